Background: an optimization exercise with open tools, aiming at small area. Do not read the settings as production practice. The RTL was checked by simulation tests, not by an equivalence proof against the original design. Order is by start time. A run may have started before the one above it ended, and the first run may already hold edits. Not every run is shown, and edits may drop behaviour that the tests do not exercise. No activity file was given, so power comes from the tool's default toggle rates.

==> flow/design.v <==
`timescale 1ns / 1ps
module M65C02_MPCv4 #(
    parameter pAddrWidth = 9
)(
    input   Rst,
    input   Clk,
    input   Wait,
    output  reg [2:0] MC,
    input   [2:0] I,
    input   [2:0] MW,
    input   [(pAddrWidth-1):0] BA,
    output  [1:0] Via,
    output  reg [(pAddrWidth-1):0] PC
);
reg     [(pAddrWidth-1):0] Next;
reg     c;
integer i;
always @(posedge Clk)
begin
    if(Rst)
        MC <= 6;
    else
        case(MC)
            4 : MC <= 6;
            6 : MC <= 7;
            7 : MC <= 5;
            5 : MC <= ((Wait) ? 0 : 4);
            0 : MC <= 2;
            2 : MC <= 3;
            3 : MC <= 1;
            1 : MC <= ((Wait) ? 0 : 4);
        endcase
end
assign Via = {I[2] & I[1], I[2] & I[0]};
always @(*)
begin
    c = 1'b1;
    for(i = 0; i < pAddrWidth; i = i + 1) begin
        Next[i] = PC[i] ^ c;
        c       = PC[i] & c;
    end
end
always @(posedge Clk)
begin
    if(Rst)
        PC <= 0;
    else if(MC == 4)
        PC <= ((I[2]) ? BA : ((I[0]) ? {BA[(pAddrWidth - 1):3], MW} : Next));
end
endmodule
`timescale 1ns / 1ps
module M65C02_AddrGen(
    input   Rst,
    input   Clk,
    input   [15:0] Vector,
    input   [3:0] NA_Op,
    input   [1:0] PC_Op,
    input   [1:0] Stk_Op,
    input   ZP,
    input   CC,
    input   BRV3,
    input   Int,
    input   Rdy,
    input   [7:0] DI,
    input   [7:0] OP1,
    input   [7:0] OP2,
    input   [7:0] StkPtr,
    input   [7:0] X,
    input   [7:0] Y,
    output  [15:0] AO,
    output  reg [15:0] PC,
    output  reg [15:0] dPC
);
reg     [ 6:0] Op_Sel;
reg     [15:0] AL, MAR;
reg     [ 7:0] AR;
reg     [15:0] NA;
reg     [ 4:0] PC_Sel;
reg     [15:0] PCL, PCR, PC_Nxt;
reg     c1, c2;
integer i, j;
always @(*)
begin
    case(NA_Op)
        4'b0000 : Op_Sel = 7'b1000_00_0;
        4'b0001 : Op_Sel = 7'b1000_00_1;
        4'b0010 : Op_Sel = 7'b0100_00_0;
        4'b0011 : Op_Sel = 7'b0100_00_1;
        4'b0100 : Op_Sel = 7'b0010_00_0;
        4'b0101 : Op_Sel = 7'b0001_00_0;
        4'b0110 : Op_Sel = 7'b0001_10_0;
        4'b0111 : Op_Sel = 7'b0001_01_0;
        4'b1110 : Op_Sel = 7'b0001_10_0;
        4'b1111 : Op_Sel = 7'b0001_01_0;
        default : Op_Sel = 7'b0001_00_0;
    endcase
end
always @(*) AL = (  ((Op_Sel[ 6]) ? PC              : 0)
                  | ((Op_Sel[ 5]) ? MAR             : 0)
                  | ((Op_Sel[ 4]) ? {8'h01, StkPtr} : 0)
                  | ((Op_Sel[ 3]) ? {OP2  , OP1   } : 0));
always @(*) AR = (  ((Op_Sel[ 2]) ? X               : 0)
                  | ((Op_Sel[ 1]) ? Y               : 0));
always @(*)
begin
    c1 = Op_Sel[0];
    for(i = 0; i < 8; i = i + 1) begin
        NA[i] = AL[i] ^ AR[i] ^ c1;
        c1    = (AL[i] & AR[i]) | (c1 & (AL[i] ^ AR[i]));
    end
    for(i = 8; i < 16; i = i + 1) begin
        NA[i] = AL[i] ^ c1;
        c1    = AL[i] & c1;
    end
end
assign AO = NA & ((ZP) ? 16'h00FF : 16'hFFFF);
always @(posedge Clk)
begin
    if(Rst)
        MAR <= Vector;
    else if((|NA_Op) & Rdy)
        MAR <= AO;
end
wire CE_PC = ((BRV3) ? ((|PC_Op) & ~Int) : (|PC_Op)) & Rdy;
always @(*)
begin
    case({PC_Op, Stk_Op})
        4'b0100, 4'b0101, 4'b0110, 4'b0111 : PC_Sel = 5'b100_0_1;
        4'b1000, 4'b1001                   : PC_Sel = 5'b010_0_0;
        4'b1010                            : PC_Sel = 5'b001_0_0;
        4'b1011                            : PC_Sel = 5'b010_0_1;
        4'b1100, 4'b1101, 4'b1110, 4'b1111 : PC_Sel = 5'b100_1_1;
        default                            : PC_Sel = 5'b100_0_0;
    endcase
end
always @(*) PCL = (  ((PC_Sel[4]) ? PC         : 0)
                   | ((PC_Sel[3]) ? { DI, OP1} : 0)
                   | ((PC_Sel[2]) ? {OP2, OP1} : 0));
always @(*) PCR =    ((PC_Sel[1] & CC) ? {{8{DI[7]}}, DI} : 0);
always @(*)
begin
    c2 = PC_Sel[0];
    for(j = 0; j < 16; j = j + 1) begin
        PC_Nxt[j] = PCL[j] ^ PCR[j] ^ c2;
        c2        = (PCL[j] & PCR[j]) | (c2 & (PCL[j] ^ PCR[j]));
    end
end
always @(posedge Clk)
begin
    if(Rst)
        PC <= Vector;
    else if(CE_PC)
        PC <= PC_Nxt;
end
always @(posedge Clk)
begin
    if(Rst)
        dPC <= Vector;
    else if(CE_PC)
        dPC <= PC;
end
endmodule
`timescale 1ns / 1ps
module M65C02_BIN(
    input   [7:0] A,
    input   [7:0] B,
    input   Ci,
    output  reg [7:0] S,
    output  reg C3,
    output  reg C6,
    output  reg C7
);
reg     c;
integer i;
always @(*)
begin
    c  = Ci;
    C3 = 1'b0;
    C6 = 1'b0;
    for(i = 0; i < 8; i = i + 1) begin
        S[i] = A[i] ^ B[i] ^ c;
        c    = (A[i] & B[i]) | (c & (A[i] ^ B[i]));
        if(i == 3) C3 = c;
        if(i == 6) C6 = c;
    end
    C7 = c;
end
endmodule
`timescale 1ns / 1ps
module M65C02_BCD(
    input   Rst,
    input   Clk,
    input   En,
    input   Op,
    input   [7:0] S,
    input   C3,
    input   C7,
    output  [8:0] Out,
    output  OV,
    output  Valid
);
reg     rEn_q, rOp_q;
wire    rEn, rOp;
reg     [7:0] rS;
reg     rC3, rC7;
wire    MSN_GT9, MSN_GT8, LSN_GT9;
wire    [1:0] DA;
wire    [7:0] K;
reg     [7:0] Adj;
reg     c;
integer i;
always @(posedge Clk)
begin
    if(Rst | ~En)
        {rEn_q, rOp_q} <= 0;
    else
        {rEn_q, rOp_q} <= {En, Op};
end
assign rEn = rEn_q & En & ~Rst;
assign rOp = rOp_q & En & ~Rst;
always @(posedge Clk)
begin
    if(Rst)
        {rC7, rC3, rS} <= 0;
    else if(En)
        {rC7, rC3, rS} <= {C7, C3, S};
end
assign MSN_GT9 = rS[7] & (rS[6] | rS[5]);
assign MSN_GT8 = rS[7] & (rS[6] | rS[5] | rS[4]);
assign LSN_GT9 = rS[3] & (rS[2] | rS[1]);
assign DA[0] = ((rOp) ? ~rC3 : rC3 | LSN_GT9);
assign DA[1] = ((rOp) ? ~rC7 | (DA[0] & MSN_GT9)
                      :  rC7 | MSN_GT9 | (DA[0] & ~rC3 & MSN_GT8));
assign K[3:0] = ((DA[0]) ? ((rOp) ? 4'hA : 4'h6) : 4'h0);
assign K[7:4] = ((DA[1]) ? ((rOp) ? ((DA[0]) ? 4'h9 : 4'hA) : 4'h6)
                         : ((DA[0] & rOp) ? 4'hF : 4'h0));
always @(*)
begin
    c = 1'b0;
    for(i = 0; i < 8; i = i + 1) begin
        Adj[i] = rS[i] ^ K[i] ^ c;
        c      = (rS[i] & K[i]) | (c & (rS[i] ^ K[i]));
    end
end
assign Out   = ((rEn) ? {(rOp ^ DA[1]), Adj} : 0);
assign OV    = ((rEn) ? DA[1]                : 0);
assign Valid = rEn;
endmodule
`timescale 1ns / 1ps
module M65C02_ALU #(
    parameter pStkPtr_Rst = 0
)(
    input   Rst,
    input   Clk,
    input   Rdy,
    input   [2:0] Reg_WE,
    input   ISR,
    input   [3:0] Op,
    input   [1:0] QSel,
    input   RSel,
    input   Sub,
    input   CSel,
    input   [2:0] WSel,
    input   [2:0] OSel,
    input   [4:0] CCSel,
    input   [2:0] Bit,
    input   [7:0] M,
    output  [7:0] Out,
    output  reg CC_Out,
    input   [1:0] StkOp,
    output  [7:0] StkPtr,
    output  reg [7:0] A,
    output  reg [7:0] X,
    output  reg [7:0] Y,
    output  reg [7:0] S,
    output  [7:0] P
);
localparam pALU_NOP = 0;
localparam pALU_ADC = 4;
localparam pALU_SBC = 5;
localparam pALU_INC = 6;
localparam pALU_DEC = 7;
localparam pALU_CMP = 15;
localparam pSel_P   = 6;
localparam pBBR  = 7;
localparam pBBS  = 6;
localparam pCC   = 8;
localparam pCS   = 9;
localparam pNE   = 10;
localparam pEQ   = 11;
localparam pVC   = 12;
localparam pVS   = 13;
localparam pPL   = 14;
localparam pMI   = 15;
localparam pCLC  = 16;
localparam pSEC  = 17;
localparam pCLI  = 18;
localparam pSEI  = 19;
localparam pCLD  = 20;
localparam pSED  = 21;
localparam pCLV  = 22;
localparam pBRK  = 23;
localparam pZ    = 24;
localparam pNZ   = 25;
localparam pNZC  = 26;
localparam pNVZ  = 27;
localparam pNVZC = 28;
localparam pPSW  = 31;
wire    En = |Reg_WE;
reg     [5:0] PSW;
wire    N, V, D, I, Z, C;
wire    [7:0] W, U, Q, T, R;
wire    Ci;
reg     [8:0] LU, SU, BU, RU, LST;
wire    [8:0] AU, DU;
wire    [7:0] Sum;
wire    C3, C6, C7;
wire    COut;
wire    En_LU, En_AU, En_DU, En_SU, En_BU, En_RU, LST_En;
wire    AU_Valid, DU_Valid, Valid;
wire    OV_DU, OV;
wire    [7:0] BitMsk;
reg     SelA, SelX, SelY, SelS, SelP;
assign W = ((QSel[0]) ? M : A);
assign U = ((QSel[0]) ? Y : X);
assign Q = ((QSel[1]) ? U : W);
assign T = ((RSel) ? 8'h01 : M);
assign R = ((Sub)  ? ~T    : T);
assign Ci = ((CSel) ? Sub : C);
M65C02_BIN BIN (.A(Q), .B(R), .Ci(Ci), .S(Sum), .C3(C3), .C6(C6), .C7(C7));
assign En_LU = (En & (Op[3:2] == 2'b00) & |Op[1:0]);
always @(*)
begin
    if(En_LU)
        case(Op[1:0])
            2'b01   : LU = {1'b0, A & M};
            2'b10   : LU = {1'b0, A | M};
            default : LU = {1'b0, A ^ M};
        endcase
    else
        LU = 0;
end
assign En_AU = (  (En & ((Op == pALU_ADC) | (Op == pALU_SBC)) & ~D)
                | (En & ((Op == pALU_INC) | (Op == pALU_DEC) | (Op == pALU_CMP))));
assign AU       = ((En_AU) ? {C7, Sum} : 0);
assign AU_Valid = En_AU;
assign En_DU = (En & ((Op == pALU_ADC) | (Op == pALU_SBC)) & D);
M65C02_BCD BCD (
    .Rst(Rst), .Clk(Clk), .En(En_DU), .Op(Sub), .S(Sum), .C3(C3), .C7(C7),
    .Out(DU), .OV(OV_DU), .Valid(DU_Valid)
);
assign OV = ((AU_Valid) ? (C7 ^ C6) : OV_DU);
assign En_SU = (En & (Op[3:2] == 2'b10));
always @(*)
begin
    if(En_SU)
        case(Op[1:0])
            2'b00 : SU = {W[7], {W[6:0], 1'b0}};
            2'b01 : SU = {W[0], {1'b0, W[7:1]}};
            2'b10 : SU = {W[7], {W[6:0], C}};
            2'b11 : SU = {W[0], {C, W[7:1]}};
        endcase
    else
        SU = 0;
end
assign En_BU = (En & ((Op[3:2] == 2'b11) & ~(Op == pALU_CMP)));
always @(*)
begin
    if(En_BU)
        case(Op[1:0])
            2'b01   : BU = {1'b0,  ~A & M};
            2'b10   : BU = {1'b0,   A | M};
            default : BU = {1'b0,   A & M};
        endcase
    else
        BU = 0;
end
assign BitMsk = (8'h01 << Bit);
assign En_RU  = (CCSel[4:2] == 3'b001);
always @(*)
begin
    if(En_RU)
        case(CCSel[1:0])
            2'b00 : RU = {1'b0,  BitMsk |  M};
            2'b01 : RU = {1'b0, ~BitMsk &  M};
            2'b10 : RU = {1'b0,  BitMsk &  M};
            2'b11 : RU = {1'b0,  BitMsk & ~M};
        endcase
    else
        RU = 0;
end
assign LST_En = ((Op == pALU_NOP) & ~En_RU);
always @(*)
begin
    if(LST_En)
        case(OSel)
            3'b001  : LST = {1'b0, A};
            3'b010  : LST = {1'b0, X};
            3'b011  : LST = {1'b0, Y};
            3'b100  : LST = 0;
            3'b101  : LST = {1'b0, S};
            3'b110  : LST = {1'b0, P};
            default : LST = {1'b0, M};
        endcase
    else
        LST = 0;
end
assign {COut, Out} = LU | AU | DU | SU | BU | RU | LST;
assign Valid = En_LU | AU_Valid | DU_Valid | En_SU | En_BU | En_RU | LST_En;
always @(*)
begin
    case(CCSel)
        pBBR    : CC_Out = |RU;
        pBBS    : CC_Out = |RU;
        pCC     : CC_Out = ~C;
        pCS     : CC_Out =  C;
        pNE     : CC_Out = ~Z;
        pEQ     : CC_Out =  Z;
        pVC     : CC_Out = ~V;
        pVS     : CC_Out =  V;
        pPL     : CC_Out = ~N;
        pMI     : CC_Out =  N;
        default : CC_Out =  1;
    endcase
end
always @(*)
begin
    casez({Reg_WE, WSel})
        6'b001???   : {SelA, SelX, SelY, SelS, SelP} = 5'b1000_1;
        6'b100001   : {SelA, SelX, SelY, SelS, SelP} = 5'b1000_1;
        6'b010???   : {SelA, SelX, SelY, SelS, SelP} = 5'b0100_1;
        6'b100010   : {SelA, SelX, SelY, SelS, SelP} = 5'b0100_1;
        6'b011???   : {SelA, SelX, SelY, SelS, SelP} = 5'b0010_1;
        6'b100011   : {SelA, SelX, SelY, SelS, SelP} = 5'b0010_1;
        6'b101???   : {SelA, SelX, SelY, SelS, SelP} = 5'b0001_0;
        6'b100101   : {SelA, SelX, SelY, SelS, SelP} = 5'b0001_0;
        6'b110???   : {SelA, SelX, SelY, SelS, SelP} = 5'b0000_1;
        6'b100110   : {SelA, SelX, SelY, SelS, SelP} = 5'b0000_1;
        6'b111???   : {SelA, SelX, SelY, SelS, SelP} = 5'b0000_1;
        6'b100111   : {SelA, SelX, SelY, SelS, SelP} = 5'b0000_1;
        default     : {SelA, SelX, SelY, SelS, SelP} = 5'b0000_0;
    endcase
end
wire WE_A = SelA & Valid & Rdy;
wire WE_X = SelX & Valid & Rdy;
wire WE_Y = SelY & Valid & Rdy;
wire WE_P = SelP & Valid & Rdy;
always @(posedge Clk)
begin
    if(Rst)
        A <= 0;
    else if(WE_A)
        A <= Out;
end
always @(posedge Clk)
begin
    if(Rst)
        X <= 0;
    else if(WE_X)
        X <= Out;
end
always @(posedge Clk)
begin
    if(Rst)
        Y <= 0;
    else if(WE_Y)
        Y <= Out;
end
always @(posedge Clk)
begin
    if(Rst)
        PSW <= 6'b00_0100;
    else if(ISR & Rdy)
        PSW <= {N, V, 1'b0, 1'b1, Z, C};
    else if(WE_P)
        case(CCSel)
            pCLC    : PSW <= {     N,   V,   D,   I,        Z,1'b0};
            pSEC    : PSW <= {     N,   V,   D,   I,        Z,1'b1};
            pCLI    : PSW <= {     N,   V,   D,1'b0,        Z,   C};
            pSEI    : PSW <= {     N,   V,   D,1'b1,        Z,   C};
            pCLD    : PSW <= {     N,   V,1'b0,   I,        Z,   C};
            pSED    : PSW <= {     N,   V,1'b1,   I,        Z,   C};
            pCLV    : PSW <= {     N,1'b0,   D,   I,        Z,   C};
            pZ      : PSW <= {     N,   V,   D,   I,~|(A & M),   C};
            pNZ     : PSW <= {Out[7],   V,   D,   I,    ~|Out,   C};
            pNZC    : PSW <= {Out[7],   V,   D,   I,    ~|Out,COut};
            pNVZ    : PSW <= {  M[7],M[6],   D,   I,~|(A & M),   C};
            pNVZC   : PSW <= {Out[7],  OV,   D,   I,    ~|Out,COut};
            pPSW    : PSW <= {Out[7:6], Out[3:0]};
            default : PSW <= PSW;
        endcase
end
assign N = PSW[5];
assign V = PSW[4];
assign D = PSW[3];
assign I = PSW[2];
assign Z = PSW[1];
assign C = PSW[0];
assign P = {N, V, 1'b1, ((CCSel == pBRK) | (OSel == pSel_P)), D, I, Z, C};
reg     [7:0] S_Sum;
reg     c;
integer i;
always @(*)
begin
    c = 1'b0;
    for(i = 0; i < 8; i = i + 1) begin
        S_Sum[i] = S[i] ^ ((i == 0) | ~StkOp[0]) ^ c;
        c        = (S[i] & ((i == 0) | ~StkOp[0])) | (c & (S[i] ^ ((i == 0) | ~StkOp[0])));
    end
end
assign StkPtr = ((&StkOp) ? S_Sum : S);
wire Ld_S = Rdy & (SelS & Valid);
wire CE_S = Rdy & StkOp[1];
always @(posedge Clk)
begin
    if(Rst)
        S <= pStkPtr_Rst;
    else if(Ld_S)
        S <= X;
    else if(CE_S)
        S <= S_Sum;
end
endmodule
`timescale 1ns / 1ps
module M65C02_Core #(
    parameter pStkPtr_Rst  = 8'hFF,
    parameter pInt_Hndlr   = 9'h021
)(
    input   Rst,
    input   Clk,
    output  IRQ_Msk,
    input   xIRQ,
    input   Int,
    input   [15:0] Vector,
    output  Done,
    output  SC,
    output  [2:0] Mode,
    output  RMW,
    output  reg IntSvc,
    output  ISR,
    output  [2:0] MC,
    output  [1:0] MemTyp,
    input   Wait,
    output  Rdy,
    output  [ 1:0] IO_Op,
    output  [15:0] AO,
    input   [ 7:0] DI,
    output  reg [7:0] DO,
    output  [ 7:0] A,
    output  [ 7:0] X,
    output  [ 7:0] Y,
    output  [ 7:0] S,
    output  [ 7:0] P,
    output  [15:0] PC,
    output  reg [7:0] IR,
    output  reg [7:0] OP1,
    output  reg [7:0] OP2
);
localparam  pNOP     = 8'hEA;
localparam  pDI_OP2  = 2'b01;
localparam  pDI_OP1  = 2'b10;
localparam  pIO_WR   = 2'b01;
localparam  pDO_PSW  = 2'b11;
wire    [2:0] I;
wire    [2:0] MW;
reg     [8:0] BA;
wire    [1:0] Via;
wire    [8:0] uPC;
reg     [30:0] uPL;
wire    [8:0] uP_BA;
wire    ZP;
wire    [3:0] NA_Op;
wire    [1:0] PC_Op;
wire    [1:0] DI_Op;
wire    [1:0] DO_Op;
wire    [1:0] Stk_Op;
wire    [2:0] Reg_WE;
reg     [23:0] IDEC;
wire    [3:0] Op;
wire    [1:0] QSel;
wire    RSel, Sub, CSel;
wire    [2:0] WSel, OSel;
wire    [4:0] CCSel;
wire    [7:0] Out;
wire    [7:0] StkPtr;
wire    CC;
wire    [15:0] dPC;
wire    WAI, BRV1, BRV2, BRV3, BMW;
assign Done = (|Via);
assign SC   = (&Via);
assign Rdy  = (MC == 4);
assign BRV1 = (Via == 2'b01);
assign BRV2 = (Via == 2'b10);
assign BRV3 = (Via == 2'b11);
assign BMW  = (I == 3'b011);
assign MW = ((WAI) ? {uP_BA[2], xIRQ, Int} : {uP_BA[2:1], Int});
always @(*)
begin
    case(Via)
        2'b01   : BA = {1'b1, DI[3:0], DI[7:4]};
        2'b11   : BA = ((Int) ? pInt_Hndlr : {1'b1, DI[3:0], DI[7:4]});
        default : BA = uP_BA;
    endcase
end
M65C02_MPCv4 #(.pAddrWidth(9)) MPCv4 (
    .Rst(Rst), .Clk(Clk), .Wait(Wait), .MC(MC),
    .I(I), .MW(MW), .BA(BA), .Via(Via), .PC(uPC)
);
always @(*)
begin
    case(uPC)
        9'h000 : uPL = 31'b1100000000010010000000000000000;
        9'h001 : uPL = 31'b0100000000000011000001010000000;
        9'h002 : uPL = 31'b0100000000000010011101001000000;
        9'h003 : uPL = 31'b1010000000000010000011111000000;
        9'h004 : uPL = 31'b0000000000000000000000000000000;
        9'h005 : uPL = 31'b0000000000000000000000000000000;
        9'h006 : uPL = 31'b0000000000000000000000000000000;
        9'h007 : uPL = 31'b0000000000000000000000000000000;
        9'h008 : uPL = 31'b0000000000000000000000000000000;
        9'h009 : uPL = 31'b0000000000000000000000000000000;
        9'h00a : uPL = 31'b0000000000000000000000000000000;
        9'h00b : uPL = 31'b0000000000000000000000000000000;
        9'h00c : uPL = 31'b0000000000000000000000000000000;
        9'h00d : uPL = 31'b0000000000000000000000000000000;
        9'h00e : uPL = 31'b0000000000000000000000000000000;
        9'h00f : uPL = 31'b0000000000000000000000000000000;
        9'h010 : uPL = 31'b0000000000000000000000000000000;
        9'h011 : uPL = 31'b0000000000000000000000000000000;
        9'h012 : uPL = 31'b0000000000000000000000000000000;
        9'h013 : uPL = 31'b0000000000000000000000000000000;
        9'h014 : uPL = 31'b0000000000000000000000000000000;
        9'h015 : uPL = 31'b0000000000000000000000000000000;
        9'h016 : uPL = 31'b0000000000000000000000000000000;
        9'h017 : uPL = 31'b0000000000000000000000000000000;
        9'h018 : uPL = 31'b0000000000000000000000000000000;
        9'h019 : uPL = 31'b0000000000000000000000000000000;
        9'h01a : uPL = 31'b0000000000000000000000000000000;
        9'h01b : uPL = 31'b0000000000000000000000000000000;
        9'h01c : uPL = 31'b0000000000000000000000000000000;
        9'h01d : uPL = 31'b0000000000000000000000000000000;
        9'h01e : uPL = 31'b0000000000000000000000000000000;
        9'h01f : uPL = 31'b0000000000000000000000000000000;
        9'h020 : uPL = 31'b1010000000000010000011111001000;
        9'h021 : uPL = 31'b1100001000100010100000101101000;
        9'h022 : uPL = 31'b0100000000000010100000110100000;
        9'h023 : uPL = 31'b0100000000000010100100111100001;
        9'h024 : uPL = 31'b0100000000000011000001010000000;
        9'h025 : uPL = 31'b0100000000000010011101001000000;
        9'h026 : uPL = 31'b1010000000000010000011111000000;
        9'h027 : uPL = 31'b0100000000000010000001101000000;
        9'h028 : uPL = 31'b0100000000000010100000101100000;
        9'h029 : uPL = 31'b1000001000000010100100110100000;
        9'h02a : uPL = 31'b0100000000000010100001010111100;
        9'h02b : uPL = 31'b0100000000000010100101001110000;
        9'h02c : uPL = 31'b1010000000000010000011111000000;
        9'h02d : uPL = 31'b1000001000000010100101001110000;
        9'h02e : uPL = 31'b1000001000000010000101101000000;
        9'h02f : uPL = 31'b0100000000000010000011101000000;
        9'h030 : uPL = 31'b0100000000000011000001010000000;
        9'h031 : uPL = 31'b1000001000000010011101001000000;
        9'h032 : uPL = 31'b0100000000000010000011101000000;
        9'h033 : uPL = 31'b0100000000000011110001010000000;
        9'h034 : uPL = 31'b1000001000000010011101001000000;
        9'h035 : uPL = 31'b0110001000001010101001010000000;
        9'h036 : uPL = 31'b0110001000001010110001010000000;
        9'h037 : uPL = 31'b0110001000001010111001010000000;
        9'h038 : uPL = 31'b0100000000001010101001010000000;
        9'h039 : uPL = 31'b0100000000001010011001001000000;
        9'h03a : uPL = 31'b0110001000000011000001010000000;
        9'h03b : uPL = 31'b0100000000001010110001010000000;
        9'h03c : uPL = 31'b0100000000001010011001001000000;
        9'h03d : uPL = 31'b0110001000000011000001010000000;
        9'h03e : uPL = 31'b0100000000001010101001010000000;
        9'h03f : uPL = 31'b0100000000001010011001001000000;
        9'h040 : uPL = 31'b0110001000000011111001010000000;
        9'h041 : uPL = 31'b0100000000000010000011101000000;
        9'h042 : uPL = 31'b0110001000000011000001010000000;
        9'h043 : uPL = 31'b0100000000000010000011101000000;
        9'h044 : uPL = 31'b0110001000000011110001010000000;
        9'h045 : uPL = 31'b0100000000000010000011101000000;
        9'h046 : uPL = 31'b0110001000000011111001010000000;
        9'h047 : uPL = 31'b0110001000001010101000100000000;
        9'h048 : uPL = 31'b0110001000001010110000100000000;
        9'h049 : uPL = 31'b0110001000001010111000100000000;
        9'h04a : uPL = 31'b0100000000001010101001010000000;
        9'h04b : uPL = 31'b0100000000001010011001001000000;
        9'h04c : uPL = 31'b0110001000000011000000100000000;
        9'h04d : uPL = 31'b0100000000001010110001010000000;
        9'h04e : uPL = 31'b0100000000001010011001001000000;
        9'h04f : uPL = 31'b0110001000000011000000100000000;
        9'h050 : uPL = 31'b0100000000001010101001010000000;
        9'h051 : uPL = 31'b0100000000001010011001001000000;
        9'h052 : uPL = 31'b0110001000000011111000100000000;
        9'h053 : uPL = 31'b0100000000000010000011101000000;
        9'h054 : uPL = 31'b0110001000000011000000100000000;
        9'h055 : uPL = 31'b0100000000000010000011101000000;
        9'h056 : uPL = 31'b0110001000000011110000100000000;
        9'h057 : uPL = 31'b0100000000000010000011101000000;
        9'h058 : uPL = 31'b0110001000000011111000100000000;
        9'h059 : uPL = 31'b0000000000000000000000000000000;
        9'h05a : uPL = 31'b0000000000000000000000000000000;
        9'h05b : uPL = 31'b0000000000000000000000000000000;
        9'h05c : uPL = 31'b0000000000000000000000000000000;
        9'h05d : uPL = 31'b0000000000000000000000000000000;
        9'h05e : uPL = 31'b0000000000000000000000000000000;
        9'h05f : uPL = 31'b0000000000000000000000000000000;
        9'h060 : uPL = 31'b1010000000000010000011111000000;
        9'h061 : uPL = 31'b1100001000100010100000101100000;
        9'h062 : uPL = 31'b0100000000001010101001010000000;
        9'h063 : uPL = 31'b0110011000001010010000100001000;
        9'h064 : uPL = 31'b0100000000001010110001010000000;
        9'h065 : uPL = 31'b0110011000001010010000100001000;
        9'h066 : uPL = 31'b0000000000000000000000000000000;
        9'h067 : uPL = 31'b0000000000000000000000000000000;
        9'h068 : uPL = 31'b0100000000000010000011101000000;
        9'h069 : uPL = 31'b0100000000000011000001010000000;
        9'h06a : uPL = 31'b0110011000000010010000100001000;
        9'h06b : uPL = 31'b0100000000000010000011101000000;
        9'h06c : uPL = 31'b0100000000000011110001010000000;
        9'h06d : uPL = 31'b0110011000000010010000100001000;
        9'h06e : uPL = 31'b0000000000000000000000000000000;
        9'h06f : uPL = 31'b0000000000000000000000000000000;
        9'h070 : uPL = 31'b0000000000000000000000000000000;
        9'h071 : uPL = 31'b0100000000001010101001010000000;
        9'h072 : uPL = 31'b1000001000000010000111110000000;
        9'h073 : uPL = 31'b0000000000000000000000000000000;
        9'h074 : uPL = 31'b0000000000000000000000000000000;
        9'h075 : uPL = 31'b0000000000000000000000000000000;
        9'h076 : uPL = 31'b0000000000000000000000000000000;
        9'h077 : uPL = 31'b0000000000000000000000000000000;
        9'h078 : uPL = 31'b0000000000000000000000000000000;
        9'h079 : uPL = 31'b0000000000000000000000000000000;
        9'h07a : uPL = 31'b0000000000000000000000000000000;
        9'h07b : uPL = 31'b0000000000000000000000000000000;
        9'h07c : uPL = 31'b0000000000000000000000000000000;
        9'h07d : uPL = 31'b0000000000000000000000000000000;
        9'h07e : uPL = 31'b0000000000000000000000000000000;
        9'h07f : uPL = 31'b0000000000000000000000000000000;
        9'h080 : uPL = 31'b0000000000000000000000000000000;
        9'h081 : uPL = 31'b0000000000000000000000000000000;
        9'h082 : uPL = 31'b0000000000000000000000000000000;
        9'h083 : uPL = 31'b0000000000000000000000000000000;
        9'h084 : uPL = 31'b0000000000000000000000000000000;
        9'h085 : uPL = 31'b0000000000000000000000000000000;
        9'h086 : uPL = 31'b0000000000000000000000000000000;
        9'h087 : uPL = 31'b0000000000000000000000000000000;
        9'h088 : uPL = 31'b0000000000000000000000000000000;
        9'h089 : uPL = 31'b0000000000000000000000000000000;
        9'h08a : uPL = 31'b0000000000000000000000000000000;
        9'h08b : uPL = 31'b0000000000000000000000000000000;
        9'h08c : uPL = 31'b0000000000000000000000000000000;
        9'h08d : uPL = 31'b0000000000000000000000000000000;
        9'h08e : uPL = 31'b0000000000000000000000000000000;
        9'h08f : uPL = 31'b0000000000000000000000000000000;
        9'h090 : uPL = 31'b0000000000000000000000000000000;
        9'h091 : uPL = 31'b0000000000000000000000000000000;
        9'h092 : uPL = 31'b0000000000000000000000000000000;
        9'h093 : uPL = 31'b0000000000000000000000000000000;
        9'h094 : uPL = 31'b0000000000000000000000000000000;
        9'h095 : uPL = 31'b0000000000000000000000000000000;
        9'h096 : uPL = 31'b0000000000000000000000000000000;
        9'h097 : uPL = 31'b0000000000000000000000000000000;
        9'h098 : uPL = 31'b0000000000000000000000000000000;
        9'h099 : uPL = 31'b0000000000000000000000000000000;
        9'h09a : uPL = 31'b0000000000000000000000000000000;
        9'h09b : uPL = 31'b0000000000000000000000000000000;
        9'h09c : uPL = 31'b0000000000000000000000000000000;
        9'h09d : uPL = 31'b0000000000000000000000000000000;
        9'h09e : uPL = 31'b0000000000000000000000000000000;
        9'h09f : uPL = 31'b0000000000000000000000000000000;
        9'h0a0 : uPL = 31'b0000000000000000000000000000000;
        9'h0a1 : uPL = 31'b0000000000000000000000000000000;
        9'h0a2 : uPL = 31'b0000000000000000000000000000000;
        9'h0a3 : uPL = 31'b0000000000000000000000000000000;
        9'h0a4 : uPL = 31'b0000000000000000000000000000000;
        9'h0a5 : uPL = 31'b0000000000000000000000000000000;
        9'h0a6 : uPL = 31'b0000000000000000000000000000000;
        9'h0a7 : uPL = 31'b0000000000000000000000000000000;
        9'h0a8 : uPL = 31'b0000000000000000000000000000000;
        9'h0a9 : uPL = 31'b0000000000000000000000000000000;
        9'h0aa : uPL = 31'b0000000000000000000000000000000;
        9'h0ab : uPL = 31'b0000000000000000000000000000000;
        9'h0ac : uPL = 31'b0000000000000000000000000000000;
        9'h0ad : uPL = 31'b0000000000000000000000000000000;
        9'h0ae : uPL = 31'b0000000000000000000000000000000;
        9'h0af : uPL = 31'b0000000000000000000000000000000;
        9'h0b0 : uPL = 31'b0000000000000000000000000000000;
        9'h0b1 : uPL = 31'b0000000000000000000000000000000;
        9'h0b2 : uPL = 31'b0000000000000000000000000000000;
        9'h0b3 : uPL = 31'b0000000000000000000000000000000;
        9'h0b4 : uPL = 31'b0000000000000000000000000000000;
        9'h0b5 : uPL = 31'b0000000000000000000000000000000;
        9'h0b6 : uPL = 31'b0000000000000000000000000000000;
        9'h0b7 : uPL = 31'b0000000000000000000000000000000;
        9'h0b8 : uPL = 31'b0000000000000000000000000000000;
        9'h0b9 : uPL = 31'b0000000000000000000000000000000;
        9'h0ba : uPL = 31'b0000000000000000000000000000000;
        9'h0bb : uPL = 31'b0000000000000000000000000000000;
        9'h0bc : uPL = 31'b0000000000000000000000000000000;
        9'h0bd : uPL = 31'b0000000000000000000000000000000;
        9'h0be : uPL = 31'b0000000000000000000000000000000;
        9'h0bf : uPL = 31'b0000000000000000000000000000000;
        9'h0c0 : uPL = 31'b0000000000000000000000000000000;
        9'h0c1 : uPL = 31'b0000000000000000000000000000000;
        9'h0c2 : uPL = 31'b0000000000000000000000000000000;
        9'h0c3 : uPL = 31'b0000000000000000000000000000000;
        9'h0c4 : uPL = 31'b0000000000000000000000000000000;
        9'h0c5 : uPL = 31'b0000000000000000000000000000000;
        9'h0c6 : uPL = 31'b0000000000000000000000000000000;
        9'h0c7 : uPL = 31'b0000000000000000000000000000000;
        9'h0c8 : uPL = 31'b0000000000000000000000000000000;
        9'h0c9 : uPL = 31'b0000000000000000000000000000000;
        9'h0ca : uPL = 31'b0000000000000000000000000000000;
        9'h0cb : uPL = 31'b0000000000000000000000000000000;
        9'h0cc : uPL = 31'b0000000000000000000000000000000;
        9'h0cd : uPL = 31'b0000000000000000000000000000000;
        9'h0ce : uPL = 31'b0000000000000000000000000000000;
        9'h0cf : uPL = 31'b0000000000000000000000000000000;
        9'h0d0 : uPL = 31'b0000000000000000000000000000000;
        9'h0d1 : uPL = 31'b0000000000000000000000000000000;
        9'h0d2 : uPL = 31'b0000000000000000000000000000000;
        9'h0d3 : uPL = 31'b0000000000000000000000000000000;
        9'h0d4 : uPL = 31'b0000000000000000000000000000000;
        9'h0d5 : uPL = 31'b0000000000000000000000000000000;
        9'h0d6 : uPL = 31'b0000000000000000000000000000000;
        9'h0d7 : uPL = 31'b0000000000000000000000000000000;
        9'h0d8 : uPL = 31'b0000000000000000000000000000000;
        9'h0d9 : uPL = 31'b0000000000000000000000000000000;
        9'h0da : uPL = 31'b0000000000000000000000000000000;
        9'h0db : uPL = 31'b0000000000000000000000000000000;
        9'h0dc : uPL = 31'b0000000000000000000000000000000;
        9'h0dd : uPL = 31'b0000000000000000000000000000000;
        9'h0de : uPL = 31'b0000000000000000000000000000000;
        9'h0df : uPL = 31'b0000000000000000000000000000000;
        9'h0e0 : uPL = 31'b0000000000000000000000000000000;
        9'h0e1 : uPL = 31'b0000000000000000000000000000000;
        9'h0e2 : uPL = 31'b0000000000000000000000000000000;
        9'h0e3 : uPL = 31'b0000000000000000000000000000000;
        9'h0e4 : uPL = 31'b0000000000000000000000000000000;
        9'h0e5 : uPL = 31'b0000000000000000000000000000000;
        9'h0e6 : uPL = 31'b0000000000000000000000000000000;
        9'h0e7 : uPL = 31'b0000000000000000000000000000000;
        9'h0e8 : uPL = 31'b0000000000000000000000000000000;
        9'h0e9 : uPL = 31'b0000000000000000000000000000000;
        9'h0ea : uPL = 31'b0000000000000000000000000000000;
        9'h0eb : uPL = 31'b0000000000000000000000000000000;
        9'h0ec : uPL = 31'b0000000000000000000000000000000;
        9'h0ed : uPL = 31'b0000000000000000000000000000000;
        9'h0ee : uPL = 31'b0000000000000000000000000000000;
        9'h0ef : uPL = 31'b0000000000000000000000000000000;
        9'h0f0 : uPL = 31'b0000000000000000000000000000000;
        9'h0f1 : uPL = 31'b0000000000000000000000000000000;
        9'h0f2 : uPL = 31'b0000000000000000000000000000000;
        9'h0f3 : uPL = 31'b0000000000000000000000000000000;
        9'h0f4 : uPL = 31'b0000000000000000000000000000000;
        9'h0f5 : uPL = 31'b0000000000000000000000000000000;
        9'h0f6 : uPL = 31'b0000000000000000000000000000000;
        9'h0f7 : uPL = 31'b0000000000000000000000000000000;
        9'h0f8 : uPL = 31'b0000000000000000000000000000000;
        9'h0f9 : uPL = 31'b0000000000000000000000000000000;
        9'h0fa : uPL = 31'b0000000000000000000000000000000;
        9'h0fb : uPL = 31'b0000000000000000000000000000000;
        9'h0fc : uPL = 31'b0110111111000010000000000000000;
        9'h0fd : uPL = 31'b1000001000010010000000000000000;
        9'h0fe : uPL = 31'b1000001000000010000000000000000;
        9'h0ff : uPL = 31'b1000001000010010000000000000000;
        9'h100 : uPL = 31'b1100001000100010100000101101100;
        9'h101 : uPL = 31'b1000001000000010000111110000000;
        9'h102 : uPL = 31'b1000001001110010000011110000000;
        9'h103 : uPL = 31'b1000001000000010000111110000000;
        9'h104 : uPL = 31'b1000001010100010100001010110000;
        9'h105 : uPL = 31'b1000001000000010000111110000000;
        9'h106 : uPL = 31'b1000001011010010100001010110000;
        9'h107 : uPL = 31'b1000001000000010000111110000000;
        9'h108 : uPL = 31'b1000001000000010000111110000000;
        9'h109 : uPL = 31'b1000001000000010000111110000000;
        9'h10a : uPL = 31'b0110001000000010000011110000000;
        9'h10b : uPL = 31'b1000001000000010000111110000000;
        9'h10c : uPL = 31'b0110001000000010000011110000000;
        9'h10d : uPL = 31'b1000001000000010000111110000000;
        9'h10e : uPL = 31'b0110001000000010000011110000000;
        9'h10f : uPL = 31'b1000001000000010000111110000000;
        9'h110 : uPL = 31'b1000001110110010000011110000000;
        9'h111 : uPL = 31'b1000001111100010000011110000000;
        9'h112 : uPL = 31'b1000001110110010000011110000000;
        9'h113 : uPL = 31'b1000001111100010000011110000000;
        9'h114 : uPL = 31'b1000001110110010000011110000000;
        9'h115 : uPL = 31'b1000001111100010000011110000000;
        9'h116 : uPL = 31'b1000001110110010000011110000000;
        9'h117 : uPL = 31'b1000001111100010000011110000000;
        9'h118 : uPL = 31'b1000010011010010000011110000000;
        9'h119 : uPL = 31'b1000010100000010000011110000000;
        9'h11a : uPL = 31'b1000001110110010000011110000000;
        9'h11b : uPL = 31'b1000001111100010000011110000000;
        9'h11c : uPL = 31'b1000001110110010000011110000000;
        9'h11d : uPL = 31'b1000001111100010000011110000000;
        9'h11e : uPL = 31'b1000001110110010000011110000000;
        9'h11f : uPL = 31'b1000001111100010000011110000000;
        9'h120 : uPL = 31'b1110000000000010000011111000000;
        9'h121 : uPL = 31'b1000001110000010000011110000000;
        9'h122 : uPL = 31'b1110000000000010000011111000000;
        9'h123 : uPL = 31'b1000001110000010000011110000000;
        9'h124 : uPL = 31'b1110000000000010000011111000000;
        9'h125 : uPL = 31'b1000001110000010000011110000000;
        9'h126 : uPL = 31'b1110000000000010000011111000000;
        9'h127 : uPL = 31'b1000001110000010000011110000000;
        9'h128 : uPL = 31'b1110000000000010000011111000000;
        9'h129 : uPL = 31'b1000010010100010000011110000000;
        9'h12a : uPL = 31'b0110001000000010000011110000000;
        9'h12b : uPL = 31'b1000001110000010000011110000000;
        9'h12c : uPL = 31'b1110000000000010000011111000000;
        9'h12d : uPL = 31'b1000001110000010000011110000000;
        9'h12e : uPL = 31'b1110000000000010000011111000000;
        9'h12f : uPL = 31'b1000001110000010000011110000000;
        9'h130 : uPL = 31'b1110000000000010000011111000000;
        9'h131 : uPL = 31'b1110000000000010000011111000000;
        9'h132 : uPL = 31'b1110000000000010000011111000000;
        9'h133 : uPL = 31'b1110000000000010000011111000000;
        9'h134 : uPL = 31'b1110000000000010000011111000000;
        9'h135 : uPL = 31'b1110000000000010000011111000000;
        9'h136 : uPL = 31'b1110000000000010000011111000000;
        9'h137 : uPL = 31'b1110000000000010000011111000000;
        9'h138 : uPL = 31'b1110000000000010000011111000000;
        9'h139 : uPL = 31'b1110000000000010000011111000000;
        9'h13a : uPL = 31'b1110000000000010000011111000000;
        9'h13b : uPL = 31'b1110000000000010000011111000000;
        9'h13c : uPL = 31'b1110000000000010000011111000000;
        9'h13d : uPL = 31'b1110000000000010000011111000000;
        9'h13e : uPL = 31'b1110000000000010000011111000000;
        9'h13f : uPL = 31'b1110000000000010000011111000000;
        9'h140 : uPL = 31'b1000011000100010000011110000000;
        9'h141 : uPL = 31'b1000011000100010000011110000000;
        9'h142 : uPL = 31'b1000001101010010000011110000000;
        9'h143 : uPL = 31'b1000001101100010000011110000000;
        9'h144 : uPL = 31'b1110000000000010000011111000000;
        9'h145 : uPL = 31'b1110000000000010000011111000000;
        9'h146 : uPL = 31'b1000010001110010000011110000000;
        9'h147 : uPL = 31'b1000010010000010000011110000000;
        9'h148 : uPL = 31'b1000010001110010000011110000000;
        9'h149 : uPL = 31'b1000010010000010000011110000000;
        9'h14a : uPL = 31'b1000001101010010000011110000000;
        9'h14b : uPL = 31'b1000001101100010000011110000000;
        9'h14c : uPL = 31'b1000001101010010000011110000000;
        9'h14d : uPL = 31'b1110000000000010000011111000000;
        9'h14e : uPL = 31'b1000001101010010000011110000000;
        9'h14f : uPL = 31'b1110000000000010000011111000000;
        9'h150 : uPL = 31'b1000001101010010000011110000000;
        9'h151 : uPL = 31'b1000001101100010000011110000000;
        9'h152 : uPL = 31'b1000001101010010000011110000000;
        9'h153 : uPL = 31'b1000001101100010000011110000000;
        9'h154 : uPL = 31'b1000001101010010000011110000000;
        9'h155 : uPL = 31'b1000001101100010000011110000000;
        9'h156 : uPL = 31'b1000001101010010000011110000000;
        9'h157 : uPL = 31'b1000001101100010000011110000000;
        9'h158 : uPL = 31'b1000010001110010000011110000000;
        9'h159 : uPL = 31'b1000010010000010000011110000000;
        9'h15a : uPL = 31'b1000001101010010000011110000000;
        9'h15b : uPL = 31'b1000001101100010000011110000000;
        9'h15c : uPL = 31'b1000001101010010000011110000000;
        9'h15d : uPL = 31'b1000001101100010000011110000000;
        9'h15e : uPL = 31'b1000001101010010000011110000000;
        9'h15f : uPL = 31'b1000001101100010000011110000000;
        9'h160 : uPL = 31'b1000011000100010000011110000000;
        9'h161 : uPL = 31'b1000011001000010000011110000000;
        9'h162 : uPL = 31'b1000011000100010000011110000000;
        9'h163 : uPL = 31'b1000011001000010000011110000000;
        9'h164 : uPL = 31'b1000011000100010000011110000000;
        9'h165 : uPL = 31'b1000011001000010000011110000000;
        9'h166 : uPL = 31'b1000011000100010000011110000000;
        9'h167 : uPL = 31'b1000011001000010000011110000000;
        9'h168 : uPL = 31'b1000010001110010000011110000000;
        9'h169 : uPL = 31'b1000010010010010000011110000000;
        9'h16a : uPL = 31'b1000001101010010000011110000000;
        9'h16b : uPL = 31'b1000001101110010000011110000000;
        9'h16c : uPL = 31'b1000011000100010000011110000000;
        9'h16d : uPL = 31'b1000011001000010000011110000000;
        9'h16e : uPL = 31'b1000011000100010000011110000000;
        9'h16f : uPL = 31'b1000011001000010000011110000000;
        9'h170 : uPL = 31'b1000011000100010000011110000000;
        9'h171 : uPL = 31'b1000011000100010000011110000000;
        9'h172 : uPL = 31'b1000011000100010000011110000000;
        9'h173 : uPL = 31'b1000011000100010000011110000000;
        9'h174 : uPL = 31'b1000011000100010000011110000000;
        9'h175 : uPL = 31'b1000011000100010000011110000000;
        9'h176 : uPL = 31'b1000011000100010000011110000000;
        9'h177 : uPL = 31'b1000011000100010000011110000000;
        9'h178 : uPL = 31'b1000011000100010000011110000000;
        9'h179 : uPL = 31'b1000011000100010000011110000000;
        9'h17a : uPL = 31'b1000011000100010000011110000000;
        9'h17b : uPL = 31'b1000011000100010000011110000000;
        9'h17c : uPL = 31'b1000011000100010000011110000000;
        9'h17d : uPL = 31'b1000011000100010000011110000000;
        9'h17e : uPL = 31'b1000011000100010000011110000000;
        9'h17f : uPL = 31'b1000011000100010000011110000000;
        9'h180 : uPL = 31'b1000001000000010100000100100000;
        9'h181 : uPL = 31'b1110000000000010000011111001100;
        9'h182 : uPL = 31'b1000001000000010100001010110000;
        9'h183 : uPL = 31'b1110000000000010000011111001100;
        9'h184 : uPL = 31'b1000001000000010100000100100000;
        9'h185 : uPL = 31'b1010000000000010000011111001100;
        9'h186 : uPL = 31'b1000001000000010100001010110000;
        9'h187 : uPL = 31'b1010000000000010000011111001100;
        9'h188 : uPL = 31'b1110000000000010000011111000110;
        9'h189 : uPL = 31'b1110000000000010000011111000010;
        9'h18a : uPL = 31'b1110000000000010000011111000110;
        9'h18b : uPL = 31'b1110000000000010000011111001100;
        9'h18c : uPL = 31'b1110000000000010000011111000110;
        9'h18d : uPL = 31'b1110000000000010000011111001100;
        9'h18e : uPL = 31'b1110000000000010000011111000100;
        9'h18f : uPL = 31'b1110000000000010000011111001100;
        9'h190 : uPL = 31'b0110001000000010000011110000000;
        9'h191 : uPL = 31'b1000010001010010000011110000000;
        9'h192 : uPL = 31'b0110001000000010000011110000000;
        9'h193 : uPL = 31'b1000010001010010000011110000000;
        9'h194 : uPL = 31'b0110001000000010000011110000000;
        9'h195 : uPL = 31'b1000010001010010000011110000000;
        9'h196 : uPL = 31'b0110001000000010000011110000000;
        9'h197 : uPL = 31'b1000010001010010000011110000000;
        9'h198 : uPL = 31'b0110001000000010000011110000000;
        9'h199 : uPL = 31'b1000010101110010000011110000000;
        9'h19a : uPL = 31'b0110001000000010000011110000000;
        9'h19b : uPL = 31'b1000010001010010000011110000000;
        9'h19c : uPL = 31'b0110001000000010000011110000000;
        9'h19d : uPL = 31'b1000010001010010000011110000000;
        9'h19e : uPL = 31'b0110001000000010000011110000000;
        9'h19f : uPL = 31'b1000010001010010000011110000000;
        9'h1a0 : uPL = 31'b1110000000000010000011111000010;
        9'h1a1 : uPL = 31'b1110000000000010000011111000010;
        9'h1a2 : uPL = 31'b1110000000000010000011111000010;
        9'h1a3 : uPL = 31'b1110000000000010000011111000010;
        9'h1a4 : uPL = 31'b1110000000000010000011111000010;
        9'h1a5 : uPL = 31'b1000001000000010100000100100000;
        9'h1a6 : uPL = 31'b1110000000000010000011111000010;
        9'h1a7 : uPL = 31'b1000001000000010100001010110000;
        9'h1a8 : uPL = 31'b1110000000000010000011111000010;
        9'h1a9 : uPL = 31'b1110000000000010000011111001010;
        9'h1aa : uPL = 31'b1110000000000010000011111000100;
        9'h1ab : uPL = 31'b1110000000000010000011111000100;
        9'h1ac : uPL = 31'b1110000000000010000011111000100;
        9'h1ad : uPL = 31'b1000001000000010100000100100000;
        9'h1ae : uPL = 31'b1110000000000010000011111000000;
        9'h1af : uPL = 31'b1000001000000010100001010110000;
        9'h1b0 : uPL = 31'b1110000000000010000011111000000;
        9'h1b1 : uPL = 31'b1110000000000010000011111000000;
        9'h1b2 : uPL = 31'b1110000000000010000011111000000;
        9'h1b3 : uPL = 31'b1110000000000010000011111000000;
        9'h1b4 : uPL = 31'b1110000000000010000011111000000;
        9'h1b5 : uPL = 31'b1110000000000010000011111000000;
        9'h1b6 : uPL = 31'b1110000000000010000011111000000;
        9'h1b7 : uPL = 31'b1110000000000010000011111000000;
        9'h1b8 : uPL = 31'b1110000000000010000011111000000;
        9'h1b9 : uPL = 31'b1110000000000010000011111000000;
        9'h1ba : uPL = 31'b1110000000000010000011111000000;
        9'h1bb : uPL = 31'b1110000000000010000011111000000;
        9'h1bc : uPL = 31'b1000111111000010000000000000000;
        9'h1bd : uPL = 31'b1001101111010010000000000000000;
        9'h1be : uPL = 31'b1110000000000010000011111000000;
        9'h1bf : uPL = 31'b1110000000000010000011111000000;
        9'h1c0 : uPL = 31'b1000011010000010000011110000000;
        9'h1c1 : uPL = 31'b1000011010000010000011110000000;
        9'h1c2 : uPL = 31'b1000010000010010000011110000000;
        9'h1c3 : uPL = 31'b1000010000110010000011110000000;
        9'h1c4 : uPL = 31'b1000001011100010000011110000000;
        9'h1c5 : uPL = 31'b1110000000000010000011111000000;
        9'h1c6 : uPL = 31'b1000001011110010000011110000000;
        9'h1c7 : uPL = 31'b1000001100100010000011110000000;
        9'h1c8 : uPL = 31'b1000010100110010000011110000000;
        9'h1c9 : uPL = 31'b1000010100110010000011110000000;
        9'h1ca : uPL = 31'b1000010000010010000011110000000;
        9'h1cb : uPL = 31'b1000010000110010000011110000000;
        9'h1cc : uPL = 31'b1000010000010010000011110000000;
        9'h1cd : uPL = 31'b1110000000000010000011111000000;
        9'h1ce : uPL = 31'b1000010000010010000011110000000;
        9'h1cf : uPL = 31'b1110000000000010000011111000000;
        9'h1d0 : uPL = 31'b1000010000010010000011110000000;
        9'h1d1 : uPL = 31'b1000010000110010000011110000000;
        9'h1d2 : uPL = 31'b1000010000010010000011110000000;
        9'h1d3 : uPL = 31'b1000010000110010000011110000000;
        9'h1d4 : uPL = 31'b1000010000010010000011110000000;
        9'h1d5 : uPL = 31'b1000010000110010000011110000000;
        9'h1d6 : uPL = 31'b1000010000010010000011110000000;
        9'h1d7 : uPL = 31'b1000010000110010000011110000000;
        9'h1d8 : uPL = 31'b1000010100110010000011110000000;
        9'h1d9 : uPL = 31'b1000010101010010000011110000000;
        9'h1da : uPL = 31'b1000010000010010000011110000000;
        9'h1db : uPL = 31'b1000010000110010000011110000000;
        9'h1dc : uPL = 31'b1000010000010010000011110000000;
        9'h1dd : uPL = 31'b1000010000110010000011110000000;
        9'h1de : uPL = 31'b1000010000010010000011110000000;
        9'h1df : uPL = 31'b1000010000110010000011110000000;
        9'h1e0 : uPL = 31'b1000011010000010000011110000000;
        9'h1e1 : uPL = 31'b1000011010110010000011110000000;
        9'h1e2 : uPL = 31'b1000011010000010000011110000000;
        9'h1e3 : uPL = 31'b1000011010110010000011110000000;
        9'h1e4 : uPL = 31'b1000011010000010000011110000000;
        9'h1e5 : uPL = 31'b1000011010110010000011110000000;
        9'h1e6 : uPL = 31'b1000011010000010000011110000000;
        9'h1e7 : uPL = 31'b1000011010110010000011110000000;
        9'h1e8 : uPL = 31'b1000010100110010000011110000000;
        9'h1e9 : uPL = 31'b1000010101010010000011110000000;
        9'h1ea : uPL = 31'b1000010000010010000011110000000;
        9'h1eb : uPL = 31'b1000010001010010000011110000000;
        9'h1ec : uPL = 31'b1000011010000010000011110000000;
        9'h1ed : uPL = 31'b1000011010110010000011110000000;
        9'h1ee : uPL = 31'b1000011010000010000011110000000;
        9'h1ef : uPL = 31'b1000011010110010000011110000000;
        9'h1f0 : uPL = 31'b1000011100010010000011110000000;
        9'h1f1 : uPL = 31'b1000011100010010000011110000000;
        9'h1f2 : uPL = 31'b1000011100010010000011110000000;
        9'h1f3 : uPL = 31'b1000011100010010000011110000000;
        9'h1f4 : uPL = 31'b1000011100010010000011110000000;
        9'h1f5 : uPL = 31'b1000011100010010000011110000000;
        9'h1f6 : uPL = 31'b1000011100010010000011110000000;
        9'h1f7 : uPL = 31'b1000011100010010000011110000000;
        9'h1f8 : uPL = 31'b1000011100010010000011110000000;
        9'h1f9 : uPL = 31'b1000011100010010000011110000000;
        9'h1fa : uPL = 31'b1000011100010010000011110000000;
        9'h1fb : uPL = 31'b1000011100010010000011110000000;
        9'h1fc : uPL = 31'b1000011100010010000011110000000;
        9'h1fd : uPL = 31'b1000011100010010000011110000000;
        9'h1fe : uPL = 31'b1000011100010010000011110000000;
        9'h1ff : uPL = 31'b1000011100010010000011110000000;
    endcase
end
assign I      = uPL[30:28];
assign uP_BA  = uPL[27:19];
assign ZP     = uPL[18];
assign MemTyp = uPL[17:16];
assign NA_Op  = uPL[15:12];
assign PC_Op  = uPL[11:10];
assign IO_Op  = uPL[9:8];
assign DI_Op  = uPL[7:6];
assign DO_Op  = uPL[7:6];
assign Stk_Op = uPL[5:4];
assign Reg_WE = uPL[3:1];
assign ISR    = uPL[0];
wire CE_IR  = (BRV1 | (BRV3 & ~Int)) & Rdy;
wire CE_OP2 = IO_Op[1] & (DI_Op == pDI_OP2) & Rdy & ~CE_IR;
wire CE_OP1 = IO_Op[1] & (DI_Op == pDI_OP1) & Rdy & ~CE_IR;
always @(posedge Clk)
begin
    if(Rst)
        OP2 <= 0;
    else if(BRV2)
        OP2 <= Vector[15:8];
    else if(CE_OP2)
        OP2 <= DI;
end
always @(posedge Clk)
begin
    if(Rst)
        OP1 <= 0;
    else if(BRV2)
        OP1 <= Vector[7:0];
    else if(CE_OP1)
        OP1 <= DI;
end
always @(posedge Clk)
begin
    if(Rst)
        IR <= pNOP;
    else if(CE_IR)
        IR <= DI;
end
always @(*)
begin
    case(IR)
        8'h00 : IDEC = 24'b010000000000011000010111;
        8'h01 : IDEC = 24'b110000100000000100011001;
        8'h02 : IDEC = 24'b001000000000000000000000;
        8'h03 : IDEC = 24'b001000000000000000000000;
        8'h04 : IDEC = 24'b110111100000011000011000;
        8'h05 : IDEC = 24'b110000100000000100011001;
        8'h06 : IDEC = 24'b110110000100011000011010;
        8'h07 : IDEC = 24'b110100000100000000000101;
        8'h08 : IDEC = 24'b100000000000000011000000;
        8'h09 : IDEC = 24'b110000100000000100011001;
        8'h0a : IDEC = 24'b101010000000000100011010;
        8'h0b : IDEC = 24'b001000000000000000000000;
        8'h0c : IDEC = 24'b110111100000011000011000;
        8'h0d : IDEC = 24'b110000100000000100011001;
        8'h0e : IDEC = 24'b110110000100011000011010;
        8'h0f : IDEC = 24'b011000000100000000000111;
        8'h10 : IDEC = 24'b011000000000000000001110;
        8'h11 : IDEC = 24'b110000100000000100011001;
        8'h12 : IDEC = 24'b110000100000000100011001;
        8'h13 : IDEC = 24'b001000000000000000000000;
        8'h14 : IDEC = 24'b110111010100011000011000;
        8'h15 : IDEC = 24'b110000100000000100011001;
        8'h16 : IDEC = 24'b110110000100011000011010;
        8'h17 : IDEC = 24'b110100000100000000000101;
        8'h18 : IDEC = 24'b101000000000011000010000;
        8'h19 : IDEC = 24'b110000100000000100011001;
        8'h1a : IDEC = 24'b101001100010100100011001;
        8'h1b : IDEC = 24'b001000000000000000000000;
        8'h1c : IDEC = 24'b110111010000011000011000;
        8'h1d : IDEC = 24'b110000100000000100011001;
        8'h1e : IDEC = 24'b110110000100011000011010;
        8'h1f : IDEC = 24'b011000000100000000000111;
        8'h20 : IDEC = 24'b011000000000000000000000;
        8'h21 : IDEC = 24'b110000010000000100011001;
        8'h22 : IDEC = 24'b001000000000000000000000;
        8'h23 : IDEC = 24'b001000000000000000000000;
        8'h24 : IDEC = 24'b110011000000011000011011;
        8'h25 : IDEC = 24'b110000010000000100011001;
        8'h26 : IDEC = 24'b110110100100011000011010;
        8'h27 : IDEC = 24'b110100000100000000000101;
        8'h28 : IDEC = 24'b100000000000011000011111;
        8'h29 : IDEC = 24'b110000010000000100011001;
        8'h2a : IDEC = 24'b101010100000000100011010;
        8'h2b : IDEC = 24'b001000000000000000000000;
        8'h2c : IDEC = 24'b110011000000011000011011;
        8'h2d : IDEC = 24'b110000010000000100011001;
        8'h2e : IDEC = 24'b110110100100011000011010;
        8'h2f : IDEC = 24'b011000000100000000000111;
        8'h30 : IDEC = 24'b011000000000000000001111;
        8'h31 : IDEC = 24'b110000010000000100011001;
        8'h32 : IDEC = 24'b110000010000000100011001;
        8'h33 : IDEC = 24'b001000000000000000000000;
        8'h34 : IDEC = 24'b110011000000011000011011;
        8'h35 : IDEC = 24'b110000010000000100011001;
        8'h36 : IDEC = 24'b110110100100011000011010;
        8'h37 : IDEC = 24'b110100000100000000000101;
        8'h38 : IDEC = 24'b101000010000011000010001;
        8'h39 : IDEC = 24'b110000010000000100011001;
        8'h3a : IDEC = 24'b101001110011100100011001;
        8'h3b : IDEC = 24'b001000000000000000000000;
        8'h3c : IDEC = 24'b110011000000011000011011;
        8'h3d : IDEC = 24'b110000010000000100011001;
        8'h3e : IDEC = 24'b110110100100011000011010;
        8'h3f : IDEC = 24'b011000000100000000000111;
        8'h40 : IDEC = 24'b011000000000011000011111;
        8'h41 : IDEC = 24'b110000110000000100011001;
        8'h42 : IDEC = 24'b001000000000000000000000;
        8'h43 : IDEC = 24'b001000000000000000000000;
        8'h44 : IDEC = 24'b001000000000000000000000;
        8'h45 : IDEC = 24'b110000110000000100011001;
        8'h46 : IDEC = 24'b110110010100011000011010;
        8'h47 : IDEC = 24'b110100000100000000000101;
        8'h48 : IDEC = 24'b100000000000000000100000;
        8'h49 : IDEC = 24'b110000110000000100011001;
        8'h4a : IDEC = 24'b101010010000000100011010;
        8'h4b : IDEC = 24'b001000000000000000000000;
        8'h4c : IDEC = 24'b011000000000000000000000;
        8'h4d : IDEC = 24'b110000110000000100011001;
        8'h4e : IDEC = 24'b110110010100011000011010;
        8'h4f : IDEC = 24'b011000000100000000000111;
        8'h50 : IDEC = 24'b011000000000000000001100;
        8'h51 : IDEC = 24'b110000110000000100011001;
        8'h52 : IDEC = 24'b110000110000000100011001;
        8'h53 : IDEC = 24'b001000000000000000000000;
        8'h54 : IDEC = 24'b001000000000000000000000;
        8'h55 : IDEC = 24'b110000110000000100011001;
        8'h56 : IDEC = 24'b110110010100011000011010;
        8'h57 : IDEC = 24'b110100000100000000000101;
        8'h58 : IDEC = 24'b101000000000011000010010;
        8'h59 : IDEC = 24'b110000110000000100011001;
        8'h5a : IDEC = 24'b100000000000000001100000;
        8'h5b : IDEC = 24'b001000000000000000000000;
        8'h5c : IDEC = 24'b001000000000000000000000;
        8'h5d : IDEC = 24'b110000110000000100011001;
        8'h5e : IDEC = 24'b110110010100011000011010;
        8'h5f : IDEC = 24'b011000000100000000000111;
        8'h60 : IDEC = 24'b011000000000000000000000;
        8'h61 : IDEC = 24'b110001000000000100011100;
        8'h62 : IDEC = 24'b001000000000000000000000;
        8'h63 : IDEC = 24'b001000000000000000000000;
        8'h64 : IDEC = 24'b110000000000000010000000;
        8'h65 : IDEC = 24'b110001000000000100011100;
        8'h66 : IDEC = 24'b110110110100011000011010;
        8'h67 : IDEC = 24'b001100000100000000000101;
        8'h68 : IDEC = 24'b100000000000000100011001;
        8'h69 : IDEC = 24'b110001000000000100011100;
        8'h6a : IDEC = 24'b110010110000000100011010;
        8'h6b : IDEC = 24'b001000000000000000000000;
        8'h6c : IDEC = 24'b011000000000000000000000;
        8'h6d : IDEC = 24'b110001000000000100011100;
        8'h6e : IDEC = 24'b110110110100011000011010;
        8'h6f : IDEC = 24'b011000000100000000000111;
        8'h70 : IDEC = 24'b011000000000000000001101;
        8'h71 : IDEC = 24'b110001000000000100011100;
        8'h72 : IDEC = 24'b110001000000000100011100;
        8'h73 : IDEC = 24'b001000000000000000000000;
        8'h74 : IDEC = 24'b110000000000000010000000;
        8'h75 : IDEC = 24'b110001000000000100011100;
        8'h76 : IDEC = 24'b110110110100011000011010;
        8'h77 : IDEC = 24'b110100000100000000000101;
        8'h78 : IDEC = 24'b101000000000011000010011;
        8'h79 : IDEC = 24'b110001000000000100011100;
        8'h7a : IDEC = 24'b100000000100001100011001;
        8'h7b : IDEC = 24'b001000000000000000000000;
        8'h7c : IDEC = 24'b011000000000000000000000;
        8'h7d : IDEC = 24'b110001000000000100011100;
        8'h7e : IDEC = 24'b110110110100011000011010;
        8'h7f : IDEC = 24'b011000000100000000000111;
        8'h80 : IDEC = 24'b011000000000000000000000;
        8'h81 : IDEC = 24'b110000000000000000100000;
        8'h82 : IDEC = 24'b001000000000000000000000;
        8'h83 : IDEC = 24'b001000000000000000000000;
        8'h84 : IDEC = 24'b110000000000000001100000;
        8'h85 : IDEC = 24'b110000000000000000100000;
        8'h86 : IDEC = 24'b110000000000000001000000;
        8'h87 : IDEC = 24'b110100000100000000000100;
        8'h88 : IDEC = 24'b101001111111101101111001;
        8'h89 : IDEC = 24'b110011000000011000011000;
        8'h8a : IDEC = 24'b101000000000000101011001;
        8'h8b : IDEC = 24'b001000000000000000000000;
        8'h8c : IDEC = 24'b110000000000000001100000;
        8'h8d : IDEC = 24'b110000000000000000100000;
        8'h8e : IDEC = 24'b110000000000000001000000;
        8'h8f : IDEC = 24'b011000000100000000000110;
        8'h90 : IDEC = 24'b011000000000000000001000;
        8'h91 : IDEC = 24'b110000000000000000100000;
        8'h92 : IDEC = 24'b110000000000000000100000;
        8'h93 : IDEC = 24'b001000000000000000000000;
        8'h94 : IDEC = 24'b110000000000000001100000;
        8'h95 : IDEC = 24'b110000000000000000100000;
        8'h96 : IDEC = 24'b110000000000000001000000;
        8'h97 : IDEC = 24'b110100000100000000000100;
        8'h98 : IDEC = 24'b101000000000000101111001;
        8'h99 : IDEC = 24'b110000000000000000100000;
        8'h9a : IDEC = 24'b101000000000010101000000;
        8'h9b : IDEC = 24'b001000000000000000000000;
        8'h9c : IDEC = 24'b110000000000000010000000;
        8'h9d : IDEC = 24'b110000000000000000100000;
        8'h9e : IDEC = 24'b110000000000000010000000;
        8'h9f : IDEC = 24'b011000000100000000000110;
        8'ha0 : IDEC = 24'b110000000000001100011001;
        8'ha1 : IDEC = 24'b110000000000000100011001;
        8'ha2 : IDEC = 24'b110000000000001000011001;
        8'ha3 : IDEC = 24'b001000000000000000000000;
        8'ha4 : IDEC = 24'b110000000000001100011001;
        8'ha5 : IDEC = 24'b110000000000000100011001;
        8'ha6 : IDEC = 24'b110000000000001000011001;
        8'ha7 : IDEC = 24'b110100000100000000000100;
        8'ha8 : IDEC = 24'b101000000000001100111001;
        8'ha9 : IDEC = 24'b110000000000000100011001;
        8'haa : IDEC = 24'b101000000000001000111001;
        8'hab : IDEC = 24'b001000000000000000000000;
        8'hac : IDEC = 24'b110000000000001100011001;
        8'had : IDEC = 24'b110000000000000100011001;
        8'hae : IDEC = 24'b110000000000001000011001;
        8'haf : IDEC = 24'b011000000100000000000110;
        8'hb0 : IDEC = 24'b011000000000000000001001;
        8'hb1 : IDEC = 24'b110000000000000100011001;
        8'hb2 : IDEC = 24'b110000000000000100011001;
        8'hb3 : IDEC = 24'b001000000000000000000000;
        8'hb4 : IDEC = 24'b110000000000001100011001;
        8'hb5 : IDEC = 24'b110000000000000100011001;
        8'hb6 : IDEC = 24'b110000000000001000011001;
        8'hb7 : IDEC = 24'b110100000100000000000100;
        8'hb8 : IDEC = 24'b101000000000011000010110;
        8'hb9 : IDEC = 24'b110000000000000100011001;
        8'hba : IDEC = 24'b101000000000001010111001;
        8'hbb : IDEC = 24'b001000000000000000000000;
        8'hbc : IDEC = 24'b110000000000001100011001;
        8'hbd : IDEC = 24'b110000000000000100011001;
        8'hbe : IDEC = 24'b110000000000001000011001;
        8'hbf : IDEC = 24'b011000000100000000000110;
        8'hc0 : IDEC = 24'b110011111101111000011010;
        8'hc1 : IDEC = 24'b110011110001111000011010;
        8'hc2 : IDEC = 24'b001000000000000000000000;
        8'hc3 : IDEC = 24'b001000000000000000000000;
        8'hc4 : IDEC = 24'b110011111101111000011010;
        8'hc5 : IDEC = 24'b110011110001111000011010;
        8'hc6 : IDEC = 24'b110101110111111000011001;
        8'hc7 : IDEC = 24'b110100000100000000000100;
        8'hc8 : IDEC = 24'b101001101110101100011001;
        8'hc9 : IDEC = 24'b110011110001111000011010;
        8'hca : IDEC = 24'b101001111011101000011001;
        8'hcb : IDEC = 24'b111000000000000000000000;
        8'hcc : IDEC = 24'b110011111101111000011010;
        8'hcd : IDEC = 24'b110011110001111000011010;
        8'hce : IDEC = 24'b110101110111111000011001;
        8'hcf : IDEC = 24'b011000000100000000000110;
        8'hd0 : IDEC = 24'b011000000000000000001010;
        8'hd1 : IDEC = 24'b110011110001111000011010;
        8'hd2 : IDEC = 24'b110011110001111000011010;
        8'hd3 : IDEC = 24'b001000000000000000000000;
        8'hd4 : IDEC = 24'b001000000000000000000000;
        8'hd5 : IDEC = 24'b110011110001111000011010;
        8'hd6 : IDEC = 24'b110101110111111000011001;
        8'hd7 : IDEC = 24'b110100000100000000000100;
        8'hd8 : IDEC = 24'b101000000000011000010100;
        8'hd9 : IDEC = 24'b110011110001111000011010;
        8'hda : IDEC = 24'b100000000000000001000000;
        8'hdb : IDEC = 24'b000000000000000000000000;
        8'hdc : IDEC = 24'b001000000000000000000000;
        8'hdd : IDEC = 24'b110011110001111000011010;
        8'hde : IDEC = 24'b110101110111111000011001;
        8'hdf : IDEC = 24'b011000000100000000000110;
        8'he0 : IDEC = 24'b110011111001111000011010;
        8'he1 : IDEC = 24'b110001010001000100011100;
        8'he2 : IDEC = 24'b001000000000000000000000;
        8'he3 : IDEC = 24'b001000000000000000000000;
        8'he4 : IDEC = 24'b110011111001111000011010;
        8'he5 : IDEC = 24'b110001010001000100011100;
        8'he6 : IDEC = 24'b110101100110111000011001;
        8'he7 : IDEC = 24'b110100000100000000000100;
        8'he8 : IDEC = 24'b101001101010101000011001;
        8'he9 : IDEC = 24'b110001010001000100011100;
        8'hea : IDEC = 24'b101000000000000000000000;
        8'heb : IDEC = 24'b001000000000000000000000;
        8'hec : IDEC = 24'b110011111001111000011010;
        8'hed : IDEC = 24'b110001010001000100011100;
        8'hee : IDEC = 24'b110101100110111000011001;
        8'hef : IDEC = 24'b011000000100000000000110;
        8'hf0 : IDEC = 24'b011000000000000000001011;
        8'hf1 : IDEC = 24'b110001010001000100011100;
        8'hf2 : IDEC = 24'b110001010001000100011100;
        8'hf3 : IDEC = 24'b001000000000000000000000;
        8'hf4 : IDEC = 24'b001000000000000000000000;
        8'hf5 : IDEC = 24'b110001010001000100011100;
        8'hf6 : IDEC = 24'b110101100110111000011001;
        8'hf7 : IDEC = 24'b110100000100000000000100;
        8'hf8 : IDEC = 24'b101000000000011000010101;
        8'hf9 : IDEC = 24'b110001010001000100011100;
        8'hfa : IDEC = 24'b100000000100001000011001;
        8'hfb : IDEC = 24'b001000000000000000000000;
        8'hfc : IDEC = 24'b001000000000000000000000;
        8'hfd : IDEC = 24'b110001010001000100011100;
        8'hfe : IDEC = 24'b110101100110111000011001;
        8'hff : IDEC = 24'b011000000100000000000110;
    endcase
end
assign Mode  = IDEC[23:21];
assign RMW   = IDEC[20];
assign Op    = IDEC[19:16];
assign QSel  = IDEC[15:14];
assign RSel  = IDEC[13];
assign Sub   = IDEC[12];
assign CSel  = IDEC[11];
assign WSel  = IDEC[10: 8];
assign OSel  = IDEC[ 7: 5];
assign CCSel = IDEC[ 4: 0];
assign WAI = &Mode;
M65C02_AddrGen AddrGen (
    .Rst(Rst), .Clk(Clk), .Vector(Vector), .NA_Op(NA_Op), .PC_Op(PC_Op),
    .Stk_Op(Stk_Op), .ZP(ZP), .CC(CC), .BRV3(BRV3), .Int(Int), .Rdy(Rdy),
    .DI(DI), .OP1(OP1), .OP2(OP2), .StkPtr(StkPtr), .X(X), .Y(Y),
    .AO(AO), .PC(PC), .dPC(dPC)
);
wire CE_IntSvc = (Int & (BRV3 | BMW)) | ((IO_Op == pIO_WR) & (DO_Op == pDO_PSW));
always @(posedge Clk)
begin
    if(Rst)
        IntSvc <= 0;
    else if(CE_IntSvc)
        IntSvc <= (Int & (BRV3 | BMW));
end
M65C02_ALU #(.pStkPtr_Rst(pStkPtr_Rst)) ALU (
    .Rst(Rst), .Clk(Clk), .Rdy(Rdy), .Reg_WE(Reg_WE), .ISR(ISR),
    .Op(Op), .QSel(QSel), .RSel(RSel), .Sub(Sub), .CSel(CSel), .WSel(WSel),
    .OSel(OSel), .CCSel(CCSel), .Bit(IR[6:4]), .M(OP1), .Out(Out),
    .CC_Out(CC), .StkOp(Stk_Op), .StkPtr(StkPtr),
    .A(A), .X(X), .Y(Y), .S(S), .P(P)
);
assign IRQ_Msk = P[2];
always @(*)
begin
    case(DO_Op)
        2'b00 : DO = Out;
        2'b01 : DO = ((IntSvc) ? dPC[15:8] : PC[15:8]);
        2'b10 : DO = ((IntSvc) ? dPC[ 7:0] : PC[ 7:0]);
        2'b11 : DO = P;
    endcase
end
endmodule
==> flow/run.sh <==
#!/bin/bash
# synth_recipe.tcl (not shown) runs the flow's synth.tcl, then flattens the netlist and writes it again
# the make line also repeats each setting of config.mk as NAME=value (left out here)
make -C /OpenROAD-flow-scripts/flow DESIGN_CONFIG=/design/flow/config.mk WORK_HOME=/design/flow/orfs CLKGATE_MAP_FILE= SYNTH_SCRIPT=/design/flow/synth_recipe.tcl finish
==> flow/config.mk <==
export PLATFORM = sky130hd
export DESIGN_NAME = M65C02_Core
export DESIGN_NICKNAME = M65C02_Core
export VERILOG_FILES = /design/flow/design.v
export SDC_FILE = /design/flow/constraint.sdc
export NUM_CORES = 4
export LEC_CHECK = 0
export ABC_AREA = 1
export CAP_MARGIN = 20
export CORE_MARGIN = 2
export CORE_UTILIZATION = 40
export SLEW_MARGIN = 20
export SYNTH_MEMORY_MAX_BITS = 32768
==> flow/constraint.sdc <==
create_clock -name core_clock -period 10.0 [get_ports {Clk}]
set_input_delay 2.0000 -clock core_clock [delete_from_list [all_inputs] [get_ports {Clk}]]
set_output_delay 2.0000 -clock core_clock [all_outputs]
set_load 0.01 [all_outputs]
==> run_results.csv, run 1 <==
group,metric,value,unit
run_status,status,"timing/DRC/antenna clean",
critical_path,regToRegSetupSlack,1750,ps
routing,first_pass_iters,6,
cells_and_area,nFillCells,4615,
cells_and_area,multiInputGateArea,0.0113,sq mm
power_and_ir_drop,p_int,1460,uW
routing,drc,0,
critical_path,criticalPathCategory,"reg -> out",
cts,hold_buffers,0,
critical_path,cp_data_required_time,8000,ps
synthesis,yosysTopAreaCellShare,16.2,%
cells_and_area,drive_gt1_share,5.88,%
floorplan,fp.dieH,213,um
power_and_ir_drop,swShare,40.8,%
sta,slew_violations,0,
critical_path,critPathCaptureType,"output port",
power_and_ir_drop,p_seq_share,36.6,%
floorplan,fp.dieW,213,um
critical_path,critPathMaxFanout,16,
placed_design,place_hpwl,65.1,mm
sta,final.min_clock_period,9310,ps
sta,fmax,107,MHz
power_and_ir_drop,irDropWorstVdd,0.000111,V
power_and_ir_drop,power_density,125,mW/mm^2
synthesis,syn_nets,2832,
critical_path,r2r_start,"IDEC[1]",
cells_and_area,final_cell_mix,"645 x nand2_1, 292 x inv_1, 257 x o21ai_0, 237 x nor2_1, 191 x a21oi_1",
cts,cts_buffer_depth,2,
synthesis,yosys_warnings,6,
routing,vias,20599,
synthesis,synth_cells,2693,
cts,cts_resized,0,
min_path,hold_end,"MPCv4.MC[1]",
critical_path,startpoint_type,"register",
sta,worst_pin_slew,1010,ps
placed_design,portBuffers,147,
cts,cts_setup_buffers,0,
synthesis,synth_area,0.0174,sq mm
sta,final-hold-violation-count,0,
synthesis,syn_area_per_cell,6.46,sq um
cts,cts.sinks,189,
routing,vias_per_cell,6.13,
critical_path,reg2reg_depth,32,
synthesis,synthDistinctLibCells,60,
global_route,grt_remaining_overflow,0,
floorplan,ios,150,
synthesis,synth_ff_type,"dfxtp_1",
critical_path,cp_data_arrival_time,7310,ps
synthesis,synth_largest_area_cell,"dfxtp_1",
cells_and_area,final_net_count,2897,
cells_and_area,area_growth_syn_to_layout,13.4,%
global_route,grt_pass1_wl,125,mm
synthesis,ys_seq_area_share,24.5,%
power_and_ir_drop,leakagePower,0.00839,uW
sta,setup_violations,0,
synthesis,synth_area_leaders,"dfxtp_1 16%, nand2_1 14%, edfxtp_1 8.3%, o21ai_0 7.4%, inv_1 6.3%",
min_path,worstHoldPathCells,1,
cells_and_area,layout_commonest_cell,"nand2_1",
synthesis,async_flop_share,0,%
sta,finalCritPeriodShare,93.1,%
job,cap_violations,0,
cts,numCtsBuffers,17,
power_and_ir_drop,clock_power_share,28.8,%
floorplan,start_util,40.5,%
power_and_ir_drop,power.net_switching,1010,uW
floorplan,rows,76,
min_path,min_from,"MPCv4.MC[0]",
sta,slew_headroom,33.0,%
cts,cts_tree,"built",
sta,fin_skew,21.9,ps
placed_design,place.gp.congestion,1.03,
power_and_ir_drop,power.share.combinational,34.7,%
global_route,grt_usage,37.4,%
synthesis,ys_ff_latch,189,
cells_and_area,regArea,0.00426,sq mm
sta,fin_tns_setup,0,ps
cts,cts-htree-levels,4,
sta,rsz0062_at_grt,"false",
synthesis,synth_edf_count,48,
routing,drt-total-wl,85.1,mm
cts,clk_pin_slew_worst_paths,80,ps
floorplan,fp.coreArea,0.0430,sq mm
routing,ant_nets,0,
global_route,grt_max_degree,80,
cts,root_buffer,"clkbuf_16",
global_route,grt_pass1_vias,19210,
global_route,antenna_found_initial,1,
cts,insertion_delay,490,ps
placed_design,dp_slack,1130,ps
routing,drtIter0Drc,2368,
sta,timing.final.ws_setup,689,ps
routing,routedWlPerCell,25.3,um
floorplan,die_area,0.0452,sq mm
critical_path,worstReg2RegEnd,"AddrGen.PC[15]",
min_path,min_path_type,"reg -> reg",
==> state kept, by name, indices dropped and copies added (netlist names) <==
| name | count |
|---|---|
| IR | 8 |
| AddrGen.PC | 16 |
| MPCv4.MC | 3 |
| ALU.BCD.rOp_q | 1 |
| ALU.X | 8 |
| IDEC | 24 |
| ALU.BCD.rS | 8 |
| AddrGen.dPC | 16 |
| IntSvc | 1 |
| ALU.BCD.rC7 | 1 |
| MPCv4.PC | 9 |
| OP1 | 8 |
| ALU.BCD.rC3 | 1 |
| AddrGen.MAR | 16 |
| ALU.Y | 8 |
| ALU.BCD.rEn_q | 1 |
| ALU.PSW | 6 |
| OP2 | 8 |
| ALU.A | 8 |
| ALU.S | 8 |
| uPL | 30 |
==> metal layers <==
layer	vias to the layer above	track usage (%)	wire length (um)
li1	9237	-	-
met1	9768	50.9	35200
met2	1347	57.0	37100
met3	247	7.06	8580
met4	0	17.9	4280
met5	-	0	0
==> cells by family (layout without fill, tap and decap cells) <==
family	after synthesis	in the layout	synth area share (%)
XOR/XNOR	14	14	0.704
AO/OA/AOI/OAI	698	698	23.5
flip-flops	189	189	24.5
AND/OR/NAND/NOR	1241	1241	30.9
buffers and inverters	439	517	10.6
other	2	6	0.0431
adder cells (fa/ha/maj)	110	110	9.72
==> through the flow <==
step / cells / area (sq um) / hold slack, ps / util [%] / power, uW
after floorplan: 2693 / 17400 / 434 / - / 1370
after global placement: 3323 / 19100 / 419 / 44.5 / 1750
after detailed placement: 3323 / 19100 / 419 / 44.5 / 1750
after CTS: 3355 / 19700 / 445 / 45.8 / 2450
after global routing: 3356 / 19700 / 470 / 45.9 / 2570
final: 3360 / 19700 / 452 / 45.9 / 2460
==> layout make-up <==
| type | count | share of cell area [%] |
|---|---|---|
| diodes | 4 | 0.0507 |
| clock buffers | 18 | 2.17 |
| clock inverters | 14 | 0.761 |
| inverters | 319 | 6.08 |
| multi-input cells | 2065 | 57.4 |
| flip-flops and latches | 189 | 21.6 |
| well taps | 585 | 3.71 |
| repair buffers | 166 | 8.26 |
==> Yosys cell counts, types with 37 or more instances <==
library cell  instances
fa_1                 42
nor3_1               44
dfxtp_1             141
o21ai_0             259
a21oi_1             191
inv_1               293
nand3_1             189
nor2_1              239
edfxtp_1             48
o211ai_1             56
ha_1                 68
nand4_1              37
nand2_1             645
clkbuf_1             53
==> worst max path at each step <==
stage               startpoint        endpoint  cells past startpoint
finish                 uPL[14]          AO[15]                     26
global route           uPL[14]          AO[15]                     26
CTS                    uPL[14]          AO[15]                     26
detailed placement       DI[0]  AddrGen.PC[15]                     26
global placement         DI[0]  AddrGen.PC[15]                     26
floorplan                DI[0]  AddrGen.PC[15]                     25
==> power groups by stage <==
stage	clock [uW]	sequential [uW]	combinational, uW
finish	709	901	854
global route	748	907	914
CTS	720	900	832
detailed placement	0	917	829
global placement	0	915	832
floorplan	0	903	466
==> critical path, cell delays in order, from the launching register on <==
cell	delay, ps
dfxtp_1	320
nor2_1	90
inv_1	80
nor2_1	750
a221oi_1	180
o21ai_0	160
fa_1	220
inv_1	60
fa_1	450
fa_1	460
fa_1	470
fa_1	460
fa_1	470
fa_1	420
inv_1	90
fa_1	170
ha_1	150
ha_1	150
ha_1	150
ha_1	140
ha_1	150
ha_1	160
ha_1	140
inv_1	40
nand2_1	50
nor3b_1	240
clkdlybuf4s50_1	590
==> run 2: too many edits to list; what changed since run 1 <==
flow/design.v: 1469 -> 8305 lines; modules unchanged: 0
  M65C02_Core: edited, 945 -> 8304 lines, shown in part
  removed: M65C02_MPCv4, M65C02_AddrGen, M65C02_BIN, M65C02_BCD, M65C02_ALU
  code outside the modules changed too, not shown
==> module M65C02_Core as of run 2, first 105 of 8304 lines <==
module M65C02_Core(Rst, Clk, IRQ_Msk, xIRQ, Int, Vector, Done, SC, Mode, RMW, IntSvc, ISR, MC, MemTyp, Wait, Rdy, IO_Op, AO, DI, DO, A
, X, Y, S, P, PC, IR, OP1, OP2);
  input Rst;
  wire Rst;
  input Clk;
  wire Clk;
  output IRQ_Msk;
  reg IRQ_Msk;
  input xIRQ;
  wire xIRQ;
  input Int;
  wire Int;
  input [15:0] Vector;
  wire [15:0] Vector;
  output Done;
  wire Done;
  output SC;
  wire SC;
  output [2:0] Mode;
  wire [2:0] Mode;
  output RMW;
  wire RMW;
  output IntSvc;
  reg IntSvc;
  output ISR;
  wire ISR;
  output [2:0] MC;
  reg [2:0] MC;
  output [1:0] MemTyp;
  wire [1:0] MemTyp;
  input Wait;
  wire Wait;
  output Rdy;
  wire Rdy;
  output [1:0] IO_Op;
  wire [1:0] IO_Op;
  output [15:0] AO;
  wire [15:0] AO;
  input [7:0] DI;
  wire [7:0] DI;
  output [7:0] DO;
  wire [7:0] DO;
  output [7:0] A;
  reg [7:0] A;
  output [7:0] X;
  reg [7:0] X;
  output [7:0] Y;
  reg [7:0] Y;
  output [7:0] S;
  reg [7:0] S;
  output [7:0] P;
  wire [7:0] P;
  output [15:0] PC;
  reg [15:0] PC;
  output [7:0] IR;
  reg [7:0] IR;
  output [7:0] OP1;
  reg [7:0] OP1;
  output [7:0] OP2;
  reg [7:0] OP2;
  wire _0000_;
  wire _0001_;
  wire _0002_;
  wire _0003_;
  wire _0004_;
  wire _0005_;
  wire _0006_;
  wire _0007_;
  wire _0008_;
  wire _0009_;
  wire _0010_;
  wire _0011_;
  wire _0012_;
  wire _0013_;
  wire _0014_;
  wire _0015_;
  wire _0016_;
  wire _0017_;
  wire _0018_;
  wire _0019_;
  wire _0020_;
  wire _0021_;
  wire _0022_;
  wire _0023_;
  wire _0024_;
  wire _0025_;
  wire _0026_;
  wire _0027_;
  wire _0028_;
  wire _0029_;
  wire _0030_;
  wire _0031_;
  wire _0032_;
  wire _0033_;
  wire _0034_;
  wire _0035_;
  wire _0036_;
  wire _0037_;
  wire _0038_;
  wire _0039_;
  wire _0040_;
  wire _0041_;
  wire _0042_;
  wire _0043_;
  wire _0044_;
==> run_results.csv, run 2 <==
group,metric,value,unit
routing,routedWlPerCell,25.1,um
cts,cts.sinks,135,
cts,insertion_delay,460,ps
sta,fin_skew,20.0,ps
critical_path,startpoint,"IR[0]",
routing,vias_per_cell,6.05,
routing,drt-total-wl,69.1,mm
critical_path,path_buf_inv,11,
routing,ant_nets,0,
synthesis,ys_seq_area_share,23.9,%
run_status,status,"timing/DRC/antenna clean",
floorplan,die_area,0.0348,sq mm
job,cap_violations,0,
global_route,grt_pass1_vias,16029,
synthesis,synthDistinctLibCells,67,
synthesis,synth_edf_count,48,
critical_path,critPathCaptureType,"output port",
synthesis,synth_largest_area_cell,"nand2_1",
sta,fmax,105,MHz
critical_path,reg2reg_depth,56,
cells_and_area,final_net_count,2389,
placed_design,place.gp.congestion,1.04,
floorplan,start_util,40.8,%
critical_path,r2r_start,"IR[0]",
sta,worst_pin_slew,879,ps
global_route,grt_remaining_overflow,0,
synthesis,synth_common_cells,"474 x nand2_1, 313 x inv_1, 261 x nor2_1",
floorplan,ios,150,
power_and_ir_drop,total_power,2090,uW
synthesis,yosysTopAreaCellShare,13.3,%
critical_path,critPathTopFamily,"adder cells",
critical_path,cp_common_cell,"inv_1",
min_path,min_from,"MC[0]",
cells_and_area,nFillCells,3479,
critical_path,critPathMaxFanout,9,
synthesis,synth_ff_type,"dfxtp_1",
cts,cts_buffer_depth,2,
placed_design,place_hpwl,55.0,mm
synthesis,syn_nets,2230,
sta,setup_violations,0,
cells_and_area,drive_gt1_share,9.64,%
global_route,antenna_found_initial,0,
cells_and_area,area_growth_syn_to_layout,20.9,%
critical_path,slowest_delay,530,ps
critical_path,cp_slowest_cell,"clkdlybuf4s50_1",
routing,vias,16675,
critical_path,cp_data_required_time,8000,ps
global_route,grt_usage,38.9,%
synthesis,ys_ff_latch,135,
power_and_ir_drop,leakagePower,0.00749,uW
floorplan,rows,66,
synthesis,yosys.cell_count.top_type,"nand2_1",
power_and_ir_drop,power_density,129,mW/mm^2
global_route,grt_pass1_wl,103,mm
global_route,grt_max_degree,47,
routing,first_pass_iters,7,
routing,drtIter0Drc,2738,
sta,rsz0062_at_grt,"false",
floorplan,fp.dieW,187,um
synthesis,synth_cells,2141,
critical_path,criticalPathCategory,"reg -> out",
sta,fin_tns_setup,0,ps
routing,drc,0,
sta,finalCritPeriodShare,95.1,%
cells_and_area,final_cell_mix,"474 x nand2_1, 313 x inv_1, 252 x nor2_1, 184 x o21ai_0, 145 x clkdlybuf4s50_1",
synthesis,async_flop_share,0,%
synthesis,syn_area_per_cell,6.23,sq um
critical_path,crit_cells,35,
cells_and_area,layout_commonest_cell,"nand2_1",
min_path,min_path_type,"reg -> reg",
floorplan,fp.dieH,187,um
placed_design,portBuffers,147,
power_and_ir_drop,irDropWorstVdd,0.000142,V
cts,root_buffer,"clkbuf_16",
synthesis,yosys_warnings,1,
sta,final.min_clock_period,9510,ps
cts,cts_setup_buffers,0,
critical_path,cp_data_arrival_time,7510,ps
cts,clk_pin_slew_worst_paths,60,ps
critical_path,startpoint_type,"register",
sta,slew_headroom,40.6,%
min_path,worstHoldPathCells,1,
synthesis,synth_area,0.0133,sq mm
cts,cts-htree-levels,4,
cts,numCtsBuffers,17,
cts,cts_tree,"built",
floorplan,fp.coreArea,0.0327,sq mm
sta,slew_violations,0,
sta,final-hold-violation-count,0,
synthesis,synth_area_leaders,"nand2_1 13%, dfxtp_1 13%, edfxtp_1 11%, inv_1 8.8%, nor2_1 7.3%",
[run 2: cell types whose count changed after synthesis, moves of 17 or more]
| cell | change |
|---|---|
| a21oi_1 | -77 |
| buf_2 | -17 |
| clkbuf_1 | -26 |
| dfxtp_1 | -54 |
| fa_1 | -23 |
| ha_1 | -27 |
| inv_1 | +20 |
| nand2_1 | -171 |
| nand3_1 | -60 |
| nand4_1 | -17 |
| nor2_1 | +22 |
| o211ai_1 | -23 |
| o21ai_0 | -73 |
[run 2: layer usage]
layer  vias to the layer above  share of wire (%)  track usage (%)
met5                         -                  0                0
met1                      7721                 38             49.2
met3                       245                 12             7.90
met2                      1248                 45             63.4
li1                       7461                  -                -
met4                         0                5.4             18.7
[run 2: power breakdown]
part	leakage, uW	switching [uW]	total [uW]	internal [uW]
Sequential	0.00119	57.4	671	614
Clock	0.000280	289	659	370
Combinational	0.00602	489	757	268
Total	0.00749	835	2090	1250
[run 2: path summary, 6_finish.rpt]
path	end	slack (ps)
min	MC[1]	420
max	DO[7]	490
min reg2reg	MC[1]	420
max reg2reg	PC[15]	820
[run 2: cell type report]
| class | count | area (sq um) | share of cell area, % |
|---|---|---|---|
| tap | 442 | 553 | 3.43 |
| antenna | 1 | 2.50 | 0.0155 |
| inverter | 351 | 1320 | 8.21 |
| clock buffer | 18 | 429 | 2.66 |
| sequential | 135 | 3200 | 19.8 |
| multi-input combinational | 1589 | 8530 | 52.9 |
| timing repair buffer | 206 | 1930 | 12.0 |
| clock inverter | 14 | 153 | 0.947 |
[run 2: worst reg2reg max path: cells and delay by family, from the launching register on]
family / cells / cell delay (ps)
adder cells (fa/ha/maj): 11 / 2660
AO/OA/AOI/OAI: 10 / 1550
flip-flops: 1 / 450
XOR/XNOR: 1 / 160
buffers and inverters: 11 / 830
AND/OR/NAND/NOR: 23 / 3300
[run 2: cell families after synthesis]
| group | share of synthesized area (%) |
|---|---|
| other | 0.0563 |
| DFF | 23.9 |
| and+or+nand+nor | 33.3 |
| adders and majority gates | 6.70 |
| xor gates and xnor gates | 0.854 |
| buffers and inverters | 12.6 |
| AOI/OAI and AO/OA | 22.7 |
[run 2: stage by stage]
step | setup WS (ps) | hold slack [ps] | util (%) | instances | area [sq um]
CTS | 111 | 427 | 49.0 | 2754 | 16000
global placement | 651 | 396 | 47.2 | 2722 | 15400
finish | 487 | 420 | 49.3 | 2756 | 16100
global route | 55.2 | 443 | 49.3 | 2755 | 16100
floorplan | 1740 | 423 | - | 2141 | 13300
detailed placement | 553 | 411 | 47.2 | 2722 | 15400
[run 2: what timing repair did]
action                                  4_1_cts  5_1_grt
resized for setup                             0       26
hold buffers                                  0        0
endpoints found under the setup margin        0        7
==> run 3, diff against run 2 <==
==> flow/flow/run.sh (new file) <==
#!/bin/bash
# Layout flow: the standard flow (standard.sh, unchanged synthesis and
# steps), with the port buffers that global placement inserts on every input
# and output made from the smallest buffer, sky130_fd_sc_hd__buf_1, instead of
# the default choice.
set -o pipefail
export BUFFER_PORTS_ARGS="-buffer_cell sky130_fd_sc_hd__buf_1"
bash standard.sh > standard.log 2>&1
==> flow/standard.sh (new file) <==
#!/bin/bash
# synth_recipe.tcl (not shown) runs the flow's synth.tcl, then flattens the netlist and writes it again
# the make line also repeats each setting of config.mk as NAME=value (left out here)
make -C /OpenROAD-flow-scripts/flow DESIGN_CONFIG=/design/flow/config.mk WORK_HOME=/design/flow/orfs CLKGATE_MAP_FILE= SYNTH_SCRIPT=/design/flow/synth_recipe.tcl "${@:-finish}"
--- a/flow/config.mk
+++ b/flow/config.mk
@@ -11,2 +11,3 @@
 export CORE_UTILIZATION = 40
+export CTS_BUF_LIST = sky130_fd_sc_hd__clkbuf_8
 export SLEW_MARGIN = 20
removed: flow/run.sh
==> run_results.csv, run 3 <==
group,metric,value,unit
run_status,status,"timing/DRC/antenna clean",
sta,fin_tns_setup,0,ps
power_and_ir_drop,power.net_switching,813,uW
sta,slew_violations,0,
routing,vias,16786,
sta,final.min_clock_period,9550,ps
job,cap_violations,0,
synthesis,synth_edf_count,48,
synthesis,synthAdderAreaFrac,6.70,%
placed_design,place_hpwl,56.1,mm
sta,fmax,105,MHz
placed_design,place.gp.congestion,1.05,
synthesis,synth_area,0.0133,sq mm
cts,insertion_delay,510,ps
cts,cts_buffer_depth,2,
cells_and_area,nFillCells,3687,
synthesis,yosys_warnings,1,
sta,fin_skew,20.3,ps
power_and_ir_drop,p_seq_share,37.6,%
synthesis,synth_ff_type,"dfxtp_1",
power_and_ir_drop,power_density,120,mW/mm^2
critical_path,cp_slowest_cell,"dfxtp_1",
synthesis,synth_largest_area_cell,"nand2_1",
sta,setup_violations,0,
global_route,grtUsageMet1,49.4,%
floorplan,die_area,0.0348,sq mm
cts,root_buffer,"clkbuf_8",
critical_path,cp_data_arrival_time,7550,ps
synthesis,ys_ff_latch,135,
critical_path,criticalPathCategory,"reg -> out",
routing,drtIter0Drc,2271,
power_and_ir_drop,leakagePower,0.00692,uW
synthesis,synthDistinctLibCells,67,
sta,worst_pin_slew,1030,ps
cells_and_area,final_net_count,2376,
floorplan,ios,150,
critical_path,cp_data_required_time,8000,ps
cts,cts-htree-levels,4,
global_route,grt_remaining_overflow,0,
cells_and_area,layout_commonest_cell,"nand2_1",
synthesis,synth_common_cells,"474 x nand2_1, 313 x inv_1, 261 x nor2_1",
cells_and_area,utilization,45.4,%
cells_and_area,final_cell_mix,"474 x nand2_1, 312 x inv_1, 259 x nor2_1, 183 x o21ai_0, 146 x buf_1",
cts,numCtsBuffers,17,
global_route,grt_use_met3,8.93,%
floorplan,rows,66,
power_and_ir_drop,power.share.combinational,37.5,%
sta,final-hold-violation-count,0,
synthesis,synth_simple_gate_area_share,33.3,%
power_and_ir_drop,clock_power_share,24.8,%
min_path,min_path_type,"reg -> reg",
placed_design,portBuffers,147,
global_route,grt_usage,39.3,%
power_and_ir_drop,swShare,45.6,%
routing,drt-total-wl,70.3,mm
global_route,grtUsageMet2,62.6,%
global_route,grt_pass1_wl,103,mm
global_route,grt_max_degree,56,
cts,cts_tree,"built",
cells_and_area,drive_gt1_share,8.83,%
cts,cts.sinks,135,
synthesis,synth_area_leaders,"nand2_1 13%, dfxtp_1 13%, edfxtp_1 11%, inv_1 8.8%, nor2_1 7.3%",
synthesis,syn_nets,2230,
synthesis,synth-xor-area-share,0.854,%
synthesis,synth_cells,2141,
routing,first_pass_iters,6,
global_route,top_usage_layer,"met2",
routing,routedWlPerCell,25.6,um
synthesis,synthMuxAreaShare,0,%
critical_path,slowest_delay,570,ps
floorplan,fp.coreArea,0.0327,sq mm
power_and_ir_drop,p_int,969,uW
synthesis,synth_top_family_by_area,"simple AND/OR/NAND/NOR gates",
sta,slew_headroom,31.3,%
routing,ant_nets,0,
critical_path,critPathMaxFanout,14,
power_and_ir_drop,total_power,1780,uW
synthesis,synth_compound_area_share,22.7,%
cts,clk_pin_slew_worst_paths,90,ps
sta,finalCritPeriodShare,95.5,%
synthesis,syn_area_per_cell,6.23,sq um
sta,rsz0062_at_grt,"false",
global_route,grt_pass1_vias,16073,
routing,drc,0,
synthesis,ys_seq_area_share,23.9,%
critical_path,startpoint_type,"register",
floorplan,start_util,40.8,%
critical_path,critPathCaptureType,"output port",
floorplan,fp.dieW,187,um
routing,vias_per_cell,6.12,
synthesis,yosysTopAreaCellShare,13.3,%
global_route,antenna_found_initial,2,
synthesis,async_flop_share,0,%
synthesis,yosys.cell_count.top_type,"nand2_1",
power_and_ir_drop,irDropWorstVdd,0.0000888,V
floorplan,fp.dieH,187,um
cells_and_area,area_growth_syn_to_layout,11.3,%
[run 3: final cells by class]
type	count	area, sq um	area share [%]
diodes	1	2.50	0.0169
clock buffers	17	234	1.58
clock inverters	15	105	0.708
inverters	351	1320	8.92
multi-input cells	1589	8510	57.3
flip-flops and latches	135	3200	21.5
well taps	442	553	3.73
repair buffers	193	918	6.19
[run 3: timing repair]
action	CTS	global route
hold buffers	0	0
buffers inserted	0	3
setup endpoints to repair	0	10
resized for setup	0	19
[run 3: cell families (layout without fill, tap and decap cells)]
group / count (synthesis) / after routing
buf+inv: 417 / 576
other cells: 2 / 3
xor+xnor: 13 / 13
flops: 135 / 135
simple gates: 1003 / 1003
fa+ha+maj: 60 / 60
compound gates: 511 / 511
[run 3: power groups by stage]
stage / clock network [uW] / logic, uW / registers, uW
after floorplan: 0 / 388 / 658
after global placement: 0 / 644 / 681
after detailed placement: 0 / 642 / 679
final: 443 / 668 / 671
after CTS: 445 / 645 / 667
after global routing: 461 / 713 / 671
[run 3: final timing paths]
path	startpoint	endpoint	slack (ps)	cells past startpoint
worst min register to register	MC[0]	MC[1]	420	1
worst max-delay path	MPCv4_PC[3]	AO[15]	450	40
worst min-delay path	MC[0]	MC[1]	420	1
worst max register to register	IR[7]	PC[15]	780	58
[run 3: through the flow]
step           worst slack, ps  instance area [sq um]  instances  hold WS (ps)
4_1_cts                   37.4                  14800       2738           423
6_report                   455                  14800       2743           424
3_5_place_dp               614                  14400       2706           401
3_3_place_gp               624                  14400       2706           394
5_1_grt                   2.24                  14800       2742           432
2_1_floorplan             1740                  13300       2141           423
[run 3: worst max-delay path, delay by kind of cell (launching register included)]
kind | cells | cell delay (ps)
buf+inv | 11 | 1190
fa+ha+maj | 7 | 2070
compound gates | 4 | 730
simple gates | 18 | 2430
flops | 1 | 570
[run 3: per-layer routing]
metal / up-vias / wire (um)
li1: 7425 / -
met2: 1233 / 30600
met5: - / 0
met4: 0 / 4430
met3: 284 / 8230
met1: 7844 / 27100
==> run 4, diff against run 3 <==
==> flow/flow/run.sh (replaced) <==
#!/bin/bash
# Layout flow: the standard flow (standard.sh) with two changes.
#  1. Synthesis is the standard synthesis script (synth_recipe.tcl, which runs
#     ORFS's synth.tcl) except for the ABC script of its final technology
#     mapping, flow/abc_map.script: an area-oriented mapping instead of
#     ORFS's abc_area.script. Registers, flattening and renaming are those of
#     the standard synthesis.
#  2. The port buffers that global placement inserts on every input and
#     output use the smallest buffer, sky130_fd_sc_hd__buf_1.
set -euo pipefail
HERE=$(pwd)
{
  printf 'proc abc {args} {\n'
  printf '  set i [lsearch -exact $args -script]\n'
  printf '  if {$i >= 0} { lset args [expr {$i + 1}] %s/flow/abc_map.script }\n' "$HERE"
  printf '  yosys abc {*}$args\n'
  printf '}\n'
  cat synth_recipe.tcl
} > my_synth.tcl
sed -e "s#SYNTH_SCRIPT=[^ ]*#SYNTH_SCRIPT=$HERE/my_synth.tcl#" standard.sh > my_standard.sh
grep -q "SYNTH_SCRIPT=$HERE/my_synth.tcl" my_standard.sh
export BUFFER_PORTS_ARGS="-buffer_cell sky130_fd_sc_hd__buf_1"
bash my_standard.sh > standard.log 2>&1
==> flow/flow/abc_map.script (new file) <==
strash
&get -n
&dch
&nf -p -R 1000
&put
topo
==> run_results.csv, run 4 <==
group,metric,value,unit
run_status,status,"timing/DRC/antenna clean",
power_and_ir_drop,leakagePower,0.00575,uW
routing,met1_length,23.7,mm
min_path,min_path_type,"reg -> reg",
placed_design,portBuffers,147,
routing,ant_nets,0,
routing,drc,0,
cells_and_area,final_net_count,1975,
critical_path,startpoint_type,"register",
synthesis,syn_area_per_cell,7.45,sq um
placed_design,place.gp.congestion,1.02,
critical_path,critPathCaptureType,"output port",
synthesis,synth_common_cells,"211 x nand2_1, 200 x nor2_1, 126 x a21oi_1",
cts,insertion_delay,490,ps
cells_and_area,layout_commonest_cell,"nand2_1",
synthesis,synth_largest_area_cell,"dfxtp_1",
sta,slew_violations,0,
synthesis,synthAdderAreaFrac,7.52,%
routing,drt-total-wl,60.1,mm
synthesis,yosys.cell_count.top_type,"nand2_1",
sta,worst_pin_slew,1120,ps
routing,vias_per_cell,6.56,
cts,root_buffer,"clkbuf_8",
global_route,grt_max_degree,79,
sta,fmax,102,MHz
global_route,grt_pass1_wl,88.1,mm
sta,fin_tns_setup,0,ps
floorplan,fp.dieH,176,um
sta,finalCritPeriodShare,97.6,%
critical_path,critPathMaxFanout,5,
routing,vias,15013,
sta,rsz0062_at_grt,"true",
global_route,antenna_found_initial,2,
global_route,grt_pass1_vias,14014,
routing,highest_layer,"met5",
synthesis,synth-xor-area-share,1.40,%
routing,first_pass_iters,6,
min_path,min_from,"MC[0]",
critical_path,cp_slowest_cell,"or4_4",
routing,wl_met2,27.3,mm
synthesis,synthDistinctLibCells,65,
cts,numCtsBuffers,17,
global_route,grt_usage,37.9,%
placed_design,dp_slack,120,ps
global_route,grt_remaining_overflow,0,
synthesis,yosys_warnings,1,
routing,routedWlPerCell,26.2,um
critical_path,slowest_delay,500,ps
synthesis,synth_top_family_by_area,"compound AO/OA/AOI/OAI gates",
cts,cts.sinks,135,
cts,cts_tree,"built",
floorplan,start_util,40.4,%
power_and_ir_drop,irDropWorstVdd,0.000123,V
sta,timing.final.ws_setup,240,ps
floorplan,fp.coreArea,0.0294,sq mm
floorplan,fp.dieW,176,um
sta,fin_skew,24.2,ps
cts,cts_buffer_depth,2,
critical_path,r2r_start,"MPCv4_PC[2]",
sta,slew_headroom,25.1,%
critical_path,cp_data_required_time,8000,ps
job,cap_violations,0,
floorplan,ios,150,
synthesis,synth_compound_area_share,29.0,%
synthesis,synth_edf_count,48,
routing,drtIter0Drc,2025,
cells_and_area,utilization,49.8,%
power_and_ir_drop,power_density,113,mW/mm^2
cts,clk_pin_slew_worst_paths,80,ps
synthesis,synth_cells,1593,
critical_path,criticalPathCategory,"reg -> out",
critical_path,path_buf_inv,9,
critical_path,reg2reg_depth,52,
floorplan,rows,63,
placed_design,place_hpwl,46.2,mm
synthesis,async_flop_share,0,%
synthesis,yosysTopAreaCellShare,14.7,%
min_path,hold_end,"MC[1]",
routing,dr_wl_met3,6.35,mm
cells_and_area,drive_gt1_share,12.3,%
critical_path,worstReg2RegEnd,"PC[14]",
synthesis,synth_area_leaders,"dfxtp_1 15%, edfxtp_1 12%, nand2_1 6.7%, nor2_1 6.3%, a21oi_1 5.3%",
synthesis,synth_area,0.0119,sq mm
synthesis,ys_seq_area_share,26.8,%
synthesis,ys_ff_latch,135,
synthesis,synth_ff_type,"dfxtp_1",
sta,setup_violations,0,
sta,final-hold-violation-count,0,
placed_design,dp.cells,2235,
min_path,worstHoldPathCells,1,
critical_path,critPathTopFamily,"simple AND/OR/NAND/NOR gates",
critical_path,regToRegSetupSlack,720,ps
critical_path,cp_common_cell,"fa_2",
synthesis,synthMuxAreaShare,4.18,%
cts,cts-htree-levels,4,
cells_and_area,area_growth_syn_to_layout,23.4,%
floorplan,die_area,0.0311,sq mm
cells_and_area,stdcell_count,2290,
cells_and_area,final_cell_mix,"204 x nand2_1, 194 x nor2_1, 144 x buf_1, 129 x buf_4, 124 x a21oi_1",
synthesis,syn_nets,1682,
critical_path,cp_data_arrival_time,7760,ps
synthesis,synth_simple_gate_area_share,27.7,%
sta,final.min_clock_period,9760,ps
## run 4: cell count changes after synthesis, sizes merged, moves of 21 or more
cell,change
buf,-30
nand2,-279
clkinv,+82
a211oi,+29
clkbuf,-27
nor2b,+28
o21ai,-101
nand3,-68
a22oi,+33
mux2i,+44
nor3,+21
nor2,-86
inv,-346
nand2b,+35
## run 4: worst max-delay path by stage
stage	startpoint	endpoint	slack [ps]	cells after the start
after floorplan	MPCv4_PC[1]	AO[15]	20	39
after global placement	MPCv4_PC[2]	AO[15]	290	42
after detailed placement	MPCv4_PC[2]	AO[15]	120	40
after CTS	MPCv4_PC[1]	AO[15]	0.07	41
after global routing	MPCv4_PC[6]	AO[15]	-120	43
final	MPCv4_PC[2]	AO[15]	240	43
## run 4: metrics by stage
stage,hold WS (ps),instance area (sq um),power [uW]
5_1_grt,479,14600,1710
4_1_cts,441,14300,1630
3_5_place_dp,418,13800,1120
6_report,439,14700,1650
2_1_floorplan,438,11900,905
3_3_place_gp,418,13800,1120
## run 4: cell type report
cell class / instances / area, sq um
well taps: 390 / 488
clock buffers: 17 / 234
diodes: 1 / 2.50
clock inverters: 15 / 186
fillers: 2995 / 14800
flip-flops and latches: 135 / 3190
multi-input cells: 1362 / 8600
repair buffers: 283 / 1610
inverters: 87 / 330
## run 4: kinds of logic (layout without fill, tap and decap cells)
family,count (synthesis),after routing
adders and majority gates,60,60
other,2,3
xor gates and xnor gates,19,19
muxes,49,49
and+or+nand+nor,708,708
AOI/OAI and AO/OA,524,524
buffers and inverters,96,402
DFF,135,135
## run 4: layer usage
layer	vias to the layer above	track usage, %
met4	2	16.8
met5	-	0
li1	6619	-
met2	1054	61.3
met3	204	8.38
met1	7134	48.3
## run 4: timing repair
item / in CTS / in global routing
pin swaps: 2 / 18
setup endpoints to repair: 7 / 17
buffers inserted: 3 / 18
hold buffers: 0 / 0
resized for setup: 15 / 73
gates cloned: 0 / 0
## run 4: power by group
part / switching [uW] / internal (uW) / total [uW]
clock: 242 / 268 / 510
combinational: 322 / 166 / 487
sequential: 45.0 / 608 / 653
total: 608 / 1040 / 1650
## Run 5: large edit since run 4, in outline
flow/design.v: 8305 -> 8169 lines; modules unchanged: 0
  M65C02_Core: edited, 8304 -> 8168 lines, shown in part
==> module M65C02_Core as of run 5, first 105 of 8168 lines <==
module M65C02_Core(Rst, Clk, IRQ_Msk, xIRQ, Int, Vector, Done, SC, Mode, RMW, IntSvc, ISR, MC, MemTyp, Wait, Rdy, IO_Op, AO, DI, DO, A
, X, Y, S, P, PC, IR, OP1, OP2);
  input Rst;
  wire Rst;
  input Clk;
  wire Clk;
  output IRQ_Msk;
  reg IRQ_Msk;
  input xIRQ;
  wire xIRQ;
  input Int;
  wire Int;
  input [15:0] Vector;
  wire [15:0] Vector;
  output Done;
  wire Done;
  output SC;
  wire SC;
  output [2:0] Mode;
  wire [2:0] Mode;
  output RMW;
  wire RMW;
  output IntSvc;
  reg IntSvc;
  output ISR;
  wire ISR;
  output [2:0] MC;
  reg [2:0] MC;
  output [1:0] MemTyp;
  wire [1:0] MemTyp;
  input Wait;
  wire Wait;
  output Rdy;
  wire Rdy;
  output [1:0] IO_Op;
  wire [1:0] IO_Op;
  output [15:0] AO;
  wire [15:0] AO;
  input [7:0] DI;
  wire [7:0] DI;
  output [7:0] DO;
  wire [7:0] DO;
  output [7:0] A;
  reg [7:0] A;
  output [7:0] X;
  reg [7:0] X;
  output [7:0] Y;
  reg [7:0] Y;
  output [7:0] S;
  reg [7:0] S;
  output [7:0] P;
  wire [7:0] P;
  output [15:0] PC;
  reg [15:0] PC;
  output [7:0] IR;
  reg [7:0] IR;
  output [7:0] OP1;
  reg [7:0] OP1;
  output [7:0] OP2;
  reg [7:0] OP2;
  wire _0000_;
  wire _0001_;
  wire _0002_;
  wire _0003_;
  wire _0004_;
  wire _0005_;
  wire _0006_;
  wire _0007_;
  wire _0008_;
  wire _0009_;
  wire _0010_;
  wire _0011_;
  wire _0012_;
  wire _0013_;
  wire _0014_;
  wire _0015_;
  wire _0016_;
  wire _0017_;
  wire _0018_;
  wire _0019_;
  wire _0020_;
  wire _0021_;
  wire _0022_;
  wire _0023_;
  wire _0024_;
  wire _0025_;
  wire _0026_;
  wire _0027_;
  wire _0028_;
  wire _0029_;
  wire _0030_;
  wire _0031_;
  wire _0032_;
  wire _0033_;
  wire _0034_;
  wire _0035_;
  wire _0036_;
  wire _0037_;
  wire _0038_;
  wire _0039_;
  wire _0040_;
  wire _0041_;
  wire _0042_;
  wire _0043_;
  wire _0044_;
removed: flow/flow/abc_map.script
==> flow/flow/run.sh (replaced) <==
#!/bin/bash
# Layout flow: the standard flow (standard.sh, unchanged synthesis and
# steps), with the port buffers that global placement inserts on every input
# and output made from the smallest buffer, sky130_fd_sc_hd__buf_1, instead of
# the default choice.
set -euo pipefail
export BUFFER_PORTS_ARGS="-buffer_cell sky130_fd_sc_hd__buf_1"
bash standard.sh > standard.log 2>&1
--- a/flow/config.mk
+++ b/flow/config.mk
@@ -10,3 +10,3 @@
 export CORE_MARGIN = 2
-export CORE_UTILIZATION = 40
+export CORE_UTILIZATION = 50
 export CTS_BUF_LIST = sky130_fd_sc_hd__clkbuf_8
==> run_results.csv, run 5 <==
group,metric,value,unit
run_status,status,"timing/DRC/antenna clean",
routing,drtIter0Drc,2770,
synthesis,synth_largest_area_cell,"nand2_1",
critical_path,criticalPathCategory,"reg -> out",
routing,drt-total-wl,64.6,mm
cts,cts_setup_buffers,0,
global_route,grt_max_degree,71,
routing,first_pass_iters,10,
cells_and_area,final_cell_mix,"548 x nand2_1, 312 x inv_1, 221 x nor2_1, 186 x o21ai_0, 163 x nand3_1",
floorplan,start_util,51.2,%
placed_design,dp_slack,985,ps
synthesis,synth_simple_gate_area_share,38.1,%
critical_path,cp_slowest_cell,"dfxtp_1",
routing,vias_per_cell,6.40,
floorplan,fp.coreArea,0.0270,sq mm
global_route,grt_pass1_wl,95.9,mm
critical_path,startpoint,"MPCv4_PC[1]",
cts,cts_tree,"built",
synthesis,synthMuxAreaShare,0,%
job,cap_violations,0,
cells_and_area,nFillCells,2751,
synthesis,synth-xor-area-share,0.633,%
sta,fmax,104,MHz
placed_design,placed_area,0.0145,sq mm
cts,insertion_delay,490,ps
synthesis,synth_area_leaders,"nand2_1 15%, dfxtp_1 12%, edfxtp_1 10%, inv_1 8.5%, o21ai_0 6.8%",
critical_path,critPathCaptureType,"output port",
sta,timing.final.ws_setup,394,ps
routing,ant_nets,0,
synthesis,syn_nets,2320,
synthesis,synthAdderAreaFrac,6.20,%
power_and_ir_drop,power_density,117,mW/mm^2
sta,fin_tns_setup,0,ps
cts,cts_buffer_depth,2,
synthesis,ys_ff_latch,133,
synthesis,yosysTopAreaCellShare,14.9,%
critical_path,slowest_delay,700,ps
cells_and_area,area_growth_syn_to_layout,8.19,%
floorplan,rows,60,
cells_and_area,drive_gt1_share,9.20,%
sta,slew_violations,0,
synthesis,synth_cells,2232,
sta,worst_pin_slew,1120,ps
floorplan,fp.dieH,170,um
global_route,grt_usage,43.9,%
floorplan,die_area,0.0290,sq mm
synthesis,synth_area,0.0138,sq mm
floorplan,ios,150,
sta,finalCritPeriodShare,96.1,%
cts,hold_buffers,0,
cells_and_area,final_net_count,2434,
critical_path,r2r_start,"IR[5]",
sta,final.min_clock_period,9610,ps
critical_path,startpoint_type,"register",
synthesis,synth_common_cells,"548 x nand2_1, 312 x inv_1, 222 x nor2_1",
floorplan,fp.dieW,170,um
synthesis,synth_top_family_by_area,"simple AND/OR/NAND/NOR gates",
routing,vias,17270,
min_path,min_from,"MC[0]",
power_and_ir_drop,leakagePower,0.00726,uW
synthesis,synth_compound_area_share,19.8,%
sta,final-hold-violation-count,0,
critical_path,cp_data_required_time,8000,ps
power_and_ir_drop,irDropWorstVdd,0.000105,V
synthesis,yosys.cell_count.top_type,"nand2_1",
global_route,grt_pass1_vias,16123,
placed_design,place.gp.congestion,1.07,
routing,routedWlPerCell,23.9,um
min_path,min_path_type,"reg -> reg",
critical_path,critPathMaxFanout,13,
critical_path,cp_common_cell,"fa_1",
placed_design,place_hpwl,50.7,mm
synthesis,synthDistinctLibCells,74,
cells_and_area,utilization,55.4,%
synthesis,yosys_warnings,1,
cts,clk_pin_slew_worst_paths,100,ps
cts,root_buffer,"clkbuf_8",
synthesis,synth_ff_type,"dfxtp_1",
synthesis,async_flop_share,0,%
cells_and_area,fin_area,0.0150,sq mm
synthesis,syn_area_per_cell,6.20,sq um
sta,fin_skew,40.3,ps
cells_and_area,layout_commonest_cell,"nand2_1",
sta,rsz0062_at_grt,"false",
cts,numCtsBuffers,17,
routing,drc,0,
global_route,grt_remaining_overflow,0,
cts,cts.sinks,133,
synthesis,synth_edf_count,48,
sta,slew_headroom,24.6,%
sta,setup_violations,0,
cts,cts-htree-levels,4,
cells_and_area,diodes,0,
synthesis,ys_seq_area_share,22.7,%
placed_design,portBuffers,147,
critical_path,cp_data_arrival_time,7610,ps
global_route,antenna_found_initial,2,
## run 5: cell types whose count changed after synthesis, moves of 25 or more
cell      change
a211oi_1     -33
o21ai_1      +33
inv_1       +312
nand2_2      +31
nand2_1     +337
o21ai_0      +64
nand2b_1     -35
clkbuf_1     +25
inv_2        +32
mux2i_1      -44
nor2b_1      -28
a22oi_1      -30
clkinv_1     -85
nand3_1      +92
## run 5: cell type report
class / instances / area [sq um] / area share (%)
Clock buffer: 17 / 234 / 1.56
Clock inverter: 15 / 184 / 1.23
Inverter: 352 / 1330 / 8.91
Multi-Input combinational cell: 1683 / 8980 / 60.0
Sequential cell: 133 / 3140 / 21.0
Tap cell: 341 / 427 / 2.85
Timing Repair Buffer: 159 / 663 / 4.43
## run 5: what timing repair did
| action | 4_1_cts | 5_1_grt |
|---|---|---|
| setup endpoints to repair | 0 | 1 |
| resized for setup | 0 | 2 |
| hold endpoints to repair | 0 | 0 |
## run 5: critical path, delay by kind of cell, from the launching register on
family	cells	cell delay [ps]
and+or+nand+nor	14	2590
adders and majority gates	8	2220
DFF	1	700
AOI/OAI and AO/OA	2	510
buffers and inverters	8	1110
## run 5: metrics by stage
step	power [uW]	cells	hold slack, ps
final	1750	2700	428
after global placement	1210	2667	388
after global routing	1800	2700	458
after floorplan	996	2232	423
after CTS	1710	2699	429
after detailed placement	1210	2667	405
## run 5: path summary, 6_finish.rpt
path                            slack (ps)  depth (start not counted)      to
worst min-delay path                   430                          1   MC[1]
worst max register to register        1790                         48  PC[15]
worst max-delay path                   390                         32  AO[15]
worst min register to register         430                          1   MC[1]
## run 5: kinds of logic after synthesis
group	Yosys count
buffers and inverters	416
and+or+nand+nor	1143
AOI/OAI and AO/OA	469
other	2
adders and majority gates	59
xor gates and xnor gates	10
DFF	133
## run 5: per-layer routing
metal | GRT usage [%] | share of wire [%] | wire (um) | vias up
met5 | 0 | 0.019 | 12 | -
met2 | 68.3 | 43 | 27800 | 1451
met4 | 30.8 | 8.5 | 5460 | 2
met1 | 53.8 | 35 | 22700 | 7817
li1 | - | - | - | 7625
met3 | 10.2 | 13 | 8640 | 375
## run 5: where the power goes
part           total [uW]  internal, uW  leakage (uW)  switching, uW
clock network         516           212      0.000199            304
registers             663           603       0.00117           60.4
logic                 573           155       0.00590            419
==> run 6, diff against run 5 <==
==> flow/flow/run.sh (replaced) <==
#!/bin/bash
# Layout flow: the standard flow (standard.sh) with two changes.
#  1. Synthesis is the standard synthesis script (synth_recipe.tcl, which runs
#     ORFS's synth.tcl) except for the ABC script of its final technology
#     mapping, flow/abc_map.script: an area-oriented mapping instead of
#     ORFS's abc_area.script. Registers, flattening and renaming are those of
#     the standard synthesis.
#  2. The port buffers that global placement inserts on every input and
#     output use the smallest buffer, sky130_fd_sc_hd__buf_1.
set -euo pipefail
HERE=$(pwd)
{
  printf 'proc abc {args} {\n'
  printf '  set i [lsearch -exact $args -script]\n'
  printf '  if {$i >= 0} { lset args [expr {$i + 1}] %s/flow/abc_map.script }\n' "$HERE"
  printf '  yosys abc {*}$args\n'
  printf '}\n'
  cat synth_recipe.tcl
} > my_synth.tcl
sed -e "s#SYNTH_SCRIPT=[^ ]*#SYNTH_SCRIPT=$HERE/my_synth.tcl#" standard.sh > my_standard.sh
grep -q "SYNTH_SCRIPT=$HERE/my_synth.tcl" my_standard.sh
export BUFFER_PORTS_ARGS="-buffer_cell sky130_fd_sc_hd__buf_1"
bash my_standard.sh > standard.log 2>&1
==> flow/flow/abc_map.script (new file) <==
strash
dch
map -D 3000
topo
buffer -c
dnsize -c -D 3000
==> run_results.csv, run 6 <==
group,metric,value,unit
sta,fin_skew,27.7,ps
job,cap_violations,0,
critical_path,startpoint_type,"register",
synthesis,synth_largest_area_cell,"dfxtp_1",
routing,drtIter0Drc,2547,
synthesis,synth_area,0.0123,sq mm
sta,fin_tns_setup,0,ps
cts,cts.sinks,133,
routing,vias,16160,
cts,hold_buffers,0,
critical_path,cp_data_required_time,8000,ps
routing,routedWlPerCell,24.7,um
min_path,min_path_type,"reg -> reg",
sta,fmax,104,MHz
synthesis,ys_ff_latch,133,
sta,rsz0062_at_grt,"false",
critical_path,criticalPathCategory,"reg -> out",
cts,cts_buffer_depth,2,
cts,root_buffer,"clkbuf_8",
global_route,grt_pass1_vias,14779,
global_route,grt_remaining_overflow,0,
power_and_ir_drop,leakagePower,0.00591,uW
cells_and_area,drive_gt1_share,5.96,%
sta,final.min_clock_period,9610,ps
floorplan,rows,57,
global_route,grt_max_degree,75,
cts,insertion_delay,490,ps
synthesis,synth_common_cells,"310 x inv_1, 300 x nand2_1, 299 x nor2_1",
critical_path,path_buf_inv,10,
floorplan,fp.coreArea,0.0242,sq mm
run_status,status,"timing/DRC/antenna clean",
placed_design,portBuffers,147,
cts,cts-htree-levels,4,
synthesis,yosysTopAreaCellShare,13.8,%
global_route,grt_usage,45.7,%
cts,cts_tree,"built",
critical_path,slowest_delay,490,ps
sta,finalCritPeriodShare,96.1,%
routing,ant_nets,0,
placed_design,place_hpwl,46.7,mm
synthesis,yosys_warnings,1,
sta,slew_violations,0,
floorplan,start_util,50.8,%
synthesis,async_flop_share,0,%
placed_design,dp.cells,2399,
power_and_ir_drop,power_density,122,mW/mm^2
floorplan,fp.dieH,161,um
critical_path,cp_common_cell,"inv_1",
synthesis,synth_area_leaders,"dfxtp_1 14%, edfxtp_1 12%, inv_1 9.4%, nand2_1 9.1%, nor2_1 9.1%",
cts,clk_pin_slew_worst_paths,110,ps
cts,numCtsBuffers,17,
placed_design,place.gp.congestion,1.07,
synthesis,syn_area_per_cell,6.34,sq um
critical_path,critPathTopFamily,"adder cells",
power_and_ir_drop,irDropWorstVdd,0.000103,V
synthesis,synth_ff_type,"dfxtp_1",
global_route,antenna_found_initial,2,
critical_path,critPathCaptureType,"output port",
synthesis,synth_edf_count,48,
synthesis,synthDistinctLibCells,52,
sta,setup_violations,0,
floorplan,die_area,0.0259,sq mm
cells_and_area,final_net_count,2189,
sta,slew_headroom,24.0,%
global_route,grt_pass1_wl,90.3,mm
synthesis,synth_cells,1945,
cells_and_area,area_growth_syn_to_layout,13.4,%
routing,drc,0,
cells_and_area,layout_commonest_cell,"inv_1",
floorplan,fp.dieW,161,um
sta,worst_pin_slew,1140,ps
critical_path,cp_slowest_cell,"dfxtp_2",
cells_and_area,final_cell_mix,"310 x inv_1, 299 x nand2_1, 292 x nor2_1, 178 x a21oi_1, 172 x o21ai_0",
synthesis,yosys.cell_count.top_type,"inv_1",
critical_path,cp_data_arrival_time,7610,ps
routing,vias_per_cell,6.62,
routing,first_pass_iters,7,
synthesis,syn_nets,2033,
synthesis,ys_seq_area_share,25.5,%
routing,drt-total-wl,60.3,mm
floorplan,ios,150,
critical_path,critPathMaxFanout,12,
sta,final-hold-violation-count,0,
cells_and_area,stdcell_count,2440,
==> run 6: through the flow <==
step	total power [uW]	hold slack, ps	util [%]	setup slack [ps]	instance area, sq um
final	1700	436	57.6	389	14000
after global placement	1110	391	55.2	741	13400
after CTS	1660	438	57.0	86.4	13800
after global routing	1740	467	57.6	0.664	14000
after detailed placement	1110	410	55.2	459	13400
after floorplan	915	423	-	1240	12300
==> run 6: path summary, 6_finish.rpt <==
| path | from | to | slack (ps) | depth (start not counted) |
|---|---|---|---|---|
| max | IR[1] | DO[7] | 390 | 31 |
| min | MC[0] | MC[1] | 440 | 1 |
| max reg2reg | MPCv4_PC[1] | PC[15] | 930 | 57 |
| min reg2reg | MC[0] | MC[1] | 440 | 1 |
==> run 6: what timing repair did <==
| item | 4_1_cts | 5_1_grt |
|---|---|---|
| setup endpoints to repair | 1 | 8 |
| pin swaps | 0 | 1 |
| setup buffers | 0 | 6 |
| gates cloned | 0 | 0 |
| gates resized for setup | 1 | 31 |
==> run 6: cell families (layout without fill, tap and decap cells) <==
kind of cell    count (synthesis)  count (layout)  share of synthesized area (%)
flops                         133             133                           25.5
xor+xnor                       12              12                          0.853
fa+ha+maj                      59              59                           6.96
compound gates                586             586                           28.8
simple gates                  771             771                           25.9
buf+inv                       382             551                           11.9
other cells                     2               4                         0.0609
==> run 6: per-layer routing <==
layer  global-route usage [%]  share of wire [%]  vias to the layer above
met5                        0                  0                        -
met4                     25.9                7.0                        0
met3                     12.2                 15                      321
met2                     65.7                 40                     1542
met1                     61.8                 38                     7299
li1                         -                  -                     6998
==> run 6: final cells by class <==
| cell class | count | area [sq um] |
|---|---|---|
| clock inverters | 15 | 216 |
| inverters | 320 | 1210 |
| clock buffers | 17 | 234 |
| repair buffers | 199 | 951 |
| well taps | 324 | 405 |
| fillers | 2366 | 10300 |
| diodes | 2 | 5.00 |
| multi-input cells | 1430 | 7800 |
| flip-flops and latches | 133 | 3160 |
==> run 6: power breakdown <==
| part | internal (uW) | switching [uW] |
|---|---|---|
| Combinational | 144 | 347 |
| Clock | 280 | 284 |
| Sequential | 599 | 46.6 |
| Total | 1020 | 678 |
## Run 7: large edit since run 6, in outline
flow/design.v: 8169 -> 8083 lines; modules unchanged: 0
  M65C02_Core: edited, 8168 -> 8082 lines, shown in part
==> module M65C02_Core as of run 7, first 105 of 8082 lines <==
module M65C02_Core(Rst, Clk, IRQ_Msk, xIRQ, Int, Vector, Done, SC, Mode, RMW, IntSvc, ISR, MC, MemTyp, Wait, Rdy, IO_Op, AO, DI, DO, A
, X, Y, S, P, PC, IR, OP1, OP2);
  input Rst;
  wire Rst;
  input Clk;
  wire Clk;
  output IRQ_Msk;
  reg IRQ_Msk;
  input xIRQ;
  wire xIRQ;
  input Int;
  wire Int;
  input [15:0] Vector;
  wire [15:0] Vector;
  output Done;
  wire Done;
  output SC;
  wire SC;
  output [2:0] Mode;
  wire [2:0] Mode;
  output RMW;
  wire RMW;
  output IntSvc;
  reg IntSvc;
  output ISR;
  wire ISR;
  output [2:0] MC;
  reg [2:0] MC;
  output [1:0] MemTyp;
  wire [1:0] MemTyp;
  input Wait;
  wire Wait;
  output Rdy;
  wire Rdy;
  output [1:0] IO_Op;
  wire [1:0] IO_Op;
  output [15:0] AO;
  wire [15:0] AO;
  input [7:0] DI;
  wire [7:0] DI;
  output [7:0] DO;
  wire [7:0] DO;
  output [7:0] A;
  reg [7:0] A;
  output [7:0] X;
  reg [7:0] X;
  output [7:0] Y;
  reg [7:0] Y;
  output [7:0] S;
  reg [7:0] S;
  output [7:0] P;
  wire [7:0] P;
  output [15:0] PC;
  reg [15:0] PC;
  output [7:0] IR;
  reg [7:0] IR;
  output [7:0] OP1;
  reg [7:0] OP1;
  output [7:0] OP2;
  reg [7:0] OP2;
  wire _0000_;
  wire _0001_;
  wire _0002_;
  wire _0003_;
  wire _0004_;
  wire _0005_;
  wire _0006_;
  wire _0007_;
  wire _0008_;
  wire _0009_;
  wire _0010_;
  wire _0011_;
  wire _0012_;
  wire _0013_;
  wire _0014_;
  wire _0015_;
  wire _0016_;
  wire _0017_;
  wire _0018_;
  wire _0019_;
  wire _0020_;
  wire _0021_;
  wire _0022_;
  wire _0023_;
  wire _0024_;
  wire _0025_;
  wire _0026_;
  wire _0027_;
  wire _0028_;
  wire _0029_;
  wire _0030_;
  wire _0031_;
  wire _0032_;
  wire _0033_;
  wire _0034_;
  wire _0035_;
  wire _0036_;
  wire _0037_;
  wire _0038_;
  wire _0039_;
  wire _0040_;
  wire _0041_;
  wire _0042_;
  wire _0043_;
  wire _0044_;
--- a/flow/flow/run.sh
+++ b/flow/flow/run.sh
@@ -4,5 +4,5 @@
 #     ORFS's synth.tcl) except for the ABC script of its final technology
-#     mapping, flow/abc_map.script: an area-oriented mapping instead of
-#     ORFS's abc_area.script. Registers, flattening and renaming are those of
-#     the standard synthesis.
+#     mapping, flow/abc_map.script: a mapping with a 3 ns delay target and
+#     area recovery instead of ORFS's abc_area.script. Registers, flattening
+#     and renaming are those of the standard synthesis.
 #  2. The port buffers that global placement inserts on every input and
--- a/flow/config.mk
+++ b/flow/config.mk
@@ -11,3 +11,2 @@
 export CORE_UTILIZATION = 50
-export CTS_BUF_LIST = sky130_fd_sc_hd__clkbuf_8
 export SLEW_MARGIN = 20
==> run_results.csv, run 7 <==
group,metric,value,unit
cells_and_area,area_growth_syn_to_layout,15.8,%
global_route,grt_usage,46.8,%
synthesis,ys_ff_latch,133,
critical_path,startpoint_type,"register",
synthesis,synth_cells,1926,
cells_and_area,drive_gt1_share,6.81,%
critical_path,critPathMaxFanout,11,
cts,numCtsBuffers,17,
routing,drtIter0Drc,2799,
critical_path,r2r_start,"IR[2]",
power_and_ir_drop,irDropWorstVdd,0.000108,V
critical_path,critPathCaptureType,"output port",
run_status,status,"timing/DRC/antenna clean",
critical_path,slowest_delay,520,ps
critical_path,reg2reg_depth,42,
placed_design,place.gp.congestion,1.07,
critical_path,cp_slowest_cell,"fa_1",
floorplan,fp.coreArea,0.0242,sq mm
cts,insertion_delay,450,ps
min_path,min_from,"MC[0]",
sta,finalCritPeriodShare,97.8,%
floorplan,die_area,0.0257,sq mm
sta,fin_skew,17.9,ps
synthesis,synth_area,0.0122,sq mm
floorplan,fp.dieH,160,um
cts,cts.sinks,133,
synthesis,synth_largest_area_cell,"dfxtp_1",
synthesis,yosys_warnings,1,
sta,rsz0062_at_grt,"true",
critical_path,worstReg2RegEnd,"PC[15]",
synthesis,syn_area_per_cell,6.34,sq um
min_path,hold_end,"MC[1]",
critical_path,cp_data_required_time,8000,ps
cells_and_area,final_net_count,2168,
critical_path,regToRegSetupSlack,1340,ps
placed_design,place_hpwl,47.1,mm
critical_path,cp_common_cell,"fa_1",
cells_and_area,final_cell_mix,"312 x nand2_1, 297 x inv_1, 248 x nor2_1, 198 x o21ai_0, 147 x a21oi_1",
synthesis,yosysTopAreaCellShare,13.9,%
cells_and_area,regArea,0.00315,sq mm
synthesis,synthDistinctLibCells,53,
synthesis,async_flop_share,0,%
cells_and_area,layout_commonest_cell,"nand2_1",
sta,final.min_clock_period,9780,ps
sta,slew_headroom,29.5,%
routing,routedWlPerCell,25.3,um
job,cap_violations,0,
global_route,grt_pass1_wl,92.0,mm
routing,drc,0,
sta,final-hold-violation-count,0,
power_and_ir_drop,leakagePower,0.00606,uW
sta,setup_violations,0,
routing,ant_nets,0,
cells_and_area,multiInputGateArea,0.00780,sq mm
synthesis,synth_common_cells,"314 x nand2_1, 301 x inv_1, 255 x nor2_1",
synthesis,synth_ff_type,"dfxtp_1",
synthesis,yosys.cell_count.top_type,"nand2_1",
sta,hold_ws,457,ps
synthesis,synth_area_leaders,"dfxtp_1 14%, edfxtp_1 12%, nand2_1 9.6%, inv_1 9.2%, o21ai_0 8.3%",
cts,cts_buffer_depth,2,
synthesis,ys_seq_area_share,25.7,%
sta,fmax,102,MHz
cts,cts_tree,"built",
sta,slew_violations,0,
routing,vias_per_cell,6.71,
floorplan,start_util,50.5,%
cts,root_buffer,"clkbuf_16",
placed_design,portBuffers,147,
synthesis,synth_edf_count,48,
power_and_ir_drop,power_density,135,mW/mm^2
sta,fin_tns_setup,0,ps
critical_path,cp_data_arrival_time,7780,ps
sta,worst_pin_slew,1050,ps
cts,clk_pin_slew_worst_paths,60,ps
floorplan,ios,150,
cells_and_area,nFillCells,2409,
global_route,grt_pass1_vias,15461,
floorplan,rows,57,
global_route,grt_max_degree,88,
synthesis,syn_nets,2006,
min_path,min_path_type,"reg -> reg",
floorplan,fp.dieW,160,um
critical_path,criticalPathCategory,"reg -> out",
min_path,worstHoldPathCells,1,
routing,vias,16293,
routing,drt-total-wl,61.4,mm
global_route,grt_remaining_overflow,0,
routing,first_pass_iters,12,
cts,cts-htree-levels,4,
global_route,antenna_found_initial,4,
-- run 7: cell count changes after synthesis, sizes merged, moves of 24 or more --
cell	change
a21oi	-33
a22oi	-24
a31oi	+29
nand3	+35
nor2	-44
o21ai	+28
-- run 7: power breakdown --
part / internal [uW] / switching (uW)
Combinational: 161 / 394
Clock: 386 / 318
Sequential: 605 / 53.2
-- run 7: layer usage --
metal,GRT usage (%),up-vias,share of wire [%]
met5,0,-,0.020
met4,35.0,2,9.0
met3,13.1,417,14
met2,72.2,1449,43
met1,55.9,7422,35
li1,-,7003,-
-- run 7: how the worst max path moves through the flow --
stage | start | end | cells after the start
2_1_floorplan | MPCv4_PC[1] | AO[15] | 46
3_3_place_gp | MPCv4_PC[2] | AO[15] | 43
3_5_place_dp | MPCv4_PC[2] | AO[15] | 43
4_1_cts | MPCv4_PC[1] | AO[14] | 39
5_1_grt | IR[4] | DO[7] | 29
6_report | IR[4] | DO[7] | 29
-- run 7: layout make-up --
cell class / instances / share of cell area (%)
multi-input combinational: 1423 / 55.1
sequential: 133 / 22.3
inverter: 308 / 8.19
timing repair buffer: 205 / 7.03
clock buffer: 17 / 3.01
tap: 324 / 2.86
clock inverter: 15 / 1.44
antenna: 4 / 0.0707
-- run 7: critical path, delay by kind of cell, from the launching register on --
| kind | cells | cell delay, ps |
|---|---|---|
| buffers and inverters | 9 | 1210 |
| flip-flops | 1 | 300 |
| AO/OA/AOI/OAI | 7 | 2080 |
| AND/OR/NAND/NOR | 6 | 1200 |
| adder cells (fa/ha/maj) | 7 | 2550 |
-- run 7: kinds of logic (layout without fill, tap and decap cells) --
kind of cell,Yosys count,count (layout),synth area share (%)
flip-flops,133,133,25.7
AND/OR/NAND/NOR,768,768,26.3
AO/OA/AOI/OAI,585,585,28.9
other,2,6,0.0615
adder cells (fa/ha/maj),51,51,6.14
buffers and inverters,370,545,11.7
XOR/XNOR,17,17,1.22
-- run 7: timing repair --
item	4_1_cts	5_1_grt
hold buffers	0	0
pin swaps	0	8
setup buffers	1	3
resized for setup	6	44
endpoints found under the setup margin	8	9
-- run 7: metrics by stage --
step / total power [uW] / util (%) / area [sq um] / setup slack, ps / std cells
after global placement: 1170 / 55.1 / 13300 / 471 / 2389
after CTS: 1870 / 57.8 / 14000 / 61.3 / 2422
after floorplan: 968 / - / 12200 / 920 / 1926
final: 1920 / 58.5 / 14200 / 220 / 2429
after detailed placement: 1180 / 55.1 / 13300 / -88.4 / 2389
after global routing: 1960 / 58.5 / 14100 / -152 / 2426
==> run 8, diff against run 7 <==
==> flow/flow/run.sh (replaced) <==
#!/bin/bash
# Layout flow: the standard flow (standard.sh, unchanged synthesis and
# steps), with the port buffers that global placement inserts on every input
# and output made from the smallest buffer, sky130_fd_sc_hd__buf_1, instead of
# the default choice.
set -euo pipefail
export BUFFER_PORTS_ARGS="-buffer_cell sky130_fd_sc_hd__buf_1"
bash standard.sh > standard.log 2>&1
removed: flow/flow/abc_map.script
==> run_results.csv, run 8 <==
group,metric,value,unit
critical_path,reg2reg_depth,47,
critical_path,critPathTopFamily,"adder cells",
global_route,grt_pass1_vias,14975,
sta,final-hold-violation-count,0,
cells_and_area,multiInputGateArea,0.00826,sq mm
power_and_ir_drop,clock_power_share,36.5,%
min_path,worstHoldPathCells,1,
synthesis,synth_largest_area_cell,"dfxtp_1",
floorplan,fp.coreArea,0.0259,sq mm
power_and_ir_drop,irDropWorstVdd,0.0000987,V
routing,drc,0,
critical_path,cp_common_cell,"fa_1",
critical_path,criticalPathCategory,"reg -> out",
sta,timing.final.ws_setup,486,ps
global_route,grt_max_degree,85,
critical_path,cp_data_arrival_time,7510,ps
sta,slew_headroom,29.5,%
synthesis,synth_area_leaders,"dfxtp_1 13%, nand2_1 12%, edfxtp_1 11%, inv_1 9.0%, o21ai_0 7.9%",
cts,cts.sinks,133,
sta,fin_tns_setup,0,ps
sta,rsz0062_at_grt,"false",
cts,root_buffer,"clkbuf_16",
min_path,hold_end,"MC[1]",
cts,clk_pin_slew_worst_paths,70,ps
cells_and_area,regArea,0.00315,sq mm
routing,vias,16172,
cts,cts_tree,"built",
critical_path,r2r_start,"IR[7]",
synthesis,synth_cells,2046,
sta,hold_ws,446,ps
synthesis,yosys.cell_count.top_type,"nand2_1",
sta,finalCritPeriodShare,95.1,%
cts,numCtsBuffers,17,
critical_path,path_buf_inv,9,
floorplan,ios,150,
synthesis,syn_area_per_cell,6.41,sq um
routing,ant_nets,0,
synthesis,synth_simple_gate_area_share,30.9,%
cells_and_area,area_growth_syn_to_layout,11.4,%
cells_and_area,final_cell_mix,"429 x nand2_1, 313 x inv_1, 205 x o21ai_0, 190 x nor2_1, 146 x buf_1",
global_route,grt_pass1_wl,90.5,mm
floorplan,start_util,50.6,%
floorplan,rows,59,
power_and_ir_drop,p_int,1150,uW
global_route,grt_usage,42.8,%
floorplan,die_area,0.0275,sq mm
cts,cts-htree-levels,4,
cells_and_area,drive_gt1_share,10.3,%
sta,worst_pin_slew,1050,ps
synthesis,synth_edf_count,48,
cts,insertion_delay,450,ps
synthesis,ys_seq_area_share,24.0,%
cts,hold_buffers,0,
critical_path,startpoint_type,"register",
power_and_ir_drop,total_power,1930,uW
synthesis,syn_nets,2126,
global_route,antenna_found_initial,3,
run_status,status,"timing/DRC/antenna clean",
synthesis,synth_compound_area_share,25.1,%
synthesis,synthMuxAreaShare,0,%
synthesis,synth_common_cells,"429 x nand2_1, 315 x inv_1, 206 x o21ai_0",
sta,fin_skew,20.1,ps
synthesis,synthDistinctLibCells,75,
routing,vias_per_cell,6.39,
critical_path,cp_slowest_cell,"dfxtp_2",
synthesis,ys_ff_latch,133,
floorplan,fp.dieH,166,um
placed_design,place_hpwl,47.1,mm
synthesis,synthAdderAreaFrac,5.73,%
sta,setup_violations,0,
routing,drt-total-wl,60.9,mm
routing,first_pass_iters,6,
routing,routedWlPerCell,24.1,um
synthesis,synth_area,0.0131,sq mm
power_and_ir_drop,p_seq_share,33.8,%
critical_path,critPathCaptureType,"output port",
placed_design,dp_slack,755,ps
power_and_ir_drop,leakagePower,0.00675,uW
power_and_ir_drop,power_density,132,mW/mm^2
sta,slew_violations,0,
min_path,min_path_type,"reg -> reg",
cells_and_area,final_net_count,2261,
critical_path,cp_data_required_time,8000,ps
critical_path,regToRegSetupSlack,2530,ps
power_and_ir_drop,power.share.combinational,29.7,%
routing,drtIter0Drc,2484,
synthesis,yosys_warnings,1,
power_and_ir_drop,power.net_switching,782,uW
cts,cts_buffer_depth,2,
placed_design,place.gp.congestion,1.03,
synthesis,yosysTopAreaCellShare,13.0,%
synthesis,synth_ff_type,"dfxtp_1",
cells_and_area,layout_commonest_cell,"nand2_1",
floorplan,fp.dieW,166,um
sta,final.min_clock_period,9510,ps
synthesis,synth_top_family_by_area,"simple AND/OR/NAND/NOR gates",
synthesis,synth-xor-area-share,1.14,%
cells_and_area,nFillCells,2614,
min_path,min_from,"MC[0]",
critical_path,slowest_delay,450,ps
critical_path,worstReg2RegEnd,"PC[15]",
critical_path,critPathMaxFanout,8,
job,cap_violations,0,
placed_design,portBuffers,147,
sta,fmax,105,MHz
global_route,grt_remaining_overflow,0,
power_and_ir_drop,swShare,40.5,%
synthesis,async_flop_share,0,%
==> run 8: cell types whose count changed in the layout (fill, tap and decap cells not counted), sizes merged, moves of 7 or more <==
| cell | delta |
|---|---|
| a22oi | -29 |
| a31oi | -31 |
| nand4 | -8 |
| o21ai | +35 |
| nor2 | -32 |
| a21oi | -23 |
| o211ai | +9 |
| or2 | +7 |
| buf | -25 |
| inv | +54 |
| nand2 | +149 |
==> run 8: area by class of cell <==
cell class,instances,share of cell area [%]
Multi-Input combinational cell,1492,56.5
Sequential cell,133,21.5
Inverter,358,9.34
Timing Repair Buffer,179,5.43
Clock buffer,17,2.91
Tap cell,335,2.87
Clock inverter,15,1.36
Antenna cell,2,0.0342
==> run 8: power groups by stage <==
stage	logic [uW]	registers, uW	clock network (uW)
after global routing	610	652	722
after detailed placement	544	660	0
after CTS	549	648	704
final	574	653	707
after floorplan	340	649	0
after global placement	541	659	0
==> run 8: metal layers <==
metal / GRT usage, % / wire length [um]
met5: 0 / 9
met2: 66.1 / 26100
met3: 9.08 / 7660
met4: 27.9 / 4750
met1: 54.2 / 22400
==> run 8: cells by family after synthesis <==
group                    count (synthesis)
adder cells (fa/ha/maj)                 51
AND/OR/NAND/NOR                        880
buffers and inverters                  421
XOR/XNOR                                17
AO/OA/AOI/OAI                          542
other                                    2
flip-flops                             133
==> run 8: repair_timing <==
| action | CTS | global route |
|---|---|---|
| buffers inserted | 0 | 5 |
| resized for setup | 0 | 5 |
| endpoints found under the setup margin | 0 | 7 |
==> run 8: worst max path at each step <==
stage	cells past startpoint	endpoint	slack, ps	from
after floorplan	42	AO[11]	1580	MPCv4_PC[1]
after global placement	43	AO[15]	940	MPCv4_PC[1]
after detailed placement	40	AO[11]	750	MPCv4_PC[1]
after CTS	40	AO[11]	280	MPCv4_PC[1]
after global routing	40	AO[11]	50	MPCv4_PC[1]
final	40	AO[11]	490	MPCv4_PC[1]
==> run 8: per-stage QoR <==
step / utilization (%) / instances / area, sq um
floorplan: - / 2046 / 13100
global placement: 53.8 / 2492 / 13900
detailed placement: 53.8 / 2492 / 13900
CTS: 56.2 / 2524 / 14600
global route: 56.4 / 2529 / 14600
finish: 56.4 / 2531 / 14600
==> run 9, diff against run 8 <==
==> flow/flow/run.sh (replaced) <==
#!/bin/bash
# Layout flow: the standard flow (standard.sh) with two changes.
#  1. Synthesis is the standard synthesis script (synth_recipe.tcl, which runs
#     ORFS's synth.tcl) except for the ABC script of its final technology
#     mapping, flow/abc_map.script: a mapping with a 3 ns delay target and
#     area recovery instead of ORFS's abc_area.script. Registers, flattening
#     and renaming are those of the standard synthesis.
#  2. The port buffers that global placement inserts on every input and
#     output use the smallest buffer, sky130_fd_sc_hd__buf_1.
set -euo pipefail
HERE=$(pwd)
{
  printf 'proc abc {args} {\n'
  printf '  set i [lsearch -exact $args -script]\n'
  printf '  if {$i >= 0} { lset args [expr {$i + 1}] %s/flow/abc_map.script }\n' "$HERE"
  printf '  yosys abc {*}$args\n'
  printf '}\n'
  cat synth_recipe.tcl
} > my_synth.tcl
sed -e "s#SYNTH_SCRIPT=[^ ]*#SYNTH_SCRIPT=$HERE/my_synth.tcl#" standard.sh > my_standard.sh
grep -q "SYNTH_SCRIPT=$HERE/my_synth.tcl" my_standard.sh
export BUFFER_PORTS_ARGS="-buffer_cell sky130_fd_sc_hd__buf_1"
bash my_standard.sh > standard.log 2>&1
==> flow/flow/abc_map.script (new file) <==
strash
dch
map -D 3000
topo
buffer -c
dnsize -c -D 3000
--- a/flow/config.mk
+++ b/flow/config.mk
@@ -8,6 +8,6 @@
 export ABC_AREA = 1
-export CAP_MARGIN = 20
+export CAP_MARGIN = 10
 export CORE_MARGIN = 2
 export CORE_UTILIZATION = 50
-export SLEW_MARGIN = 20
+export SLEW_MARGIN = 10
 export SYNTH_MEMORY_MAX_BITS = 32768
==> run_results.csv, run 9 <==
group,metric,value,unit
routing,vias,16293,
synthesis,synth_largest_area_cell,"dfxtp_1",
cells_and_area,area_growth_syn_to_layout,15.8,%
job,cap_violations,0,
synthesis,yosysTopAreaCellShare,13.9,%
synthesis,ys_seq_area_share,25.7,%
power_and_ir_drop,power_density,135,mW/mm^2
synthesis,yosys_warnings,1,
routing,drtIter0Drc,2799,
critical_path,critPathMaxFanout,11,
global_route,grt_pass1_vias,15461,
critical_path,slowest_delay,520,ps
routing,vias_per_cell,6.71,
routing,ant_nets,0,
cts,insertion_delay,450,ps
floorplan,fp.dieW,160,um
cts,cts.sinks,133,
synthesis,synth_ff_type,"dfxtp_1",
critical_path,worstReg2RegEnd,"PC[15]",
critical_path,regToRegSetupSlack,1340,ps
synthesis,synth_area_leaders,"dfxtp_1 14%, edfxtp_1 12%, nand2_1 9.6%, inv_1 9.2%, o21ai_0 8.3%",
placed_design,portBuffers,147,
cts,numCtsBuffers,17,
floorplan,fp.dieH,160,um
cts,clk_pin_slew_worst_paths,60,ps
global_route,antenna_found_initial,4,
synthesis,synth_cells,1926,
critical_path,cp_data_arrival_time,7780,ps
run_status,status,"timing/DRC/antenna clean",
cells_and_area,fin_area,0.0142,sq mm
cells_and_area,layout_commonest_cell,"nand2_1",
sta,hold_ws,457,ps
floorplan,rows,57,
synthesis,synth_common_cells,"314 x nand2_1, 301 x inv_1, 255 x nor2_1",
sta,final-hold-violation-count,0,
min_path,min_path_type,"reg -> reg",
routing,routedWlPerCell,25.3,um
cts,cts-htree-levels,4,
placed_design,place_hpwl,47.1,mm
routing,first_pass_iters,12,
placed_design,placed_area,0.0133,sq mm
sta,rsz0062_at_grt,"true",
min_path,hold_end,"MC[1]",
critical_path,cp_data_required_time,8000,ps
min_path,min_from,"MC[0]",
synthesis,syn_area_per_cell,6.34,sq um
cells_and_area,stdcell_count,2429,
cells_and_area,final_cell_mix,"312 x nand2_1, 297 x inv_1, 248 x nor2_1, 198 x o21ai_0, 147 x a21oi_1",
global_route,grt_max_degree,88,
cells_and_area,drive_gt1_share,6.81,%
sta,fmax,102,MHz
cts,cts_tree,"built",
cts,cts_buffer_depth,2,
synthesis,syn_nets,2006,
critical_path,cp_slowest_cell,"fa_1",
cells_and_area,final_net_count,2168,
sta,setup_violations,0,
critical_path,r2r_start,"IR[2]",
cts,root_buffer,"clkbuf_16",
global_route,grt_pass1_wl,92.0,mm
synthesis,ys_ff_latch,133,
sta,final.min_clock_period,9780,ps
sta,fin_tns_setup,0,ps
critical_path,critPathCaptureType,"output port",
synthesis,async_flop_share,0,%
floorplan,die_area,0.0257,sq mm
cts,hold_buffers,0,
global_route,grt_remaining_overflow,0,
synthesis,yosys.cell_count.top_type,"nand2_1",
critical_path,criticalPathCategory,"reg -> out",
synthesis,synthDistinctLibCells,53,
synthesis,synth_edf_count,48,
synthesis,synth_area,0.0122,sq mm
min_path,worstHoldPathCells,1,
sta,slew_headroom,29.5,%
sta,worst_pin_slew,1050,ps
floorplan,ios,150,
sta,slew_violations,0,
floorplan,fp.coreArea,0.0242,sq mm
placed_design,dp.cells,2389,
routing,drc,0,
routing,drt-total-wl,61.4,mm
critical_path,cp_common_cell,"fa_1",
critical_path,reg2reg_depth,42,
critical_path,startpoint_type,"register",
placed_design,place.gp.congestion,1.07,
power_and_ir_drop,leakagePower,0.00606,uW
floorplan,start_util,50.5,%
global_route,grt_usage,46.8,%
sta,fin_skew,17.9,ps
cells_and_area,nFillCells,2409,
power_and_ir_drop,irDropWorstVdd,0.000108,V
sta,finalCritPeriodShare,97.8,%
## run 9: cell types whose count changed after synthesis, moves of 15 or more
cell and change:
a22oi_1 +29, clkbuf_1 +24, a31oi_1 +31, nand2_1 -115, nor2_1 +64, nand3_2 -15, inv_2 -36, o21ai_1 -29
nor2_2 -15, nand2_2 -30, a21oi_1 +34
## run 9: where the power goes
part / switching (uW) / total, uW / internal, uW / leakage, uW
clock network: 318 / 704 / 386 / 0.000310
registers: 53.2 / 658 / 605 / 0.00117
logic: 394 / 556 / 161 / 0.00458
total: 765 / 1920 / 1150 / 0.00606
## run 9: cells by family after synthesis
family                   Yosys count  synth area share (%)
AO/OA/AOI/OAI                    585                  28.9
XOR/XNOR                          17                  1.22
buffers and inverters            370                  11.7
AND/OR/NAND/NOR                  768                  26.3
adder cells (fa/ha/maj)           51                  6.14
other                              2                0.0615
flip-flops                       133                  25.7
## run 9: final cells by class
type / count / area (sq um) / share of cell area, %
Multi-Input combinational cell: 1423 / 7800 / 55.1
Sequential cell: 133 / 3150 / 22.3
Inverter: 308 / 1160 / 8.19
Timing Repair Buffer: 205 / 995 / 7.03
Clock buffer: 17 / 425 / 3.01
Tap cell: 324 / 405 / 2.86
Clock inverter: 15 / 204 / 1.44
Antenna cell: 4 / 10.0 / 0.0707
## run 9: timing repair
| action | CTS | global route |
|---|---|---|
| endpoints found under the setup margin | 8 | 9 |
| resized for setup | 6 | 44 |
| buffers inserted | 1 | 3 |
| pin swaps | 0 | 8 |
## run 9: how the worst max path moves through the flow
| stage | from | endpoint | slack [ps] | depth (start not counted) |
|---|---|---|---|---|
| 2_1_floorplan | MPCv4_PC[1] | AO[15] | 920 | 46 |
| 3_3_place_gp | MPCv4_PC[2] | AO[15] | 470 | 43 |
| 6_report | IR[4] | DO[7] | 220 | 29 |
| 4_1_cts | MPCv4_PC[1] | AO[14] | 60 | 39 |
| 3_5_place_dp | MPCv4_PC[2] | AO[15] | -90 | 43 |
| 5_1_grt | IR[4] | DO[7] | -150 | 29 |
## run 9: per-layer routing
layer	part of all wire [%]	up-vias	GRT usage (%)	wire length, um
met1	35	7422	55.9	21300
met4	9.0	2	35.0	5510
met5	0.020	-	0	12
met3	14	417	13.1	8410
met2	43	1449	72.2	26100
li1	-	7003	-	-
## run 9: critical path: cells and delay by family, from the launching register on
family	cells	cell delay, ps
adders and majority gates	7	2550
and+or+nand+nor	6	1200
buffers and inverters	9	1210
AOI/OAI and AO/OA	7	2080
DFF	1	300
## run 9: stage by stage
stage               util, %  total power (uW)  setup WS, ps
detailed placement     55.1              1180         -88.4
CTS                    57.8              1870          61.3
floorplan                 -               968           920
global route           58.5              1960          -152
global placement       55.1              1170           471
finish                 58.5              1920           220

[re-timing with driven ports]
Ports are ideal in the flow. The routed layouts listed here were re-timed in OpenROAD.
Step 1 (the two cells are an assumption about what drives the block):
set clk [get_ports {Clk}]
set_driving_cell -lib_cell sky130_fd_sc_hd__clkbuf_16 $clk
set_driving_cell -lib_cell sky130_fd_sc_hd__buf_2 [delete_from_list [all_inputs] $clk]
Step 2, shift: input delay + t, output delay - t, t = (earliest + latest rising clock arrival at the registers) / 2. This alone moves slack from input paths to output paths.
a / b / c = ideal ports / drivers / drivers and shift; a / b = the first two.
run	t, ns	setup WS [ns]	worst setup path at the end	cell pins on the clock port's net
run 1	0.540	0.689 / 0.632 / 1.158	input to register	1
run 2	0.504	0.487 / 0.430 / 0.821	register to register	1
run 3	0.554	0.455 / 0.403 / 0.776	register to register	1
run 4	0.527	0.240 / 0.193 / 0.718	register to register	1
run 5	0.526	0.394 / 0.341 / 0.868	register to output	1
run 6	0.526	0.389 / 0.336 / 0.862	register to output	1
run 7	0.492	0.220 / 0.164 / 0.656	register to output	1
run 8	0.492	0.486 / 0.432 / 0.924	register to output	1
run 9	0.492	0.220 / 0.164 / 0.656	register to output	1
After both steps setup and hold are still met in every run listed.
